This design comes from an exercise in tuning for small area on the open sky130 flow, not from production work. Function was checked by simulation only, so behaviour that the tests miss may differ from the original. Order is by start time. A run may have started before the one above it ended, and the first run may already hold edits. Some runs may be left out. An edit can pass the tests and still lose a function that they never use.

===== flow/design.v =====
module spdif_decoder ( input clk_in,
    input reset, 
    input rx_in,
    output i2s_bck, 
    output i2s_ws, 
    output i2s_d0,
    output edgedetect
);
  wire clk; 
  assign clk = clk_in; 
  reg [6:0] correlator; 
  always @(posedge clk, negedge reset) 
  begin  
    if (!reset)
      correlator <= 7'b0000000; 
    else 
      correlator <= {correlator[6:0], rx_in};  
  end     
  assign rxup   = rxedge & correlator[1];            
  assign rxdown = rxedge & !correlator[1];           
  assign rxedge = (correlator[2] ^ correlator[1]);   
  localparam  bckclks=17;
  reg [7:0] bitcnt;
  reg [7:0] bckcnt;
  reg [7:0] bitlength;
  reg bitedge_detected; 
  reg i2s_bck_reg, i2s_bck_next; 
  reg phase_reg; 
  always @(posedge clk, negedge reset) 
  begin 
    if (reset == 0)
    begin
      phase_reg <= 1'b0;
      bckcnt    <= 8'h00;
      bitcnt    <= 8'h00;
      bitlength <= 8'h00;
      bitedge_detected  <= 1'b0;
      i2s_bck_reg <= 1'b0;
    end
    else
    begin 
      if (rxedge == 1) 
      begin 
        bitlength        <= bitcnt; 
        bitcnt           <= 8'h00;
        bitedge_detected <= 1'b1;
        if (rxup == 1)
        begin
          bckcnt           <= 8'h00;
          if (((bckcnt > 2*bckclks+8) & (bckcnt < 3*bckclks+8) & (bckcnt!=bitcnt)) | 
             ((bckcnt > 4*bckclks+8) & (bckcnt < 5*bckclks+8)))
            phase_reg <= !phase_reg;
        end
      end 
      else 
      begin
        bitlength <= bitlength;
        bitedge_detected <= 1'b0;   
        bitcnt    <= bitcnt + 8'h01;
        bckcnt    <= bckcnt + 8'h01;
        i2s_bck_reg <= i2s_bck_next;
      end
    end     
  end
  assign edgedetect = rxup;   
  always @* 
  begin
    if (bckcnt <= bckclks)
      i2s_bck_next = !phase_reg;
    else if (bckcnt <= bckclks*2)
      i2s_bck_next = phase_reg;
    else if (bckcnt <= bckclks*3)
      i2s_bck_next = !phase_reg;
    else if (bckcnt <= bckclks*4)
      i2s_bck_next = phase_reg;
    else if (bckcnt <= bckclks*5)
      i2s_bck_next = !phase_reg;
    else if (bckcnt <= bckclks*6)
      i2s_bck_next = phase_reg;
    else if (bckcnt <= bckclks*7)
      i2s_bck_next = !phase_reg;
    else
      i2s_bck_next = !phase_reg;  
  end
  assign i2s_bck = i2s_bck_reg;
 localparam [3:0]   
    INIT_ST            = 4'b0000,
    SEARCH_ST          = 4'b0001,
    FOUND_1_0_ST       = 4'b0010,
    FOUND_1_1_ST       = 4'b0011,
    FOUND_0_ST         = 4'b0100,
    FOUND_SYNC_0_ST    = 4'b0101,
    FOUND_SYNC_B_ST    = 4'b0110,
    FOUND_SYNC_B1_ST   = 4'b0111,
    FOUND_SYNC_B2_ST   = 4'b1000,
    FOUND_SYNC_W_ST    = 4'b1001,
    FOUND_SYNC_W1_ST   = 4'b1010,
    FOUND_SYNC_W2_ST   = 4'b1011,
    FOUND_SYNC_M_ST    = 4'b1100,
    FOUND_SYNC_M1_ST   = 4'b1101,
    FOUND_SYNC_M2_ST   = 4'b1110;
  reg  next_det ; 
 reg [23:0] pcmbufL , pcmbufL_next;
 reg [23:0] pcmbufR , pcmbufR_next;
 reg [4:0]  pcm_index, pcm_index_next ;     
 reg [3:0] ext_state; 
 reg [3:0] ext_next;
 reg i2s_ws_reg, i2s_ws_next;
 reg i2s_d0_reg, i2s_d0_next; 
 assign i2s_ws    = i2s_ws_reg; 
 assign i2s_d0    = i2s_d0_reg; 
 always @(posedge clk, negedge reset)
 begin
   if (!reset) 
   begin 
      ext_state <= INIT_ST; 
      pcm_index <= 5'h00;
      i2s_ws_reg <= 1'b0;
      i2s_d0_reg <= 1'b0;
      pcmbufL <= 24'h0;
      pcmbufR <= 24'h0;
   end
   else 
   begin
     ext_state <= ext_next; 
     pcm_index <= pcm_index_next; 
     i2s_ws_reg <= i2s_ws_next; 
     i2s_d0_reg <= i2s_d0_next; 
     pcmbufL <= pcmbufL_next;
     pcmbufR <= pcmbufR_next;
   end
 end
 localparam [7:0] T3 = 42;
 localparam [7:0] T2 = 38;
 localparam [7:0] T1 = 20;  
 always @*
 begin
    ext_next = ext_state;
    pcm_index_next = pcm_index; 
    pcmbufL_next = pcmbufL; 
    pcmbufR_next = pcmbufR; 
    next_det = 1'b0;
    i2s_ws_next = i2s_ws_reg; 
    i2s_d0_next = i2s_d0_reg;
    case(ext_state) 
      INIT_ST :      
        begin
          i2s_ws_next  = 1'b0;
          i2s_d0_next  = 1'b0;
          ext_next = SEARCH_ST; 
        end     
      SEARCH_ST :    
        begin 
          i2s_ws_next   = 1'b0;
          if (bitedge_detected & (bitlength > T3))
          begin 
            ext_next =  FOUND_SYNC_0_ST; 
          end
        end        
      FOUND_SYNC_0_ST : 
        begin 
          if (bitedge_detected) 
          begin 
            if (bitlength <= T1) 
              ext_next = FOUND_SYNC_B_ST;      
            else if  (bitlength <= T2 ) 
              ext_next = FOUND_SYNC_W_ST;      
            else if  (bitlength > T3) 
              ext_next = FOUND_SYNC_M_ST;      
            else 
              ext_next = SEARCH_ST; 
          end
        end
      FOUND_SYNC_B_ST :  
        begin 
          if (bitedge_detected & (bitlength <= T1) )
            ext_next = FOUND_SYNC_B1_ST;
        end                   
      FOUND_SYNC_B1_ST : 
        begin 
          if (bitedge_detected & (bitlength >= T3) )
            ext_next = FOUND_SYNC_B2_ST;
        end 
      FOUND_SYNC_B2_ST :               
        begin 
          i2s_ws_next = 1'b0; 
          pcm_index_next = 0; 
          if (bitedge_detected) 
          begin 
            if (bitlength <= T1) 
              ext_next = FOUND_1_0_ST; 
            else if (bitlength > (T1) )
              ext_next = FOUND_0_ST; 
            else 
              ext_next = SEARCH_ST;
          end 
        end
      FOUND_SYNC_W_ST :                    
        begin 
          if (bitedge_detected & (bitlength <= T1) )
            ext_next = FOUND_SYNC_W1_ST;
        end                   
      FOUND_SYNC_W1_ST : 
        begin 
          if (bitedge_detected & (bitlength > T1) & (bitlength < T3))
            ext_next = FOUND_SYNC_W2_ST;
        end 
      FOUND_SYNC_W2_ST :               
        begin 
          i2s_ws_next = 1'b1;
          pcm_index_next = 0; 
          if (bitedge_detected) 
          begin 
            if (bitlength <= T1) 
              ext_next = FOUND_1_0_ST; 
            else if (bitlength > T1 )
              ext_next = FOUND_0_ST;
            else 
              ext_next = SEARCH_ST;
          end 
        end
      FOUND_SYNC_M_ST :                   
        begin 
          if (bitedge_detected & (bitlength <= T1) )
            ext_next = FOUND_SYNC_M1_ST;
        end                   
      FOUND_SYNC_M1_ST : 
        begin 
          if (bitedge_detected & (bitlength <= T1) )
            ext_next = FOUND_SYNC_M2_ST;
        end 
      FOUND_SYNC_M2_ST :               
        begin 
          next_det    = 1'b1;
          i2s_ws_next = 1'b0; 
          pcm_index_next = 0; 
          if (bitedge_detected) 
          begin 
            if (bitlength <= T1) 
              ext_next = FOUND_1_0_ST; 
            else if (bitlength > T1 )
              ext_next = FOUND_0_ST;    
            else 
              ext_next = SEARCH_ST;
          end 
        end
      FOUND_1_0_ST : 
        begin 
          if (bitedge_detected & (bitlength <=T1))
            ext_next = FOUND_1_1_ST;
        end
      FOUND_1_1_ST : 
        begin  
          if (pcm_index < 24) 
            if (i2s_ws_reg==0) 
              i2s_d0_next  = pcmbufR[pcm_index]; 
            else 
              i2s_d0_next  = pcmbufL[pcm_index]; 
          if (bitedge_detected) 
          begin 
            if (pcm_index < 24) 
            begin  
              if (i2s_ws_reg==0) 
              begin 
                pcmbufL_next = {pcmbufL[22:0],1'b1}; 
              end                 
              else 
              begin 
                pcmbufR_next = {pcmbufR[22:0],1'b1};  
              end
            end
            pcm_index_next = pcm_index + 1; 
            if (bitlength <= T1)
              ext_next = FOUND_1_0_ST;
            else if ((bitlength > T1) & (bitlength < T3))  
              ext_next = FOUND_0_ST;
            else if (bitlength > T3 )   
              ext_next = FOUND_SYNC_0_ST;
          end
        end
      FOUND_0_ST :
        begin 
          if (pcm_index < 24) 
            if (i2s_ws_reg==0) 
              i2s_d0_next  = pcmbufR[pcm_index]; 
            else 
              i2s_d0_next  = pcmbufL[pcm_index]; 
          if (bitedge_detected) 
          begin 
            if (pcm_index < 24) 
            begin  
                if (i2s_ws_reg==0) 
                begin 
                  pcmbufL_next = {pcmbufL[22:0],1'b0}; 
                end                 
                else 
                begin 
                  pcmbufR_next = {pcmbufR[22:0],1'b0}; 
                end
            end 
            pcm_index_next = pcm_index + 1; 
            if (bitlength <= T1)
              ext_next = FOUND_1_0_ST;
            else if ((bitlength > T1) & (bitlength < T3))  
              ext_next = FOUND_0_ST;
            else if (bitlength > T3 )   
              ext_next = FOUND_SYNC_0_ST;
          end
        end
      default : ext_next =  INIT_ST;
    endcase 
  end    
endmodule
module timer_simple(
     input clk_in, 
     input reset,
     input timer_start,
     output timer_timeout 
     );
   parameter RELOAD_VAL = 16'h5000;
   reg [15:0] counter_reg; 
   reg timer_state_run;
   assign timer_timeout = (counter_reg == RELOAD_VAL) ?1'b1:1'b0; 
   always @(posedge clk_in , negedge reset)
   begin
       if (!reset)
       begin 
         timer_state_run <= 0;
         counter_reg     <= RELOAD_VAL; 
       end 
       else
       begin 
         if (timer_state_run) 
         begin 
           counter_reg    <= counter_reg - 16'h0001 ;
           timer_state_run <= 1;
           if (counter_reg == 0)
           begin
             timer_state_run <= 0; 
           end  
         end 
         else 
         begin 
           counter_reg     <= RELOAD_VAL;
           timer_state_run <= 0;   
           if (timer_start) 
           begin 
             timer_state_run <= 1;   
             counter_reg    <= counter_reg - 16'h0001 ;
           end
         end 
       end
   end
endmodule
module amp_state_control (
    input clk_in,
    input reset,
    input audio_locked_in,
    input nerror_in,
    output nenable_out, 
    output nmute_out,
    output send_config_out);
  wire mute;
  wire enable_delayed; 
  wire timer_timeout;
  reg send_config;  
  reg send_config_delayed;
  reg timer_start;
  reg nenable_reg;
  timer_simple tim(
      .clk_in(clk_in),
      .reset(reset),
      .timer_start(timer_start),
      .timer_timeout(timer_timeout)); 
  localparam [3:0]  
    INIT_ST          = 4'b0000,
    ENABLED_0_ST     = 4'b0001,
    ENABLED_1_ST     = 4'b0010,
    ENABLED_WAIT_ST  = 4'b0011,
    SEND_CFG_0_ST    = 4'b0100,
    SEND_CFG_1_ST    = 4'b0101,
    SEND_CFG_WAIT_ST = 4'b0110,
    UNMUTE_ST        = 4'b0111,
    MUTE_ST          = 4'b1000; 
  reg [3:0] amp_state_reg,  amp_state_next; 
  always @(posedge clk_in , negedge reset)
  begin 
    if (!reset) 
      amp_state_reg <= INIT_ST; 
    else 
      amp_state_reg <= amp_state_next; 
  end 
  always @* 
  begin  
    amp_state_next = amp_state_reg; 
    case(amp_state_reg) 
      INIT_ST :  
        begin
          send_config         = 1'b0;  
          send_config_delayed = 1'b0;
          nenable_reg         = 1'b1;
          timer_start         = 1'b0;
          amp_state_next      = ENABLED_0_ST; 
        end
      ENABLED_0_ST: 
        begin 
         send_config         = 1'b0;  
         send_config_delayed = 1'b0;
         nenable_reg         = 1'b0;
         timer_start         = 1'b1;   
         amp_state_next      = ENABLED_1_ST; 
        end 
      ENABLED_1_ST: 
        begin 
         send_config         = 1'b0;  
         send_config_delayed = 1'b0;
         nenable_reg         = 1'b0;
         timer_start         = 1'b0;   
         amp_state_next      = ENABLED_WAIT_ST; 
        end 
      ENABLED_WAIT_ST: 
        begin 
         send_config         = 1'b0;  
         send_config_delayed = 1'b0;
         nenable_reg         = 1'b0;
         timer_start         = 1'b0;   
         if(timer_timeout) 
         begin 
             amp_state_next = SEND_CFG_0_ST; 
         end 
        end
      SEND_CFG_0_ST:
        begin
          send_config         = 1'b1;  
          send_config_delayed = 1'b0;
          nenable_reg         = 1'b0;
          timer_start         = 1'b1;
          amp_state_next    = SEND_CFG_1_ST; 
        end
      SEND_CFG_1_ST:
        begin
          send_config         = 1'b1;  
          send_config_delayed = 1'b0;
          nenable_reg         = 1'b0;
          timer_start         = 1'b0;
          amp_state_next   = SEND_CFG_WAIT_ST; 
        end
      SEND_CFG_WAIT_ST: 
        begin
          send_config         = 1'b1;  
          send_config_delayed = 1'b0;
          nenable_reg         = 1'b0;
          timer_start         = 1'b0;
          if (timer_timeout) 
            amp_state_next = UNMUTE_ST; 
          else  
            amp_state_next = SEND_CFG_WAIT_ST; 
        end
      UNMUTE_ST: 
        begin
         send_config         = 1'b1;  
         send_config_delayed = 1'b1;
         nenable_reg         = 1'b0;
         timer_start         = 1'b0;
         if (!nerror_in) 
           amp_state_next = MUTE_ST; 
         else  
           amp_state_next = UNMUTE_ST; 
        end
      MUTE_ST: 
        begin
         send_config         = 1'b1;  
         send_config_delayed = 1'b0;
         nenable_reg         = 1'b0;
         timer_start         = 1'b0;
         amp_state_next      = MUTE_ST; 
        end
      default: 
        begin
         send_config         = 1'b0;  
         send_config_delayed = 1'b0;
         nenable_reg         = 1'b1;
         timer_start         = 1'b0;
         amp_state_next      = INIT_ST; 
        end
    endcase
  end 
  assign nenable_out = nenable_reg ;
  assign mute      = ~audio_locked_in | ~send_config_delayed;
  assign nmute_out = ~mute;  
  assign send_config_out = send_config; 
endmodule 
module clk_div 
  #( parameter DIV = 5 )
  (  input clk_in, 
     input reset,
     output tick ); 
   reg [5:0] cc_reg; 
   assign tick = (cc_reg[DIV:0] == {1'b0, {DIV{1'b1}}}); 
   always @(posedge clk_in , negedge reset)
   begin
       if (!reset)
         cc_reg <= 0;
       else
         cc_reg <= cc_reg + 6'h01;
   end
endmodule
module amp_i2c_master (
    input clk_in,
    input reset, 
    input send_cfg, 
    output sda, 
    output scl); 
   localparam [3:0] 
        INIT_ST                = 0,
        INIT_I2C_ST            = 1,
        WAIT_TRIGGER_ST        = 2, 
        SEND_I2C_START_ST      = 3, 
        SEND_I2C_ADR_ST        = 4,
        LOAD_CMD_ST            = 5, 
        DECODE_CMD_ST          = 6,
        SEND_ADR_MSB_ST        = 7,
        SEND_ADR_LSB_ST        = 8, 
        LOAD_DATA_ST           = 9, 
        SEND_DATA_ST           = 10,
        SEND_I2C_STOP_ST       = 11,
        SET_OFFSET_ST          = 12,
        DONE_ST                = 13; 
   wire tick; 
   clk_div div(clk_in,reset,tick);   
   wire [7:0] opcode; 
   reg [2:0] boot_index, boot_next; 
   reg [3:0] state_reg , next_reg; 
   reg [5:0] i2c_cnt , next_cnt;
   reg i2c_scl, i2c_scl_next;
   reg i2c_sda, i2c_sda_next;  
   assign sda = i2c_sda; 
   assign scl = i2c_scl;  
   wire [6:0] i2c_address; 
   assign i2c_address = 7'b0100000;  
   reg [7:0] opcode_rom;
   always @*
     case (boot_index)
       3'd0: opcode_rom = 8'h40;        
       3'd1: opcode_rom = 8'h18;        
       3'd2: opcode_rom = 8'd53;        
       3'd3: opcode_rom = 8'h08;        
       default: opcode_rom = 8'hff;     
     endcase
   assign opcode = opcode_rom;  
   wire [3:0] bit_pos = i2c_cnt[5:2];
   wire adr_bit = (bit_pos >= 4'd2 && bit_pos <= 4'd8) ? i2c_address[bit_pos - 4'd2] : 1'b0;
   wire op_bit  = (bit_pos >= 4'd1 && bit_pos <= 4'd8) ? opcode[bit_pos - 4'd1] : 1'b0;
 always @(posedge clk_in , negedge reset) 
    begin
    if (!reset) 
    begin
      state_reg  <= INIT_ST; 
      boot_index <= 3'b000;
      i2c_cnt    <= 6'b000000;
      i2c_scl    <= 1;
      i2c_sda    <= 1;
    end
    else if (tick) 
    begin 
      state_reg <= next_reg; 
      i2c_cnt   <= next_cnt;
      boot_index <= boot_next; 
    i2c_scl  <= i2c_scl_next; 
      i2c_sda  <= i2c_sda_next; 
    end
   end
   always @*  
   begin
    boot_next = boot_index;   
    next_reg = state_reg;
    next_cnt = i2c_cnt - 6'b1 ;
    i2c_scl_next  = i2c_scl;
    i2c_sda_next  = i2c_sda;
    case (state_reg) 
      INIT_ST:
        begin
            boot_next   = 3'b0;  
            i2c_sda_next      = 1; 
            i2c_scl_next      = 1;
            next_reg     =  WAIT_TRIGGER_ST; 
        end 
      WAIT_TRIGGER_ST: 
        begin 
            boot_next   = 3'b0;  
            i2c_sda_next      = 1; 
            i2c_scl_next      = 1; 
            if (send_cfg) 
                next_reg  = LOAD_CMD_ST; 
        end     
      LOAD_CMD_ST: 
        begin
             i2c_sda_next      = 1; 
             i2c_scl_next      = 1; 
           if (opcode[7] == 1'b0 ) 
            begin
              next_reg     = SEND_I2C_START_ST; 
            end
           else if (opcode[7:6] == 2'b10) 
           begin
             boot_next  = boot_index + 3'h1; 
             next_reg    = LOAD_CMD_ST; 
           end
           else if (opcode[7:5] == 3'b110)  
              next_reg     = SEND_I2C_START_ST; 
           else 
              next_reg     = DONE_ST; 
        end 
      SEND_I2C_START_ST: 
        begin 
            i2c_sda_next      = 0; 
            i2c_scl_next      = 1; 
            next_reg     = SEND_I2C_ADR_ST;
            next_cnt     = 18*2;
         end 
      SEND_I2C_ADR_ST: 
        begin
          if (i2c_cnt == 0) 
          begin
            next_reg     = SEND_ADR_LSB_ST;
            next_cnt     = 18*2;
          end
          if (i2c_cnt > 6 ) 
            i2c_sda_next = adr_bit;
          else if (i2c_cnt > 4)
            i2c_sda_next = 0;              
          else 
            i2c_sda_next = 1;              
          if (i2c_cnt[1:0] == 2'b00) 
             i2c_scl_next = 0; 
          else if(i2c_cnt[1:0] == 2'b01)
             i2c_scl_next = 1;
          else if(i2c_cnt[1:0] == 2'b10)
             i2c_scl_next = 1;
          else if(i2c_cnt[1:0] == 2'b11)
             i2c_scl_next = 0;
        end   
       SEND_ADR_LSB_ST:
        begin
          if (i2c_cnt == 0) 
          begin
            boot_next    = boot_index + 3'b001;
            next_reg     = SEND_DATA_ST;
            next_cnt     = 18*2;
          end
          if (i2c_cnt > 2 ) 
            i2c_sda_next = op_bit;
          else 
            i2c_sda_next = 1;              
          if (i2c_cnt[1:0] == 2'b00) 
             i2c_scl_next = 0; 
          else if(i2c_cnt[1:0] == 2'b01)
             i2c_scl_next = 1;
          else if(i2c_cnt[1:0] == 2'b10)
             i2c_scl_next = 1;
          else if(i2c_cnt[1:0] == 2'b11)
             i2c_scl_next = 0;
        end   
      LOAD_DATA_ST: 
      begin 
          next_reg      = SEND_DATA_ST; 
          next_cnt      = 20;
      end       
      SEND_DATA_ST:
      begin
          if (i2c_cnt == 0) 
          begin
            next_reg   =  SEND_I2C_STOP_ST;
            next_cnt   =  14;
            i2c_scl_next = 1;
          end
          if (i2c_cnt > 2 ) 
            i2c_sda_next = op_bit;
          else 
            i2c_sda_next = 1;              
          if (i2c_cnt[1:0] == 2'b00) 
             i2c_scl_next = 0; 
          else if(i2c_cnt[1:0] == 2'b01)
             i2c_scl_next = 1;
          else if(i2c_cnt[1:0] == 2'b10)
             i2c_scl_next = 1;
          else if(i2c_cnt[1:0] == 2'b11)
             i2c_scl_next = 0;
        end   
      SEND_I2C_STOP_ST:
      begin
         if (i2c_cnt == 0) 
         begin
            next_reg     = LOAD_CMD_ST;
            boot_next    = boot_index + 3'b001;
            i2c_sda_next = 1;
            i2c_scl_next = 1;
         end
         else if (i2c_cnt > 2 )      
         begin 
            i2c_scl_next = 1;
            i2c_sda_next = 0; 
         end
         else if (i2c_cnt == 1 )
         begin
            i2c_scl_next = 1;
            i2c_sda_next = 0; 
         end     
      end        
      DONE_ST:
      begin 
        i2c_scl_next = 1; 
        i2c_sda_next = 1;
        next_reg   =  DONE_ST; 
      end
    endcase
   end
endmodule
module amp_frontend (
    input reset, 
    input wire clk,
    input rx_in, 
    input nerror_in,
    output i2s_bck,
    output i2s_ws,
    output i2s_d0,
    output i2c_sda,
    output i2c_scl,
    output nenable_out,
    output nmute_out);
    wire audio_locked = 1'b1;
    wire rx_out_tmp;
    wire send_config;
    wire i2s_bck_tmp, i2s_ws_tmp, i2s_d0_tmp;
    spdif_decoder spdif(
      .clk_in(clk),
      .reset(!reset),
      .rx_in(rx_in),
      .i2s_bck(i2s_bck_tmp),
      .i2s_ws(i2s_ws_tmp),
      .i2s_d0(i2s_d0_tmp),
      .edgedetect(rx_out_tmp)); 
    assign i2s_d0 = i2s_d0_tmp ;
    assign i2s_ws = i2s_ws_tmp ;
    assign i2s_bck = i2s_bck_tmp ;
    amp_state_control ctrl ( 
        .clk_in(clk),
        .reset(!reset),
        .audio_locked_in(audio_locked),
        .nerror_in(nerror_in), 
        .nenable_out(nenable_out),
        .nmute_out(nmute_out),
        .send_config_out(send_config)); 
    amp_i2c_master i2c (
        .clk_in(clk),
        .reset(!reset),
        .send_cfg(send_config),
        .sda(i2c_sda),
        .scl(i2c_scl)); 
endmodule

===== flow/run.sh =====
#!/bin/bash
# synth_recipe.tcl (not shown) runs the flow's synth.tcl, then flattens the netlist and writes it again
# the make line also repeats each setting of config.mk as NAME=value (left out here)
make -C /OpenROAD-flow-scripts/flow DESIGN_CONFIG=/design/flow/config.mk WORK_HOME=/design/flow/orfs CLKGATE_MAP_FILE= SYNTH_SCRIPT=/design/flow/synth_recipe.tcl finish

===== flow/config.mk =====
export PLATFORM = sky130hd
export DESIGN_NAME = amp_frontend
export DESIGN_NICKNAME = amp_frontend
export VERILOG_FILES = /design/flow/design.v
export SDC_FILE = /design/flow/constraint.sdc
export NUM_CORES = 4
export LEC_CHECK = 0
export CAP_MARGIN = 20
export CORE_MARGIN = 2
export CORE_UTILIZATION = 40
export SLEW_MARGIN = 20

===== flow/constraint.sdc =====
create_clock -name core_clock -period 10.0 [get_ports {clk}]
set_input_delay 2.0000 -clock core_clock [delete_from_list [all_inputs] [get_ports {clk}]]
set_output_delay 2.0000 -clock core_clock [all_outputs]
set_load 0.01 [all_outputs]

==> results of run 1 <==
[layout make-up]
type | count | area, µm²
clock buffers | 23 | 468
fillers | 1633 | 9900
repair buffers | 11 | 108
clock inverters | 9 | 106
flip-flops and latches | 131 | 3280
well taps | 229 | 287
inverters | 33 | 126
multi-input cells | 506 | 3810
[cells by family (layout without fill, tap and decap cells)]
group,after synthesis,after routing,share of synthesized area
compound gates,143,143,0.127
xor+xnor,45,45,0.0532
fa+ha+maj,25,25,0.0419
buf+inv,79,76,0.0434
flops,131,131,0.443
mux,78,78,0.141
simple gates,215,215,0.151
[worst min path at each step]
| stage | from | endpoint | cells after the start |
|---|---|---|---|
| final | spdif.correlator[0]$_DFF_PP0_ | spdif.correlator[1]$_DFF_PP0_ | 0 |
| after global routing | spdif.correlator[0]$_DFF_PP0_ | spdif.correlator[1]$_DFF_PP0_ | 0 |
| after CTS | spdif.correlator[0]$_DFF_PP0_ | spdif.correlator[1]$_DFF_PP0_ | 0 |
| after detailed placement | spdif.correlator[0]$_DFF_PP0_ | spdif.correlator[1]$_DFF_PP0_ | 0 |
| after global placement | spdif.correlator[0]$_DFF_PP0_ | spdif.correlator[1]$_DFF_PP0_ | 0 |
| after floorplan | spdif.correlator[0]$_DFF_PP0_ | spdif.correlator[1]$_DFF_PP0_ | 0 |
[cell usage in the layout, fill, tap and decap left out, types with 4 or more instances in the layout]
| cell | netlist | layout |
|---|---|---|
| dfrtp_1 | 127 | 127 |
| mux2_2 | 59 | 59 |
| nor2_1 | 53 | 53 |
| nand2_1 | 45 | 45 |
| o21ai_0 | 37 | 37 |
| inv_1 | 33 | 32 |
| a21oi_1 | 31 | 30 |
| xor2_1 | 24 | 24 |
| ha_1 | 24 | 24 |
| nor3_1 | 22 | 22 |
| xnor2_1 | 21 | 21 |
| nand3_1 | 20 | 20 |
| clkbuf_16 | 0 | 17 |
| mux4_2 | 15 | 15 |
| nand2b_1 | 13 | 13 |
| or3_1 | 10 | 10 |
| nand4_1 | 10 | 10 |
| clkdlybuf4s50_1 | 0 | 10 |
| o22ai_1 | 7 | 7 |
| or2_2 | 6 | 6 |
| a21o_1 | 6 | 6 |
| o31ai_1 | 6 | 6 |
| a31oi_1 | 6 | 6 |
| a41oi_1 | 5 | 5 |
| nand3b_1 | 4 | 4 |
| and2_1 | 4 | 4 |
| a22oi_1 | 4 | 4 |
| nor3b_1 | 4 | 4 |
| mux2i_1 | 4 | 4 |
| o211ai_1 | 4 | 4 |
| a221oi_1 | 4 | 4 |
| clkbuf_1 | 37 | 4 |
| dfstp_2 | 4 | 4 |
[metal layers]
metal  global-route usage  wire, µm
met1                0.202      6750
met2                0.258      7060
met3               0.0315       323
met4               0.0553       194
met5                    0         0
[stage by stage]
stage	instance area (µm²)	setup slack, ns	util	hold slack, ns	cells
global placement	7610	6.07	0.421	0.336	910
floorplan	7410	4.51	-	0.331	716
detailed placement	7610	6.01	0.421	0.344	910
finish	8190	6.01	0.453	0.353	942
CTS	8190	5.99	0.453	0.357	942
global route	8190	5.91	0.453	0.378	942
==> summary.md, run 1 <==
| Metric | Value |
|---|---|
| Die Height | `140 µm` |
| Fin Setup TNS | `0 ns` |
| Min-Delay Path Class | `reg -> reg` |
| Yosys warnings | `8` |
| RSZ-0062 raised after global routing | `false` |
| Status | `timing/DRC/antenna clean` |
| Critical Path Stages | `3` |
| Num rows | `49` |
| Post-CTS Setup Inserts | `0` |
| Final Cycle Share | `0.399` |
| CP startpoint | `ctrl.amp_state_reg[0]$_DFFE_PP0P_` |
| Layout Skew | `0.00577 ns` |
| Main synth FF type | `dfrtp_1` |
| Setup Viol. Count Final | `0` |
| GPL Wtd Cong | `0.879` |
| Critical path class | `reg -> out` |
| Syn Nets | `744` |
| Max Slew Vio Count | `0` |
| Area leader, netlist | `dfrtp_1` |
| Clock sink count | `131` |
| Buffer depth of the longest clock path | `2` |
| Area Growth Syn to Fin | `10.5%` |
| Via count | `5217` |
| Drt first-iter violations | `343` |
| Final nets | `728` |
| Number of buffers added on ports | `10` |
| FF-to-FF End | `spdif.pcmbufL[19]$_DFFE_PP0P_` |
| Initial Util | `0.410` |
| CTS buffer count | `17` |
| Async set or reset register ratio after synthesis | `1.00` |
| CTS tree | `done` |
| Max Cap Viol | `0` |
| Grt ovf | `0` |
| CP max-delay cell | `clkdlybuf4s50_1` |
| Netlist cell types | `72` |
| Reg2Reg Setup Slack | `6.77 ns` |
| 1st-pass router iterations | `7` |
| Share of layout cells above drive strength 1 | `0.174` |
| Count leader, synth | `dfrtp_1` |
| Worst path arrival time | `1.99 ns` |
| Final HPWL DP | `9730 µm` |
| Number of enable flip-flop cells after synthesis | `0` |
| CP delay by family, top | `buffers and inverters` |
| CP peak stage delay | `0.55 ns` |
| Post-synthesis sequential area ratio | `0.443` |
| RR Startpoint | `spdif.ext_state[2]$_DFFE_PP0P_` |
| Antenna Violating Nets Remaining | `0` |
| Num ports | `11` |
| Count of state elements after synthesis | `131` |
| Post-CTS sizing | `0` |
| Worst Path Max Fanout | `7` |
| Die Area | `19600 µm²` |
| GRT Total Usage | `0.155` |
| Initial antenna violation count | `0` |
| Via-to-Cell Ratio | `5.54` |
| Synth cell count leaders | `dfrtp_1 (127), mux2_2 (59), nor2_1 (53)` |
| Drt drc | `0` |
| Die W | `140 µm` |
| CTS Root Cell | `clkbuf_16` |
| # diodes | `0` |
| Largest net degree at the start of global routing | `68` |
| Synth top area share | `0.429` |
| Vias in the first global route | `5258` |
| Worst-Margin Slew | `1.08 ns` |
| Final WL | `14300 µm` |
| Routed len/inst | `15.2 µm` |
| Clk Latency, worst-skew pair | `0.41 ns` |
| Final hold vios | `0` |
| Worst Path Buf+Inv | `1` |
| CP Cell Sequence | `nor3_1, xor2_1, clkdlybuf4s50_1` |
| Kind of end point of the critical path | `output pin` |
| Fmax | `251 MHz` |
| Post-Syn Area | `7410 µm²` |
| Worst Path Required | `8.00 ns` |
| Depth of the most critical reg-to-reg path | `5` |
| Worst-path clk slew | `0.06 ns` |
| Most area-consuming cells after synthesis | `dfrtp_1 (43%), mux2_2 (9.0%), mux4_2 (4.6%)` |
| H-Tree Depth | `4` |
| Worst Setup EP | `nenable_out` |
| CORE AREA | `18100 µm²` |
| Post-CTS Hold Buffers | `0` |
| Mean post-synth cell area | `10.4 µm²` |
| Synthesized instance count | `716` |
| Worst setup SP type | `register` |
| Min Tclk post-route | `3.99 ns` |
| First-pass GRT wire length | `25200 µm` |
| Rel. slew slack | `0.279` |
Power of run 1 is not shown: the default activity estimate is doubtful for this run.
==> run 2, diff against run 1 <==
==> flow/design.v (replaced) <==
module spdif_decoder (
    input clk_in,
    input reset,             
    input rx_in,
    output i2s_bck,
    output i2s_ws,
    output i2s_d0,
    output init_st);         
  reg [2:0] corr;
  always @(posedge clk_in, posedge reset)
    if (reset) corr <= 3'b000;
    else       corr <= {corr[1:0], rx_in};
  wire rxedge = corr[2] ^ corr[1];
  wire rxup   = rxedge & corr[1];
  wire rxdown = rxedge & !corr[1];
  reg [7:0] bckcnt;
  reg [7:0] bitlen;
  reg bitedge;
  reg diffnz;
  reg bck_reg;
  reg phase;
  wire bck_hi = ((bckcnt >= 8'd18) & (bckcnt <= 8'd34)) |
                ((bckcnt >= 8'd52) & (bckcnt <= 8'd68)) |
                ((bckcnt >= 8'd86) & (bckcnt <= 8'd102));
  wire flip = ((bckcnt >= 8'd43) & (bckcnt <= 8'd58) & diffnz) |
              ((bckcnt >= 8'd77) & (bckcnt <= 8'd92));
  always @(posedge clk_in, posedge reset)
    if (reset) begin
      bckcnt  <= 8'h00;
      bitlen  <= 8'hff;
      bitedge <= 1'b0;
      diffnz  <= 1'b0;
      bck_reg <= 1'b0;
      phase   <= 1'b0;
    end else begin
      bitedge <= rxedge;
      bitlen  <= bitedge ? 8'h00 : bitlen + 8'h01;
      if (rxup) begin
        bckcnt <= 8'h00;
        diffnz <= 1'b0;
        if (flip) phase <= !phase;
      end else if (rxdown) begin
        diffnz <= (bckcnt != 8'h00);
      end else begin
        bckcnt  <= bckcnt + 8'h01;
        bck_reg <= bck_hi ^ !phase;
      end
    end
  assign i2s_bck = bck_reg;
  wire le20 = bitlen <= 8'd20;
  wire le38 = bitlen <= 8'd38;
  wire lt42 = bitlen <  8'd42;
  wire gt42 = bitlen >  8'd42;
  localparam [3:0]
    INIT_ST          = 4'b0000,
    SEARCH_ST        = 4'b0001,
    FOUND_1_0_ST     = 4'b0010,
    FOUND_1_1_ST     = 4'b0011,
    FOUND_0_ST       = 4'b0100,
    FOUND_SYNC_0_ST  = 4'b0101,
    FOUND_SYNC_B_ST  = 4'b0110,
    FOUND_SYNC_B1_ST = 4'b0111,
    FOUND_SYNC_B2_ST = 4'b1000,
    FOUND_SYNC_W_ST  = 4'b1001,
    FOUND_SYNC_W1_ST = 4'b1010,
    FOUND_SYNC_W2_ST = 4'b1011,
    FOUND_SYNC_M_ST  = 4'b1100,
    FOUND_SYNC_M1_ST = 4'b1101,
    FOUND_SYNC_M2_ST = 4'b1110;
  reg [3:0] st, st_next;
  reg [4:0] idx;
  reg ws_reg, d0_reg;
  reg [23:0] bufL, bufR;
  assign init_st = (st == INIT_ST);
  assign i2s_ws = ws_reg;
  assign i2s_d0 = d0_reg;
  wire data_st = (st == FOUND_1_1_ST) | (st == FOUND_0_ST);
  wire sync2_st = (st == FOUND_SYNC_B2_ST) | (st == FOUND_SYNC_W2_ST) | (st == FOUND_SYNC_M2_ST);
  wire in24 = idx < 5'd24;
  wire shift = data_st & bitedge & in24;
  wire newbit = (st == FOUND_1_1_ST);
  always @* begin
    st_next = st;
    case (st)
      INIT_ST:          st_next = SEARCH_ST;
      SEARCH_ST:        if (bitedge & gt42) st_next = FOUND_SYNC_0_ST;
      FOUND_SYNC_0_ST:  if (bitedge) st_next = le20 ? FOUND_SYNC_B_ST :
                                               le38 ? FOUND_SYNC_W_ST :
                                               gt42 ? FOUND_SYNC_M_ST : SEARCH_ST;
      FOUND_SYNC_B_ST:  if (bitedge & le20) st_next = FOUND_SYNC_B1_ST;
      FOUND_SYNC_B1_ST: if (bitedge & !lt42) st_next = FOUND_SYNC_B2_ST;
      FOUND_SYNC_W_ST:  if (bitedge & le20) st_next = FOUND_SYNC_W1_ST;
      FOUND_SYNC_W1_ST: if (bitedge & !le20 & lt42) st_next = FOUND_SYNC_W2_ST;
      FOUND_SYNC_M_ST:  if (bitedge & le20) st_next = FOUND_SYNC_M1_ST;
      FOUND_SYNC_M1_ST: if (bitedge & le20) st_next = FOUND_SYNC_M2_ST;
      FOUND_SYNC_B2_ST, FOUND_SYNC_W2_ST, FOUND_SYNC_M2_ST,
      FOUND_1_0_ST:     if (bitedge) begin
                          if (le20) st_next = (st == FOUND_1_0_ST) ? FOUND_1_1_ST : FOUND_1_0_ST;
                          else if (st != FOUND_1_0_ST) st_next = FOUND_0_ST;
                        end
      FOUND_1_1_ST, FOUND_0_ST:
                        if (bitedge) begin
                          if (le20) st_next = FOUND_1_0_ST;
                          else if (lt42) st_next = FOUND_0_ST;
                          else if (gt42) st_next = FOUND_SYNC_0_ST;
                        end
      default:          st_next = SEARCH_ST;
    endcase
  end
  always @(posedge clk_in, posedge reset)
    if (reset) begin
      st     <= INIT_ST;
      idx    <= 5'd0;
      ws_reg <= 1'b0;
      d0_reg <= 1'b0;
      bufL   <= 24'h0;
      bufR   <= 24'h0;
    end else begin
      st <= st_next;
      if (sync2_st) idx <= 5'd0;
      else if (data_st & bitedge) idx <= idx + 5'd1;
      if (sync2_st) ws_reg <= (st == FOUND_SYNC_W2_ST);
      else if ((st == INIT_ST) | (st == SEARCH_ST)) ws_reg <= 1'b0;
      if (st == INIT_ST) d0_reg <= 1'b0;
      else if (data_st & in24) d0_reg <= ws_reg ? bufL[idx] : bufR[idx];
      if (shift & !ws_reg) bufL <= {bufL[22:0], newbit};
      if (shift & ws_reg)  bufR <= {bufR[22:0], newbit};
    end
endmodule
module timer_simple (
    input clk_in,
    input reset,             
    input [15:0] cnt,
    output reg done);
   wire hit = &{cnt[15:14], cnt[11:5], cnt[2:1]};
   always @(posedge clk_in, posedge reset)
     if (reset)    done <= 1'b0;
     else if (hit) done <= 1'b1;
endmodule
module amp_state_control (
    input clk_in,
    input reset,             
    input nerror_in,
    output nmute_out,
    output i2c_active,
    output [7:0] i2c_tick);
  wire [15:0] cnt;
  wire done;
  reg muted;
  clk_div div (.clk_in(clk_in), .reset(reset), .cnt(cnt));
  timer_simple tim (.clk_in(clk_in), .reset(reset), .cnt(cnt), .done(done));
  always @(posedge clk_in, posedge reset)
    if (reset) muted <= 1'b0;
    else if (done & !nerror_in) muted <= 1'b1;
  assign nmute_out = done & !muted;
  assign i2c_active = cnt[15] & !cnt[14] & !done;
  assign i2c_tick = cnt[13:6];
endmodule
module clk_div (
    input clk_in,
    input reset,             
    output reg [15:0] cnt);
   always @(posedge clk_in, posedge reset)
     if (reset) cnt <= 16'h2fe0;
     else       cnt <= cnt + 16'h0001;
endmodule
module amp_i2c_master (
    input [7:0] tick_idx,
    input active,
    output sda,
    output scl);
   reg [1:0] lines;
   always @*
     case (tick_idx)
       8'd0: lines = 2'b11;
       8'd1: lines = 2'b11;
       8'd2: lines = 2'b01;
       8'd3: lines = 2'b00;
       8'd4: lines = 2'b00;
       8'd5: lines = 2'b01;
       8'd6: lines = 2'b01;
       8'd7: lines = 2'b00;
       8'd8: lines = 2'b10;
       8'd9: lines = 2'b11;
       8'd10: lines = 2'b11;
       8'd11: lines = 2'b10;
       8'd12: lines = 2'b00;
       8'd13: lines = 2'b01;
       8'd14: lines = 2'b01;
       8'd15: lines = 2'b00;
       8'd16: lines = 2'b00;
       8'd17: lines = 2'b01;
       8'd18: lines = 2'b01;
       8'd19: lines = 2'b00;
       8'd20: lines = 2'b00;
       8'd21: lines = 2'b01;
       8'd22: lines = 2'b01;
       8'd23: lines = 2'b00;
       8'd24: lines = 2'b00;
       8'd25: lines = 2'b01;
       8'd26: lines = 2'b01;
       8'd27: lines = 2'b00;
       8'd28: lines = 2'b00;
       8'd29: lines = 2'b01;
       8'd30: lines = 2'b01;
       8'd31: lines = 2'b00;
       8'd32: lines = 2'b00;
       8'd33: lines = 2'b01;
       8'd34: lines = 2'b01;
       8'd35: lines = 2'b10;
       8'd36: lines = 2'b10;
       8'd37: lines = 2'b11;
       8'd38: lines = 2'b11;
       8'd39: lines = 2'b10;
       8'd40: lines = 2'b00;
       8'd41: lines = 2'b00;
       8'd42: lines = 2'b01;
       8'd43: lines = 2'b01;
       8'd44: lines = 2'b00;
       8'd45: lines = 2'b10;
       8'd46: lines = 2'b11;
       8'd47: lines = 2'b11;
       8'd48: lines = 2'b10;
       8'd49: lines = 2'b00;
       8'd50: lines = 2'b01;
       8'd51: lines = 2'b01;
       8'd52: lines = 2'b00;
       8'd53: lines = 2'b00;
       8'd54: lines = 2'b01;
       8'd55: lines = 2'b01;
       8'd56: lines = 2'b00;
       8'd57: lines = 2'b00;
       8'd58: lines = 2'b01;
       8'd59: lines = 2'b01;
       8'd60: lines = 2'b00;
       8'd61: lines = 2'b00;
       8'd62: lines = 2'b01;
       8'd63: lines = 2'b01;
       8'd64: lines = 2'b00;
       8'd65: lines = 2'b00;
       8'd66: lines = 2'b01;
       8'd67: lines = 2'b01;
       8'd68: lines = 2'b00;
       8'd69: lines = 2'b00;
       8'd70: lines = 2'b01;
       8'd71: lines = 2'b01;
       8'd72: lines = 2'b00;
       8'd73: lines = 2'b00;
       8'd74: lines = 2'b11;
       8'd75: lines = 2'b11;
       8'd76: lines = 2'b10;
       8'd77: lines = 2'b00;
       8'd78: lines = 2'b00;
       8'd79: lines = 2'b01;
       8'd80: lines = 2'b01;
       8'd81: lines = 2'b00;
       8'd82: lines = 2'b00;
       8'd83: lines = 2'b01;
       8'd84: lines = 2'b01;
       8'd85: lines = 2'b00;
       8'd86: lines = 2'b00;
       8'd87: lines = 2'b01;
       8'd88: lines = 2'b01;
       8'd89: lines = 2'b00;
       8'd90: lines = 2'b10;
       8'd91: lines = 2'b11;
       8'd92: lines = 2'b11;
       8'd93: lines = 2'b10;
       8'd94: lines = 2'b10;
       8'd95: lines = 2'b11;
       8'd96: lines = 2'b11;
       8'd97: lines = 2'b10;
       8'd98: lines = 2'b00;
       8'd99: lines = 2'b01;
       8'd100: lines = 2'b01;
       8'd101: lines = 2'b00;
       8'd102: lines = 2'b00;
       8'd103: lines = 2'b01;
       8'd104: lines = 2'b01;
       8'd105: lines = 2'b00;
       8'd106: lines = 2'b00;
       8'd107: lines = 2'b01;
       8'd108: lines = 2'b01;
       8'd109: lines = 2'b00;
       8'd110: lines = 2'b00;
       8'd111: lines = 2'b11;
       8'd112: lines = 2'b11;
       8'd113: lines = 2'b10;
       8'd114: lines = 2'b01;
       8'd115: lines = 2'b01;
       8'd116: lines = 2'b01;
       8'd117: lines = 2'b01;
       8'd118: lines = 2'b01;
       8'd119: lines = 2'b01;
       8'd120: lines = 2'b01;
       8'd121: lines = 2'b01;
       8'd122: lines = 2'b01;
       8'd123: lines = 2'b01;
       8'd124: lines = 2'b01;
       8'd125: lines = 2'b01;
       8'd126: lines = 2'b01;
       8'd127: lines = 2'b01;
       8'd128: lines = 2'b11;
       8'd129: lines = 2'b11;
       8'd130: lines = 2'b01;
       8'd131: lines = 2'b00;
       8'd132: lines = 2'b00;
       8'd133: lines = 2'b01;
       8'd134: lines = 2'b01;
       8'd135: lines = 2'b00;
       8'd136: lines = 2'b10;
       8'd137: lines = 2'b11;
       8'd138: lines = 2'b11;
       8'd139: lines = 2'b10;
       8'd140: lines = 2'b00;
       8'd141: lines = 2'b01;
       8'd142: lines = 2'b01;
       8'd143: lines = 2'b00;
       8'd144: lines = 2'b00;
       8'd145: lines = 2'b01;
       8'd146: lines = 2'b01;
       8'd147: lines = 2'b00;
       8'd148: lines = 2'b00;
       8'd149: lines = 2'b01;
       8'd150: lines = 2'b01;
       8'd151: lines = 2'b00;
       8'd152: lines = 2'b00;
       8'd153: lines = 2'b01;
       8'd154: lines = 2'b01;
       8'd155: lines = 2'b00;
       8'd156: lines = 2'b00;
       8'd157: lines = 2'b01;
       8'd158: lines = 2'b01;
       8'd159: lines = 2'b00;
       8'd160: lines = 2'b00;
       8'd161: lines = 2'b01;
       8'd162: lines = 2'b01;
       8'd163: lines = 2'b10;
       8'd164: lines = 2'b10;
       8'd165: lines = 2'b11;
       8'd166: lines = 2'b11;
       8'd167: lines = 2'b10;
       8'd168: lines = 2'b00;
       8'd169: lines = 2'b00;
       8'd170: lines = 2'b01;
       8'd171: lines = 2'b01;
       8'd172: lines = 2'b00;
       8'd173: lines = 2'b00;
       8'd174: lines = 2'b01;
       8'd175: lines = 2'b01;
       8'd176: lines = 2'b00;
       8'd177: lines = 2'b10;
       8'd178: lines = 2'b11;
       8'd179: lines = 2'b11;
       8'd180: lines = 2'b10;
       8'd181: lines = 2'b10;
       8'd182: lines = 2'b11;
       8'd183: lines = 2'b11;
       8'd184: lines = 2'b10;
       8'd185: lines = 2'b00;
       8'd186: lines = 2'b01;
       8'd187: lines = 2'b01;
       8'd188: lines = 2'b00;
       8'd189: lines = 2'b10;
       8'd190: lines = 2'b11;
       8'd191: lines = 2'b11;
       8'd192: lines = 2'b10;
       8'd193: lines = 2'b00;
       8'd194: lines = 2'b01;
       8'd195: lines = 2'b01;
       8'd196: lines = 2'b00;
       8'd197: lines = 2'b10;
       8'd198: lines = 2'b11;
       8'd199: lines = 2'b11;
       8'd200: lines = 2'b10;
       8'd201: lines = 2'b00;
       8'd202: lines = 2'b11;
       8'd203: lines = 2'b11;
       8'd204: lines = 2'b10;
       8'd205: lines = 2'b00;
       8'd206: lines = 2'b00;
       8'd207: lines = 2'b01;
       8'd208: lines = 2'b01;
       8'd209: lines = 2'b00;
       8'd210: lines = 2'b00;
       8'd211: lines = 2'b01;
       8'd212: lines = 2'b01;
       8'd213: lines = 2'b00;
       8'd214: lines = 2'b00;
       8'd215: lines = 2'b01;
       8'd216: lines = 2'b01;
       8'd217: lines = 2'b00;
       8'd218: lines = 2'b00;
       8'd219: lines = 2'b01;
       8'd220: lines = 2'b01;
       8'd221: lines = 2'b00;
       8'd222: lines = 2'b10;
       8'd223: lines = 2'b11;
       8'd224: lines = 2'b11;
       8'd225: lines = 2'b10;
       8'd226: lines = 2'b00;
       8'd227: lines = 2'b01;
       8'd228: lines = 2'b01;
       8'd229: lines = 2'b00;
       8'd230: lines = 2'b00;
       8'd231: lines = 2'b01;
       8'd232: lines = 2'b01;
       8'd233: lines = 2'b00;
       8'd234: lines = 2'b00;
       8'd235: lines = 2'b01;
       8'd236: lines = 2'b01;
       8'd237: lines = 2'b00;
       8'd238: lines = 2'b00;
       8'd239: lines = 2'b11;
       8'd240: lines = 2'b11;
       8'd241: lines = 2'b10;
       8'd242: lines = 2'b01;
       8'd243: lines = 2'b01;
       8'd244: lines = 2'b01;
       8'd245: lines = 2'b01;
       8'd246: lines = 2'b01;
       8'd247: lines = 2'b01;
       8'd248: lines = 2'b01;
       8'd249: lines = 2'b01;
       8'd250: lines = 2'b01;
       8'd251: lines = 2'b01;
       8'd252: lines = 2'b01;
       8'd253: lines = 2'b01;
       8'd254: lines = 2'b01;
       8'd255: lines = 2'b01;
       default: lines = 2'b11;
     endcase
   assign sda = !active | lines[1];
   assign scl = !active | lines[0];
endmodule
module amp_frontend (
    input reset,
    input wire clk,
    input rx_in,
    input nerror_in,
    output i2s_bck,
    output i2s_ws,
    output i2s_d0,
    output i2c_sda,
    output i2c_scl,
    output nenable_out,
    output nmute_out);
    wire init_st;
    wire i2c_active;
    wire [7:0] i2c_tick;
    spdif_decoder spdif (
      .clk_in(clk),
      .reset(reset),
      .rx_in(rx_in),
      .i2s_bck(i2s_bck),
      .i2s_ws(i2s_ws),
      .i2s_d0(i2s_d0),
      .init_st(init_st));
    assign nenable_out = init_st;
    amp_state_control ctrl (
      .clk_in(clk),
      .reset(reset),
      .nerror_in(nerror_in),
      .nmute_out(nmute_out),
      .i2c_active(i2c_active),
      .i2c_tick(i2c_tick));
    amp_i2c_master i2c (
      .tick_idx(i2c_tick),
      .active(i2c_active),
      .sda(i2c_sda),
      .scl(i2c_scl));
endmodule
==> run 2 against run 1 <==
Compared with the run above: critical path type unchanged; routed wire length decreased by 32%; via count shrank 29%; core utilization is 0.35 points lower.
==> summary.md, run 2 <==
| Metric | Value |
|---|---|
| Status | `timing/DRC/antenna clean` |
| Worst Path Required | `8.00 ns (about the same)` |
| Area Growth Syn to Fin | `8.90%` |
| Post-synthesis sequential area ratio | `0.460 (+0.0169)` |
| Depth of the most critical reg-to-reg path | `6 (+1)` |
| 1st-pass router iterations | `6 (-1)` |
| H-Tree Depth | `3 (-1)` |
| Yosys warnings | `5 (-3)` |
| Buffer depth of the longest clock path | `2 (unchanged)` |
| Min-Delay Path Class | `reg -> reg` |
| Final WL | `9800 µm (-32%)` |
| Share of layout cells above drive strength 1 | `0.134 (-0.0399)` |
| Post-CTS sizing | `0 (unchanged)` |
| Worst Path Max Fanout | `8 (+1)` |
| GPL Wtd Cong | `0.904 (+2.8%)` |
| CORE AREA | `13300 µm² (-26%)` |
| Antenna Violating Nets Remaining | `0 (unchanged)` |
| Via-to-Cell Ratio | `5.45 (-1.6%)` |
| Async set or reset register ratio after synthesis | `1.00 (unchanged)` |
| Synthesized instance count | `505 (-29%)` |
| Num rows | `42 (-14%)` |
| Kind of end point of the critical path | `output pin` |
| Grt ovf | `0 (unchanged)` |
| Min-Delay Endpoint | `spdif.corr[1]$_DFF_PP0_` |
| Clk Latency, worst-skew pair | `0.35 ns (-0.06 ns)` |
| RR Startpoint | `spdif.st[2]$_DFFE_PP0P_` |
| CTS buffer count | `9 (-8)` |
| Count of state elements after synthesis | `100 (-24%)` |
| Num ports | `11 (unchanged)` |
| # diodes | `0 (unchanged)` |
| Via count | `3683 (-29%)` |
| Post-CTS Hold Buffers | `0 (unchanged)` |
| CP max-delay cell | `dfstp_2` |
| Min Tclk post-route | `4.76 ns (+0.768 ns)` |
| Max Cap Viol | `0 (unchanged)` |
| Final nets | `514 (-29%)` |
| Fillcell total | `1267 (-22%)` |
| Mean post-synth cell area | `10.9 µm² (+4.9%)` |
| Count leader, synth | `dfrtp_1` |
| Worst Path Buf+Inv | `2 (+1)` |
| Area leader, netlist | `dfrtp_1` |
| Largest net degree at the start of global routing | `53 (-22%)` |
| Layout Skew | `0.0110 ns (+0.00523 ns)` |
| Max Slew Vio Count | `0 (unchanged)` |
| CP Cell Sequence | `inv_1, ha_1, ha_1, mux2i_1, a21oi_1, a21oi_1, a21oi_1, o211ai_1, clkdlybuf4s50_1` |
| Die Area | `14700 µm² (-25%)` |
| Post-Syn Area | `5490 µm² (-26%)` |
| Drt first-iter violations | `233 (-32%)` |
| Final HPWL DP | `6650 µm (-32%)` |
| Fin Setup TNS | `0 ns (unchanged)` |
| First-pass GRT wire length | `17500 µm (-30%)` |
| Post-CTS Setup Inserts | `0 (unchanged)` |
| Critical path class | `reg -> out` |
| Worst setup SP type | `register` |
| Clock sink count | `100 (-24%)` |
| Vias in the first global route | `3612 (-31%)` |
| CP peak stage delay | `0.60 ns (+0.05 ns)` |
| Netlist cell types | `64 (-11%)` |
| Number of buffers added on ports | `10 (unchanged)` |
| Most frequent cell on the critical path | `a21oi_1` |
| Drt drc | `0 (unchanged)` |
| Initial Util | `0.413 (+0.00275)` |
| Rel. slew slack | `0.493 (+0.214)` |
| CP delay by family, top | `buffers and inverters` |
| Number of enable flip-flop cells after synthesis | `0 (unchanged)` |
| Synth top area share | `0.383 (-0.0456)` |
| Worst-Margin Slew | `0.760 ns (-0.321 ns)` |
| RSZ-0062 raised after global routing | `false` |
| Worst-path clk slew | `0.07 ns (about the same)` |
| Syn Nets | `524 (-30%)` |
| Hold path depth | `0 (unchanged)` |
| GRT Total Usage | `0.148 (-0.00673)` |
| Fmax | `210 MHz (-16%)` |
| Die W | `121 µm (-14%)` |
| Worst path arrival time | `2.76 ns (+0.77 ns)` |
| Die Height | `121 µm (-14%)` |
| Most area-consuming cells after synthesis | `dfrtp_1 (38%), mux2_1 (7.8%), dfstp_2 (7.7%)` |
| Synth cell count leaders | `dfrtp_1 (84), mux2_1 (38), nor2_1 (33)` |
| Reg2Reg Setup Slack | `7.18 ns (+0.41 ns)` |
| Initial antenna violation count | `0 (unchanged)` |
| Commonest non-fill, non-tap cell in the layout | `dfrtp_1` |
| FF-to-FF End | `spdif.bufL[9]$_DFFE_PP0P_` |
| Main synth FF type | `dfrtp_1` |
| Final hold vios | `0 (unchanged)` |
| Hold Crit Start | `spdif.corr[0]$_DFF_PP0_` |
| CTS Root Cell | `clkbuf_16` |
| CTS tree | `done` |
| Most frequent cells in the layout | `dfrtp_1 (84), mux2_1 (38), nor2_1 (33)` |
| Routed len/inst | `14.5 µm (-4.7%)` |
| Setup Viol. Count Final | `0 (unchanged)` |
| Final Cycle Share | `0.476 (+0.0768)` |
run 2: cell count changes in the layout (fill, tap and decap cells not counted), moves of 12 or more:
cell     previous run  this run
mux2_2             59        10
dfrtp_1           127        84
mux2_1              0        38
nor2_1             53        33
o21ai_0            37        21
nor3_1             22         8
nand2_1            45        32
dfstp_2             4        16
run 2: worst max-delay path by stage:
| stage | start | end | cells after the start |
|---|---|---|---|
| floorplan | reset | ctrl.div.cnt[0]$_DFF_PP0_ | 1 |
| global placement | ctrl.div.cnt[7]$_DFF_PP1_ | i2c_sda | 9 |
| detailed placement | ctrl.div.cnt[7]$_DFF_PP1_ | i2c_sda | 9 |
| CTS | ctrl.div.cnt[7]$_DFF_PP1_ | i2c_sda | 9 |
| global route | ctrl.div.cnt[7]$_DFF_PP1_ | i2c_sda | 9 |
| finish | ctrl.div.cnt[7]$_DFF_PP1_ | i2c_sda | 9 |
run 2: layout make-up:
class / instances / area (µm²) / area share
Clock buffer: 9 / 225 / 0.0377
Timing Repair Buffer: 13 / 123 / 0.0205
Sequential cell: 100 / 2520 / 0.422
Inverter: 22 / 85.1 / 0.0142
Tap cell: 176 / 220 / 0.0369
Multi-Input combinational cell: 349 / 2720 / 0.455
Clock inverter: 7 / 81.3 / 0.0136
run 2: per-stage QoR:
stage          utilization  hold WS [ns]  instance area [µm²]  instances  setup slack [ns]
2_1_floorplan            -         0.331                 5490        505              5.41
3_3_place_gp         0.426         0.340                 5670        660              5.65
3_5_place_dp         0.426         0.335                 5670        660              5.60
4_1_cts              0.449         0.351                 5970        676              5.21
5_1_grt              0.449         0.361                 5970        676              5.07
6_report             0.449         0.348                 5970        676              5.24
run 2: kinds of logic after synthesis:
family | count (synthesis) | synth area share
buffers and inverters | 56 | 0.0449
multiplexers | 67 | 0.165
AO/OA/AOI/OAI | 92 | 0.111
adder cells (fa/ha/maj) | 16 | 0.0360
flip-flops | 100 | 0.460
AND/OR/NAND/NOR | 144 | 0.135
XOR/XNOR | 30 | 0.0479
run 2: layer usage:
metal / part of all wire / track usage
met2: 0.46 / 0.229
met3: 0.031 / 0.0357
met5: 0 / 0
met1: 0.49 / 0.204
met4: 0.017 / 0.0494
Power of run 2 is not shown: the default activity estimate is doubtful for this run.
==> run 3, diff against run 2 <==
--- a/flow/config.mk
+++ b/flow/config.mk
@@ -8,4 +8,5 @@
 export CAP_MARGIN = 20
 export CORE_MARGIN = 2
 export CORE_UTILIZATION = 40
+export CTS_BUF_LIST = sky130_fd_sc_hd__clkbuf_2 sky130_fd_sc_hd__clkbuf_4 sky130_fd_sc_hd__clkbuf_8
 export SLEW_MARGIN = 20
==> run 3 against run 2 <==
Compared with the run above: still clean; via count is 1.2% lower; first-iteration DRC count is 21% lower; routed wire length is 0.18% lower; synthesized cell count stayed put; core utilization is 0.76 points lower; clock skew is 0.0054 ns higher; fmax is 0.92% lower; register-to-register slack hardly changed; final cell count stayed put; critical path type unchanged.
==> summary.md, run 3 <==
| Metric | Value |
|---|---|
| CP max-delay cell | `dfstp_2` |
| 1st-pass router iterations | `6 (unchanged)` |
| Count leader, synth | `dfrtp_1` |
| Via-to-Cell Ratio | `5.38 (-1.2%)` |
| Area leader, netlist | `dfrtp_1` |
| CP startpoint | `ctrl.div.cnt[7]$_DFF_PP1_` |
| H-Tree Depth | `3 (unchanged)` |
| Die Area | `14700 µm² (unchanged)` |
| Async set or reset register ratio after synthesis | `1.00 (unchanged)` |
| Share of layout cells above drive strength 1 | `0.134 (unchanged)` |
| Syn Nets | `524 (unchanged)` |
| Post-CTS Hold Buffers | `0 (unchanged)` |
| Layout Skew | `0.0164 ns (+0.00536 ns)` |
| Num ports | `11 (unchanged)` |
| Grt ovf | `0 (unchanged)` |
| CP delay by family, top | `buffers and inverters` |
| # diodes | `0 (unchanged)` |
| Final WL | `9780 µm (-0.18%)` |
| Kind of end point of the critical path | `output pin` |
| Finished Core Util | `0.442 (-0.00762)` |
| Worst-Margin Slew | `0.765 ns (+0.00489 ns)` |
| RR Startpoint | `spdif.st[2]$_DFFE_PP0P_` |
| GPL Wtd Cong | `0.904 (unchanged)` |
| Die W | `121 µm (unchanged)` |
| Synth cell count leaders | `dfrtp_1 (84), mux2_1 (38), nor2_1 (33)` |
| Largest net degree at the start of global routing | `53 (unchanged)` |
| Buffer depth of the longest clock path | `2 (unchanged)` |
| Post-CTS sizing | `0 (unchanged)` |
| Area Growth Syn to Fin | `7.05%` |
| Worst path arrival time | `2.80 ns (+0.04 ns)` |
| Clk Latency, worst-skew pair | `0.38 ns (+0.03 ns)` |
| Routed len/inst | `14.5 µm (-0.18%)` |
| Num rows | `42 (unchanged)` |
| Number of buffers added on ports | `10 (unchanged)` |
| Rel. slew slack | `0.490 (-0.00326)` |
| CTS Root Cell | `clkbuf_8` |
| Initial antenna violation count | `0 (unchanged)` |
| CP Cell Sequence | `inv_1, ha_1, ha_1, mux2i_1, a21oi_1, a21oi_1, a21oi_1, o211ai_1, clkdlybuf4s50_1` |
| Setup Viol. Count Final | `0 (unchanged)` |
| Synthesized instance count | `505 (unchanged)` |
| Post-Syn Area | `5490 µm² (unchanged)` |
| Final nets | `514 (unchanged)` |
| Max Slew Vio Count | `0 (unchanged)` |
| Final HPWL DP | `6650 µm (unchanged)` |
| Vias in the first global route | `3598 (-0.39%)` |
| Setup slack after layout | `5.20 ns (-0.0443 ns)` |
| Min-Delay Path Class | `reg -> reg` |
| Via count | `3638 (-1.2%)` |
| Antenna Violating Nets Remaining | `0 (unchanged)` |
| GRT Total Usage | `0.148 (about the same)` |
| Min Tclk post-route | `4.80 ns (+0.0443 ns)` |
| Hold Crit Start | `spdif.corr[0]$_DFF_PP0_` |
| First-pass GRT wire length | `17500 µm (-0.15%)` |
| Most frequent cells in the layout | `dfrtp_1 (84), mux2_1 (38), nor2_1 (33)` |
| Commonest non-fill, non-tap cell in the layout | `dfrtp_1` |
| Critical path class | `reg -> out` |
| Yosys warnings | `5 (unchanged)` |
| Drt first-iter violations | `184 (-21%)` |
| Post-synthesis sequential area ratio | `0.460 (unchanged)` |
| Drt drc | `0 (unchanged)` |
| CP peak stage delay | `0.61 ns (about the same)` |
| Final hold vios | `0 (unchanged)` |
| Initial Util | `0.413 (unchanged)` |
| Netlist cell types | `64 (unchanged)` |
| Worst-path clk slew | `0.10 ns (+0.03 ns)` |
| Status | `timing/DRC/antenna clean` |
| CTS buffer count | `9 (unchanged)` |
| Die Height | `121 µm (unchanged)` |
| CTS tree | `done` |
| Worst Path Max Fanout | `8 (unchanged)` |
| Max Cap Viol | `0 (unchanged)` |
| Fin Setup TNS | `0 ns (unchanged)` |
| Fmax | `208 MHz (-0.92%)` |
| Clock sink count | `100 (unchanged)` |
| Dpl ws | `5.60 ns (unchanged)` |
| Number of enable flip-flop cells after synthesis | `0 (unchanged)` |
| Worst setup SP type | `register` |
| Worst Path Required | `8.00 ns (about the same)` |
| CORE AREA | `13300 µm² (unchanged)` |
| Most area-consuming cells after synthesis | `dfrtp_1 (38%), mux2_1 (7.8%), dfstp_2 (7.7%)` |
| Most frequent cell on the critical path | `a21oi_1` |
| Count of state elements after synthesis | `100 (unchanged)` |
| Mean post-synth cell area | `10.9 µm² (unchanged)` |
| Main synth FF type | `dfrtp_1` |
| Final Cycle Share | `0.480 (+0.00443)` |
| Synth top area share | `0.383 (unchanged)` |
| Worst Path Buf+Inv | `2 (unchanged)` |
| RSZ-0062 raised after global routing | `false` |
| Post-CTS Setup Inserts | `0 (unchanged)` |
[run 3: cell counts after synthesis]
No cell type changed its count.
[run 3: layout make-up]
cell class | instances | area [µm²]
inverter | 22 | 85.1
multi-input combinational | 349 | 2720
clock inverter | 7 | 81.3
tap | 176 | 220
fill | 1278 | 7420
clock buffer | 9 | 124
timing repair buffer | 13 | 123
sequential | 100 | 2520
[run 3: logic make-up (layout without fill, tap and decap cells)]
kind of cell	Yosys count	in the layout	synth area share
and+or+nand+nor	144	144	0.135
xor gates and xnor gates	30	30	0.0479
adders and majority gates	16	16	0.0360
AOI/OAI and AO/OA	92	92	0.111
muxes	67	67	0.165
DFF	100	100	0.460
buffers and inverters	56	51	0.0449
[run 3: path summary, 6_finish.rpt]
check,endpoint,slack (ns),cells after the start
max,i2c_sda,5.20,9
min,spdif.corr[1]$_DFF_PP0_,0.35,0
max reg2reg,spdif.bufL[9]$_DFFE_PP0P_,7.17,6
min reg2reg,spdif.corr[1]$_DFF_PP0_,0.35,0
max in group asynchronous,spdif.bufR[15]$_DFFE_PP0P_,6.88,3
min in group asynchronous,spdif.bck_reg$_DFFE_PP0P_,2.06,2
[run 3: routing by layer]
metal	part of all wire	vias up	track usage	wire length, µm
met2	0.46	55	0.228	4540
li1	-	1784	-	-
met3	0.032	11	0.0357	313
met1	0.49	1788	0.204	4770
met5	0	-	0	0
met4	0.015	0	0.0516	149
[run 3: stage by stage]
step | cells | cell area (µm²) | hold slack, ns
global route | 676 | 5870 | 0.375
floorplan | 505 | 5490 | 0.331
global placement | 660 | 5670 | 0.340
CTS | 676 | 5870 | 0.362
detailed placement | 660 | 5670 | 0.335
finish | 676 | 5870 | 0.354
Power of run 3 is not shown: the default activity estimate is doubtful for this run.
==> run 4, diff against run 3 <==
==> flow/flow/run.sh (new file) <==
#!/bin/bash
cp standard.sh standard_sh.log
export CTS_ARGS="-sink_clustering_enable -repair_clock_nets -dont_use_dummy_load -buf_list {sky130_fd_sc_hd__clkbuf_4 sky130_fd_sc_hd__clkbuf_8}"
export BUFFER_PORTS_ARGS="-buffer_cell sky130_fd_sc_hd__buf_1"
bash standard.sh > standard.log 2>&1
==> flow/standard.sh (new file) <==
#!/bin/bash
# synth_recipe.tcl (not shown) runs the flow's synth.tcl, then flattens the netlist and writes it again
# the make line also repeats each setting of config.mk as NAME=value (left out here)
make -C /OpenROAD-flow-scripts/flow DESIGN_CONFIG=/design/flow/config.mk WORK_HOME=/design/flow/orfs CLKGATE_MAP_FILE= SYNTH_SCRIPT=/design/flow/synth_recipe.tcl "${@:-finish}"
--- a/flow/config.mk
+++ b/flow/config.mk
@@ -8,5 +8,4 @@
 export CAP_MARGIN = 20
 export CORE_MARGIN = 2
 export CORE_UTILIZATION = 40
-export CTS_BUF_LIST = sky130_fd_sc_hd__clkbuf_2 sky130_fd_sc_hd__clkbuf_4 sky130_fd_sc_hd__clkbuf_8
 export SLEW_MARGIN = 20
removed: flow/run.sh
==> run 4 against run 3 <==
Compared with the run above: still clean; synthesized cell count is the same; final cell count shrank 1.0%; non-clock buffer count is the same; via count grew 0.80%; routed wire length grew 1.8%; sequential share of layout area grew 1.1 points; fmax grew 7.0%; first-iteration DRC count grew 17%; core utilization shrank 1.1 points; critical path type unchanged.
==> summary.md, run 4 <==
| Metric | Value |
|---|---|
| Rel. slew slack | `0.470 (-0.0200)` |
| Async set or reset register ratio after synthesis | `1.00 (unchanged)` |
| GPL Wtd Cong | `0.927 (+2.6%)` |
| Setup slack after layout | `5.51 ns (+0.313 ns)` |
| # diodes | `0 (unchanged)` |
| CP Cell Sequence | `inv_1, ha_1, ha_1, nor3_1, a21oi_1, a21oi_1, o221ai_1, o211ai_1, buf_1` |
| Min-Delay Path Class | `reg -> reg` |
| Die Area | `14700 µm² (unchanged)` |
| Post-Layout Cell Count | `669 (-1.0%)` |
| Critical path class | `reg -> out` |
| Post-synthesis sequential area ratio | `0.460 (unchanged)` |
| Worst-Margin Slew | `0.795 ns (+0.0300 ns)` |
| Kind of end point of the critical path | `output pin` |
| Mean post-synth cell area | `10.9 µm² (unchanged)` |
| Worst Path Required | `8.00 ns (about the same)` |
| Worst-path clk slew | `0.09 ns (about the same)` |
| Final Cycle Share | `0.449 (-0.0313)` |
| Fmax | `223 MHz (+7.0%)` |
| H-Tree Depth | `3 (unchanged)` |
| RSZ-0062 raised after global routing | `false` |
| Synthesized instance count | `505 (unchanged)` |
| Worst path arrival time | `2.49 ns (-0.31 ns)` |
| Buffer depth of the longest clock path | `2 (unchanged)` |
| Number of buffers added on ports | `10 (unchanged)` |
| Status | `timing/DRC/antenna clean` |
| CTS Root Cell | `clkbuf_8` |
| Clock sink count | `100 (unchanged)` |
| Die Height | `121 µm (unchanged)` |
| Synth top area share | `0.383 (unchanged)` |
| Area Growth Syn to Fin | `4.43%` |
| Initial antenna violation count | `0 (unchanged)` |
| Post-CTS sizing | `0 (unchanged)` |
| Max Cap Viol | `0 (unchanged)` |
| Most area-consuming cells after synthesis | `dfrtp_1 (38%), mux2_1 (7.8%), dfstp_2 (7.7%)` |
| Grt ovf | `0 (unchanged)` |
| Yosys warnings | `5 (unchanged)` |
| CTS buffer count | `9 (unchanged)` |
| Post-CTS Hold Buffers | `0 (unchanged)` |
| Num ports | `11 (unchanged)` |
| Count of state elements after synthesis | `100 (unchanged)` |
| Final hold vios | `0 (unchanged)` |
| Share of layout cells above drive strength 1 | `0.122 (-0.0123)` |
| Worst Path Max Fanout | `8 (unchanged)` |
| 1st-pass router iterations | `4 (-2)` |
| Initial Util | `0.413 (unchanged)` |
| Min Tclk post-route | `4.49 ns (-0.313 ns)` |
| CORE AREA | `13300 µm² (unchanged)` |
| Most frequent cells in the layout | `dfrtp_1 (84), mux2_1 (38), nor2_1 (33)` |
| CP max-delay cell | `dfstp_2` |
| Synth cell count leaders | `dfrtp_1 (84), mux2_1 (38), nor2_1 (33)` |
| Syn Nets | `524 (unchanged)` |
| Die W | `121 µm (unchanged)` |
| Setup Viol. Count Final | `0 (unchanged)` |
| Via-to-Cell Ratio | `5.48 (+1.9%)` |
| Clk Latency, worst-skew pair | `0.36 ns (-0.02 ns)` |
| Main synth FF type | `dfrtp_1` |
| Post-Syn Area | `5490 µm² (unchanged)` |
| Worst setup SP type | `register` |
| Area leader, netlist | `dfrtp_1` |
| Drt drc | `0 (unchanged)` |
| Final WL | `9960 µm (+1.8%)` |
| Commonest non-fill, non-tap cell in the layout | `dfrtp_1` |
| Number of enable flip-flop cells after synthesis | `0 (unchanged)` |
| First-pass GRT wire length | `17700 µm (+0.98%)` |
| Num rows | `42 (unchanged)` |
| Layout Skew | `0.0182 ns (+0.00186 ns)` |
| Max Slew Vio Count | `0 (unchanged)` |
| Largest net degree at the start of global routing | `54 (+1.9%)` |
| Placed cell count | `660 (unchanged)` |
| Final nets | `514 (unchanged)` |
| GRT Total Usage | `0.150 (+0.00244)` |
| Final HPWL DP | `6760 µm (+1.6%)` |
| Fin Setup TNS | `0 ns (unchanged)` |
| Drt first-iter violations | `215 (+17%)` |
| Count leader, synth | `dfrtp_1` |
| Antenna Violating Nets Remaining | `0 (unchanged)` |
| CP peak stage delay | `0.60 ns (about the same)` |
| Via count | `3667 (+0.80%)` |
| Netlist cell types | `64 (unchanged)` |
| Vias in the first global route | `3642 (+1.2%)` |
| CTS tree | `done` |
| Routed len/inst | `14.9 µm (+2.9%)` |
| Post-CTS Setup Inserts | `0 (unchanged)` |
| Dpl ws | `5.94 ns (+0.344 ns)` |
==> run 4: cells by family after synthesis <==
| group | count (synthesis) | share of synthesized area |
|---|---|---|
| buf+inv | 56 | 0.0449 |
| simple gates | 144 | 0.135 |
| fa+ha+maj | 16 | 0.0360 |
| xor+xnor | 30 | 0.0479 |
| flops | 100 | 0.460 |
| compound gates | 92 | 0.111 |
| mux | 67 | 0.165 |
==> run 4: area by class of cell <==
class	count	area [µm²]
clock buffers	9	124
fillers	1262	7570
inverters	22	85.1
multi-input cells	349	2720
flip-flops and latches	100	2520
well taps	176	220
repair buffers	13	60.1
==> run 4: metrics by stage <==
stage | cell area, µm² | util | hold slack, ns
after detailed placement | 5600 | 0.422 | 0.357
after global routing | 5730 | 0.431 | 0.386
after floorplan | 5490 | - | 0.331
after global placement | 5600 | 0.422 | 0.338
after CTS | 5730 | 0.431 | 0.386
final | 5730 | 0.431 | 0.378
==> run 4: worst max-delay path, delay by kind of cell (launching register included) <==
kind | cells | cell delay [ns]
adder cells (fa/ha/maj) | 2 | 0.54
AND/OR/NAND/NOR | 1 | 0.14
buffers and inverters | 2 | 0.30
flip-flops | 1 | 0.60
AO/OA/AOI/OAI | 4 | 0.54
==> run 4: worst paths after layout <==
kind	from	to	depth (start not counted)	slack, ns
setup / recovery	ctrl.div.cnt[7]$_DFF_PP1_	i2c_sda	9	5.51
hold / removal	spdif.corr[0]$_DFF_PP0_	spdif.corr[1]$_DFF_PP0_	0	0.38
setup reg to reg	spdif.st[2]$_DFFE_PP0P_	spdif.bufR[5]$_DFFE_PP0P_	6	7.28
hold reg to reg	spdif.corr[0]$_DFF_PP0_	spdif.corr[1]$_DFF_PP0_	0	0.38
max in group asynchronous	reset	spdif.bufR[8]$_DFFE_PP0P_	3	7.23
min in group asynchronous	reset	spdif.corr[0]$_DFF_PP0_	2	1.69
==> run 4: layer usage <==
metal	global-route usage	vias to the layer above	wire length, µm
li1	-	1779	-
met1	0.207	1822	4900
met2	0.230	54	4610
met3	0.0357	12	297
met4	0.0603	0	155
met5	0	-	0
Power of run 4 is not shown: the default activity estimate is doubtful for this run.
==> run 5, diff against run 4 <==
==> flow/flow/run.sh (replaced) <==
#!/bin/bash
# The standard layout (standard.sh), with the clock tree built without
# dummy loads and with the buffers and clustering below, and minimum-size
# port buffers. Each tool's output goes to the ORFS logs; make's to standard.log.
export CTS_ARGS="-sink_clustering_enable -repair_clock_nets -dont_use_dummy_load -buf_list {sky130_fd_sc_hd__clkbuf_16} -sink_clustering_size 100 -sink_clustering_max_diameter 500"
export BUFFER_PORTS_ARGS="-buffer_cell sky130_fd_sc_hd__buf_1"
bash standard.sh > standard.log 2>&1
==> run 5 against run 4 <==
Compared with the run above: global-route usage up 0.17 points; clock skew down 0.0028 ns; still clean on timing, DRC and antenna; critical endpoint unchanged; via count about the same; sequential share of layout area down 0.77 points; clock-buffer cell count unchanged; sequential cell count unchanged; largest cell class unchanged; final cell count unchanged.
==> summary.md, run 5 <==
| Metric | Value |
|---|---|
| Worst Path Required | `8.00 ns (about the same)` |
| Post-CTS Hold Buffers | `0 (unchanged)` |
| Rel. slew slack | `0.469 (-0.00133)` |
| Kind of end point of the critical path | `output pin` |
| Finished Core Util | `0.438 (+0.00762)` |
| Count of state elements after synthesis | `100 (unchanged)` |
| Routed len/inst | `15.1 µm (+1.5%)` |
| Min-Delay Endpoint | `spdif.corr[1]$_DFF_PP0_` |
| Worst-path clk slew | `0.07 ns (-0.02 ns)` |
| Yosys warnings | `5 (unchanged)` |
| Synthesized instance count | `505 (unchanged)` |
| Fmax | `224 MHz (+0.49%)` |
| Post-synthesis sequential area ratio | `0.460 (unchanged)` |
| Largest net degree at the start of global routing | `54 (unchanged)` |
| Setup Viol. Count Final | `0 (unchanged)` |
| Initial antenna violation count | `0 (unchanged)` |
| Layout Skew | `0.0154 ns (-0.00281 ns)` |
| RSZ-0062 raised after global routing | `false` |
| Clock sink count | `100 (unchanged)` |
| Max Slew Vio Count | `0 (unchanged)` |
| Final hold vios | `0 (unchanged)` |
| Worst Path Buf+Inv | `2 (unchanged)` |
| Num rows | `42 (unchanged)` |
| Via count | `3670 (+0.082%)` |
| Hold Crit Start | `spdif.corr[0]$_DFF_PP0_` |
| Final HPWL DP | `6760 µm (unchanged)` |
| Mean post-synth cell area | `10.9 µm² (unchanged)` |
| Via-to-Cell Ratio | `5.49 (about the same)` |
| Count leader, synth | `dfrtp_1` |
| Worst-Margin Slew | `0.797 ns (+0.00200 ns)` |
| Critical path class | `reg -> out` |
| CP Cell Sequence | `inv_1, ha_1, ha_1, nor3_1, a21oi_1, a21oi_1, o221ai_1, o211ai_1, buf_1` |
| 1st-pass router iterations | `4 (unchanged)` |
| Placed cell count | `660 (unchanged)` |
| Final Cycle Share | `0.447 (-0.00221)` |
| Hold slack | `0.375 ns (-0.00339 ns)` |
| Worst setup SP type | `register` |
| Vias in the first global route | `3646 (+0.11%)` |
| Die Area | `14700 µm² (unchanged)` |
| RR Startpoint | `spdif.st[2]$_DFFE_PP0P_` |
| Most area-consuming cells after synthesis | `dfrtp_1 (38%), mux2_1 (7.8%), dfstp_2 (7.7%)` |
| Final WL | `10100 µm (+1.5%)` |
| Syn Nets | `524 (unchanged)` |
| Initial Util | `0.413 (unchanged)` |
| GPL Wtd Cong | `0.927 (unchanged)` |
| FF-to-FF End | `spdif.bufR[22]$_DFFE_PP0P_` |
| First-pass GRT wire length | `17800 µm (+0.63%)` |
| Reg2Reg Setup Slack | `7.27 ns (about the same)` |
| Max Cap Viol | `0 (unchanged)` |
| Hold path depth | `0 (unchanged)` |
| Die Height | `121 µm (unchanged)` |
| Final nets | `514 (unchanged)` |
| Num ports | `11 (unchanged)` |
| Min Tclk post-route | `4.47 ns (-0.0221 ns)` |
| CORE AREA | `13300 µm² (unchanged)` |
| Main synth FF type | `dfrtp_1` |
| Post-CTS sizing | `0 (unchanged)` |
| H-Tree Depth | `3 (unchanged)` |
| Post-Syn Area | `5490 µm² (unchanged)` |
| Clk Latency, worst-skew pair | `0.35 ns (about the same)` |
| Drt drc | `0 (unchanged)` |
| Synth cell count leaders | `dfrtp_1 (84), mux2_1 (38), nor2_1 (33)` |
| Most frequent cells in the layout | `dfrtp_1 (84), mux2_1 (38), nor2_1 (33)` |
| Area leader, netlist | `dfrtp_1` |
| # diodes | `0 (unchanged)` |
| Number of enable flip-flop cells after synthesis | `0 (unchanged)` |
| CP delay by family, top | `flip-flops` |
| Die W | `121 µm (unchanged)` |
| Share of layout cells above drive strength 1 | `0.122 (unchanged)` |
| Grt ovf | `0 (unchanged)` |
| Area Growth Syn to Fin | `6.27%` |
| Worst path arrival time | `2.47 ns (-0.02 ns)` |
| CTS tree | `done` |
| Buffer depth of the longest clock path | `2 (unchanged)` |
| GRT Total Usage | `0.152 (+0.00170)` |
| CP max-delay cell | `dfstp_2` |
| CTS buffer count | `9 (unchanged)` |
| CP peak stage delay | `0.60 ns (about the same)` |
| Worst Path Max Fanout | `8 (unchanged)` |
| Synth top area share | `0.383 (unchanged)` |
| Commonest non-fill, non-tap cell in the layout | `dfrtp_1` |
| Post-CTS Setup Inserts | `0 (unchanged)` |
| Fin Setup TNS | `0 ns (unchanged)` |
| Number of buffers added on ports | `10 (unchanged)` |
| CTS Root Cell | `clkbuf_16` |
| Status | `timing/DRC/antenna clean` |
| Post-Layout Cell Count | `669 (unchanged)` |
| Min-Delay Path Class | `reg -> reg` |
| Async set or reset register ratio after synthesis | `1.00 (unchanged)` |
| Depth of the most critical reg-to-reg path | `6 (unchanged)` |
| Netlist cell types | `64 (unchanged)` |
| Drt first-iter violations | `201 (-6.5%)` |
| Antenna Violating Nets Remaining | `0 (unchanged)` |
## run 5: cell counts after synthesis
Identical to the previous run, type by type.
## run 5: per-stage QoR
| stage | worst slack [ns] | instance area, µm² |
|---|---|---|
| 6_report | 5.53 | 5830 |
| 5_1_grt | 5.36 | 5830 |
| 4_1_cts | 5.54 | 5830 |
| 3_5_place_dp | 5.94 | 5600 |
| 3_3_place_gp | 6.02 | 5600 |
| 2_1_floorplan | 5.41 | 5490 |
## run 5: how the worst max path moves through the flow
stage,start,endpoint,slack (ns),cells past startpoint
global placement,ctrl.div.cnt[7]$_DFF_PP1_,i2c_sda,6.02,9
detailed placement,ctrl.div.cnt[7]$_DFF_PP1_,i2c_sda,5.94,9
CTS,ctrl.div.cnt[7]$_DFF_PP1_,i2c_sda,5.54,9
finish,ctrl.div.cnt[7]$_DFF_PP1_,i2c_sda,5.53,9
global route,ctrl.div.cnt[7]$_DFF_PP1_,i2c_sda,5.36,9
floorplan,reset,ctrl.div.cnt[0]$_DFF_PP0_,5.41,1
## run 5: worst register-to-register path: stages, from the launching register on
cell	delay, ns
dfrtp_1	0.67
nor2b_1	0.32
a32oi_1	0.18
a21oi_1	0.40
nand3_1	0.35
buf_4	0.36
mux2_1	0.34
## run 5: cells by family (layout without fill, tap and decap cells)
group                      count (synthesis)  count (layout)  share of synthesized area
buffers and inverters                     56              44                     0.0449
DFF                                      100             100                      0.460
adders and majority gates                 16              16                     0.0360
AOI/OAI and AO/OA                         92              92                      0.111
and+or+nand+nor                          144             144                      0.135
xor gates and xnor gates                  30              30                     0.0479
muxes                                     67              67                      0.165
## run 5: metal layers
metal  vias to the layer above  track usage  routed length, µm  share of wire
met3                        15       0.0399                366          0.036
met5                         -            0                  0              0
li1                       1779            -                  -              -
met1                      1820        0.208               4900           0.48
met2                        56        0.231               4660           0.46
met4                         0       0.0581                186          0.018
## run 5: area by class of cell
| type | count | area (µm²) |
|---|---|---|
| multi-input combinational | 349 | 2720 |
| inverter | 22 | 85.1 |
| fill | 1252 | 7470 |
| timing repair buffer | 13 | 60.1 |
| tap | 176 | 220 |
| clock buffer | 9 | 225 |
| sequential | 100 | 2520 |
Power of run 5 is not shown: the default activity estimate is doubtful for this run.
==> run 6, diff against run 5 <==
==> flow/flow/run.sh (replaced) <==
#!/bin/bash
# The standard layout (standard.sh), with the clock tree built without
# dummy loads and with the buffers and clustering below, and minimum-size
# port buffers. Each tool's output goes to the ORFS logs; make's to standard.log.
export CTS_ARGS="-sink_clustering_enable -repair_clock_nets -dont_use_dummy_load -buf_list {sky130_fd_sc_hd__clkbuf_8 sky130_fd_sc_hd__clkbuf_16} -sink_clustering_size 50 -sink_clustering_max_diameter 200"
export BUFFER_PORTS_ARGS="-buffer_cell sky130_fd_sc_hd__buf_1"
bash standard.sh > standard.log 2>&1
==> run 6 against run 5 <==
Compared with the run above: still clean on timing, DRC and antenna; routed wire length did not move; non-clock buffer count is the same; sequential cell count unchanged; die area unchanged; global-route usage unchanged; fmax did not move; first-iteration DRC count unchanged; core utilization did not move; synthesized cell count stayed put; area after synthesis unchanged; final cell count is the same; via count unchanged; critical endpoint unchanged.
==> summary.md, run 6 <==
| Metric | Value |
|---|---|
| Status | `timing/DRC/antenna clean` |
| Routed len/inst | `15.1 µm (unchanged)` |
| Number of enable flip-flop cells after synthesis | `0 (unchanged)` |
| CP max-delay cell | `dfstp_2` |
| Worst Path Max Fanout | `8 (unchanged)` |
| Post-CTS Hold Buffers | `0 (unchanged)` |
| CTS tree | `done` |
| Final WL | `10100 µm (unchanged)` |
| Worst Setup EP | `i2c_sda` |
| Async set or reset register ratio after synthesis | `1.00 (unchanged)` |
| Critical path class | `reg -> out` |
| Min-Delay Path Class | `reg -> reg` |
| Final hold vios | `0 (unchanged)` |
| Worst-path clk slew | `0.07 ns (about the same)` |
| Fin Setup TNS | `0 ns (unchanged)` |
| H-Tree Depth | `3 (unchanged)` |
| 1st-pass router iterations | `4 (unchanged)` |
| Final nets | `514 (unchanged)` |
| Area Growth Syn to Fin | `6.27% (unchanged)` |
| Post-Syn Area | `5490 µm² (unchanged)` |
| Count of state elements after synthesis | `100 (unchanged)` |
| Most area-consuming cells after synthesis | `dfrtp_1 (38%), mux2_1 (7.8%), dfstp_2 (7.7%)` |
| First-pass GRT wire length | `17800 µm (unchanged)` |
| Synth cell count leaders | `dfrtp_1 (84), mux2_1 (38), nor2_1 (33)` |
| FF-to-FF End | `spdif.bufR[22]$_DFFE_PP0P_` |
| Worst-Margin Slew | `0.797 ns (unchanged)` |
| Die Area | `14700 µm² (unchanged)` |
| Yosys warnings | `5 (unchanged)` |
| Min Tclk post-route | `4.47 ns (unchanged)` |
| Clock sink count | `100 (unchanged)` |
| Synthesized instance count | `505 (unchanged)` |
| CP startpoint | `ctrl.div.cnt[7]$_DFF_PP1_` |
| CTS buffer count | `9 (unchanged)` |
| Fmax | `224 MHz (unchanged)` |
| RSZ-0062 raised after global routing | `false` |
| CTS Root Cell | `clkbuf_16` |
| Mean post-synth cell area | `10.9 µm² (unchanged)` |
| Via count | `3670 (unchanged)` |
| Main synth FF type | `dfrtp_1` |
| Fillcell total | `1252 (unchanged)` |
| Most frequent cells in the layout | `dfrtp_1 (84), mux2_1 (38), nor2_1 (33)` |
| Count leader, synth | `dfrtp_1` |
| CP peak stage delay | `0.60 ns (about the same)` |
| Post-CTS Setup Inserts | `0 (unchanged)` |
| Num rows | `42 (unchanged)` |
| Vias in the first global route | `3646 (unchanged)` |
| Share of layout cells above drive strength 1 | `0.122 (unchanged)` |
| Post-CTS sizing | `0 (unchanged)` |
| Largest net degree at the start of global routing | `54 (unchanged)` |
| Critical Path Stages | `9 (unchanged)` |
| Buffer depth of the longest clock path | `2 (unchanged)` |
| Layout Skew | `0.0154 ns (unchanged)` |
| Max Cap Viol | `0 (unchanged)` |
| CP Cell Sequence | `inv_1, ha_1, ha_1, nor3_1, a21oi_1, a21oi_1, o221ai_1, o211ai_1, buf_1` |
| Depth of the most critical reg-to-reg path | `6 (unchanged)` |
| Num ports | `11 (unchanged)` |
| Die W | `121 µm (unchanged)` |
| Final HPWL DP | `6760 µm (unchanged)` |
| Via-to-Cell Ratio | `5.49 (unchanged)` |
| Initial antenna violation count | `0 (unchanged)` |
| RR Startpoint | `spdif.st[2]$_DFFE_PP0P_` |
| Total area of sequential cells | `2520 µm² (unchanged)` |
| CORE AREA | `13300 µm² (unchanged)` |
| Worst Path Buf+Inv | `2 (unchanged)` |
| Final Cycle Share | `0.447 (unchanged)` |
| Multi-input gate area | `2720 µm² (unchanged)` |
| Netlist cell types | `64 (unchanged)` |
| Worst setup SP type | `register` |
| Worst Path Required | `8.00 ns (about the same)` |
| Syn Nets | `524 (unchanged)` |
| Worst path arrival time | `2.47 ns (about the same)` |
| Setup Viol. Count Final | `0 (unchanged)` |
| GRT Total Usage | `0.152 (unchanged)` |
| Die Height | `121 µm (unchanged)` |
| Max Slew Vio Count | `0 (unchanged)` |
| Commonest non-fill, non-tap cell in the layout | `dfrtp_1` |
| Rel. slew slack | `0.469 (unchanged)` |
| Clk Latency, worst-skew pair | `0.35 ns (about the same)` |
| Synth top area share | `0.383 (unchanged)` |
| CP delay by family, top | `flip-flops` |
| Number of buffers added on ports | `10 (unchanged)` |
| Initial Util | `0.413 (unchanged)` |
| Reg2Reg Setup Slack | `7.27 ns (about the same)` |
| Area leader, netlist | `dfrtp_1` |
| Drt first-iter violations | `201 (unchanged)` |
| Post-synthesis sequential area ratio | `0.460 (unchanged)` |
| Kind of end point of the critical path | `output pin` |
| # diodes | `0 (unchanged)` |
| Drt drc | `0 (unchanged)` |
| GPL Wtd Cong | `0.927 (unchanged)` |
| Antenna Violating Nets Remaining | `0 (unchanged)` |
| Grt ovf | `0 (unchanged)` |
run 6: cell counts after synthesis:
Identical to the previous run, type by type.
run 6: per-layer routing:
layer | share of wire | wire, µm | up-vias | track usage
met5 | 0 | 0 | - | 0
met4 | 0.018 | 186 | 0 | 0.0581
li1 | - | - | 1779 | -
met3 | 0.036 | 366 | 15 | 0.0399
met1 | 0.48 | 4900 | 1820 | 0.208
met2 | 0.46 | 4660 | 56 | 0.231
run 6: worst min path at each step:
stage	slack [ns]	from	endpoint	cells after the start
after global placement	0.34	spdif.corr[0]$_DFF_PP0_	spdif.corr[1]$_DFF_PP0_	0
final	0.37	spdif.corr[0]$_DFF_PP0_	spdif.corr[1]$_DFF_PP0_	0
after global routing	0.38	spdif.corr[0]$_DFF_PP0_	spdif.corr[1]$_DFF_PP0_	0
after CTS	0.38	spdif.corr[0]$_DFF_PP0_	spdif.corr[1]$_DFF_PP0_	0
after detailed placement	0.36	spdif.corr[0]$_DFF_PP0_	spdif.corr[1]$_DFF_PP0_	0
after floorplan	0.33	spdif.corr[0]$_DFF_PP0_	spdif.corr[1]$_DFF_PP0_	0
run 6: cell families (layout without fill, tap and decap cells):
family	Yosys count	after routing	share of synthesized area
compound gates	92	92	0.111
xor+xnor	30	30	0.0479
fa+ha+maj	16	16	0.0360
buf+inv	56	44	0.0449
flops	100	100	0.460
mux	67	67	0.165
simple gates	144	144	0.135
run 6: stage by stage:
step           setup WS, ns  instances  hold WS [ns]  cell area [µm²]   util
2_1_floorplan          5.41        505         0.331             5490      -
3_3_place_gp           6.02        660         0.338             5600  0.422
3_5_place_dp           5.94        660         0.357             5600  0.422
4_1_cts                5.54        669         0.380             5830  0.438
5_1_grt                5.36        669         0.381             5830  0.438
6_report               5.53        669         0.375             5830  0.438
run 6: layout make-up:
| class | instances | area share |
|---|---|---|
| inverters | 22 | 0.0146 |
| well taps | 176 | 0.0378 |
| flip-flops and latches | 100 | 0.433 |
| clock buffers | 9 | 0.0386 |
| multi-input cells | 349 | 0.466 |
| repair buffers | 13 | 0.0103 |
Power of run 6 is not shown: the default activity estimate is doubtful for this run.
==> run 7, diff against run 6 <==
==> flow/flow/run.sh (replaced) <==
#!/bin/bash
# The standard layout (standard.sh), with the clock tree built without
# dummy loads and with the buffers and clustering below, and minimum-size
# port buffers. Each tool's output goes to the ORFS logs; make's to standard.log.
export CTS_ARGS="-repair_clock_nets -dont_use_dummy_load -buf_list {sky130_fd_sc_hd__clkbuf_16}"
export BUFFER_PORTS_ARGS="-buffer_cell sky130_fd_sc_hd__buf_1"
bash standard.sh > standard.log 2>&1
==> run 7 against run 6 <==
Compared with the run above: global-route usage did not move; core utilization unchanged; worst setup slack unchanged; sequential cell count did not move; fmax unchanged; die area unchanged; worst hold slack unchanged; clock-buffer cell count unchanged; via count stayed put; area after synthesis did not move; critical path type unchanged; largest cell class unchanged; highest routed layer unchanged.
==> summary.md, run 7 <==
| Metric | Value |
|---|---|
| CP max-delay cell | `dfstp_2` |
| Worst setup SP type | `register` |
| Hold Crit Start | `spdif.corr[0]$_DFF_PP0_` |
| Layout Skew | `0.0154 ns (unchanged)` |
| Synth cell count leaders | `dfrtp_1 (84), mux2_1 (38), nor2_1 (33)` |
| Die W | `121 µm (unchanged)` |
| Min-Delay Endpoint | `spdif.corr[1]$_DFF_PP0_` |
| Final WL | `10100 µm (unchanged)` |
| Final Cycle Share | `0.447 (unchanged)` |
| CORE AREA | `13300 µm² (unchanged)` |
| First-pass GRT wire length | `17800 µm (unchanged)` |
| Initial Util | `0.413 (unchanged)` |
| Fillcell total | `1252 (unchanged)` |
| Wl on met1 | `4900 µm (unchanged)` |
| Count of state elements after synthesis | `100 (unchanged)` |
| Commonest non-fill, non-tap cell in the layout | `dfrtp_1` |
| Post-synthesis sequential area ratio | `0.460 (unchanged)` |
| Num ports | `11 (unchanged)` |
| CP delay by family, top | `flip-flops` |
| GPL Wtd Cong | `0.927 (unchanged)` |
| Area leader, netlist | `dfrtp_1` |
| Final HPWL DP | `6760 µm (unchanged)` |
| Worst Path Max Fanout | `8 (unchanged)` |
| Vias in the first global route | `3646 (unchanged)` |
| Synthesized instance count | `505 (unchanged)` |
| # diodes | `0 (unchanged)` |
| Hold path depth | `0 (unchanged)` |
| Min Tclk post-route | `4.47 ns (unchanged)` |
| Area Growth Syn to Fin | `6.27% (unchanged)` |
| Grt ovf | `0 (unchanged)` |
| Most frequent cells in the layout | `dfrtp_1 (84), mux2_1 (38), nor2_1 (33)` |
| Die Height | `121 µm (unchanged)` |
| Top Metal Used | `met4` |
| Kind of end point of the critical path | `output pin` |
| Status | `timing/DRC/antenna clean` |
| Synth top area share | `0.383 (unchanged)` |
| Initial antenna violation count | `0 (unchanged)` |
| Fin Setup TNS | `0 ns (unchanged)` |
| Yosys warnings | `5 (unchanged)` |
| Worst path arrival time | `2.47 ns (about the same)` |
| Critical path class | `reg -> out` |
| Syn Nets | `524 (unchanged)` |
| Multi-input gate area | `2720 µm² (unchanged)` |
| Number of buffers added on ports | `10 (unchanged)` |
| Share of layout cells above drive strength 1 | `0.122 (unchanged)` |
| Number of enable flip-flop cells after synthesis | `0 (unchanged)` |
| Worst Path Required | `8.00 ns (about the same)` |
| CP peak stage delay | `0.60 ns (about the same)` |
| Routed len/inst | `15.1 µm (unchanged)` |
| Count leader, synth | `dfrtp_1` |
| Post-Syn Area | `5490 µm² (unchanged)` |
| Worst Path Buf+Inv | `2 (unchanged)` |
| Antenna Violating Nets Remaining | `0 (unchanged)` |
| Reg2Reg Setup Slack | `7.27 ns (about the same)` |
| Largest net degree at the start of global routing | `54 (unchanged)` |
| Main synth FF type | `dfrtp_1` |
| Async set or reset register ratio after synthesis | `1.00 (unchanged)` |
| CTS tree | `done` |
| Final hold vios | `0 (unchanged)` |
| Num rows | `42 (unchanged)` |
| 1st-pass router iterations | `4 (unchanged)` |
| Worst-Margin Slew | `0.797 ns (unchanged)` |
| Fmax | `224 MHz (unchanged)` |
| Die Area | `14700 µm² (unchanged)` |
| H-Tree Depth | `3 (unchanged)` |
| Mean post-synth cell area | `10.9 µm² (unchanged)` |
| Most area-consuming cells after synthesis | `dfrtp_1 (38%), mux2_1 (7.8%), dfstp_2 (7.7%)` |
| Min-Delay Path Class | `reg -> reg` |
| Via-to-Cell Ratio | `5.49 (unchanged)` |
| Clk Latency, worst-skew pair | `0.35 ns (about the same)` |
| Buffer depth of the longest clock path | `2 (unchanged)` |
| Post-CTS Hold Buffers | `0 (unchanged)` |
| Clock sink count | `100 (unchanged)` |
| Final nets | `514 (unchanged)` |
| Depth of the most critical reg-to-reg path | `6 (unchanged)` |
| Worst-path clk slew | `0.07 ns (about the same)` |
| Post-CTS Setup Inserts | `0 (unchanged)` |
| FF-to-FF End | `spdif.bufR[22]$_DFFE_PP0P_` |
| Drt drc | `0 (unchanged)` |
| Netlist cell types | `64 (unchanged)` |
| CTS Root Cell | `clkbuf_16` |
| Max Cap Viol | `0 (unchanged)` |
| Setup Viol. Count Final | `0 (unchanged)` |
| Drt first-iter violations | `201 (unchanged)` |
| Total area of sequential cells | `2520 µm² (unchanged)` |
| GRT Total Usage | `0.152 (unchanged)` |
| Via count | `3670 (unchanged)` |
| CP Cell Sequence | `inv_1, ha_1, ha_1, nor3_1, a21oi_1, a21oi_1, o221ai_1, o211ai_1, buf_1` |
| Rel. slew slack | `0.469 (unchanged)` |
| CTS buffer count | `9 (unchanged)` |
| RSZ-0062 raised after global routing | `false` |
| Wire length on met3 | `366 µm (unchanged)` |
| Max Slew Vio Count | `0 (unchanged)` |
| RR Startpoint | `spdif.st[2]$_DFFE_PP0P_` |
| Post-CTS sizing | `0 (unchanged)` |
| WL met2 | `4660 µm (unchanged)` |
==> run 7: cell counts in the layout (fill, tap and decap cells not counted) <==
No cell type changed its count.
==> run 7: metrics by stage <==
stage | setup WS [ns] | util | instances | cell area [µm²] | hold slack (ns)
floorplan | 5.41 | - | 505 | 5490 | 0.331
global placement | 6.02 | 0.422 | 660 | 5600 | 0.338
detailed placement | 5.94 | 0.422 | 660 | 5600 | 0.357
CTS | 5.54 | 0.438 | 669 | 5830 | 0.380
global route | 5.36 | 0.438 | 669 | 5830 | 0.381
finish | 5.53 | 0.438 | 669 | 5830 | 0.375
==> run 7: worst reg2reg max path, stage by stage (launching register included) <==
cell and delay, ns:
dfrtp_1 0.67, nor2b_1 0.32, a32oi_1 0.18, a21oi_1 0.40, nand3_1 0.35, buf_4 0.36
mux2_1 0.34
==> run 7: layout make-up <==
cell class,instances,share of cell area
clock buffer,9,0.0386
tap,176,0.0378
inverter,22,0.0146
multi-input combinational,349,0.466
sequential,100,0.433
timing repair buffer,13,0.0103
==> run 7: cells by family after synthesis <==
family                     synth area share
AOI/OAI and AO/OA                     0.111
xor gates and xnor gates             0.0479
adders and majority gates            0.0360
buffers and inverters                0.0449
DFF                                   0.460
muxes                                 0.165
and+or+nand+nor                       0.135
==> run 7: worst max-delay path by stage <==
| stage | startpoint | endpoint | slack [ns] | cells after the start |
|---|---|---|---|---|
| 2_1_floorplan | reset | ctrl.div.cnt[0]$_DFF_PP0_ | 5.41 | 1 |
| 3_3_place_gp | ctrl.div.cnt[7]$_DFF_PP1_ | i2c_sda | 6.02 | 9 |
| 3_5_place_dp | ctrl.div.cnt[7]$_DFF_PP1_ | i2c_sda | 5.94 | 9 |
| 4_1_cts | ctrl.div.cnt[7]$_DFF_PP1_ | i2c_sda | 5.54 | 9 |
| 5_1_grt | ctrl.div.cnt[7]$_DFF_PP1_ | i2c_sda | 5.36 | 9 |
| 6_report | ctrl.div.cnt[7]$_DFF_PP1_ | i2c_sda | 5.53 | 9 |
==> run 7: metal layers <==
metal,up-vias,track usage
met4,0,0.0581
met1,1820,0.208
met2,56,0.231
met5,-,0
met3,15,0.0399
li1,1779,-
Power of run 7 is not shown: the default activity estimate is doubtful for this run.
==> run 8, diff against run 7 <==
==> flow/flow/run.sh (replaced) <==
#!/bin/bash
# The standard layout (standard.sh), with the clock tree built without
# dummy loads and with the buffers and clustering below, and minimum-size
# port buffers. Each tool's output goes to the ORFS logs; make's to standard.log.
export CTS_ARGS="-repair_clock_nets -dont_use_dummy_load -sink_clustering_enable -sink_clustering_levels 1 -sink_clustering_size 50 -sink_clustering_max_diameter 300 -buf_list {sky130_fd_sc_hd__clkbuf_8 sky130_fd_sc_hd__clkbuf_16}"
export BUFFER_PORTS_ARGS="-buffer_cell sky130_fd_sc_hd__buf_1"
bash standard.sh > standard.log 2>&1
==> run 8 against run 7 <==
Compared with the run above: still clean on timing, DRC and antenna; die area unchanged; via count unchanged; core utilization unchanged; sequential share of layout area unchanged; critical path depth stayed put; worst setup slack is the same; final cell count unchanged; design area stayed put; synthesized cell count stayed put; first-iteration DRC count did not move; worst hold slack did not move; critical endpoint unchanged.
==> summary.md, run 8 <==
| Metric | Value |
|---|---|
| Status | `timing/DRC/antenna clean` |
| Min-Delay Path Class | `reg -> reg` |
| Async set or reset register ratio after synthesis | `1.00 (unchanged)` |
| Worst-Margin Slew | `0.797 ns (unchanged)` |
| GRT Total Usage | `0.152 (unchanged)` |
| CTS tree | `done` |
| Synth top area share | `0.383 (unchanged)` |
| Final HPWL DP | `6760 µm (unchanged)` |
| Max Slew Vio Count | `0 (unchanged)` |
| CTS Root Cell | `clkbuf_16` |
| Post-CTS Setup Inserts | `0 (unchanged)` |
| Worst-path clk slew | `0.07 ns (about the same)` |
| Largest net degree at the start of global routing | `54 (unchanged)` |
| Synth cell count leaders | `dfrtp_1 (84), mux2_1 (38), nor2_1 (33)` |
| CTS buffer count | `9 (unchanged)` |
| Via count | `3670 (unchanged)` |
| Area Growth Syn to Fin | `6.27% (unchanged)` |
| Worst Path Required | `8.00 ns (about the same)` |
| Vias in the first global route | `3646 (unchanged)` |
| Drt first-iter violations | `201 (unchanged)` |
| Count of state elements after synthesis | `100 (unchanged)` |
| Area leader, netlist | `dfrtp_1` |
| Final WL | `10100 µm (unchanged)` |
| RSZ-0062 raised after global routing | `false` |
| Die Area | `14700 µm² (unchanged)` |
| Rel. slew slack | `0.469 (unchanged)` |
| Max Cap Viol | `0 (unchanged)` |
| Most frequent cells in the layout | `dfrtp_1 (84), mux2_1 (38), nor2_1 (33)` |
| Worst path arrival time | `2.47 ns (about the same)` |
| Share of layout cells above drive strength 1 | `0.122 (unchanged)` |
| H-Tree Depth | `3 (unchanged)` |
| Initial antenna violation count | `0 (unchanged)` |
| Main synth FF type | `dfrtp_1` |
| Mean post-synth cell area | `10.9 µm² (unchanged)` |
| Commonest non-fill, non-tap cell in the layout | `dfrtp_1` |
| Clk Latency, worst-skew pair | `0.35 ns (about the same)` |
| Buffer depth of the longest clock path | `2 (unchanged)` |
| Post-synthesis sequential area ratio | `0.460 (unchanged)` |
| Grt ovf | `0 (unchanged)` |
| CORE AREA | `13300 µm² (unchanged)` |
| Kind of end point of the critical path | `output pin` |
| Setup Viol. Count Final | `0 (unchanged)` |
| Fin Setup TNS | `0 ns (unchanged)` |
| Setup slack after layout | `5.53 ns (unchanged)` |
| Hold slack | `0.375 ns (unchanged)` |
| Post-CTS Hold Buffers | `0 (unchanged)` |
| GPL Wtd Cong | `0.927 (unchanged)` |
| Min Tclk post-route | `4.47 ns (unchanged)` |
| Number of enable flip-flop cells after synthesis | `0 (unchanged)` |
| Final nets | `514 (unchanged)` |
| Post-CTS sizing | `0 (unchanged)` |
| Synthesized instance count | `505 (unchanged)` |
| Count leader, synth | `dfrtp_1` |
| First-pass GRT wire length | `17800 µm (unchanged)` |
| Die W | `121 µm (unchanged)` |
| Yosys warnings | `5 (unchanged)` |
| Fillcell total | `1252 (unchanged)` |
| Fmax | `224 MHz (unchanged)` |
| Num ports | `11 (unchanged)` |
| Syn Nets | `524 (unchanged)` |
| Via-to-Cell Ratio | `5.49 (unchanged)` |
| Num rows | `42 (unchanged)` |
| # diodes | `0 (unchanged)` |
| Die Height | `121 µm (unchanged)` |
| Layout Skew | `0.0154 ns (unchanged)` |
| Post-Syn Area | `5490 µm² (unchanged)` |
| Netlist cell types | `64 (unchanged)` |
| Worst setup SP type | `register` |
| Routed len/inst | `15.1 µm (unchanged)` |
| Worst Path Max Fanout | `8 (unchanged)` |
| 1st-pass router iterations | `4 (unchanged)` |
| Final hold vios | `0 (unchanged)` |
| Number of buffers added on ports | `10 (unchanged)` |
| Most area-consuming cells after synthesis | `dfrtp_1 (38%), mux2_1 (7.8%), dfstp_2 (7.7%)` |
| Dpl ws | `5.94 ns (unchanged)` |
| Drt drc | `0 (unchanged)` |
| Initial Util | `0.413 (unchanged)` |
| Clock sink count | `100 (unchanged)` |
| Final Cycle Share | `0.447 (unchanged)` |
| Critical path class | `reg -> out` |
| Antenna Violating Nets Remaining | `0 (unchanged)` |
[run 8: kinds of logic after synthesis]
group / synth area share
and+or+nand+nor: 0.135
DFF: 0.460
AOI/OAI and AO/OA: 0.111
muxes: 0.165
buffers and inverters: 0.0449
xor gates and xnor gates: 0.0479
adders and majority gates: 0.0360
[run 8: layer usage]
layer  vias to the layer above  global-route usage  part of all wire
met1                      1820               0.208              0.48
met3                        15              0.0399             0.036
li1                       1779                   -                 -
met4                         0              0.0581             0.018
met2                        56               0.231              0.46
met5                         -                   0                 0
[run 8: per-stage QoR]
| step | util | std cells | area (µm²) |
|---|---|---|---|
| after floorplan | - | 505 | 5490 |
| after global placement | 0.422 | 660 | 5600 |
| after detailed placement | 0.422 | 660 | 5600 |
| after CTS | 0.438 | 669 | 5830 |
| after global routing | 0.438 | 669 | 5830 |
| final | 0.438 | 669 | 5830 |
[run 8: layout make-up]
cell class | count | area, µm² | share of cell area
inverters | 22 | 85.1 | 0.0146
flip-flops and latches | 100 | 2520 | 0.433
clock buffers | 9 | 225 | 0.0386
repair buffers | 13 | 60.1 | 0.0103
multi-input cells | 349 | 2720 | 0.466
well taps | 176 | 220 | 0.0378
[run 8: worst max-delay path, cell delays in order (launching register included)]
cell,delay [ns]
dfstp_2,0.60
inv_1,0.13
ha_1,0.24
ha_1,0.30
nor3_1,0.14
a21oi_1,0.07
a21oi_1,0.22
o221ai_1,0.14
o211ai_1,0.11
buf_1,0.17
[run 8: final timing paths]
kind	startpoint	to	slack, ns	cells after the start
setup / recovery	ctrl.div.cnt[7]$_DFF_PP1_	i2c_sda	5.53	9
min in group asynchronous	reset	spdif.corr[0]$_DFF_PP0_	1.71	2
max in group asynchronous	reset	spdif.bufR[8]$_DFFE_PP0P_	7.21	3
setup reg to reg	spdif.st[2]$_DFFE_PP0P_	spdif.bufR[22]$_DFFE_PP0P_	7.27	6
hold / removal	spdif.corr[0]$_DFF_PP0_	spdif.corr[1]$_DFF_PP0_	0.37	0
hold reg to reg	spdif.corr[0]$_DFF_PP0_	spdif.corr[1]$_DFF_PP0_	0.37	0
Power of run 8 is not shown: the default activity estimate is doubtful for this run.
==> run 9, diff against run 8 <==
==> flow/flow/run.sh (replaced) <==
#!/bin/bash
# The standard layout (standard.sh), with the clock tree built without
# dummy loads and with the buffers and clustering below, and minimum-size
# port buffers. Each tool's output goes to the ORFS logs; make's to standard.log.
export CTS_ARGS="-repair_clock_nets -dont_use_dummy_load -sink_clustering_enable -sink_buffer_max_cap_derate 1.0 -buf_list {sky130_fd_sc_hd__clkbuf_8 sky130_fd_sc_hd__clkbuf_16}"
export BUFFER_PORTS_ARGS="-buffer_cell sky130_fd_sc_hd__buf_1"
bash standard.sh > standard.log 2>&1
==> run 9 against run 8 <==
Compared with the run above: still clean on timing, DRC and antenna; final cell count unchanged; largest cell class unchanged; core utilization is 0.76 points lower; routed wire length fell by 1.5%; register-to-register slack is essentially flat; area after synthesis is the same; synthesized cell count did not move; worst hold slack improved by 0.0034 ns; die area stayed put.
==> summary.md, run 9 <==
| Metric | Value |
|---|---|
| Most area-consuming cells after synthesis | `dfrtp_1 (38%), mux2_1 (7.8%), dfstp_2 (7.7%)` |
| Rel. slew slack | `0.470 (+0.00133)` |
| Synthesized instance count | `505 (unchanged)` |
| 1st-pass router iterations | `4 (unchanged)` |
| Die Height | `121 µm (unchanged)` |
| Dpl ws | `5.94 ns (unchanged)` |
| Number of buffers added on ports | `10 (unchanged)` |
| Final Cycle Share | `0.449 (+0.00221)` |
| Fillcell total | `1262 (+0.80%)` |
| Hold path depth | `0 (unchanged)` |
| Count of state elements after synthesis | `100 (unchanged)` |
| Count leader, synth | `dfrtp_1` |
| H-Tree Depth | `3 (unchanged)` |
| Synth cell count leaders | `dfrtp_1 (84), mux2_1 (38), nor2_1 (33)` |
| Min-Delay Path Class | `reg -> reg` |
| Main synth FF type | `dfrtp_1` |
| Worst Setup EP | `i2c_sda` |
| # diodes | `0 (unchanged)` |
| CORE AREA | `13300 µm² (unchanged)` |
| CP startpoint | `ctrl.div.cnt[7]$_DFF_PP1_` |
| CTS buffer count | `9 (unchanged)` |
| Post-CTS sizing | `0 (unchanged)` |
| Status | `timing/DRC/antenna clean` |
| Clock sink count | `100 (unchanged)` |
| Worst path arrival time | `2.49 ns (+0.02 ns)` |
| Share of layout cells above drive strength 1 | `0.122 (unchanged)` |
| Post-Syn Area | `5490 µm² (unchanged)` |
| Drt first-iter violations | `215 (+7.0%)` |
| Mean post-synth cell area | `10.9 µm² (unchanged)` |
| Final HPWL DP | `6760 µm (unchanged)` |
| Max Slew Vio Count | `0 (unchanged)` |
| Num rows | `42 (unchanged)` |
| Syn Nets | `524 (unchanged)` |
| Via count | `3667 (-0.082%)` |
| Synth top area share | `0.383 (unchanged)` |
| Reg2Reg Setup Slack | `7.28 ns (about the same)` |
| Vias in the first global route | `3642 (-0.11%)` |
| RR Startpoint | `spdif.st[2]$_DFFE_PP0P_` |
| Min Tclk post-route | `4.49 ns (+0.0221 ns)` |
| CTS tree | `done` |
| CTS Root Cell | `clkbuf_8` |
| Die Area | `14700 µm² (unchanged)` |
| Clk Latency, worst-skew pair | `0.36 ns (about the same)` |
| Area leader, netlist | `dfrtp_1` |
| Initial Util | `0.413 (unchanged)` |
| Most frequent cells in the layout | `dfrtp_1 (84), mux2_1 (38), nor2_1 (33)` |
| Fin Setup TNS | `0 ns (unchanged)` |
| Kind of end point of the critical path | `output pin` |
| Depth of the most critical reg-to-reg path | `6 (unchanged)` |
| Drt drc | `0 (unchanged)` |
| Setup Viol. Count Final | `0 (unchanged)` |
| Worst Path Required | `8.00 ns (about the same)` |
| Commonest non-fill, non-tap cell in the layout | `dfrtp_1` |
| Async set or reset register ratio after synthesis | `1.00 (unchanged)` |
| GRT Total Usage | `0.150 (-0.00170)` |
| Worst Path Max Fanout | `8 (unchanged)` |
| Netlist cell types | `64 (unchanged)` |
| Layout Skew | `0.0182 ns (+0.00281 ns)` |
| Antenna Violating Nets Remaining | `0 (unchanged)` |
| Num ports | `11 (unchanged)` |
| Fmax | `223 MHz (-0.49%)` |
| FF-to-FF End | `spdif.bufR[5]$_DFFE_PP0P_` |
| Final hold vios | `0 (unchanged)` |
| Worst-Margin Slew | `0.795 ns (-0.00200 ns)` |
| Final WL | `9960 µm (-1.5%)` |
| Post-CTS Setup Inserts | `0 (unchanged)` |
| Yosys warnings | `5 (unchanged)` |
| Critical path class | `reg -> out` |
| Buffer depth of the longest clock path | `2 (unchanged)` |
| Grt ovf | `0 (unchanged)` |
| Die W | `121 µm (unchanged)` |
| Initial antenna violation count | `0 (unchanged)` |
| Largest net degree at the start of global routing | `54 (unchanged)` |
| Worst-path clk slew | `0.09 ns (+0.02 ns)` |
| Setup slack after layout | `5.51 ns (-0.0221 ns)` |
| Max Cap Viol | `0 (unchanged)` |
| Final nets | `514 (unchanged)` |
| Routed len/inst | `14.9 µm (-1.5%)` |
| GPL Wtd Cong | `0.927 (unchanged)` |
| First-pass GRT wire length | `17700 µm (-0.62%)` |
| Post-synthesis sequential area ratio | `0.460 (unchanged)` |
| Worst setup SP type | `register` |
| Via-to-Cell Ratio | `5.48 (about the same)` |
| Area Growth Syn to Fin | `4.43%` |
| Number of enable flip-flop cells after synthesis | `0 (unchanged)` |
| Post-CTS Hold Buffers | `0 (unchanged)` |
| RSZ-0062 raised after global routing | `false` |
==> run 9: worst min path at each step <==
stage	start	to	slack, ns
final	spdif.corr[0]$_DFF_PP0_	spdif.corr[1]$_DFF_PP0_	0.38
after global routing	spdif.corr[0]$_DFF_PP0_	spdif.corr[1]$_DFF_PP0_	0.39
after CTS	spdif.corr[0]$_DFF_PP0_	spdif.corr[1]$_DFF_PP0_	0.39
after detailed placement	spdif.corr[0]$_DFF_PP0_	spdif.corr[1]$_DFF_PP0_	0.36
after global placement	spdif.corr[0]$_DFF_PP0_	spdif.corr[1]$_DFF_PP0_	0.34
after floorplan	spdif.corr[0]$_DFF_PP0_	spdif.corr[1]$_DFF_PP0_	0.33
==> run 9: worst max-delay path, stage by stage (launching register included) <==
cell      delay, ns
dfstp_2        0.60
inv_1          0.13
ha_1           0.24
ha_1           0.30
nor3_1         0.14
a21oi_1        0.07
a21oi_1        0.22
o221ai_1       0.14
o211ai_1       0.11
buf_1          0.17
==> run 9: layout make-up <==
| type | count | area (µm²) | area share |
|---|---|---|---|
| Multi-Input combinational cell | 349 | 2720 | 0.474 |
| Timing Repair Buffer | 13 | 60.1 | 0.0105 |
| Clock buffer | 9 | 124 | 0.0216 |
| Inverter | 22 | 85.1 | 0.0149 |
| Sequential cell | 100 | 2520 | 0.440 |
| Tap cell | 176 | 220 | 0.0384 |
==> run 9: stage by stage <==
stage          cells  hold slack, ns  instance area [µm²]   util
2_1_floorplan    505           0.331                 5490      -
3_3_place_gp     660           0.338                 5600  0.422
3_5_place_dp     660           0.357                 5600  0.422
4_1_cts          669           0.386                 5730  0.431
5_1_grt          669           0.386                 5730  0.431
6_report         669           0.378                 5730  0.431
==> run 9: per-layer routing <==
metal / global-route usage / wire length, µm / up-vias
li1: - / - / 1779
met1: 0.207 / 4900 / 1822
met2: 0.230 / 4610 / 54
met3: 0.0357 / 297 / 12
met4: 0.0603 / 155 / 0
met5: 0 / 0 / -
==> run 9: cell families (layout without fill, tap and decap cells) <==
logic type | count (synthesis) | in the layout | share of synthesized area
buffers and inverters | 56 | 44 | 0.0449
flip-flops | 100 | 100 | 0.460
XOR/XNOR | 30 | 30 | 0.0479
AO/OA/AOI/OAI | 92 | 92 | 0.111
AND/OR/NAND/NOR | 144 | 144 | 0.135
multiplexers | 67 | 67 | 0.165
adder cells (fa/ha/maj) | 16 | 16 | 0.0360
Power of run 9 is not shown: the default activity estimate is doubtful for this run.
==> run 10, diff against run 9 <==
==> flow/flow/run.sh (replaced) <==
#!/bin/bash
# The standard layout (standard.sh), with the clock tree built without
# dummy loads and with the buffers and clustering below, and minimum-size
# port buffers. Each tool's output goes to the ORFS logs; make's to standard.log.
export CTS_ARGS="-repair_clock_nets -dont_use_dummy_load -sink_clustering_enable -sink_buffer_max_cap_derate 0.5 -sink_clustering_size 40 -buf_list {sky130_fd_sc_hd__clkbuf_16}"
export BUFFER_PORTS_ARGS="-buffer_cell sky130_fd_sc_hd__buf_1"
bash standard.sh > standard.log 2>&1
==> run 10 against run 9 <==
Compared with the run above: worst setup slack gained 0.022 ns; core utilization up 0.76 points; clock skew is 0.0028 ns lower; clock-buffer cell count stayed put.
==> summary.md, run 10 <==
| Metric | Value |
|---|---|
| Rel. slew slack | `0.469 (-0.00133)` |
| Post-CTS Hold Buffers | `0 (unchanged)` |
| Mean post-synth cell area | `10.9 µm² (unchanged)` |
| CORE AREA | `13300 µm² (unchanged)` |
| First-pass GRT wire length | `17800 µm (+0.63%)` |
| Num ports | `11 (unchanged)` |
| Largest net degree at the start of global routing | `54 (unchanged)` |
| Async set or reset register ratio after synthesis | `1.00 (unchanged)` |
| Via count | `3670 (+0.082%)` |
| Synthesized instance count | `505 (unchanged)` |
| Final WL | `10100 µm (+1.5%)` |
| Worst path arrival time | `2.47 ns (-0.02 ns)` |
| Area Growth Syn to Fin | `6.27%` |
| Layout Skew | `0.0154 ns (-0.00281 ns)` |
| Clk Latency, worst-skew pair | `0.35 ns (about the same)` |
| Final Cycle Share | `0.447 (-0.00221)` |
| # diodes | `0 (unchanged)` |
| Final nets | `514 (unchanged)` |
| Worst Path Required | `8.00 ns (about the same)` |
| Worst Path Max Fanout | `8 (unchanged)` |
| Via-to-Cell Ratio | `5.49 (about the same)` |
| Fin Setup TNS | `0 ns (unchanged)` |
| Commonest non-fill, non-tap cell in the layout | `dfrtp_1` |
| Post-synthesis sequential area ratio | `0.460 (unchanged)` |
| Min Tclk post-route | `4.47 ns (-0.0221 ns)` |
| GRT Total Usage | `0.152 (+0.00170)` |
| Die W | `121 µm (unchanged)` |
| Drt drc | `0 (unchanged)` |
| Buffer depth of the longest clock path | `2 (unchanged)` |
| Setup Viol. Count Final | `0 (unchanged)` |
| Final hold vios | `0 (unchanged)` |
| Die Area | `14700 µm² (unchanged)` |
| Worst-path clk slew | `0.07 ns (-0.02 ns)` |
| Yosys warnings | `5 (unchanged)` |
| Die Height | `121 µm (unchanged)` |
| Fmax | `224 MHz (+0.49%)` |
| H-Tree Depth | `3 (unchanged)` |
| Drt first-iter violations | `201 (-6.5%)` |
| Synth cell count leaders | `dfrtp_1 (84), mux2_1 (38), nor2_1 (33)` |
| Most frequent cells in the layout | `dfrtp_1 (84), mux2_1 (38), nor2_1 (33)` |
| Clock sink count | `100 (unchanged)` |
| CTS tree | `done` |
| Synth top area share | `0.383 (unchanged)` |
| Number of buffers added on ports | `10 (unchanged)` |
| Post-Syn Area | `5490 µm² (unchanged)` |
| Final HPWL DP | `6760 µm (unchanged)` |
| Status | `timing/DRC/antenna clean` |
| Critical path class | `reg -> out` |
| Min-Delay Path Class | `reg -> reg` |
| Worst setup SP type | `register` |
| Count of state elements after synthesis | `100 (unchanged)` |
| Worst-Margin Slew | `0.797 ns (+0.00200 ns)` |
| RSZ-0062 raised after global routing | `false` |
| Grt ovf | `0 (unchanged)` |
| Main synth FF type | `dfrtp_1` |
| Max Slew Vio Count | `0 (unchanged)` |
| CTS buffer count | `9 (unchanged)` |
| Post-CTS Setup Inserts | `0 (unchanged)` |
| 1st-pass router iterations | `4 (unchanged)` |
| Routed len/inst | `15.1 µm (+1.5%)` |
| Initial Util | `0.413 (unchanged)` |
| Post-CTS sizing | `0 (unchanged)` |
| GPL Wtd Cong | `0.927 (unchanged)` |
| Syn Nets | `524 (unchanged)` |
| Initial antenna violation count | `0 (unchanged)` |
| Vias in the first global route | `3646 (+0.11%)` |
| Netlist cell types | `64 (unchanged)` |
| Count leader, synth | `dfrtp_1` |
| Number of enable flip-flop cells after synthesis | `0 (unchanged)` |
| Kind of end point of the critical path | `output pin` |
| Max Cap Viol | `0 (unchanged)` |
| CTS Root Cell | `clkbuf_16` |
| Most area-consuming cells after synthesis | `dfrtp_1 (38%), mux2_1 (7.8%), dfstp_2 (7.7%)` |
| Antenna Violating Nets Remaining | `0 (unchanged)` |
| Share of layout cells above drive strength 1 | `0.122 (unchanged)` |
| Area leader, netlist | `dfrtp_1` |
| Num rows | `42 (unchanged)` |
## run 10: area by class of cell
type,instances,area (µm²)
Fill cell,1252,7470
Clock buffer,9,225
Sequential cell,100,2520
Timing Repair Buffer,13,60.1
Multi-Input combinational cell,349,2720
Inverter,22,85.1
Tap cell,176,220
## run 10: cells by family after synthesis
family | count (synthesis) | share of synthesized area
and+or+nand+nor | 144 | 0.135
xor gates and xnor gates | 30 | 0.0479
buffers and inverters | 56 | 0.0449
DFF | 100 | 0.460
muxes | 67 | 0.165
AOI/OAI and AO/OA | 92 | 0.111
adders and majority gates | 16 | 0.0360
## run 10: worst paths after layout
kind	start	slack (ns)	endpoint	depth (start not counted)
max	ctrl.div.cnt[7]$_DFF_PP1_	5.53	i2c_sda	9
min in group asynchronous	reset	1.71	spdif.corr[0]$_DFF_PP0_	2
max in group asynchronous	reset	7.21	spdif.bufR[8]$_DFFE_PP0P_	3
max reg2reg	spdif.st[2]$_DFFE_PP0P_	7.27	spdif.bufR[22]$_DFFE_PP0P_	6
min	spdif.corr[0]$_DFF_PP0_	0.37	spdif.corr[1]$_DFF_PP0_	0
min reg2reg	spdif.corr[0]$_DFF_PP0_	0.37	spdif.corr[1]$_DFF_PP0_	0
## run 10: layer usage
metal / up-vias / GRT usage / share of wire
met5: - / 0 / 0
met4: 0 / 0.0581 / 0.018
met3: 15 / 0.0399 / 0.036
met2: 56 / 0.231 / 0.46
met1: 1820 / 0.208 / 0.48
li1: 1779 / - / -
## run 10: critical path, cell delays in order, from the launching register on
cell,delay [ns]
dfstp_2,0.60
inv_1,0.13
ha_1,0.24
ha_1,0.30
nor3_1,0.14
a21oi_1,0.07
a21oi_1,0.22
o221ai_1,0.14
o211ai_1,0.11
buf_1,0.17
## run 10: stage by stage
stage          hold slack, ns  setup slack [ns]   util  instance area, µm²  std cells
3_5_place_dp            0.357              5.94  0.422                5600        660
3_3_place_gp            0.338              6.02  0.422                5600        660
4_1_cts                 0.380              5.54  0.438                5830        669
6_report                0.375              5.53  0.438                5830        669
2_1_floorplan           0.331              5.41      -                5490        505
5_1_grt                 0.381              5.36  0.438                5830        669
Power of run 10 is not shown: the default activity estimate is doubtful for this run.
==> run 11, diff against run 10 <==
==> flow/flow/run.sh (replaced) <==
#!/bin/bash
# The standard layout (standard.sh) with three changes:
#  - synthesis maps the logic with an area-oriented ABC recipe (area.abc) and
#    leaves adders to ABC instead of mapping them to adder cells first;
#  - the clock tree is built without dummy load cells;
#  - ports get minimum-size buffers.
# make's output goes to standard.log; each tool's log is in orfs/logs.
set -euo pipefail
W=$PWD
export AREA_ABC_SCRIPT=$W/flow/area.abc
export FLOW_SYNTH_TCL=$W/synth_recipe.tcl
export ADDER_MAP_FILE=
export CTS_ARGS="-sink_clustering_enable -repair_clock_nets -dont_use_dummy_load -buf_list {sky130_fd_sc_hd__clkbuf_4 sky130_fd_sc_hd__clkbuf_8}"
export BUFFER_PORTS_ARGS="-buffer_cell sky130_fd_sc_hd__buf_1"
sed "s#SYNTH_SCRIPT=[^ ]*#SYNTH_SCRIPT=$W/flow/area_synth.tcl#" standard.sh > area_standard.sh
grep -q "SYNTH_SCRIPT=$W/flow/area_synth.tcl" area_standard.sh
bash area_standard.sh > standard.log 2>&1
==> flow/flow/area.abc (new file) <==
strash
&get -n
&fraig -x
&put
scorr
dc2
strash
&get -n
&deepsyn -T 30 -S 7
&put
dch -f
amap
==> flow/flow/area_synth.tcl (new file) <==
# The standard flow's synthesis script (synth_recipe.tcl, which sources ORFS's synth.tcl)
# with one change: the ABC call uses the area-oriented recipe in area.abc
# instead of ORFS's speed script. Registers are mapped before ABC runs, so
# they are the same as in the standard synthesis.
proc abc {args} {
  set i [lsearch $args -script]
  if {$i >= 0} { lset args [expr {$i + 1}] $::env(AREA_ABC_SCRIPT) }
  yosys abc {*}$args
}
source $::env(FLOW_SYNTH_TCL)
==> run 11 against run 10 <==
Compared with the run above: die area fell by 16%; non-clock buffer count did not move; area after synthesis fell by 17%; routed wire length fell by 8.1%; clock-buffer cell count did not move; via count fell by 1.7%; core utilization rose by 0.91 points; clock skew rose by 0.0089 ns; register-to-register slack got worse by 0.71 ns.
==> summary.md, run 11 <==
| Metric | Value |
|---|---|
| Status | `timing/DRC/antenna clean` |
| CP max-delay cell | `dfstp_2` |
| CP Cell Sequence | `clkinv_1, nor2_1, clkinv_1, a22oi_1, nor2_1, or4_1, a31oi_1, or3_1, buf_1` |
| CORE AREA | `11000 µm² (-17%)` |
| Post-CTS Hold Buffers | `0 (unchanged)` |
| GRT Total Usage | `0.162 (+0.00943)` |
| Worst Path Buf+Inv | `3 (+1)` |
| Commonest non-fill, non-tap cell in the layout | `nor2_1` |
| RR Startpoint | `ctrl.div.cnt[1]$_DFF_PP0_` |
| CTS buffer count | `9 (unchanged)` |
| H-Tree Depth | `3 (unchanged)` |
| Final WL | `9300 µm (-8.1%)` |
| Fin Setup TNS | `0 ns (unchanged)` |
| Async set or reset register ratio after synthesis | `1.00 (unchanged)` |
| Number of enable flip-flop cells after synthesis | `0 (unchanged)` |
| Final HPWL DP | `6700 µm (-0.86%)` |
| CP delay by family, top | `simple AND/OR/NAND/NOR gates` |
| Clock sink count | `100 (unchanged)` |
| Post-CTS sizing | `0 (unchanged)` |
| # diodes | `0 (unchanged)` |
| Initial antenna violation count | `0 (unchanged)` |
| Critical path class | `reg -> out` |
| Post-Syn Area | `4550 µm² (-17%)` |
| Fmax | `219 MHz (-2.3%)` |
| Max Cap Viol | `0 (unchanged)` |
| CP startpoint | `ctrl.div.cnt[7]$_DFF_PP1_` |
| Post-synthesis sequential area ratio | `0.554 (+0.0940)` |
| Synth cell count leaders | `nor2_1 (105), dfrtp_1 (84), clkinv_1 (79)` |
| Via count | `3609 (-1.7%)` |
| Final Cycle Share | `0.457 (+0.0105)` |
| Rel. slew slack | `0.398 (-0.0712)` |
| Max Slew Vio Count | `0 (unchanged)` |
| Worst-Margin Slew | `0.904 ns (+0.107 ns)` |
| Number of buffers added on ports | `10 (unchanged)` |
| Area Growth Syn to Fin | `7.94%` |
| Worst-path clk slew | `0.08 ns (about the same)` |
| Worst setup SP type | `register` |
| CTS tree | `done` |
| Post-CTS Setup Inserts | `0 (unchanged)` |
| Num ports | `11 (unchanged)` |
| Mean post-synth cell area | `9.15 µm² (-16%)` |
| Drt first-iter violations | `193 (-4.0%)` |
| Grt ovf | `0 (unchanged)` |
| Routed len/inst | `14.1 µm (-6.8%)` |
| Count of state elements after synthesis | `100 (unchanged)` |
| GPL Wtd Cong | `0.880 (-5.1%)` |
| Min-Delay Path Class | `reg -> reg` |
| Hold Crit Start | `spdif.corr[0]$_DFF_PP0_` |
| CP peak stage delay | `0.61 ns (about the same)` |
| Vias in the first global route | `3525 (-3.3%)` |
| Num rows | `38 (-9.5%)` |
| Final hold vios | `0 (unchanged)` |
| Buffer depth of the longest clock path | `2 (unchanged)` |
| Antenna Violating Nets Remaining | `0 (unchanged)` |
| Count leader, synth | `nor2_1` |
| Area leader, netlist | `dfrtp_1` |
| 1st-pass router iterations | `6 (+2)` |
| CTS Root Cell | `clkbuf_8` |
| Worst path arrival time | `2.57 ns (+0.10 ns)` |
| Layout Skew | `0.0243 ns (+0.00890 ns)` |
| Min Tclk post-route | `4.57 ns (+0.105 ns)` |
| First-pass GRT wire length | `16500 µm (-7.1%)` |
| Final nets | `526 (+2.3%)` |
| Worst Path Max Fanout | `8 (unchanged)` |
| Kind of end point of the critical path | `output pin` |
| Synth top area share | `0.462 (+0.0783)` |
| Initial Util | `0.415 (+0.00210)` |
| Worst Path Required | `8.00 ns (about the same)` |
| Main synth FF type | `dfrtp_1` |
| Die Height | `111 µm (-8.6%)` |
| Clk Latency, worst-skew pair | `0.36 ns (about the same)` |
| Largest net degree at the start of global routing | `74 (+37%)` |
| Share of layout cells above drive strength 1 | `0.0558 (-0.0659)` |
| Syn Nets | `502 (-4.2%)` |
| Netlist cell types | `34 (-47%)` |
| Synthesized instance count | `498 (-1.4%)` |
| Die Area | `12300 µm² (-16%)` |
| RSZ-0062 raised after global routing | `false` |
| Most frequent cells in the layout | `nor2_1 (105), dfrtp_1 (84), clkinv_1 (78)` |
| Drt drc | `0 (unchanged)` |
| Most area-consuming cells after synthesis | `dfrtp_1 (46%), dfstp_2 (9.2%), nor2_1 (8.7%)` |
| Hold slack | `0.362 ns (-0.0130 ns)` |
| Via-to-Cell Ratio | `5.47 (-0.32%)` |
| Yosys warnings | `5 (unchanged)` |
| Setup Viol. Count Final | `0 (unchanged)` |
| Die W | `111 µm (-8.6%)` |
## run 11: per-layer routing
metal  track usage  share of wire
met3        0.0361          0.030
met1         0.225           0.49
met4        0.0567          0.020
met5             0              0
met2         0.250           0.46
## run 11: stage by stage
step           std cells  worst slack, ns   util  instance area, µm²
2_1_floorplan        498             6.07      -                4550
3_3_place_gp         651             5.83  0.436                4790
3_5_place_dp         651             5.80  0.436                4790
4_1_cts              660             5.40  0.448                4920
5_1_grt              660             5.22  0.448                4920
6_report             660             5.43  0.448                4920
## run 11: cell families after synthesis
logic type      count (synthesis)  synth area share
compound gates                149             0.227
buf+inv                        79            0.0651
flops                         100             0.554
simple gates                  170             0.154
## run 11: final cells by class
class / instances / area (µm²)
Sequential cell: 100 / 2520
Multi-Input combinational cell: 319 / 1740
Timing Repair Buffer: 13 / 60.1
Fill cell: 1082 / 6070
Clock buffer: 9 / 124
Inverter: 79 / 299
Tap cell: 140 / 175
## run 11: worst paths after layout
kind | end | slack, ns | depth (start not counted)
worst max-delay path | i2c_sda | 5.43 | 9
max in group asynchronous | spdif.bufR[0]$_DFFE_PP0P_ | 7.17 | 3
min in group asynchronous | spdif.d0_reg$_DFFE_PP0P_ | 1.60 | 2
worst max register to register | ctrl.div.cnt[15]$_DFF_PP0_ | 6.56 | 20
worst min-delay path | spdif.corr[1]$_DFF_PP0_ | 0.36 | 0
worst min register to register | spdif.corr[1]$_DFF_PP0_ | 0.36 | 0
## run 11: worst register-to-register path, delay by kind of cell, from the launching register on
| kind | cells | cell delay (ns) |
|---|---|---|
| simple gates | 12 | 2.10 |
| buf+inv | 7 | 0.77 |
| flops | 1 | 0.36 |
| compound gates | 1 | 0.10 |
Power of run 11 is not shown: the default activity estimate is doubtful for this run.
==> run 12, diff against run 11 <==
--- a/flow/config.mk
+++ b/flow/config.mk
@@ -7,5 +7,5 @@
 export LEC_CHECK = 0
 export CAP_MARGIN = 20
 export CORE_MARGIN = 2
-export CORE_UTILIZATION = 40
+export CORE_UTILIZATION = 65
 export SLEW_MARGIN = 20
==> run 12 against run 11 <==
Compared with the run above: still clean on timing, DRC and antenna; first-iteration DRC count increased by 54%; clock-buffer cell count unchanged; critical path depth unchanged; sequential cell count unchanged; area after synthesis unchanged; final cell count decreased by 6.7%; fmax decreased by 0.69%; synthesized cell count unchanged; critical endpoint unchanged.
==> summary.md, run 12 <==
| Metric | Value |
|---|---|
| Max Slew Vio Count | `0 (unchanged)` |
| Commonest non-fill, non-tap cell in the layout | `nor2_1` |
| Worst path arrival time | `2.60 ns (+0.03 ns)` |
| Adder-cell share of the synthesized area | `0 (unchanged)` |
| Dpl ws | `5.82 ns (+0.0136 ns)` |
| Main synth FF type | `dfrtp_1` |
| Die Height | `87.7 µm (-21%)` |
| Fin Setup TNS | `0 ns (unchanged)` |
| Post-synthesis sequential area ratio | `0.554 (unchanged)` |
| Min-Delay Path Class | `reg -> reg` |
| Min Tclk post-route | `4.60 ns (+0.0318 ns)` |
| Worst-Margin Slew | `0.708 ns (-0.196 ns)` |
| Setup Viol. Count Final | `0 (unchanged)` |
| CP delay by family, top | `simple AND/OR/NAND/NOR gates` |
| Hold Crit Start | `spdif.corr[0]$_DFF_PP0_` |
| 1st-pass router iterations | `5 (-1)` |
| GRT Total Usage | `0.255 (+0.0937)` |
| CP peak stage delay | `0.60 ns (about the same)` |
| RR Startpoint | `ctrl.div.cnt[1]$_DFF_PP0_` |
| Setup slack after layout | `5.40 ns (-0.0318 ns)` |
| Vias in the first global route | `3390 (-3.8%)` |
| CORE AREA | `6790 µm² (-38%)` |
| Async set or reset register ratio after synthesis | `1.00 (unchanged)` |
| Routed len/inst | `14.7 µm (+4.4%)` |
| Largest family of logic cells by synthesized area | `compound AO/OA/AOI/OAI gates` |
| Status | `timing/DRC/antenna clean` |
| Post-CTS Setup Inserts | `0 (unchanged)` |
| Number of enable flip-flop cells after synthesis | `0 (unchanged)` |
| Initial Util | `0.670 (+0.256)` |
| Placed cell count | `607 (-6.8%)` |
| Worst setup SP type | `register` |
| Max Cap Viol | `0 (unchanged)` |
| Post-CTS sizing | `0 (unchanged)` |
| Final WL | `9060 µm (-2.5%)` |
| Netlist cell types | `34 (unchanged)` |
| Area Growth Syn to Fin | `6.73%` |
| H-Tree Depth | `3 (unchanged)` |
| Largest net degree at the start of global routing | `56 (-24%)` |
| Fmax | `217 MHz (-0.69%)` |
| Reg2Reg Setup Slack | `6.58 ns (+0.02 ns)` |
| Count leader, synth | `nor2_1` |
| Synth top area share | `0.462 (unchanged)` |
| First-pass GRT wire length | `15600 µm (-5.8%)` |
| Antenna Violating Nets Remaining | `0 (unchanged)` |
| Num ports | `11 (unchanged)` |
| Rel. slew slack | `0.523 (+0.126)` |
| Mean post-synth cell area | `9.15 µm² (unchanged)` |
| CP Cell Sequence | `clkinv_1, nor2_1, clkinv_1, a22oi_1, nor2_1, or4_1, a31oi_1, or3_1, buf_1` |
| Via-to-Cell Ratio | `5.90 (+7.8%)` |
| Post-Syn Area | `4550 µm² (unchanged)` |
| Worst Path Max Fanout | `8 (unchanged)` |
| Layout Skew | `0.0195 ns (-0.00483 ns)` |
| CP max-delay cell | `dfstp_2` |
| Yosys warnings | `5 (unchanged)` |
| Final hold vios | `0 (unchanged)` |
| Initial antenna violation count | `0 (unchanged)` |
| Post-Layout Cell Count | `616 (-6.7%)` |
| Count of state elements after synthesis | `100 (unchanged)` |
| Final Cycle Share | `0.460 (+0.00318)` |
| Most area-consuming cells after synthesis | `dfrtp_1 (46%), dfstp_2 (9.2%), nor2_1 (8.7%)` |
| XOR/XNOR Fraction of Synth Area | `0 (unchanged)` |
| Synth Area in Compound Gates | `0.227 (unchanged)` |
| Synthesized instance count | `498 (unchanged)` |
| Via count | `3632 (+0.64%)` |
| Worst Path Buf+Inv | `3 (unchanged)` |
| Synth cell count leaders | `nor2_1 (105), dfrtp_1 (84), clkinv_1 (79)` |
| Drt drc | `0 (unchanged)` |
| Hold path depth | `0 (unchanged)` |
| Critical path class | `reg -> out` |
| Num rows | `30 (-21%)` |
| Die W | `87.7 µm (-21%)` |
| Depth of the most critical reg-to-reg path | `20 (unchanged)` |
| FF-to-FF End | `ctrl.div.cnt[15]$_DFF_PP0_` |
| Final HPWL DP | `6450 µm (-3.7%)` |
| CTS Root Cell | `clkbuf_8` |
| Post-CTS Hold Buffers | `0 (unchanged)` |
| Worst-path clk slew | `0.09 ns (about the same)` |
| Worst Path Required | `8.00 ns (about the same)` |
| Min-Delay Endpoint | `spdif.corr[1]$_DFF_PP0_` |
| Area leader, netlist | `dfrtp_1` |
| RSZ-0062 raised after global routing | `false` |
| Mux contribution to synthesized area | `0 (unchanged)` |
| Kind of end point of the critical path | `output pin` |
| CTS buffer count | `9 (unchanged)` |
| Buffer depth of the longest clock path | `2 (unchanged)` |
| Fillcell total | `535 (-51%)` |
| Number of buffers added on ports | `10 (unchanged)` |
| Simple-gate share of the synthesized area | `0.154 (unchanged)` |
| Hold slack | `0.358 ns (-0.00386 ns)` |
| Most frequent cells in the layout | `nor2_1 (105), dfrtp_1 (84), clkinv_1 (78)` |
| Clock sink count | `100 (unchanged)` |
| Grt ovf | `0 (unchanged)` |
| Critical Path Stages | `9 (unchanged)` |
| Syn Nets | `502 (unchanged)` |
| Final nets | `526 (unchanged)` |
| Drt first-iter violations | `297 (+54%)` |
| GPL Wtd Cong | `0.905 (+2.9%)` |
| Share of layout cells above drive strength 1 | `0.0558 (unchanged)` |
| CTS tree | `done` |
| Clk Latency, worst-skew pair | `0.35 ns (about the same)` |
| # diodes | `0 (unchanged)` |
| Die Area | `7690 µm² (-37%)` |
run 12: cell counts after synthesis:
Identical to the previous run, type by type.
run 12: metrics by stage:
step	area (µm²)	util
2_1_floorplan	4550	-
3_3_place_gp	4740	0.697
4_1_cts	4860	0.715
5_1_grt	4860	0.715
6_report	4860	0.715
3_5_place_dp	4740	0.697
run 12: area by class of cell:
| class | count | area, µm² | share of cell area |
|---|---|---|---|
| Sequential cell | 100 | 2520 | 0.519 |
| Timing Repair Buffer | 13 | 60.1 | 0.0124 |
| Clock buffer | 9 | 124 | 0.0255 |
| Inverter | 79 | 299 | 0.0615 |
| Tap cell | 96 | 120 | 0.0247 |
| Multi-Input combinational cell | 319 | 1740 | 0.357 |
run 12: worst register-to-register path, stage by stage, from the launching register on:
cell      delay (ns)
dfrtp_1         0.36
clkinv_1        0.08
nor2_1          0.16
and3_1          0.23
nand2_1         0.10
nor2_1          0.14
clkinv_1        0.12
nor2_1          0.14
clkinv_1        0.09
nor2_1          0.25
clkinv_1        0.13
nor2_1          0.14
clkinv_1        0.10
nor3_1          0.30
clkinv_1        0.15
nor2_1          0.17
clkinv_1        0.11
nor2_1          0.17
nand2_1         0.11
nor2_1          0.16
o21ai_0         0.09
run 12: logic make-up (layout without fill, tap and decap cells):
group | after synthesis | in the layout
and+or+nand+nor | 170 | 170
buffers and inverters | 79 | 101
AOI/OAI and AO/OA | 149 | 149
DFF | 100 | 100
run 12: per-layer routing:
layer  share of wire  GRT usage  up-vias
met5               0          0        -
met4           0.014     0.0615        0
met3           0.036     0.0518       11
met2            0.47      0.410       73
met1            0.48      0.361     1728
li1                -          -     1820
run 12: worst max-delay path by stage:
stage,endpoint,slack (ns),startpoint
floorplan,i2c_sda,6.07,ctrl.div.cnt[7]$_DFF_PP1_
finish,i2c_sda,5.40,ctrl.div.cnt[7]$_DFF_PP1_
global placement,i2c_sda,5.82,ctrl.div.cnt[7]$_DFF_PP1_
CTS,i2c_sda,5.42,ctrl.div.cnt[7]$_DFF_PP1_
global route,i2c_sda,5.22,ctrl.div.cnt[7]$_DFF_PP1_
detailed placement,i2c_sda,5.82,ctrl.div.cnt[7]$_DFF_PP1_
Power of run 12 is not shown: the default activity estimate is doubtful for this run.
==> run 13, diff against run 12 <==
--- a/flow/flow/run.sh
+++ b/flow/flow/run.sh
@@ -10,7 +10,7 @@
 export AREA_ABC_SCRIPT=$W/flow/area.abc
 export FLOW_SYNTH_TCL=$W/synth_recipe.tcl
 export ADDER_MAP_FILE=
-export CTS_ARGS="-sink_clustering_enable -repair_clock_nets -dont_use_dummy_load -buf_list {sky130_fd_sc_hd__clkbuf_4 sky130_fd_sc_hd__clkbuf_8}"
+export CTS_ARGS="-sink_clustering_enable -repair_clock_nets -dont_use_dummy_load -buf_list {sky130_fd_sc_hd__clkbuf_2 sky130_fd_sc_hd__clkbuf_4 sky130_fd_sc_hd__clkbuf_8} -sink_clustering_size 20 -sink_clustering_max_diameter 60"
 export BUFFER_PORTS_ARGS="-buffer_cell sky130_fd_sc_hd__buf_1"
 sed "s#SYNTH_SCRIPT=[^ ]*#SYNTH_SCRIPT=$W/flow/area_synth.tcl#" standard.sh > area_standard.sh
 grep -q "SYNTH_SCRIPT=$W/flow/area_synth.tcl" area_standard.sh
==> run 13 against run 12 <==
Compared with the run above: global-route usage did not move; design area did not move; first-iteration DRC count did not move; die area did not move; core utilization did not move; final cell count did not move; critical path depth did not move; clock skew did not move; non-clock buffer count did not move; worst setup slack did not move; clock-buffer cell count did not move; worst hold slack did not move.
==> summary.md, run 13 <==
| Metric | Value |
|---|---|
| Count leader, synth | `nor2_1` |
| Worst Path Max Fanout | `8 (unchanged)` |
| Main synth FF type | `dfrtp_1` |
| Finished Core Util | `0.715 (unchanged)` |
| Top Metal Used | `met4` |
| Wl on met1 | `4340 µm (unchanged)` |
| CP Cell Sequence | `clkinv_1, nor2_1, clkinv_1, a22oi_1, nor2_1, or4_1, a31oi_1, or3_1, buf_1` |
| Syn Nets | `502 (unchanged)` |
| Post-CTS Hold Buffers | `0 (unchanged)` |
| Final Cycle Share | `0.460 (unchanged)` |
| Commonest non-fill, non-tap cell in the layout | `nor2_1` |
| First-pass GRT wire length | `15600 µm (unchanged)` |
| Netlist cell types | `34 (unchanged)` |
| Via count | `3632 (unchanged)` |
| Worst Path Buf+Inv | `3 (unchanged)` |
| Synthesized instance count | `498 (unchanged)` |
| Count of state elements after synthesis | `100 (unchanged)` |
| Max Slew Vio Count | `0 (unchanged)` |
| CP delay by family, top | `simple AND/OR/NAND/NOR gates` |
| H-Tree Depth | `3 (unchanged)` |
| Final HPWL DP | `6450 µm (unchanged)` |
| Post-Syn Area | `4550 µm² (unchanged)` |
| Final hold vios | `0 (unchanged)` |
| Yosys warnings | `5 (unchanged)` |
| Layout Skew | `0.0195 ns (unchanged)` |
| GRT Total Usage | `0.255 (unchanged)` |
| Die Area | `7690 µm² (unchanged)` |
| Die Height | `87.7 µm (unchanged)` |
| Fillcell total | `535 (unchanged)` |
| Synth top area share | `0.462 (unchanged)` |
| Clock sink count | `100 (unchanged)` |
| Synth cell count leaders | `nor2_1 (105), dfrtp_1 (84), clkinv_1 (79)` |
| Die W | `87.7 µm (unchanged)` |
| Initial Util | `0.670 (unchanged)` |
| Final WL | `9060 µm (unchanged)` |
| # diodes | `0 (unchanged)` |
| Kind of end point of the critical path | `output pin` |
| Status | `timing/DRC/antenna clean` |
| Routed len/inst | `14.7 µm (unchanged)` |
| Share of layout cells above drive strength 1 | `0.0558 (unchanged)` |
| Setup Viol. Count Final | `0 (unchanged)` |
| Fmax | `217 MHz (unchanged)` |
| Setup slack after layout | `5.40 ns (unchanged)` |
| WL met2 | `4280 µm (unchanged)` |
| Grt ovf | `0 (unchanged)` |
| Buffer depth of the longest clock path | `2 (unchanged)` |
| CP max-delay cell | `dfstp_2` |
| Clk Latency, worst-skew pair | `0.35 ns (about the same)` |
| Via-to-Cell Ratio | `5.90 (unchanged)` |
| Critical path class | `reg -> out` |
| Num ports | `11 (unchanged)` |
| Drt first-iter violations | `297 (unchanged)` |
| Antenna Violating Nets Remaining | `0 (unchanged)` |
| Number of enable flip-flop cells after synthesis | `0 (unchanged)` |
| Max Cap Viol | `0 (unchanged)` |
| Worst-path clk slew | `0.09 ns (about the same)` |
| Worst-Margin Slew | `0.708 ns (unchanged)` |
| Area leader, netlist | `dfrtp_1` |
| Final nets | `526 (unchanged)` |
| Mean post-synth cell area | `9.15 µm² (unchanged)` |
| Worst setup SP type | `register` |
| Min-Delay Path Class | `reg -> reg` |
| Num rows | `30 (unchanged)` |
| CTS Root Cell | `clkbuf_8` |
| Post-CTS sizing | `0 (unchanged)` |
| Worst path arrival time | `2.60 ns (about the same)` |
| CTS tree | `done` |
| GPL Wtd Cong | `0.905 (unchanged)` |
| Dpl ws | `5.82 ns (unchanged)` |
| Post-synthesis sequential area ratio | `0.554 (unchanged)` |
| Rel. slew slack | `0.523 (unchanged)` |
| Largest net degree at the start of global routing | `56 (unchanged)` |
| Min Tclk post-route | `4.60 ns (unchanged)` |
| Vias in the first global route | `3390 (unchanged)` |
| RSZ-0062 raised after global routing | `false` |
| Most frequent cells in the layout | `nor2_1 (105), dfrtp_1 (84), clkinv_1 (78)` |
| CORE AREA | `6790 µm² (unchanged)` |
| Wire length on met3 | `323 µm (unchanged)` |
| Number of buffers added on ports | `10 (unchanged)` |
| Drt drc | `0 (unchanged)` |
| Initial antenna violation count | `0 (unchanged)` |
| Fin Setup TNS | `0 ns (unchanged)` |
| Worst Path Required | `8.00 ns (about the same)` |
| Most area-consuming cells after synthesis | `dfrtp_1 (46%), dfstp_2 (9.2%), nor2_1 (8.7%)` |
| Area Growth Syn to Fin | `6.73% (unchanged)` |
| 1st-pass router iterations | `5 (unchanged)` |
| CTS buffer count | `9 (unchanged)` |
| Post-CTS Setup Inserts | `0 (unchanged)` |
| Async set or reset register ratio after synthesis | `1.00 (unchanged)` |
| CP peak stage delay | `0.60 ns (about the same)` |
-- run 13: cell counts after synthesis --
No cell type changed its count.
-- run 13: worst reg2reg max path, cell delays in order (launching register included) --
cell      delay, ns
dfrtp_1        0.36
clkinv_1       0.08
nor2_1         0.16
and3_1         0.23
nand2_1        0.10
nor2_1         0.14
clkinv_1       0.12
nor2_1         0.14
clkinv_1       0.09
nor2_1         0.25
clkinv_1       0.13
nor2_1         0.14
clkinv_1       0.10
nor3_1         0.30
clkinv_1       0.15
nor2_1         0.17
clkinv_1       0.11
nor2_1         0.17
nand2_1        0.11
nor2_1         0.16
o21ai_0        0.09
-- run 13: cell families (layout without fill, tap and decap cells) --
family                 Yosys count  count (layout)  synth area share
DFF                            100             100             0.554
buffers and inverters           79             101            0.0651
AOI/OAI and AO/OA              149             149             0.227
and+or+nand+nor                170             170             0.154
-- run 13: cell type report --
cell class | instances | area [µm²] | area share
sequential | 100 | 2520 | 0.519
inverter | 79 | 299 | 0.0615
multi-input combinational | 319 | 1740 | 0.357
tap | 96 | 120 | 0.0247
clock buffer | 9 | 124 | 0.0255
timing repair buffer | 13 | 60.1 | 0.0124
-- run 13: final timing paths --
kind                                      startpoint                          to  slack (ns)  cells after the start
max                        ctrl.div.cnt[7]$_DFF_PP1_                     i2c_sda        5.40                      9
min                          spdif.corr[0]$_DFF_PP0_     spdif.corr[1]$_DFF_PP0_        0.36                      0
max reg2reg                ctrl.div.cnt[1]$_DFF_PP0_  ctrl.div.cnt[15]$_DFF_PP0_        6.58                     20
min reg2reg                  spdif.corr[0]$_DFF_PP0_     spdif.corr[1]$_DFF_PP0_        0.36                      0
max in group asynchronous                      reset     spdif.st[3]$_DFFE_PP0P_        7.23                      3
min in group asynchronous                      reset      ctrl.muted$_DFFE_PP0P_        1.68                      2
-- run 13: metal layers --
layer	global-route usage	up-vias
li1	-	1820
met1	0.361	1728
met2	0.410	73
met3	0.0518	11
met4	0.0615	0
met5	0	-
-- run 13: metrics by stage --
stage	hold WS, ns	std cells	instance area (µm²)
floorplan	0.331	498	4550
finish	0.358	616	4860
CTS	0.360	616	4860
global placement	0.336	607	4740
detailed placement	0.338	607	4740
global route	0.368	616	4860
Power of run 13 is not shown: the default activity estimate is doubtful for this run.
==> run 14, diff against run 13 <==
--- a/flow/design.v
+++ b/flow/design.v
@@ -132,7 +132,7 @@
     input reset,             
     input [15:0] cnt,
     output reg done);
-   wire hit = &{cnt[15:14], cnt[11:5], cnt[2:1]};
+   wire hit = &{cnt[15:14], cnt[11:6], cnt[5], !cnt[4], cnt[3:2]};
    always @(posedge clk_in, posedge reset)
      if (reset)    done <= 1'b0;
      else if (hit) done <= 1'b1;
@@ -159,10 +159,20 @@
 module clk_div (
     input clk_in,
     input reset,             
-    output reg [15:0] cnt);
+    output [15:0] cnt);
+   reg [9:0] hi;
+   reg [5:0] lo;
+   wire lo_z = (lo[4:0] == 5'b00000);
+   wire wrap = lo[5] & lo_z;
    always @(posedge clk_in, posedge reset)
-     if (reset) cnt <= 16'h2fe0;
-     else       cnt <= cnt + 16'h0001;
+     if (reset) begin
+       hi <= 10'h0bf;
+       lo <= 6'b100100;
+     end else begin
+       lo <= {lo[4:0], lo[5] ^ lo[4] ^ lo_z};
+       if (wrap) hi <= hi + 10'h001;
+     end
+   assign cnt = {hi, lo};
 endmodule
 module amp_i2c_master (
     input [7:0] tick_idx,
--- a/flow/flow/run.sh
+++ b/flow/flow/run.sh
@@ -10,7 +10,7 @@
 export AREA_ABC_SCRIPT=$W/flow/area.abc
 export FLOW_SYNTH_TCL=$W/synth_recipe.tcl
 export ADDER_MAP_FILE=
-export CTS_ARGS="-sink_clustering_enable -repair_clock_nets -dont_use_dummy_load -buf_list {sky130_fd_sc_hd__clkbuf_2 sky130_fd_sc_hd__clkbuf_4 sky130_fd_sc_hd__clkbuf_8} -sink_clustering_size 20 -sink_clustering_max_diameter 60"
+export CTS_ARGS="-sink_clustering_enable -repair_clock_nets -dont_use_dummy_load -buf_list {sky130_fd_sc_hd__clkbuf_4 sky130_fd_sc_hd__clkbuf_8}"
 export BUFFER_PORTS_ARGS="-buffer_cell sky130_fd_sc_hd__buf_1"
 sed "s#SYNTH_SCRIPT=[^ ]*#SYNTH_SCRIPT=$W/flow/area_synth.tcl#" standard.sh > area_standard.sh
 grep -q "SYNTH_SCRIPT=$W/flow/area_synth.tcl" area_standard.sh
--- a/flow/config.mk
+++ b/flow/config.mk
@@ -7,5 +7,5 @@
 export LEC_CHECK = 0
 export CAP_MARGIN = 20
 export CORE_MARGIN = 2
-export CORE_UTILIZATION = 65
+export CORE_UTILIZATION = 40
 export SLEW_MARGIN = 20
==> run 14 against run 13 <==
Compared with the run above: still clean; synthesized cell count increased by 0.80%; first-iteration DRC count up 7.1%; core utilization down 27 points; critical path depth fell by 1; fmax rose by 8.7%; area after synthesis down 0.44%; clock skew rose by 0.019 ns.
==> summary.md, run 14 <==
| Metric | Value |
|---|---|
| Final HPWL DP | `6680 µm (+3.5%)` |
| Via-to-Cell Ratio | `5.41 (-8.3%)` |
| Worst-path clk slew | `0.08 ns (about the same)` |
| Depth of the most critical reg-to-reg path | `12 (-40%)` |
| Syn Nets | `506 (+0.80%)` |
| Synthesized instance count | `502 (+0.80%)` |
| Worst path arrival time | `2.24 ns (-0.36 ns)` |
| Share of layout cells above drive strength 1 | `0.0573 (+0.00148)` |
| Grt ovf | `0 (unchanged)` |
| FF-to-FF End | `spdif.bufL[2]$_DFFE_PP0P_` |
| Final hold vios | `0 (unchanged)` |
| RR Startpoint | `spdif.st[1]$_DFFE_PP0P_` |
| Post-CTS sizing | `0 (unchanged)` |
| Post-Syn Area | `4530 µm² (-0.44%)` |
| First-pass GRT wire length | `16600 µm (+6.4%)` |
| Buffer depth of the longest clock path | `2 (unchanged)` |
| Vias in the first global route | `3487 (+2.9%)` |
| Most area-consuming cells after synthesis | `dfrtp_1 (46%), dfstp_2 (9.9%), o22ai_1 (7.7%)` |
| Num rows | `38 (+27%)` |
| Die Height | `110 µm (+26%)` |
| CTS tree | `done` |
| Worst Path Required | `8.00 ns (about the same)` |
| Worst Path Buf+Inv | `2 (-1)` |
| Yosys warnings | `5 (unchanged)` |
| Initial Util | `0.415 (-0.256)` |
| CTS Root Cell | `clkbuf_8` |
| Most frequent cells in the layout | `clkinv_1 (90), nor2_1 (83), dfrtp_1 (83)` |
| Post-CTS Setup Inserts | `0 (unchanged)` |
| Routed len/inst | `14.2 µm (-3.4%)` |
| Clock sink count | `100 (unchanged)` |
| H-Tree Depth | `3 (unchanged)` |
| Post-synthesis sequential area ratio | `0.557 (+0.00272)` |
| Area leader, netlist | `dfrtp_1` |
| Worst Path Max Fanout | `6 (-2)` |
| Synth top area share | `0.458 (-0.00348)` |
| Status | `timing/DRC/antenna clean` |
| Area Growth Syn to Fin | `7.97%` |
| Die W | `110 µm (+26%)` |
| Mean post-synth cell area | `9.03 µm² (-1.2%)` |
| Fmax | `236 MHz (+8.7%)` |
| CP Cell Sequence | `clkinv_1, nand2_1, a22oi_1, nor4_1, a31oi_1, o21a_1, o31ai_1, buf_1` |
| Min Tclk post-route | `4.24 ns (-0.370 ns)` |
| Final WL | `9440 µm (+4.2%)` |
| Worst-Margin Slew | `0.738 ns (+0.0307 ns)` |
| Die Area | `12200 µm² (+59%)` |
| Hold path depth | `0 (unchanged)` |
| Largest net degree at the start of global routing | `52 (-7.1%)` |
| Async set or reset register ratio after synthesis | `1.00 (unchanged)` |
| Min-Delay Path Class | `reg -> reg` |
| CTS buffer count | `9 (unchanged)` |
| Final Cycle Share | `0.424 (-0.0370)` |
| CORE AREA | `10900 µm² (+61%)` |
| Hold Crit Start | `spdif.corr[0]$_DFF_PP0_` |
| Drt first-iter violations | `318 (+7.1%)` |
| Kind of end point of the critical path | `output pin` |
| Clk Latency, worst-skew pair | `0.38 ns (+0.03 ns)` |
| Setup Viol. Count Final | `0 (unchanged)` |
| Antenna Violating Nets Remaining | `0 (unchanged)` |
| RSZ-0062 raised after global routing | `false` |
| Initial antenna violation count | `0 (unchanged)` |
| Fin Setup TNS | `0 ns (unchanged)` |
| Synth cell count leaders | `clkinv_1 (91), dfrtp_1 (83), nor2_1 (83)` |
| CP peak stage delay | `0.55 ns (-0.05 ns)` |
| Drt drc | `0 (unchanged)` |
| CP delay by family, top | `compound AO/OA/AOI/OAI gates` |
| Post-CTS Hold Buffers | `0 (unchanged)` |
| Count of state elements after synthesis | `100 (unchanged)` |
| Via count | `3589 (-1.2%)` |
| Netlist cell types | `38 (+12%)` |
| Max Slew Vio Count | `0 (unchanged)` |
| CP max-delay cell | `dfstp_2` |
| Number of enable flip-flop cells after synthesis | `0 (unchanged)` |
| Reg2Reg Setup Slack | `7.26 ns (+0.68 ns)` |
| Rel. slew slack | `0.508 (-0.0155)` |
| Worst setup SP type | `register` |
| Layout Skew | `0.0383 ns (+0.0189 ns)` |
| Count leader, synth | `clkinv_1` |
| Min-Delay Endpoint | `spdif.corr[1]$_DFF_PP0_` |
| Number of buffers added on ports | `10 (unchanged)` |
| Num ports | `11 (unchanged)` |
| Final nets | `530 (+0.76%)` |
| Main synth FF type | `dfrtp_1` |
| Commonest non-fill, non-tap cell in the layout | `clkinv_1` |
| Max Cap Viol | `0 (unchanged)` |
| # diodes | `0 (unchanged)` |
| Critical path class | `reg -> out` |
| GRT Total Usage | `0.165 (-0.0907)` |
| 1st-pass router iterations | `4 (-1)` |
| GPL Wtd Cong | `0.889 (-1.8%)` |
[run 14: cell count changes after synthesis, sizes merged, moves of 6 or more]
cell    delta
clkinv    +12
o21a       +6
nor2      -22
o22ai     +30
o22a      -28
[run 14: how the worst max path moves through the flow]
stage | slack, ns | to | startpoint | cells after the start
after CTS | 5.76 | i2c_sda | ctrl.div.hi[1]$_DFFE_PP1P_ | 8
after global placement | 6.26 | i2c_sda | ctrl.div.hi[1]$_DFFE_PP1P_ | 8
after global routing | 5.63 | i2c_sda | ctrl.div.hi[1]$_DFFE_PP1P_ | 8
final | 5.76 | i2c_sda | ctrl.div.hi[1]$_DFFE_PP1P_ | 8
after detailed placement | 6.17 | i2c_sda | ctrl.div.hi[1]$_DFFE_PP1P_ | 8
after floorplan | 6.32 | ctrl.div.hi[6]$_DFFE_PP0P_ | reset | 1
[run 14: area by class of cell]
| class | instances | area (µm²) |
|---|---|---|
| Clock buffer | 9 | 124 |
| Timing Repair Buffer | 13 | 60.1 |
| Sequential cell | 100 | 2520 |
| Tap cell | 140 | 175 |
| Multi-Input combinational cell | 311 | 1670 |
| Fill cell | 1068 | 6040 |
| Inverter | 91 | 344 |
[run 14: metrics by stage]
step | hold WS [ns] | util | setup slack, ns | area, µm² | std cells
3_5_place_dp | 0.340 | 0.436 | 6.17 | 4770 | 655
4_1_cts | 0.361 | 0.448 | 5.76 | 4900 | 664
2_1_floorplan | 0.331 | - | 6.32 | 4530 | 502
3_3_place_gp | 0.335 | 0.436 | 6.26 | 4770 | 655
6_report | 0.355 | 0.448 | 5.76 | 4900 | 664
5_1_grt | 0.388 | 0.448 | 5.63 | 4900 | 664
[run 14: kinds of logic (layout without fill, tap and decap cells)]
kind of cell / Yosys count / in the layout / synth area share
AND/OR/NAND/NOR: 162 / 162 / 0.156
AO/OA/AOI/OAI: 149 / 149 / 0.212
flip-flops: 100 / 100 / 0.557
buffers and inverters: 91 / 113 / 0.0753
[run 14: metal layers]
layer / wire [µm] / GRT usage / up-vias / share of wire
li1: - / - / 1818 / -
met1: 4590 / 0.221 / 1692 / 0.49
met2: 4400 / 0.258 / 65 / 0.47
met3: 277 / 0.0477 / 14 / 0.029
met4: 170 / 0.0533 / 0 / 0.018
met5: 0 / 0 / - / 0
Power of run 14 is not shown: the default activity estimate is doubtful for this run.
==> run 15, diff against run 14 <==
--- a/flow/design.v
+++ b/flow/design.v
@@ -51,62 +51,58 @@
   wire le38 = bitlen <= 8'd38;
   wire lt42 = bitlen <  8'd42;
   wire gt42 = bitlen >  8'd42;
-  localparam [3:0]
-    INIT_ST          = 4'b0000,
-    SEARCH_ST        = 4'b0001,
-    FOUND_1_0_ST     = 4'b0010,
-    FOUND_1_1_ST     = 4'b0011,
-    FOUND_0_ST       = 4'b0100,
-    FOUND_SYNC_0_ST  = 4'b0101,
-    FOUND_SYNC_B_ST  = 4'b0110,
-    FOUND_SYNC_B1_ST = 4'b0111,
-    FOUND_SYNC_B2_ST = 4'b1000,
-    FOUND_SYNC_W_ST  = 4'b1001,
-    FOUND_SYNC_W1_ST = 4'b1010,
-    FOUND_SYNC_W2_ST = 4'b1011,
-    FOUND_SYNC_M_ST  = 4'b1100,
-    FOUND_SYNC_M1_ST = 4'b1101,
-    FOUND_SYNC_M2_ST = 4'b1110;
-  reg [3:0] st, st_next;
+  reg [3:0] st;
   reg [4:0] idx;
   reg ws_reg, d0_reg;
   reg [23:0] bufL, bufR;
-  assign init_st = (st == INIT_ST);
   assign i2s_ws = ws_reg;
   assign i2s_d0 = d0_reg;
-  wire data_st = (st == FOUND_1_1_ST) | (st == FOUND_0_ST);
-  wire sync2_st = (st == FOUND_SYNC_B2_ST) | (st == FOUND_SYNC_W2_ST) | (st == FOUND_SYNC_M2_ST);
-  wire in24 = idx < 5'd24;
-  wire shift = data_st & bitedge & in24;
-  wire newbit = (st == FOUND_1_1_ST);
+  localparam [3:0] INIT_ST = 4'd15;
+  localparam [3:0] SEARCH_ST = 4'd7;
+  localparam [3:0] S0_ST = 4'd1;
+  localparam [3:0] B_ST = 4'd14;
+  localparam [3:0] B1_ST = 4'd8;
+  localparam [3:0] W_ST = 4'd13;
+  localparam [3:0] W1_ST = 4'd5;
+  localparam [3:0] M_ST = 4'd2;
+  localparam [3:0] M1_ST = 4'd0;
+  localparam [3:0] X2L_ST = 4'd6;
+  localparam [3:0] W2_ST = 4'd4;
+  localparam [3:0] F10_ST = 4'd12;
+  localparam [3:0] F11_ST = 4'd9;
+  localparam [3:0] F0_ST = 4'd11;
+  reg [3:0] st_next;
   always @* begin
     st_next = st;
     case (st)
-      INIT_ST:          st_next = SEARCH_ST;
-      SEARCH_ST:        if (bitedge & gt42) st_next = FOUND_SYNC_0_ST;
-      FOUND_SYNC_0_ST:  if (bitedge) st_next = le20 ? FOUND_SYNC_B_ST :
-                                               le38 ? FOUND_SYNC_W_ST :
-                                               gt42 ? FOUND_SYNC_M_ST : SEARCH_ST;
-      FOUND_SYNC_B_ST:  if (bitedge & le20) st_next = FOUND_SYNC_B1_ST;
-      FOUND_SYNC_B1_ST: if (bitedge & !lt42) st_next = FOUND_SYNC_B2_ST;
-      FOUND_SYNC_W_ST:  if (bitedge & le20) st_next = FOUND_SYNC_W1_ST;
-      FOUND_SYNC_W1_ST: if (bitedge & !le20 & lt42) st_next = FOUND_SYNC_W2_ST;
-      FOUND_SYNC_M_ST:  if (bitedge & le20) st_next = FOUND_SYNC_M1_ST;
-      FOUND_SYNC_M1_ST: if (bitedge & le20) st_next = FOUND_SYNC_M2_ST;
-      FOUND_SYNC_B2_ST, FOUND_SYNC_W2_ST, FOUND_SYNC_M2_ST,
-      FOUND_1_0_ST:     if (bitedge) begin
-                          if (le20) st_next = (st == FOUND_1_0_ST) ? FOUND_1_1_ST : FOUND_1_0_ST;
-                          else if (st != FOUND_1_0_ST) st_next = FOUND_0_ST;
-                        end
-      FOUND_1_1_ST, FOUND_0_ST:
-                        if (bitedge) begin
-                          if (le20) st_next = FOUND_1_0_ST;
-                          else if (lt42) st_next = FOUND_0_ST;
-                          else if (gt42) st_next = FOUND_SYNC_0_ST;
-                        end
-      default:          st_next = SEARCH_ST;
+      INIT_ST:   st_next = SEARCH_ST;
+      SEARCH_ST: if (bitedge & gt42) st_next = S0_ST;
+      S0_ST:     if (bitedge) st_next = le20 ? B_ST : le38 ? W_ST : gt42 ? M_ST : SEARCH_ST;
+      B_ST:      if (bitedge & le20) st_next = B1_ST;
+      B1_ST:     if (bitedge & !lt42) st_next = X2L_ST;
+      W_ST:      if (bitedge & le20) st_next = W1_ST;
+      W1_ST:     if (bitedge & !le20 & lt42) st_next = W2_ST;
+      M_ST:      if (bitedge & le20) st_next = M1_ST;
+      M1_ST:     if (bitedge & le20) st_next = X2L_ST;
+      X2L_ST, W2_ST: if (bitedge) st_next = le20 ? F10_ST : F0_ST;
+      F10_ST:    if (bitedge & le20) st_next = F11_ST;
+      F11_ST, F0_ST: if (bitedge) begin
+                   if (le20) st_next = F10_ST;
+                   else if (lt42) st_next = F0_ST;
+                   else if (gt42) st_next = S0_ST;
+                 end
+      default:   st_next = SEARCH_ST;
     endcase
   end
+  wire init_st_w = (st == INIT_ST);
+  wire data_st  = (st == F11_ST) | (st == F0_ST);
+  wire sync2_st = (st == X2L_ST) | (st == W2_ST);
+  wire w2_st    = (st == W2_ST);
+  wire search_st = (st == SEARCH_ST);
+  wire newbit   = (st == F11_ST);
+  assign init_st = init_st_w;
+  wire in24 = idx < 5'd24;
+  wire shift = data_st & bitedge & in24;
   always @(posedge clk_in, posedge reset)
     if (reset) begin
       st     <= INIT_ST;
@@ -119,9 +115,9 @@
       st <= st_next;
       if (sync2_st) idx <= 5'd0;
       else if (data_st & bitedge) idx <= idx + 5'd1;
-      if (sync2_st) ws_reg <= (st == FOUND_SYNC_W2_ST);
-      else if ((st == INIT_ST) | (st == SEARCH_ST)) ws_reg <= 1'b0;
-      if (st == INIT_ST) d0_reg <= 1'b0;
+      if (sync2_st) ws_reg <= w2_st;
+      else if (init_st_w | search_st) ws_reg <= 1'b0;
+      if (init_st_w) d0_reg <= 1'b0;
       else if (data_st & in24) d0_reg <= ws_reg ? bufL[idx] : bufR[idx];
       if (shift & !ws_reg) bufL <= {bufL[22:0], newbit};
       if (shift & ws_reg)  bufR <= {bufR[22:0], newbit};
--- a/flow/flow/run.sh
+++ b/flow/flow/run.sh
@@ -1,6 +1,7 @@
 #!/bin/bash
 # The standard layout (standard.sh) with three changes:
-#  - synthesis maps the logic with an area-oriented ABC recipe (area.abc) and
+#  - synthesis maps the logic with an area-oriented ABC recipe (area.abc,
+#    best of a few seeds) and
 #    leaves adders to ABC instead of mapping them to adder cells first;
 #  - the clock tree is built without dummy load cells;
 #  - ports get minimum-size buffers.
@@ -9,6 +10,8 @@
 W=$PWD
 export AREA_ABC_SCRIPT=$W/flow/area.abc
 export FLOW_SYNTH_TCL=$W/synth_recipe.tcl
+export AREA_ABC_DIR=$W/abc_runs
+mkdir -p $AREA_ABC_DIR
 export ADDER_MAP_FILE=
 export CTS_ARGS="-sink_clustering_enable -repair_clock_nets -dont_use_dummy_load -buf_list {sky130_fd_sc_hd__clkbuf_4 sky130_fd_sc_hd__clkbuf_8}"
 export BUFFER_PORTS_ARGS="-buffer_cell sky130_fd_sc_hd__buf_1"
==> flow/flow/area.abc (replaced) <==
strash
&get -n
&fraig -x
&put
scorr
dc2
strash
&get -n
&deepsyn -T 30 -S SEED
&put
dch -f
amap
==> flow/flow/area_synth.tcl (replaced) <==
# The standard flow's synthesis script (synth_recipe.tcl, which sources ORFS's synth.tcl)
# with one change: the ABC call uses the area-oriented recipe in area.abc
# instead of ORFS's speed script. The recipe's &deepsyn step is run with a
# few random seeds and the mapping with the smallest cell area is kept.
# Registers are mapped before ABC runs, so they are the same as in the
# standard synthesis.
proc abc {args} {
  set i [lsearch $args -script]
  set lib [lindex $args [expr {[lsearch $args -liberty] + 1}]]
  set recipe [read [set f [open $::env(AREA_ABC_SCRIPT)]]][close $f]
  yosys design -save pre_abc
  set best_area ""
  foreach seed {1 3 7 11} {
    yosys design -load pre_abc
    set script $::env(AREA_ABC_DIR)/area_seed$seed.abc
    set f [open $script w]
    puts -nonewline $f [string map [list SEED $seed] $recipe]
    close $f
    if {$i >= 0} { lset args [expr {$i + 1}] $script }
    yosys abc {*}$args
    yosys tee -q -o $::env(AREA_ABC_DIR)/area_seed$seed.stat stat -liberty $lib
    set f [open $::env(AREA_ABC_DIR)/area_seed$seed.stat]
    regexp {Chip area for module [^:]*:\s*([0-9.]+)} [read $f] -> area
    close $f
    puts "area-oriented ABC, seed $seed: cell area $area"
    if {$best_area eq "" || $area < $best_area} {
      set best_area $area
      set best_seed $seed
      yosys design -save best_abc
    }
  }
  puts "area-oriented ABC: keeping seed $best_seed ($best_area)"
  yosys design -load best_abc
}
source $::env(FLOW_SYNTH_TCL)
==> run 15 against run 14 <==
Compared with the run above: clock skew down 0.017 ns; synthesized cell count down 4.0%; fmax down 1.1%; routed wire length down 2.0%; area after synthesis down 0.88%; final cell count down 3.0%; via count up 0.28%; critical endpoint unchanged.
==> summary.md, run 15 <==
| Metric | Value |
|---|---|
| Status | `timing/DRC/antenna clean` |
| CTS tree | `done` |
| Largest net degree at the start of global routing | `81 (+56%)` |
| Min-Delay Path Class | `reg -> reg` |
| Netlist cell types | `36 (-5.3%)` |
| Met2 Usage GRT | `0.268 (+0.0105)` |
| Count of state elements after synthesis | `100 (unchanged)` |
| CP max-delay cell | `dfstp_2` |
| Initial antenna violation count | `0 (unchanged)` |
| Post-Syn Area | `4490 µm² (-0.88%)` |
| Num rows | `38 (unchanged)` |
| Area leader, netlist | `dfrtp_1` |
| Fillcell total | `1066 (-0.19%)` |
| GR met3 Demand/Resource | `0.0288 (-0.0189)` |
| RSZ-0062 raised after global routing | `false` |
| Final WL | `9250 µm (-2.0%)` |
| Post-CTS Hold Buffers | `0 (unchanged)` |
| # diodes | `0 (unchanged)` |
| Worst path arrival time | `2.28 ns (+0.04 ns)` |
| Drt drc | `0 (unchanged)` |
| Busiest grt layer | `met2` |
| Via count | `3599 (+0.28%)` |
| Final HPWL DP | `6470 µm (-3.1%)` |
| Worst setup SP type | `register` |
| Reg2Reg Setup Slack | `7.17 ns (-0.09 ns)` |
| CTS Root Cell | `clkbuf_8` |
| Area Growth Syn to Fin | `8.05% (about the same)` |
| Antenna Violating Nets Remaining | `0 (unchanged)` |
| Routed len/inst | `14.4 µm (+1.1%)` |
| Final nets | `510 (-3.8%)` |
| Final hold vios | `0 (unchanged)` |
| Worst-path clk slew | `0.09 ns (about the same)` |
| Clock sink count | `100 (unchanged)` |
| Final Cycle Share | `0.428 (+0.00459)` |
| Most frequent cells in the layout | `nor2_1 (86), dfrtp_1 (79), clkinv_1 (70)` |
| Share of layout cells above drive strength 1 | `0.0675 (+0.0102)` |
| Post-CTS sizing | `0 (unchanged)` |
| Max Slew Vio Count | `0 (unchanged)` |
| Met1 Resource Use GR | `0.230 (+0.00939)` |
| Async set or reset register ratio after synthesis | `1.00 (unchanged)` |
| CP Cell Sequence | `clkinv_1, a22oi_1, nor2_1, nor4_1, nor2_1, nor3_1, nor2_1, nor2_1, a31oi_1, buf_1` |
| Via-to-Cell Ratio | `5.59 (+3.4%)` |
| H-Tree Depth | `3 (unchanged)` |
| Layout Skew | `0.0217 ns (-0.0167 ns)` |
| Buffer depth of the longest clock path | `2 (unchanged)` |
| Commonest non-fill, non-tap cell in the layout | `nor2_1` |
| Most frequent cell on the critical path | `nor2_1` |
| Die Height | `110 µm (-0.43%)` |
| Min Tclk post-route | `4.28 ns (+0.0459 ns)` |
| Critical path class | `reg -> out` |
| Max Cap Viol | `0 (unchanged)` |
| Number of enable flip-flop cells after synthesis | `0 (unchanged)` |
| CORE AREA | `10900 µm² (-0.44%)` |
| Number of buffers added on ports | `10 (unchanged)` |
| Kind of end point of the critical path | `output pin` |
| Fmax | `234 MHz (-1.1%)` |
| Post-CTS Setup Inserts | `0 (unchanged)` |
| Initial Util | `0.413 (-0.00187)` |
| Mean post-synth cell area | `9.32 µm² (+3.2%)` |
| Syn Nets | `486 (-4.0%)` |
| Die W | `110 µm (-0.43%)` |
| Drt first-iter violations | `225 (-29%)` |
| Main synth FF type | `dfrtp_1` |
| First-pass GRT wire length | `16100 µm (-2.6%)` |
| Vias in the first global route | `3486 (-0.029%)` |
| Fin Setup TNS | `0 ns (unchanged)` |
| Grt ovf | `0 (unchanged)` |
| Synth cell count leaders | `nor2_1 (86), dfrtp_1 (79), clkinv_1 (71)` |
| Synth top area share | `0.440 (-0.0182)` |
| CP peak stage delay | `0.52 ns (-0.03 ns)` |
| 1st-pass router iterations | `4 (unchanged)` |
| Worst Path Max Fanout | `7 (+1)` |
| CTS buffer count | `9 (unchanged)` |
| Setup Viol. Count Final | `0 (unchanged)` |
| Yosys warnings | `5 (unchanged)` |
| Worst Path Required | `8.00 ns (about the same)` |
| GPL Wtd Cong | `0.920 (+3.5%)` |
| Post-synthesis sequential area ratio | `0.563 (+0.00607)` |
| Count leader, synth | `nor2_1` |
| Most area-consuming cells after synthesis | `dfrtp_1 (44%), dfstp_2 (12%), nor2_1 (7.2%)` |
| Die Area | `12100 µm² (-0.85%)` |
| GRT Total Usage | `0.169 (+0.00411)` |
| Worst-Margin Slew | `0.961 ns (+0.222 ns)` |
| Clk Latency, worst-skew pair | `0.37 ns (about the same)` |
| Synthesized instance count | `482 (-4.0%)` |
| Rel. slew slack | `0.360 (-0.148)` |
| Num ports | `11 (unchanged)` |
==> run 15: final cells by class <==
| cell class | count | area, µm² | share of cell area |
|---|---|---|---|
| Clock buffer | 9 | 124 | 0.0255 |
| Sequential cell | 100 | 2530 | 0.521 |
| Multi-Input combinational cell | 311 | 1700 | 0.350 |
| Tap cell | 140 | 175 | 0.0361 |
| Timing Repair Buffer | 13 | 60.1 | 0.0124 |
| Inverter | 71 | 269 | 0.0554 |
==> run 15: per-layer routing <==
layer,share of wire,wire [µm]
met4,0.019,179
met3,0.026,237
met5,0,0
met1,0.48,4470
met2,0.47,4370
==> run 15: logic make-up (layout without fill, tap and decap cells) <==
kind of cell	count (synthesis)	count (layout)	synth area share
AOI/OAI and AO/OA	163	163	0.239
xor gates and xnor gates	1	1	0.00195
buffers and inverters	71	93	0.0593
DFF	100	100	0.563
and+or+nand+nor	147	147	0.138
==> run 15: metrics by stage <==
step / setup slack [ns] / hold WS, ns / cell area, µm² / utilization / cells
5_1_grt: 5.62 / 0.367 / 4860 / 0.446 / 644
6_report: 5.72 / 0.355 / 4860 / 0.446 / 644
3_3_place_gp: 6.26 / 0.333 / 4730 / 0.435 / 635
2_1_floorplan: 6.33 / 0.331 / 4490 / - / 482
4_1_cts: 5.76 / 0.358 / 4860 / 0.446 / 644
3_5_place_dp: 6.15 / 0.335 / 4730 / 0.435 / 635
==> run 15: worst paths after layout <==
kind	start	end	cells after the start
min reg2reg	spdif.corr[0]$_DFF_PP0_	spdif.corr[1]$_DFF_PP0_	0
max	ctrl.div.hi[0]$_DFFE_PP1P_	i2c_sda	10
min	spdif.corr[0]$_DFF_PP0_	spdif.corr[1]$_DFF_PP0_	0
min in group asynchronous	reset	spdif.corr[0]$_DFF_PP0_	2
max reg2reg	spdif.st[0]$_DFFE_PP1P_	spdif.bufL[13]$_DFFE_PP0P_	9
max in group asynchronous	reset	spdif.bufL[19]$_DFFE_PP0P_	3
==> run 15: critical path, delay by kind of cell (launching register included) <==
family | cells | cell delay (ns)
AO/OA/AOI/OAI | 2 | 0.31
buffers and inverters | 2 | 0.33
flip-flops | 1 | 0.52
AND/OR/NAND/NOR | 6 | 0.78
Power of run 15 is not shown: the default activity estimate is doubtful for this run.
==> run 16, diff against run 15 <==
--- a/flow/flow/area_synth.tcl
+++ b/flow/flow/area_synth.tcl
@@ -10,7 +10,7 @@
   set recipe [read [set f [open $::env(AREA_ABC_SCRIPT)]]][close $f]
   yosys design -save pre_abc
   set best_area ""
-  foreach seed {1 3 7 11} {
+  foreach seed {1 3 7 11 13 19 29 37} {
     yosys design -load pre_abc
     set script $::env(AREA_ABC_DIR)/area_seed$seed.abc
     set f [open $script w]
==> run 16 against run 15 <==
Compared with the run above: still clean on timing, DRC and antenna; area after synthesis shrank 0.70%; worst hold slack barely moved; sequential cell count unchanged; routed wire length is 0.38% lower; global-route usage down 0.14 points; first-iteration DRC count fell by 11%; design area shrank 0.64%; clock skew increased by 0.0026 ns; synthesized cell count shrank 6.6%; via count is 4.4% lower; die area down 0.67%; critical endpoint unchanged.
==> summary.md, run 16 <==
| Metric | Value |
|---|---|
| Max Cap Viol | `0 (unchanged)` |
| CP Cell Sequence | `clkinv_1, nor2_1, nor2_1, a21oi_1, o21ai_0, o41a_1, o221ai_1, buf_1` |
| Kind of end point of the critical path | `output pin` |
| RSZ-0062 raised after global routing | `false` |
| Die W | `110 µm (-0.34%)` |
| Worst Path Max Fanout | `8 (+1)` |
| Routed len/inst | `15.1 µm (+4.8%)` |
| Antenna Violating Nets Remaining | `0 (unchanged)` |
| Setup Viol. Count Final | `0 (unchanged)` |
| Clk Latency, worst-skew pair | `0.36 ns (about the same)` |
| Most area-consuming cells after synthesis | `dfrtp_1 (44%), dfstp_2 (12%), o22a_1 (9.4%)` |
| GPL Wtd Cong | `0.902 (-1.9%)` |
| Via count | `3441 (-4.4%)` |
| Synth top area share | `0.443 (+0.00308)` |
| GRT Total Usage | `0.167 (-0.00140)` |
| Max Slew Vio Count | `0 (unchanged)` |
| Min Tclk post-route | `4.24 ns (-0.0379 ns)` |
| CORE AREA | `10800 µm² (-0.44%)` |
| Async set or reset register ratio after synthesis | `1.00 (unchanged)` |
| Worst path arrival time | `2.24 ns (-0.04 ns)` |
| CTS Root Cell | `clkbuf_8` |
| Synth cell count leaders | `nor2_1 (82), dfrtp_1 (79), o22a_1 (48)` |
| Initial Util | `0.412 (-0.00108)` |
| Num rows | `38 (unchanged)` |
| Count leader, synth | `nor2_1` |
| Clock sink count | `100 (unchanged)` |
| Die Height | `110 µm (-0.34%)` |
| Yosys warnings | `5 (unchanged)` |
| Mean post-synth cell area | `9.92 µm² (+6.4%)` |
| Post-CTS sizing | `0 (unchanged)` |
| Grt ovf | `0 (unchanged)` |
| # diodes | `0 (unchanged)` |
| Worst Path Required | `8.00 ns (about the same)` |
| Final nets | `478 (-6.3%)` |
| Fmax | `236 MHz (+0.89%)` |
| Via-to-Cell Ratio | `5.62 (+0.61%)` |
| Post-synthesis sequential area ratio | `0.567 (+0.00394)` |
| Layout Skew | `0.0243 ns (+0.00261 ns)` |
| Worst setup SP type | `register` |
| Initial antenna violation count | `0 (unchanged)` |
| Synthesized instance count | `450 (-6.6%)` |
| Worst-Margin Slew | `0.732 ns (-0.229 ns)` |
| Num ports | `11 (unchanged)` |
| Critical path class | `reg -> out` |
| Min-Delay Path Class | `reg -> reg` |
| Status | `timing/DRC/antenna clean` |
| Drt first-iter violations | `200 (-11%)` |
| Buffer depth of the longest clock path | `2 (unchanged)` |
| H-Tree Depth | `3 (unchanged)` |
| Post-CTS Hold Buffers | `0 (unchanged)` |
| Main synth FF type | `dfrtp_1` |
| Syn Nets | `454 (-6.6%)` |
| Drt drc | `0 (unchanged)` |
| Count of state elements after synthesis | `100 (unchanged)` |
| Worst-path clk slew | `0.09 ns (about the same)` |
| Final hold vios | `0 (unchanged)` |
| Most frequent cells in the layout | `nor2_1 (82), dfrtp_1 (79), o22a_1 (48)` |
| First-pass GRT wire length | `15800 µm (-2.4%)` |
| Largest net degree at the start of global routing | `58 (-28%)` |
| CTS buffer count | `9 (unchanged)` |
| Netlist cell types | `39 (+8.3%)` |
| Post-CTS Setup Inserts | `0 (unchanged)` |
| Post-Syn Area | `4460 µm² (-0.70%)` |
| Fin Setup TNS | `0 ns (unchanged)` |
| CP peak stage delay | `0.61 ns (+0.09 ns)` |
| Final Cycle Share | `0.424 (-0.00379)` |
| 1st-pass router iterations | `6 (+2)` |
| Final WL | `9220 µm (-0.38%)` |
| Number of enable flip-flop cells after synthesis | `0 (unchanged)` |
| Commonest non-fill, non-tap cell in the layout | `nor2_1` |
| Number of buffers added on ports | `10 (unchanged)` |
| Rel. slew slack | `0.512 (+0.152)` |
| Most frequent cell on the critical path | `nor2_1` |
| Die Area | `12000 µm² (-0.67%)` |
| Area Growth Syn to Fin | `8.10% (about the same)` |
| Vias in the first global route | `3396 (-2.6%)` |
| Share of layout cells above drive strength 1 | `0.0720 (+0.00457)` |
| Final HPWL DP | `6330 µm (-2.1%)` |
| CP max-delay cell | `dfstp_2` |
| Area leader, netlist | `dfrtp_1` |
| CTS tree | `done` |
## run 16: cell types whose count changed after synthesis, sizes merged, moves of 4 or more
cell,previous run,this run
o22a,19,48
nor3,16,23
a2111oi,8,0
nor4,7,1
a21oi,26,21
nor2,86,82
o21ai,31,24
o22ai,38,13
clkinv,71,46
o221ai,1,7
## run 16: area by class of cell
class / count / area [µm²]
clock buffer: 9 / 124
tap: 140 / 175
fill: 1036 / 6020
multi-input combinational: 304 / 1760
inverter: 46 / 175
timing repair buffer: 13 / 60.1
sequential: 100 / 2530
## run 16: per-stage QoR
stage	hold WS [ns]	utilization	setup WS, ns	area, µm²	std cells
2_1_floorplan	0.331	-	6.33	4460	450
3_3_place_gp	0.338	0.434	6.15	4700	603
3_5_place_dp	0.343	0.434	6.17	4700	603
4_1_cts	0.360	0.445	5.76	4820	612
5_1_grt	0.364	0.445	5.62	4820	612
6_report	0.356	0.445	5.76	4820	612
## run 16: final timing paths
kind / depth (start not counted) / from / endpoint / slack [ns]
setup reg to reg: 9 / spdif.st[0]$_DFFE_PP1P_ / spdif.bufL[2]$_DFFE_PP0P_ / 7.05
max in group asynchronous: 3 / reset / spdif.diffnz$_DFFE_PP0N_ / 7.20
setup / recovery: 8 / ctrl.div.hi[1]$_DFFE_PP1P_ / i2c_sda / 5.76
hold / removal: 0 / spdif.corr[0]$_DFF_PP0_ / spdif.corr[1]$_DFF_PP0_ / 0.36
min in group asynchronous: 2 / reset / ctrl.div.hi[6]$_DFFE_PP0P_ / 1.68
hold reg to reg: 0 / spdif.corr[0]$_DFF_PP0_ / spdif.corr[1]$_DFF_PP0_ / 0.36
## run 16: critical path: cells and delay by family, from the launching register on
kind | cells | cell delay (ns)
simple gates | 2 | 0.37
flops | 1 | 0.61
buf+inv | 2 | 0.31
compound gates | 4 | 0.59
## run 16: routing by layer
layer  vias up  GRT usage  part of all wire
li1       1694          -                 -
met1      1667      0.219              0.48
met2        60      0.273              0.47
met3        20     0.0273             0.029
met4         0     0.0750             0.021
met5         -          0                 0
## run 16: cells by family after synthesis
group / share of synthesized area
AO/OA/AOI/OAI: 0.257
AND/OR/NAND/NOR: 0.138
flip-flops: 0.567
buffers and inverters: 0.0387
Power of run 16 is not shown: the default activity estimate is doubtful for this run.
==> run 17, diff against run 16 <==
--- a/flow/design.v
+++ b/flow/design.v
@@ -28,12 +28,10 @@
     if (reset) begin
       bckcnt  <= 8'h00;
       bitlen  <= 8'hff;
-      bitedge <= 1'b0;
       diffnz  <= 1'b0;
       bck_reg <= 1'b0;
       phase   <= 1'b0;
     end else begin
-      bitedge <= rxedge;
       bitlen  <= bitedge ? 8'h00 : bitlen + 8'h01;
       if (rxup) begin
         bckcnt <= 8'h00;
@@ -106,15 +104,12 @@
   always @(posedge clk_in, posedge reset)
     if (reset) begin
       st     <= INIT_ST;
-      idx    <= 5'd0;
       ws_reg <= 1'b0;
       d0_reg <= 1'b0;
       bufL   <= 24'h0;
       bufR   <= 24'h0;
     end else begin
       st <= st_next;
-      if (sync2_st) idx <= 5'd0;
-      else if (data_st & bitedge) idx <= idx + 5'd1;
       if (sync2_st) ws_reg <= w2_st;
       else if (init_st_w | search_st) ws_reg <= 1'b0;
       if (init_st_w) d0_reg <= 1'b0;
@@ -122,6 +117,11 @@
       if (shift & !ws_reg) bufL <= {bufL[22:0], newbit};
       if (shift & ws_reg)  bufR <= {bufR[22:0], newbit};
     end
+  always @(posedge clk_in) begin
+    bitedge <= rxedge;
+    if (sync2_st) idx <= 5'd0;
+    else if (data_st & bitedge) idx <= idx + 5'd1;
+  end
 endmodule
 module timer_simple (
     input clk_in,
==> run 17 against run 16 <==
Compared with the run above: area after synthesis is 0.90% lower; critical path depth is 1 lower; final cell count stayed put; via count is 2.5% lower; worst hold slack hardly changed; die area is 0.86% lower; synthesized cell count stayed put; global-route usage is 0.27 points lower; core utilization is 0.19 points lower; clock skew is 0.0027 ns higher.
==> summary.md, run 17 <==
| Metric | Value |
|---|---|
| Rel. slew slack | `0.528 (+0.0157)` |
| Count of state elements after synthesis | `100 (unchanged)` |
| Worst-path clk slew | `0.07 ns (-0.02 ns)` |
| Post-synthesis sequential area ratio | `0.565 (-0.00166)` |
| Count leader, synth | `nor2_1` |
| Synth cell count leaders | `nor2_1 (75), dfrtp_1 (73), o22a_1 (47)` |
| Via-to-Cell Ratio | `5.48 (-2.5%)` |
| Final Cycle Share | `0.425 (+0.000895)` |
| Number of buffers added on ports | `10 (unchanged)` |
| Vias in the first global route | `3171 (-6.6%)` |
| Largest family of logic cells by synthesized area | `compound AO/OA/AOI/OAI gates` |
| Placed cell count | `603 (unchanged)` |
| XOR/XNOR Fraction of Synth Area | `0 (unchanged)` |
| Synthesized instance count | `450 (unchanged)` |
| Post-CTS Setup Inserts | `0 (unchanged)` |
| 1st-pass router iterations | `5 (-1)` |
| CP peak stage delay | `0.61 ns (about the same)` |
| CTS Root Cell | `clkbuf_8` |
| Area leader, netlist | `dfrtp_1` |
| Main synth FF type | `dfrtp_1` |
| Worst Path Required | `8.00 ns (about the same)` |
| Number of enable flip-flop cells after synthesis | `0 (unchanged)` |
| Final hold vios | `0 (unchanged)` |
| CP Cell Sequence | `clkinv_1, a2111oi_0, a221oi_1, o21ai_0, nand2_1, o221ai_1, buf_1` |
| Largest net degree at the start of global routing | `59 (+1.7%)` |
| Final WL | `9010 µm (-2.3%)` |
| Antenna Violating Nets Remaining | `0 (unchanged)` |
| Initial antenna violation count | `0 (unchanged)` |
| Initial Util | `0.410 (-0.00190)` |
| Simple-gate share of the synthesized area | `0.145 (+0.00691)` |
| Worst path arrival time | `2.25 ns (about the same)` |
| RSZ-0062 raised after global routing | `false` |
| H-Tree Depth | `3 (unchanged)` |
| Final nets | `478 (unchanged)` |
| Die Area | `11900 µm² (-0.86%)` |
| Via count | `3354 (-2.5%)` |
| Worst Path Buf+Inv | `2 (unchanged)` |
| Finished Core Util | `0.443 (-0.00187)` |
| Worst Path Max Fanout | `8 (unchanged)` |
| Mean post-synth cell area | `9.83 µm² (-0.90%)` |
| Fmax | `235 MHz (-0.21%)` |
| Mux contribution to synthesized area | `0 (unchanged)` |
| Num rows | `38 (unchanged)` |
| Commonest non-fill, non-tap cell in the layout | `nor2_1` |
| CORE AREA | `10800 µm² (-0.44%)` |
| Dpl ws | `6.15 ns (-0.0232 ns)` |
| Drt first-iter violations | `296 (+48%)` |
| Area Growth Syn to Fin | `8.15% (about the same)` |
| Kind of end point of the critical path | `output pin` |
| Setup Viol. Count Final | `0 (unchanged)` |
| # diodes | `0 (unchanged)` |
| CP max-delay cell | `dfstp_2` |
| CTS tree | `done` |
| Status | `timing/DRC/antenna clean` |
| Max Slew Vio Count | `0 (unchanged)` |
| Worst setup SP type | `register` |
| Syn Nets | `454 (unchanged)` |
| Die Height | `109 µm (-0.43%)` |
| First-pass GRT wire length | `15200 µm (-3.5%)` |
| Most area-consuming cells after synthesis | `dfrtp_1 (41%), dfstp_2 (12%), o22a_1 (9.3%)` |
| Post-CTS Hold Buffers | `0 (unchanged)` |
| Routed len/inst | `14.7 µm (-2.3%)` |
| GRT Total Usage | `0.165 (-0.00267)` |
| Fillcell total | `997 (-3.8%)` |
| Netlist cell types | `34 (-13%)` |
| Buffer depth of the longest clock path | `2 (unchanged)` |
| Post-Layout Cell Count | `612 (unchanged)` |
| Adder-cell share of the synthesized area | `0 (unchanged)` |
| Grt ovf | `0 (unchanged)` |
| CP delay by family, top | `compound AO/OA/AOI/OAI gates` |
| Clock sink count | `100 (unchanged)` |
| Async set or reset register ratio after synthesis | `0.940 (-0.0600)` |
| Most frequent cells in the layout | `nor2_1 (75), dfrtp_1 (73), o22a_1 (47)` |
| Drt drc | `0 (unchanged)` |
| Worst-Margin Slew | `0.708 ns (-0.0236 ns)` |
| Min-Delay Path Class | `reg -> reg` |
| Max Cap Viol | `0 (unchanged)` |
| Final HPWL DP | `6200 µm (-2.1%)` |
| CTS buffer count | `9 (unchanged)` |
| Yosys warnings | `5 (unchanged)` |
| Share of layout cells above drive strength 1 | `0.0720 (unchanged)` |
| Critical path class | `reg -> out` |
| Setup slack after layout | `5.75 ns (-0.00895 ns)` |
| Post-Syn Area | `4420 µm² (-0.90%)` |
| Synth top area share | `0.413 (-0.0299)` |
| GPL Wtd Cong | `0.938 (+4.0%)` |
| Fin Setup TNS | `0 ns (unchanged)` |
| Clk Latency, worst-skew pair | `0.37 ns (about the same)` |
| Synth Area in Compound Gates | `0.258 (+0.00119)` |
| Layout Skew | `0.0269 ns (+0.00265 ns)` |
| Num ports | `11 (unchanged)` |
| Post-CTS sizing | `0 (unchanged)` |
| Die W | `109 µm (-0.43%)` |
| Min Tclk post-route | `4.25 ns (+0.00895 ns)` |
[run 17: kinds of logic after synthesis]
logic type	count (synthesis)
DFF	100
and+or+nand+nor	153
buffers and inverters	38
AOI/OAI and AO/OA	159
[run 17: through the flow]
step / cell area [µm²] / hold slack [ns]
floorplan: 4420 / 0.331
global placement: 4660 / 0.331
detailed placement: 4660 / 0.336
CTS: 4780 / 0.355
global route: 4780 / 0.371
finish: 4780 / 0.355
[run 17: final timing paths]
path,startpoint,to,slack (ns),depth (start not counted)
worst max-delay path,ctrl.div.hi[1]$_DFFE_PP1P_,i2c_sda,5.75,7
min in group asynchronous,reset,spdif.d0_reg$_DFFE_PP0P_,1.67,2
worst max register to register,spdif.st[3]$_DFFE_PP1P_,spdif.bufL[18]$_DFFE_PP0P_,7.03,9
worst min register to register,spdif.corr[0]$_DFF_PP0_,spdif.corr[1]$_DFF_PP0_,0.36,0
max in group asynchronous,reset,spdif.bufR[14]$_DFFE_PP0P_,7.17,3
worst min-delay path,spdif.corr[0]$_DFF_PP0_,spdif.corr[1]$_DFF_PP0_,0.36,0
[run 17: area by class of cell]
| cell class | instances | area (µm²) | share of cell area |
|---|---|---|---|
| flip-flops and latches | 100 | 2500 | 0.522 |
| repair buffers | 13 | 60.1 | 0.0126 |
| well taps | 140 | 175 | 0.0366 |
| inverters | 38 | 144 | 0.0301 |
| multi-input cells | 312 | 1780 | 0.372 |
| clock buffers | 9 | 124 | 0.0259 |
[run 17: routing by layer]
| layer | vias up | GRT usage | share of wire |
|---|---|---|---|
| met4 | 0 | 0.0723 | 0.019 |
| met5 | - | 0 | 0 |
| met3 | 16 | 0.0293 | 0.038 |
| li1 | 1699 | - | - |
| met1 | 1581 | 0.234 | 0.51 |
| met2 | 58 | 0.245 | 0.44 |
Power of run 17 is not shown: the default activity estimate is doubtful for this run.
==> run 18, diff against run 17 <==
--- a/flow/design.v
+++ b/flow/design.v
@@ -55,20 +55,20 @@
   reg [23:0] bufL, bufR;
   assign i2s_ws = ws_reg;
   assign i2s_d0 = d0_reg;
-  localparam [3:0] INIT_ST = 4'd15;
-  localparam [3:0] SEARCH_ST = 4'd7;
-  localparam [3:0] S0_ST = 4'd1;
-  localparam [3:0] B_ST = 4'd14;
-  localparam [3:0] B1_ST = 4'd8;
-  localparam [3:0] W_ST = 4'd13;
-  localparam [3:0] W1_ST = 4'd5;
-  localparam [3:0] M_ST = 4'd2;
-  localparam [3:0] M1_ST = 4'd0;
-  localparam [3:0] X2L_ST = 4'd6;
-  localparam [3:0] W2_ST = 4'd4;
-  localparam [3:0] F10_ST = 4'd12;
-  localparam [3:0] F11_ST = 4'd9;
-  localparam [3:0] F0_ST = 4'd11;
+  localparam [3:0] INIT_ST = 4'd7;
+  localparam [3:0] SEARCH_ST = 4'd5;
+  localparam [3:0] S0_ST = 4'd12;
+  localparam [3:0] B_ST = 4'd13;
+  localparam [3:0] B1_ST = 4'd1;
+  localparam [3:0] W_ST = 4'd0;
+  localparam [3:0] W1_ST = 4'd3;
+  localparam [3:0] M_ST = 4'd10;
+  localparam [3:0] M1_ST = 4'd2;
+  localparam [3:0] X2L_ST = 4'd9;
+  localparam [3:0] W2_ST = 4'd8;
+  localparam [3:0] F10_ST = 4'd6;
+  localparam [3:0] F11_ST = 4'd4;
+  localparam [3:0] F0_ST = 4'd14;
   reg [3:0] st_next;
   always @* begin
     st_next = st;
==> run 18 against run 17 <==
Compared with the run above: sequential cell count is the same; non-clock buffer count is the same; register-to-register slack is essentially flat; core utilization is essentially flat; via count grew 1.7%; still clean on timing, DRC and antenna; routed wire length grew 1.4%; global-route usage grew 0.85 points; die area shrank 0.11%; clock skew shrank 0.0091 ns; synthesized cell count grew 1.3%; worst setup slack lost 0.067 ns; sequential share of layout area is essentially flat; highest routed layer unchanged.
==> summary.md, run 18 <==
| Metric | Value |
|---|---|
| Status | `timing/DRC/antenna clean` |
| Post-CTS Setup Inserts | `0 (unchanged)` |
| Worst setup SP type | `register` |
| Routed len/inst | `14.8 µm (+0.41%)` |
| Final nets | `484 (+1.3%)` |
| Simple-gate share of the synthesized area | `0.150 (+0.00554)` |
| Clock sink count | `100 (unchanged)` |
| Setup Viol. Count Final | `0 (unchanged)` |
| XOR/XNOR Fraction of Synth Area | `0.00198 (+0.00198)` |
| Fmax | `232 MHz (-1.5%)` |
| Hold Crit Start | `spdif.corr[0]$_DFF_PP0_` |
| Main synth FF type | `dfrtp_1` |
| Synth Area in Compound Gates | `0.241 (-0.0173)` |
| Die W | `109 µm (about the same)` |
| Adder-cell share of the synthesized area | `0 (unchanged)` |
| Synth top area share | `0.419 (+0.00613)` |
| Synthesized instance count | `456 (+1.3%)` |
| Most frequent cells in the layout | `nor2_1 (92), dfrtp_1 (74), clkinv_1 (48), o22a_1 (48)` |
| CORE AREA | `10800 µm² (unchanged)` |
| Drt first-iter violations | `225 (-24%)` |
| Area Growth Syn to Fin | `8.16% (about the same)` |
| GRT Total Usage | `0.173 (+0.00855)` |
| Mux contribution to synthesized area | `0 (unchanged)` |
| Worst path arrival time | `2.32 ns (+0.07 ns)` |
| Final Cycle Share | `0.432 (+0.00667)` |
| First-pass GRT wire length | `15900 µm (+4.8%)` |
| Syn Nets | `460 (+1.3%)` |
| Final HPWL DP | `6310 µm (+1.7%)` |
| Final hold vios | `0 (unchanged)` |
| Synth cell count leaders | `nor2_1 (92), dfrtp_1 (74), clkinv_1 (49)` |
| Vias in the first global route | `3344 (+5.5%)` |
| CTS Root Cell | `clkbuf_8` |
| GPL Wtd Cong | `0.904 (-3.6%)` |
| Share of layout cells above drive strength 1 | `0.0690 (-0.00300)` |
| Die Height | `109 µm (about the same)` |
| RSZ-0062 raised after global routing | `false` |
| Met1 Resource Use GR | `0.234 (-0.000688)` |
| Initial antenna violation count | `0 (unchanged)` |
| Rel. slew slack | `0.367 (-0.161)` |
| Post-Syn Area | `4420 µm² (-0.11%)` |
| RR Startpoint | `spdif.st[1]$_DFFE_PP1P_` |
| # diodes | `0 (unchanged)` |
| H-Tree Depth | `3 (unchanged)` |
| Min Tclk post-route | `4.32 ns (+0.0667 ns)` |
| Final WL | `9130 µm (+1.4%)` |
| Via count | `3412 (+1.7%)` |
| Critical path class | `reg -> out` |
| Die Area | `11900 µm² (-0.11%)` |
| Layout Skew | `0.0178 ns (-0.00915 ns)` |
| Num ports | `11 (unchanged)` |
| Kind of end point of the critical path | `output pin` |
| CTS tree | `done` |
| Worst Path Required | `8.00 ns (about the same)` |
| Clk Latency, worst-skew pair | `0.36 ns (about the same)` |
| GR met3 Demand/Resource | `0.0335 (+0.00418)` |
| Number of buffers added on ports | `10 (unchanged)` |
| Drt drc | `0 (unchanged)` |
| Max Cap Viol | `0 (unchanged)` |
| CTS buffer count | `9 (unchanged)` |
| Post-CTS sizing | `0 (unchanged)` |
| Post-CTS Hold Buffers | `0 (unchanged)` |
| Busiest grt layer | `met2` |
| Num rows | `38 (unchanged)` |
| Largest net degree at the start of global routing | `77 (+31%)` |
| Grt ovf | `0 (unchanged)` |
| Min-Delay Path Class | `reg -> reg` |
| Buffer depth of the longest clock path | `2 (unchanged)` |
| Netlist cell types | `37 (+8.8%)` |
| Antenna Violating Nets Remaining | `0 (unchanged)` |
| Most area-consuming cells after synthesis | `dfrtp_1 (42%), dfstp_2 (12%), o22a_1 (9.5%)` |
| 1st-pass router iterations | `4 (-1)` |
| Async set or reset register ratio after synthesis | `0.940 (unchanged)` |
| Initial Util | `0.409 (-0.000464)` |
| CP startpoint | `ctrl.div.hi[2]$_DFFE_PP1P_` |
| Worst Path Max Fanout | `6 (-2)` |
| Area leader, netlist | `dfrtp_1` |
| Worst-path clk slew | `0.09 ns (+0.02 ns)` |
| Post-synthesis sequential area ratio | `0.565 (about the same)` |
| Number of enable flip-flop cells after synthesis | `0 (unchanged)` |
| Via-to-Cell Ratio | `5.52 (+0.74%)` |
| Mean post-synth cell area | `9.69 µm² (-1.4%)` |
| Commonest non-fill, non-tap cell in the layout | `nor2_1` |
| Largest family of logic cells by synthesized area | `compound AO/OA/AOI/OAI gates` |
| Worst-Margin Slew | `0.950 ns (+0.241 ns)` |
| Met2 Usage GRT | `0.275 (+0.0297)` |
| Count of state elements after synthesis | `100 (unchanged)` |
| Count leader, synth | `nor2_1` |
| Max Slew Vio Count | `0 (unchanged)` |
| Yosys warnings | `5 (unchanged)` |
| Fin Setup TNS | `0 ns (unchanged)` |
[run 18: cell count changes in the layout (fill, tap and decap cells not counted), sizes merged, moves of 3 or more]
cell    delta
a211oi     -5
a21oi      +3
clkinv    +11
nand2     -14
nand3      -3
nor2      +17
nor4       +4
o211ai     -4
o221a      -3
[run 18: per-layer routing]
metal | vias up | routed length, µm
met3 | 14 | 381
met1 | 1630 | 4410
li1 | 1704 | -
met4 | 0 | 146
met2 | 64 | 4200
met5 | - | 0
[run 18: through the flow]
| stage | instance area, µm² | hold slack, ns | std cells | utilization | setup slack [ns] |
|---|---|---|---|---|---|
| 3_5_place_dp | 4650 | 0.341 | 609 | 0.431 | 6.07 |
| 3_3_place_gp | 4650 | 0.334 | 609 | 0.431 | 6.10 |
| 4_1_cts | 4780 | 0.366 | 618 | 0.443 | 5.66 |
| 5_1_grt | 4780 | 0.394 | 618 | 0.443 | 5.54 |
| 6_report | 4780 | 0.369 | 618 | 0.443 | 5.68 |
| 2_1_floorplan | 4420 | 0.331 | 456 | - | 6.28 |
[run 18: area by class of cell]
| class | instances | area (µm²) |
|---|---|---|
| clock buffers | 9 | 124 |
| fillers | 1046 | 6010 |
| inverters | 49 | 185 |
| multi-input cells | 307 | 1740 |
| flip-flops and latches | 100 | 2500 |
| well taps | 140 | 175 |
| repair buffers | 13 | 60.1 |
[run 18: kinds of logic after synthesis]
group / count (synthesis)
buffers and inverters: 49
XOR/XNOR: 1
AO/OA/AOI/OAI: 150
AND/OR/NAND/NOR: 156
flip-flops: 100
[run 18: final timing paths]
path                       cells after the start  slack, ns                    endpoint
min in group asynchronous                      2       1.54  ctrl.div.hi[8]$_DFFE_PP0P_
min reg2reg                                    0       0.37     spdif.corr[1]$_DFF_PP0_
max reg2reg                                   10       7.02   spdif.bufR[5]$_DFFE_PP0P_
min                                            0       0.37     spdif.corr[1]$_DFF_PP0_
max                                            8       5.68                     i2c_sda
max in group asynchronous                      3       7.20    spdif.d0_reg$_DFFE_PP0P_
[run 18: worst max-delay path, cell delays in order, from the launching register on]
cell,delay (ns)
dfstp_2,0.58
clkinv_1,0.16
nor2_1,0.17
a21oi_1,0.07
or4_1,0.40
a31oi_1,0.20
nor2_1,0.08
a31oi_1,0.14
buf_1,0.17
Power of run 18 is not shown: the default activity estimate is doubtful for this run.
==> run 19, diff against run 18 <==
--- a/flow/design.v
+++ b/flow/design.v
@@ -55,20 +55,20 @@
   reg [23:0] bufL, bufR;
   assign i2s_ws = ws_reg;
   assign i2s_d0 = d0_reg;
-  localparam [3:0] INIT_ST = 4'd7;
-  localparam [3:0] SEARCH_ST = 4'd5;
-  localparam [3:0] S0_ST = 4'd12;
-  localparam [3:0] B_ST = 4'd13;
-  localparam [3:0] B1_ST = 4'd1;
-  localparam [3:0] W_ST = 4'd0;
-  localparam [3:0] W1_ST = 4'd3;
-  localparam [3:0] M_ST = 4'd10;
-  localparam [3:0] M1_ST = 4'd2;
-  localparam [3:0] X2L_ST = 4'd9;
-  localparam [3:0] W2_ST = 4'd8;
-  localparam [3:0] F10_ST = 4'd6;
-  localparam [3:0] F11_ST = 4'd4;
-  localparam [3:0] F0_ST = 4'd14;
+  localparam [3:0] INIT_ST = 4'd15;
+  localparam [3:0] SEARCH_ST = 4'd7;
+  localparam [3:0] S0_ST = 4'd1;
+  localparam [3:0] B_ST = 4'd14;
+  localparam [3:0] B1_ST = 4'd8;
+  localparam [3:0] W_ST = 4'd13;
+  localparam [3:0] W1_ST = 4'd5;
+  localparam [3:0] M_ST = 4'd2;
+  localparam [3:0] M1_ST = 4'd0;
+  localparam [3:0] X2L_ST = 4'd6;
+  localparam [3:0] W2_ST = 4'd4;
+  localparam [3:0] F10_ST = 4'd12;
+  localparam [3:0] F11_ST = 4'd9;
+  localparam [3:0] F0_ST = 4'd11;
   reg [3:0] st_next;
   always @* begin
     st_next = st;
--- a/flow/flow/run.sh
+++ b/flow/flow/run.sh
@@ -13,7 +13,7 @@
 export AREA_ABC_DIR=$W/abc_runs
 mkdir -p $AREA_ABC_DIR
 export ADDER_MAP_FILE=
-export CTS_ARGS="-sink_clustering_enable -repair_clock_nets -dont_use_dummy_load -buf_list {sky130_fd_sc_hd__clkbuf_4 sky130_fd_sc_hd__clkbuf_8}"
+export CTS_ARGS="-repair_clock_nets -dont_use_dummy_load -sink_clustering_size 50 -buf_list {sky130_fd_sc_hd__clkbuf_16}"
 export BUFFER_PORTS_ARGS="-buffer_cell sky130_fd_sc_hd__buf_1"
 sed "s#SYNTH_SCRIPT=[^ ]*#SYNTH_SCRIPT=$W/flow/area_synth.tcl#" standard.sh > area_standard.sh
 grep -q "SYNTH_SCRIPT=$W/flow/area_synth.tcl" area_standard.sh
--- a/flow/flow/area_synth.tcl
+++ b/flow/flow/area_synth.tcl
@@ -10,7 +10,7 @@
   set recipe [read [set f [open $::env(AREA_ABC_SCRIPT)]]][close $f]
   yosys design -save pre_abc
   set best_area ""
-  foreach seed {1 3 7 11 13 19 29 37} {
+  foreach seed {19} {
     yosys design -load pre_abc
     set script $::env(AREA_ABC_DIR)/area_seed$seed.abc
     set f [open $script w]
==> run 19 against run 18 <==
Compared with the run above: still clean on timing, DRC and antenna; core utilization rose by 1.4 points; die area rose by 2.2%; sequential share of layout area decreased by 2.2 points; area after synthesis increased by 2.3%; critical endpoint unchanged; largest cell class unchanged.
==> summary.md, run 19 <==
| Metric | Value |
|---|---|
| Status | `timing/DRC/antenna clean` |
| Total area of sequential cells | `2500 µm² (about the same)` |
| Yosys warnings | `5 (unchanged)` |
| # diodes | `0 (unchanged)` |
| Largest net degree at the start of global routing | `55 (-29%)` |
| Die Height | `110 µm (+1.1%)` |
| Most frequent cells in the layout | `nor2_1 (102), dfrtp_1 (73), clkinv_1 (67)` |
| Fillcell total | `1085 (+3.7%)` |
| Worst path arrival time | `2.35 ns (+0.03 ns)` |
| CORE AREA | `10900 µm² (+1.3%)` |
| Min Tclk post-route | `4.35 ns (+0.0275 ns)` |
| Via-to-Cell Ratio | `5.43 (-1.6%)` |
| Clock sink count | `100 (unchanged)` |
| GPL Wtd Cong | `0.932 (+3.1%)` |
| 1st-pass router iterations | `5 (+1)` |
| Synth top area share | `0.404 (-0.0150)` |
| Die W | `110 µm (+1.1%)` |
| Max Slew Vio Count | `0 (unchanged)` |
| CTS buffer count | `9 (unchanged)` |
| Post-Syn Area | `4520 µm² (+2.3%)` |
| Worst setup SP type | `register` |
| Fmax | `230 MHz (-0.63%)` |
| Rel. slew slack | `0.511 (+0.144)` |
| Layout Skew | `0.0105 ns (-0.00734 ns)` |
| Post-CTS Setup Inserts | `0 (unchanged)` |
| Mean post-synth cell area | `9.04 µm² (-6.7%)` |
| Critical path class | `reg -> out` |
| Final WL | `9370 µm (+2.6%)` |
| Antenna Violating Nets Remaining | `0 (unchanged)` |
| Main synth FF type | `dfrtp_1` |
| Worst-Margin Slew | `0.726 ns (-0.223 ns)` |
| Worst-path clk slew | `0.06 ns (-0.03 ns)` |
| Routed len/inst | `14.2 µm (-4.2%)` |
| Placed cell count | `653 (+7.2%)` |
| Drt first-iter violations | `229 (+1.8%)` |
| Finished Core Util | `0.457 (+0.0138)` |
| CP peak stage delay | `0.65 ns (+0.07 ns)` |
| GRT Total Usage | `0.173 (+0.000241)` |
| Number of enable flip-flop cells after synthesis | `0 (unchanged)` |
| Syn Nets | `504 (+9.6%)` |
| Final HPWL DP | `6750 µm (+7.1%)` |
| Multi-input gate area | `1780 µm² (+2.3%)` |
| Num ports | `11 (unchanged)` |
| Most area-consuming cells after synthesis | `dfrtp_1 (40%), dfstp_2 (12%), nor2_1 (8.5%)` |
| CTS tree | `done` |
| Synth cell count leaders | `nor2_1 (102), dfrtp_1 (73), clkinv_1 (68)` |
| CTS Root Cell | `clkbuf_16` |
| Area Growth Syn to Fin | `10.4%` |
| Setup slack after layout | `5.65 ns (-0.0275 ns)` |
| Worst Path Max Fanout | `7 (+1)` |
| First-pass GRT wire length | `16300 µm (+2.5%)` |
| Worst Path Buf+Inv | `2 (unchanged)` |
| Final nets | `528 (+9.1%)` |
| Number of buffers added on ports | `10 (unchanged)` |
| Buffer depth of the longest clock path | `2 (unchanged)` |
| Share of layout cells above drive strength 1 | `0.0690 (-0.0000721)` |
| Async set or reset register ratio after synthesis | `0.940 (unchanged)` |
| Via count | `3597 (+5.4%)` |
| Final hold vios | `0 (unchanged)` |
| Post-synthesis sequential area ratio | `0.553 (-0.0126)` |
| Die Area | `12200 µm² (+2.2%)` |
| Num rows | `38 (unchanged)` |
| Drt drc | `0 (unchanged)` |
| Commonest non-fill, non-tap cell in the layout | `nor2_1` |
| RSZ-0062 raised after global routing | `false` |
| Post-Layout Cell Count | `662 (+7.1%)` |
| CP Cell Sequence | `clkinv_1, nand2_1, nor2_1, a2111oi_0, o311a_1, a31oi_1, buf_1` |
| Area leader, netlist | `dfrtp_1` |
| CP max-delay cell | `a2111oi_0` |
| Kind of end point of the critical path | `output pin` |
| Worst Path Required | `8.00 ns (about the same)` |
| Netlist cell types | `38 (+2.7%)` |
| Max Cap Viol | `0 (unchanged)` |
| Post-CTS sizing | `0 (unchanged)` |
| Fin Setup TNS | `0 ns (unchanged)` |
| Setup Viol. Count Final | `0 (unchanged)` |
| Final Cycle Share | `0.435 (+0.00275)` |
| Count leader, synth | `nor2_1` |
| H-Tree Depth | `3 (unchanged)` |
| CP delay by family, top | `compound AO/OA/AOI/OAI gates` |
| Grt ovf | `0 (unchanged)` |
| Clk Latency, worst-skew pair | `0.33 ns (-0.03 ns)` |
| Count of state elements after synthesis | `100 (unchanged)` |
| Initial Util | `0.413 (+0.00404)` |
| Initial antenna violation count | `0 (unchanged)` |
| Vias in the first global route | `3488 (+4.3%)` |
| Dpl ws | `6.01 ns (-0.0579 ns)` |
| Min-Delay Path Class | `reg -> reg` |
| Post-CTS Hold Buffers | `0 (unchanged)` |
| Synthesized instance count | `500 (+9.6%)` |
-- run 19: area by class of cell --
type	instances	share of cell area
multi-input cells	332	0.356
flip-flops and latches	100	0.501
inverters	68	0.0514
repair buffers	13	0.0120
well taps	140	0.0351
clock buffers	9	0.0451
-- run 19: metal layers --
layer,wire length [µm],vias to the layer above,track usage
met4,110,0,0.0455
met2,4420,63,0.276
met5,0,-,0
met3,336,9,0.0412
met1,4510,1708,0.239
li1,-,1817,-
-- run 19: worst reg2reg max path, stage by stage (launching register included) --
cell and delay, ns:
dfstp_2 0.54, clkinv_1 0.09, nor2_1 0.11, nor2_1 0.04, o21ai_0 0.57, clkinv_1 0.30, o31ai_1 0.47, clkinv_1 0.18
nor2_1 0.17, a221oi_1 0.09, or2_0 0.23, a31oi_1 0.27, o21a_1 0.16, nor3_1 0.04
-- run 19: worst paths after layout --
path / slack [ns] / cells after the start / endpoint / start
hold / removal: 0.36 / 0 / spdif.corr[1]$_DFF_PP0_ / spdif.corr[0]$_DFF_PP0_
hold reg to reg: 0.36 / 0 / spdif.corr[1]$_DFF_PP0_ / spdif.corr[0]$_DFF_PP0_
setup / recovery: 5.65 / 7 / i2c_sda / ctrl.div.hi[2]$_DFFE_PP1P_
max in group asynchronous: 7.13 / 3 / spdif.bufR[2]$_DFFE_PP0P_ / reset
min in group asynchronous: 1.74 / 2 / spdif.corr[0]$_DFF_PP0_ / reset
setup reg to reg: 6.66 / 13 / spdif.st[1]$_DFFE_PP1P_ / spdif.bitlen[2]$_DFF_PP1_
-- run 19: through the flow --
step,cell area (µm²),hold slack (ns)
floorplan,4520,0.331
global placement,4770,0.333
detailed placement,4770,0.346
CTS,4990,0.360
global route,4990,0.375
finish,4990,0.355
-- run 19: cells by family after synthesis --
family,after synthesis,share of synthesized area
AND/OR/NAND/NOR,176,0.164
AO/OA/AOI/OAI,156,0.227
flip-flops,100,0.553
buffers and inverters,68,0.0565
Power of run 19 is not shown: the default activity estimate is doubtful for this run.
==> run 20, diff against run 19 <==
--- a/flow/design.v
+++ b/flow/design.v
@@ -27,12 +27,12 @@
   always @(posedge clk_in, posedge reset)
     if (reset) begin
       bckcnt  <= 8'h00;
-      bitlen  <= 8'hff;
+      bitedge <= 1'b1;
       diffnz  <= 1'b0;
       bck_reg <= 1'b0;
       phase   <= 1'b0;
     end else begin
-      bitlen  <= bitedge ? 8'h00 : bitlen + 8'h01;
+      bitedge <= rxedge;
       if (rxup) begin
         bckcnt <= 8'h00;
         diffnz <= 1'b0;
@@ -55,20 +55,20 @@
   reg [23:0] bufL, bufR;
   assign i2s_ws = ws_reg;
   assign i2s_d0 = d0_reg;
-  localparam [3:0] INIT_ST = 4'd15;
-  localparam [3:0] SEARCH_ST = 4'd7;
-  localparam [3:0] S0_ST = 4'd1;
-  localparam [3:0] B_ST = 4'd14;
-  localparam [3:0] B1_ST = 4'd8;
-  localparam [3:0] W_ST = 4'd13;
-  localparam [3:0] W1_ST = 4'd5;
-  localparam [3:0] M_ST = 4'd2;
-  localparam [3:0] M1_ST = 4'd0;
-  localparam [3:0] X2L_ST = 4'd6;
-  localparam [3:0] W2_ST = 4'd4;
-  localparam [3:0] F10_ST = 4'd12;
-  localparam [3:0] F11_ST = 4'd9;
-  localparam [3:0] F0_ST = 4'd11;
+  localparam [3:0] INIT_ST = 4'd7;
+  localparam [3:0] SEARCH_ST = 4'd5;
+  localparam [3:0] S0_ST = 4'd12;
+  localparam [3:0] B_ST = 4'd13;
+  localparam [3:0] B1_ST = 4'd1;
+  localparam [3:0] W_ST = 4'd0;
+  localparam [3:0] W1_ST = 4'd3;
+  localparam [3:0] M_ST = 4'd10;
+  localparam [3:0] M1_ST = 4'd2;
+  localparam [3:0] X2L_ST = 4'd9;
+  localparam [3:0] W2_ST = 4'd8;
+  localparam [3:0] F10_ST = 4'd6;
+  localparam [3:0] F11_ST = 4'd4;
+  localparam [3:0] F0_ST = 4'd14;
   reg [3:0] st_next;
   always @* begin
     st_next = st;
@@ -118,7 +118,7 @@
       if (shift & ws_reg)  bufR <= {bufR[22:0], newbit};
     end
   always @(posedge clk_in) begin
-    bitedge <= rxedge;
+    bitlen <= bitedge ? 8'h00 : bitlen + 8'h01;
     if (sync2_st) idx <= 5'd0;
     else if (data_st & bitedge) idx <= idx + 5'd1;
   end
--- a/flow/flow/run.sh
+++ b/flow/flow/run.sh
@@ -13,7 +13,7 @@
 export AREA_ABC_DIR=$W/abc_runs
 mkdir -p $AREA_ABC_DIR
 export ADDER_MAP_FILE=
-export CTS_ARGS="-repair_clock_nets -dont_use_dummy_load -sink_clustering_size 50 -buf_list {sky130_fd_sc_hd__clkbuf_16}"
+export CTS_ARGS="-sink_clustering_enable -repair_clock_nets -dont_use_dummy_load -buf_list {sky130_fd_sc_hd__clkbuf_4 sky130_fd_sc_hd__clkbuf_8}"
 export BUFFER_PORTS_ARGS="-buffer_cell sky130_fd_sc_hd__buf_1"
 sed "s#SYNTH_SCRIPT=[^ ]*#SYNTH_SCRIPT=$W/flow/area_synth.tcl#" standard.sh > area_standard.sh
 grep -q "SYNTH_SCRIPT=$W/flow/area_synth.tcl" area_standard.sh
--- a/flow/flow/area_synth.tcl
+++ b/flow/flow/area_synth.tcl
@@ -10,7 +10,7 @@
   set recipe [read [set f [open $::env(AREA_ABC_SCRIPT)]]][close $f]
   yosys design -save pre_abc
   set best_area ""
-  foreach seed {19} {
+  foreach seed {1 3 7 11 13 19 29 37} {
     yosys design -load pre_abc
     set script $::env(AREA_ABC_DIR)/area_seed$seed.abc
     set f [open $script w]
==> run 20 against run 19 <==
Compared with the run above: synthesized cell count fell by 4.4%; worst setup slack improved by 0.18 ns; via count fell by 2.7%; first-iteration DRC count rose by 25%; sequential cell count did not move; fmax rose by 4.4%; core utilization fell by 1.6 points; final cell count fell by 3.3%; clock skew rose by 0.017 ns; area after synthesis fell by 2.7%; highest routed layer unchanged.
==> summary.md, run 20 <==
| Metric | Value |
|---|---|
| Post-CTS sizing | `0 (unchanged)` |
| Mean post-synth cell area | `9.20 µm² (+1.7%)` |
| Post-synthesis sequential area ratio | `0.558 (+0.00533)` |
| Worst setup SP type | `register` |
| GPL Wtd Cong | `0.957 (+2.7%)` |
| Routed len/inst | `13.7 µm (-3.0%)` |
| 1st-pass router iterations | `6 (+1)` |
| Yosys warnings | `5 (unchanged)` |
| Worst Path Max Fanout | `5 (-2)` |
| CP Cell Sequence | `clkinv_1, nand2_1, clkinv_1, nor2_1, o221ai_1, o221a_1, nor3_1, nor2_1, o21ai_0, buf_1` |
| Num rows | `38 (unchanged)` |
| Drt drc | `0 (unchanged)` |
| Netlist cell types | `32 (-16%)` |
| Synth top area share | `0.421 (+0.0171)` |
| First-pass GRT wire length | `15400 µm (-5.6%)` |
| Depth of the most critical reg-to-reg path | `9 (-4)` |
| Antenna Violating Nets Remaining | `0 (unchanged)` |
| Async set or reset register ratio after synthesis | `0.870 (-0.0700)` |
| Area leader, netlist | `dfrtp_1` |
| Grt ovf | `0 (unchanged)` |
| Synth cell count leaders | `nor2_1 (97), dfrtp_1 (74), clkinv_1 (56)` |
| CP max-delay cell | `dfstp_2` |
| CTS Root Cell | `clkbuf_8` |
| Main synth FF type | `dfrtp_1` |
| Max Cap Viol | `0 (unchanged)` |
| Drt first-iter violations | `286 (+25%)` |
| Buffer depth of the longest clock path | `2 (unchanged)` |
| Commonest non-fill, non-tap cell in the layout | `nor2_1` |
| Final Cycle Share | `0.416 (-0.0183)` |
| Count of state elements after synthesis | `100 (unchanged)` |
| GRT Total Usage | `0.166 (-0.00758)` |
| Most area-consuming cells after synthesis | `dfrtp_1 (42%), nor2_1 (8.3%), dfstp_2 (7.8%)` |
| Critical path class | `reg -> out` |
| Worst Path Required | `8.00 ns (about the same)` |
| Num ports | `11 (unchanged)` |
| Worst-path clk slew | `0.10 ns (+0.04 ns)` |
| Worst Path Buf+Inv | `3 (+1)` |
| Min Tclk post-route | `4.16 ns (-0.183 ns)` |
| Clk Latency, worst-skew pair | `0.36 ns (+0.03 ns)` |
| Largest net degree at the start of global routing | `67 (+22%)` |
| Max Slew Vio Count | `0 (unchanged)` |
| H-Tree Depth | `3 (unchanged)` |
| CTS buffer count | `9 (unchanged)` |
| Final nets | `506 (-4.2%)` |
| Post-CTS Hold Buffers | `0 (unchanged)` |
| Final HPWL DP | `6330 µm (-6.3%)` |
| # diodes | `0 (unchanged)` |
| Final WL | `8790 µm (-6.2%)` |
| Number of buffers added on ports | `10 (unchanged)` |
| Final hold vios | `0 (unchanged)` |
| Post-CTS Setup Inserts | `0 (unchanged)` |
| Finished Core Util | `0.441 (-0.0158)` |
| CP peak stage delay | `0.58 ns (-0.07 ns)` |
| Hold path depth | `0 (unchanged)` |
| Via-to-Cell Ratio | `5.47 (+0.68%)` |
| Area Growth Syn to Fin | `8.20%` |
| Critical Path Stages | `10 (+3)` |
| Syn Nets | `482 (-4.4%)` |
| RSZ-0062 raised after global routing | `false` |
| Hold slack | `0.359 ns (+0.00361 ns)` |
| Worst-Margin Slew | `0.807 ns (+0.0810 ns)` |
| Min-Delay Path Class | `reg -> reg` |
| CP delay by family, top | `flip-flops` |
| Number of enable flip-flop cells after synthesis | `0 (unchanged)` |
| Post-Syn Area | `4400 µm² (-2.7%)` |
| Die W | `109 µm (-1.3%)` |
| Rel. slew slack | `0.462 (-0.0489)` |
| Vias in the first global route | `3362 (-3.6%)` |
| Via count | `3501 (-2.7%)` |
| Die Height | `109 µm (-1.3%)` |
| CORE AREA | `10800 µm² (-1.3%)` |
| Status | `timing/DRC/antenna clean` |
| Layout Skew | `0.0272 ns (+0.0168 ns)` |
| Kind of end point of the critical path | `output pin` |
| Synthesized instance count | `478 (-4.4%)` |
| Worst path arrival time | `2.16 ns (-0.19 ns)` |
| Fin Setup TNS | `0 ns (unchanged)` |
| Setup Viol. Count Final | `0 (unchanged)` |
| Die Area | `11800 µm² (-2.6%)` |
| Initial antenna violation count | `0 (unchanged)` |
| Clock sink count | `100 (unchanged)` |
| Most frequent cells in the layout | `nor2_1 (97), dfrtp_1 (74), clkinv_1 (55)` |
| Share of layout cells above drive strength 1 | `0.0520 (-0.0170)` |
| Count leader, synth | `nor2_1` |
| Initial Util | `0.407 (-0.00601)` |
| CTS tree | `done` |
| Fmax | `240 MHz (+4.4%)` |
## run 20: cells by family (layout without fill, tap and decap cells)
logic type,after synthesis,count (layout),share of synthesized area
buffers and inverters,56,78,0.0478
DFF,100,100,0.558
AOI/OAI and AO/OA,154,154,0.237
and+or+nand+nor,168,168,0.157
## run 20: final cells by class
class,instances,area [µm²]
clock buffers,9,124
fillers,1038,6040
inverters,56,211
multi-input cells,322,1730
flip-flops and latches,100,2450
well taps,140,175
repair buffers,13,60.1
## run 20: metal layers
| metal | GRT usage | share of wire | routed length (µm) | vias up |
|---|---|---|---|---|
| li1 | - | - | - | 1745 |
| met4 | 0.0614 | 0.021 | 187 | 0 |
| met2 | 0.268 | 0.47 | 4150 | 77 |
| met1 | 0.216 | 0.47 | 4160 | 1655 |
| met5 | 0 | 0 | 0 | - |
| met3 | 0.0418 | 0.034 | 299 | 24 |
## run 20: path summary, 6_finish.rpt
| check | from | endpoint | slack [ns] |
|---|---|---|---|
| setup / recovery | ctrl.div.hi[3]$_DFFE_PP1P_ | i2c_sda | 5.84 |
| hold / removal | spdif.corr[0]$_DFF_PP0_ | spdif.corr[1]$_DFF_PP0_ | 0.36 |
| setup reg to reg | spdif.st[2]$_DFFE_PP1P_ | spdif.bufR[13]$_DFFE_PP0P_ | 7.11 |
| hold reg to reg | spdif.corr[0]$_DFF_PP0_ | spdif.corr[1]$_DFF_PP0_ | 0.36 |
| max in group asynchronous | reset | spdif.bufR[7]$_DFFE_PP0P_ | 7.23 |
| min in group asynchronous | reset | ctrl.div.hi[6]$_DFFE_PP0P_ | 1.59 |
## run 20: through the flow
step / setup WS (ns) / cells / instance area (µm²)
after global placement: 6.31 / 631 / 4630
after floorplan: 6.51 / 478 / 4400
final: 5.84 / 640 / 4760
after CTS: 5.83 / 640 / 4760
after detailed placement: 6.25 / 631 / 4630
after global routing: 5.53 / 640 / 4760
Power of run 20 is not shown: the default activity estimate is doubtful for this run.
==> run 21, diff against run 20 <==
--- a/flow/design.v
+++ b/flow/design.v
@@ -106,17 +106,22 @@
       st     <= INIT_ST;
       ws_reg <= 1'b0;
       d0_reg <= 1'b0;
-      bufL   <= 24'h0;
-      bufR   <= 24'h0;
     end else begin
       st <= st_next;
       if (sync2_st) ws_reg <= w2_st;
       else if (init_st_w | search_st) ws_reg <= 1'b0;
       if (init_st_w) d0_reg <= 1'b0;
       else if (data_st & in24) d0_reg <= ws_reg ? bufL[idx] : bufR[idx];
+    end
+  always @(posedge clk_in) begin
+    if (init_st_w) begin
+      bufL <= 24'h0;
+      bufR <= 24'h0;
+    end else begin
       if (shift & !ws_reg) bufL <= {bufL[22:0], newbit};
       if (shift & ws_reg)  bufR <= {bufR[22:0], newbit};
     end
+  end
   always @(posedge clk_in) begin
     bitlen <= bitedge ? 8'h00 : bitlen + 8'h01;
     if (sync2_st) idx <= 5'd0;
==> run 21 against run 20 <==
Compared with the run above: fmax is 5.2% lower; final cell count grew 1.9%; worst setup slack got worse by 0.23 ns; clock-buffer cell count unchanged; sequential share of layout area is 2.9 points lower; clock skew rose by 0.0028 ns; die area down 4.2%; still clean; via count up 1.6%.
==> summary.md, run 21 <==
| Metric | Value |
|---|---|
| Most frequent cell on the critical path | `nand2_1` |
| Share of layout cells above drive strength 1 | `0.0446 (-0.00743)` |
| Routed len/inst | `13.4 µm (-2.6%)` |
| Antenna Violating Nets Remaining | `0 (unchanged)` |
| Post-DP Area | `4420 µm² (-4.6%)` |
| Grt ovf | `0 (unchanged)` |
| Count leader, synth | `clkinv_1` |
| CP peak stage delay | `0.57 ns (about the same)` |
| Post-CTS Hold Buffers | `0 (unchanged)` |
| Critical path class | `reg -> out` |
| Final HPWL DP | `6140 µm (-2.9%)` |
| RR Startpoint | `spdif.st[2]$_DFFE_PP1P_` |
| Setup Viol. Count Final | `0 (unchanged)` |
| XOR/XNOR Fraction of Synth Area | `0 (unchanged)` |
| Commonest non-fill, non-tap cell in the layout | `clkinv_1` |
| Count of state elements after synthesis | `100 (unchanged)` |
| Die W | `107 µm (-2.1%)` |
| Die Height | `107 µm (-2.1%)` |
| CP max-delay cell | `dfstp_2` |
| Clk Latency, worst-skew pair | `0.36 ns (about the same)` |
| GRT Total Usage | `0.163 (-0.00236)` |
| Critical Path Stages | `9 (-1)` |
| CORE AREA | `10300 µm² (-4.8%)` |
| Max Slew Vio Count | `0 (unchanged)` |
| Number of buffers added on ports | `10 (unchanged)` |
| Async set or reset register ratio after synthesis | `0.390 (-0.480)` |
| Via count | `3556 (+1.6%)` |
| Kind of end point of the critical path | `output pin` |
| Die Area | `11400 µm² (-4.2%)` |
| Synth Area in Compound Gates | `0.241 (+0.00359)` |
| Fmax | `228 MHz (-5.2%)` |
| Depth of the most critical reg-to-reg path | `6 (-3)` |
| Synth top area share | `0.290 (-0.131)` |
| Netlist cell types | `41 (+28%)` |
| Post-synthesis sequential area ratio | `0.526 (-0.0319)` |
| Post-CTS sizing | `0 (unchanged)` |
| Post-route cell area | `4550 µm² (-4.4%)` |
| Via-to-Cell Ratio | `5.45 (-0.30%)` |
| Number of enable flip-flop cells after synthesis | `0 (unchanged)` |
| Num ports | `11 (unchanged)` |
| Synth cell count leaders | `clkinv_1 (93), nor2_1 (81), o22ai_1 (64)` |
| CTS buffer count | `9 (unchanged)` |
| Area Growth Syn to Fin | `8.06%` |
| Worst-path clk slew | `0.08 ns (-0.02 ns)` |
| First-pass GRT wire length | `15200 µm (-1.4%)` |
| Syn Nets | `500 (+3.7%)` |
| CP startpoint | `ctrl.div.hi[1]$_DFFE_PP1P_` |
| Max Cap Viol | `0 (unchanged)` |
| Simple-gate share of the synthesized area | `0.150 (-0.00689)` |
| Mean post-synth cell area | `8.48 µm² (-7.8%)` |
| # diodes | `0 (unchanged)` |
| Min-Delay Path Class | `reg -> reg` |
| Rel. slew slack | `0.369 (-0.0932)` |
| Layout Skew | `0.0300 ns (+0.00281 ns)` |
| Worst Path Required | `8.00 ns (about the same)` |
| Initial antenna violation count | `0 (unchanged)` |
| Initial Util | `0.409 (+0.00193)` |
| Fin Setup TNS | `0 ns (unchanged)` |
| H-Tree Depth | `3 (unchanged)` |
| FF-to-FF End | `spdif.bufR[3]$_SDFFE_PP0P_` |
| CTS tree | `done` |
| Largest family of logic cells by synthesized area | `compound AO/OA/AOI/OAI gates` |
| Fillcell total | `1021 (-1.6%)` |
| Reg2Reg Setup Slack | `6.64 ns (-0.47 ns)` |
| Vias in the first global route | `3383 (+0.62%)` |
| 1st-pass router iterations | `5 (-1)` |
| Mux contribution to synthesized area | `0 (unchanged)` |
| Yosys warnings | `5 (unchanged)` |
| Post-Syn Area | `4210 µm² (-4.3%)` |
| Drt drc | `0 (unchanged)` |
| Buffer depth of the longest clock path | `2 (unchanged)` |
| GPL Wtd Cong | `0.919 (-4.0%)` |
| Area leader, netlist | `dfxtp_1` |
| Drt first-iter violations | `149 (-48%)` |
| Worst setup SP type | `register` |
| Most frequent cells in the layout | `clkinv_1 (93), nor2_1 (81), o22ai_1 (64)` |
| Num rows | `37 (-2.6%)` |
| Worst path arrival time | `2.39 ns (+0.23 ns)` |
| Worst Setup EP | `i2c_sda` |
| Final nets | `522 (+3.2%)` |
| RSZ-0062 raised after global routing | `false` |
| Worst-Margin Slew | `0.945 ns (+0.137 ns)` |
| Post-CTS Setup Inserts | `0 (unchanged)` |
| Clock sink count | `100 (unchanged)` |
| Worst Path Buf+Inv | `2 (-1)` |
| Main synth FF type | `dfxtp_1` |
| Final Cycle Share | `0.439 (+0.0227)` |
| Min Tclk post-route | `4.39 ns (+0.227 ns)` |
| Adder-cell share of the synthesized area | `0 (unchanged)` |
| Synthesized instance count | `496 (+3.8%)` |
| Final WL | `8720 µm (-0.77%)` |
| Worst Path Max Fanout | `7 (+2)` |
| Most area-consuming cells after synthesis | `dfxtp_1 (29%), dfrtp_1 (15%), o22ai_1 (9.5%)` |
| Largest net degree at the start of global routing | `40 (-40%)` |
| CTS Root Cell | `clkbuf_8` |
| Final hold vios | `0 (unchanged)` |
| CP delay by family, top | `simple AND/OR/NAND/NOR gates` |
| Status | `timing/DRC/antenna clean` |
| CP Cell Sequence | `clkinv_1, nand2_1, nand2_1, and2_0, o32a_1, nor4_1, nor2_1, o21ai_0, buf_1` |
## run 21: cell types whose count changed in the layout (fill, tap and decap cells not counted), moves of 7 or more
cell       change
nor2_1        -16
dfrtp_1       -48
o22ai_1       +37
o22a_1        -31
a2111oi_0      +7
dfxtp_1       +48
clkinv_1      +38
nand2_1       -10
## run 21: worst min path at each step
stage | startpoint | to | slack, ns | cells after the start
2_1_floorplan | spdif.corr[0]$_DFF_PP0_ | spdif.corr[1]$_DFF_PP0_ | 0.33 | 0
3_3_place_gp | spdif.corr[0]$_DFF_PP0_ | spdif.corr[1]$_DFF_PP0_ | 0.34 | 0
3_5_place_dp | spdif.corr[0]$_DFF_PP0_ | spdif.corr[1]$_DFF_PP0_ | 0.35 | 0
4_1_cts | spdif.corr[0]$_DFF_PP0_ | spdif.corr[1]$_DFF_PP0_ | 0.37 | 0
5_1_grt | spdif.corr[0]$_DFF_PP0_ | spdif.corr[1]$_DFF_PP0_ | 0.38 | 0
6_report | spdif.corr[0]$_DFF_PP0_ | spdif.corr[1]$_DFF_PP0_ | 0.37 | 0
## run 21: routing by layer
metal / share of wire / track usage / up-vias
met5: 0 / 0 / -
li1: - / - / 1800
met3: 0.038 / 0.0386 / 18
met2: 0.47 / 0.275 / 88
met4: 0.017 / 0.0492 / 0
met1: 0.47 / 0.209 / 1650
## run 21: worst register-to-register path, cell delays in order, from the launching register on
cell and delay [ns]:
dfstp_2 0.63, o21ai_0 0.13, or3_1 0.35, a21oi_1 0.26, nand3_1 0.70, nand2b_1 0.98
o22ai_1 0.15
## run 21: area by class of cell
type | instances | area, µm² | area share
Clock buffer | 9 | 124 | 0.0273
Inverter | 93 | 349 | 0.0768
Multi-Input combinational cell | 303 | 1640 | 0.362
Sequential cell | 100 | 2210 | 0.487
Tap cell | 136 | 170 | 0.0374
Timing Repair Buffer | 11 | 45.0 | 0.00991
## run 21: cells by family after synthesis
| kind of cell | Yosys count |
|---|---|
| AND/OR/NAND/NOR | 146 |
| buffers and inverters | 93 |
| flip-flops | 100 |
| AO/OA/AOI/OAI | 157 |
## run 21: per-stage QoR
stage          worst slack, ns  utilization  cells  hold WS [ns]
2_1_floorplan             6.19            -    496         0.331
5_1_grt                   5.41        0.442    652         0.379
3_5_place_dp              6.01        0.430    643         0.354
6_report                  5.61        0.442    652         0.365
3_3_place_gp              6.08        0.430    643         0.336
4_1_cts                   5.61        0.442    652         0.371
Power of run 21 is not shown: the default activity estimate is doubtful for this run.
==> run 22, diff against run 21 <==
--- a/flow/design.v
+++ b/flow/design.v
@@ -6,10 +6,26 @@
     output i2s_ws,
     output i2s_d0,
     output init_st);         
+  localparam [3:0] INIT_ST = 4'd7;
+  localparam [3:0] SEARCH_ST = 4'd5;
+  localparam [3:0] S0_ST = 4'd12;
+  localparam [3:0] B_ST = 4'd13;
+  localparam [3:0] B1_ST = 4'd1;
+  localparam [3:0] W_ST = 4'd0;
+  localparam [3:0] W1_ST = 4'd3;
+  localparam [3:0] M_ST = 4'd10;
+  localparam [3:0] M1_ST = 4'd2;
+  localparam [3:0] X2L_ST = 4'd9;
+  localparam [3:0] W2_ST = 4'd8;
+  localparam [3:0] F10_ST = 4'd6;
+  localparam [3:0] F11_ST = 4'd4;
+  localparam [3:0] F0_ST = 4'd14;
+  reg [3:0] st;
+  wire init = (st == INIT_ST);
+  assign init_st = init;
   reg [2:0] corr;
-  always @(posedge clk_in, posedge reset)
-    if (reset) corr <= 3'b000;
-    else       corr <= {corr[1:0], rx_in};
+  always @(posedge clk_in)
+    corr <= {corr[1:0] & {2{!init}}, rx_in};
   wire rxedge = corr[2] ^ corr[1];
   wire rxup   = rxedge & corr[1];
   wire rxdown = rxedge & !corr[1];
@@ -25,14 +41,23 @@
   wire flip = ((bckcnt >= 8'd43) & (bckcnt <= 8'd58) & diffnz) |
               ((bckcnt >= 8'd77) & (bckcnt <= 8'd92));
   always @(posedge clk_in, posedge reset)
-    if (reset) begin
-      bckcnt  <= 8'h00;
-      bitedge <= 1'b1;
-      diffnz  <= 1'b0;
+    if (reset)
       bck_reg <= 1'b0;
+    else if (init)
+      bck_reg <= 1'b1;
+    else if (!rxedge)
+      bck_reg <= bck_hi ^ !phase;
+  assign i2s_bck = bck_reg;
+  always @(posedge clk_in)
+    if (init) begin
+      bckcnt  <= 8'h01;
+      bitedge <= 1'b0;
+      bitlen  <= 8'h00;
+      diffnz  <= 1'b0;
       phase   <= 1'b0;
     end else begin
       bitedge <= rxedge;
+      bitlen  <= bitedge ? 8'h00 : bitlen + 8'h01;
       if (rxup) begin
         bckcnt <= 8'h00;
         diffnz <= 1'b0;
@@ -40,35 +65,13 @@
       end else if (rxdown) begin
         diffnz <= (bckcnt != 8'h00);
       end else begin
-        bckcnt  <= bckcnt + 8'h01;
-        bck_reg <= bck_hi ^ !phase;
+        bckcnt <= bckcnt + 8'h01;
       end
     end
-  assign i2s_bck = bck_reg;
   wire le20 = bitlen <= 8'd20;
   wire le38 = bitlen <= 8'd38;
   wire lt42 = bitlen <  8'd42;
   wire gt42 = bitlen >  8'd42;
-  reg [3:0] st;
-  reg [4:0] idx;
-  reg ws_reg, d0_reg;
-  reg [23:0] bufL, bufR;
-  assign i2s_ws = ws_reg;
-  assign i2s_d0 = d0_reg;
-  localparam [3:0] INIT_ST = 4'd7;
-  localparam [3:0] SEARCH_ST = 4'd5;
-  localparam [3:0] S0_ST = 4'd12;
-  localparam [3:0] B_ST = 4'd13;
-  localparam [3:0] B1_ST = 4'd1;
-  localparam [3:0] W_ST = 4'd0;
-  localparam [3:0] W1_ST = 4'd3;
-  localparam [3:0] M_ST = 4'd10;
-  localparam [3:0] M1_ST = 4'd2;
-  localparam [3:0] X2L_ST = 4'd9;
-  localparam [3:0] W2_ST = 4'd8;
-  localparam [3:0] F10_ST = 4'd6;
-  localparam [3:0] F11_ST = 4'd4;
-  localparam [3:0] F0_ST = 4'd14;
   reg [3:0] st_next;
   always @* begin
     st_next = st;
@@ -92,13 +95,14 @@
       default:   st_next = SEARCH_ST;
     endcase
   end
-  wire init_st_w = (st == INIT_ST);
-  wire data_st  = (st == F11_ST) | (st == F0_ST);
-  wire sync2_st = (st == X2L_ST) | (st == W2_ST);
-  wire w2_st    = (st == W2_ST);
+  wire data_st   = (st == F11_ST) | (st == F0_ST);
+  wire sync2_st  = (st == X2L_ST) | (st == W2_ST);
+  wire w2_st     = (st == W2_ST);
   wire search_st = (st == SEARCH_ST);
-  wire newbit   = (st == F11_ST);
-  assign init_st = init_st_w;
+  wire newbit    = (st == F11_ST);
+  reg [4:0] idx;
+  reg ws_reg, d0_reg;
+  reg [23:0] bufL, bufR;
   wire in24 = idx < 5'd24;
   wire shift = data_st & bitedge & in24;
   always @(posedge clk_in, posedge reset)
@@ -109,21 +113,20 @@
     end else begin
       st <= st_next;
       if (sync2_st) ws_reg <= w2_st;
-      else if (init_st_w | search_st) ws_reg <= 1'b0;
-      if (init_st_w) d0_reg <= 1'b0;
+      else if (init | search_st) ws_reg <= 1'b0;
+      if (init) d0_reg <= 1'b0;
       else if (data_st & in24) d0_reg <= ws_reg ? bufL[idx] : bufR[idx];
     end
+  assign i2s_ws = ws_reg;
+  assign i2s_d0 = d0_reg;
   always @(posedge clk_in) begin
-    if (init_st_w) begin
+    if (init) begin
       bufL <= 24'h0;
       bufR <= 24'h0;
     end else begin
       if (shift & !ws_reg) bufL <= {bufL[22:0], newbit};
       if (shift & ws_reg)  bufR <= {bufR[22:0], newbit};
     end
-  end
-  always @(posedge clk_in) begin
-    bitlen <= bitedge ? 8'h00 : bitlen + 8'h01;
     if (sync2_st) idx <= 5'd0;
     else if (data_st & bitedge) idx <= idx + 5'd1;
   end
==> run 22 against run 21 <==
Compared with the run above: final cell count up 1.8%; highest routed layer unchanged; design area down 1.3%; clock-buffer cell count unchanged; register-to-register slack better by 0.05 ns; largest cell class unchanged; global-route usage down 0.096 points; via count down 1.9%; sequential cell count unchanged; non-clock buffer count unchanged; core utilization down 0.16 points; routed wire length down 4.2%; still clean on timing, DRC and antenna; worst setup slack better by 0.0042 ns; synthesized cell count up 2.4%.
==> summary.md, run 22 <==
| Metric | Value |
|---|---|
| Die Area | `11200 µm² (-1.3%)` |
| Via-to-Cell Ratio | `5.25 (-3.7%)` |
| CTS Root Cell | `clkbuf_8` |
| CORE AREA | `10200 µm² (-0.90%)` |
| Fillcell total | `1010 (-1.1%)` |
| Final WL | `8360 µm (-4.2%)` |
| Mean post-synth cell area | `8.17 µm² (-3.7%)` |
| Final HPWL DP | `5970 µm (-2.9%)` |
| Area Growth Syn to Fin | `8.17%` |
| Main synth FF type | `dfxtp_1` |
| Kind of end point of the critical path | `output pin` |
| Most area-consuming cells after synthesis | `dfxtp_1 (36%), o22ai_1 (8.9%), clkinv_1 (8.8%)` |
| Layout Skew | `0.0223 ns (-0.00776 ns)` |
| Grt ovf | `0 (unchanged)` |
| Final nets | `534 (+2.3%)` |
| CP peak stage delay | `0.58 ns (about the same)` |
| CTS tree | `done` |
| Max Cap Viol | `0 (unchanged)` |
| Netlist cell types | `34 (-17%)` |
| Die W | `106 µm (-0.66%)` |
| First-pass GRT wire length | `15000 µm (-1.7%)` |
| RSZ-0062 raised after global routing | `false` |
| Routed len/inst | `12.6 µm (-5.9%)` |
| Multi-input gate area | `1640 µm² (about the same)` |
| Rel. slew slack | `0.365 (-0.00352)` |
| CP Cell Sequence | `clkinv_1, nor2_1, nor3_1, o21a_1, a2111oi_0, o21ai_0, o211ai_1, nand3_1, buf_1` |
| Antenna Violating Nets Remaining | `0 (unchanged)` |
| Post-CTS Hold Buffers | `0 (unchanged)` |
| Commonest non-fill, non-tap cell in the layout | `clkinv_1` |
| Drt drc | `0 (unchanged)` |
| Min-Delay Path Class | `reg -> reg` |
| Post-CTS Setup Inserts | `0 (unchanged)` |
| Top Metal Used | `met4` |
| Worst Path Max Fanout | `6 (-1)` |
| Total area of sequential cells | `2140 µm² (-3.2%)` |
| Count leader, synth | `clkinv_1` |
| Worst Path Required | `8.00 ns (about the same)` |
| Critical path class | `reg -> out` |
| 1st-pass router iterations | `5 (unchanged)` |
| GRT Total Usage | `0.162 (-0.000962)` |
| Yosys warnings | `5 (unchanged)` |
| Fmax | `228 MHz (about the same)` |
| Via count | `3489 (-1.9%)` |
| Synth top area share | `0.362 (+0.0716)` |
| # diodes | `0 (unchanged)` |
| CTS buffer count | `9 (unchanged)` |
| Drt first-iter violations | `182 (+22%)` |
| Post-Layout Cell Count | `664 (+1.8%)` |
| CP delay by family, top | `compound AO/OA/AOI/OAI gates` |
| Synthesized instance count | `508 (+2.4%)` |
| Worst setup SP type | `register` |
| Number of enable flip-flop cells after synthesis | `0 (unchanged)` |
| Syn Nets | `512 (+2.4%)` |
| Synth cell count leaders | `clkinv_1 (97), nor2_1 (89), dfxtp_1 (75)` |
| Post-synthesis sequential area ratio | `0.516 (-0.00989)` |
| WL met2 | `3880 µm (-6.1%)` |
| Worst path arrival time | `2.39 ns (about the same)` |
| Clock sink count | `100 (unchanged)` |
| Buffer depth of the longest clock path | `2 (unchanged)` |
| Fin Setup TNS | `0 ns (unchanged)` |
| Wl on met1 | `4060 µm (-1.5%)` |
| Post-Syn Area | `4150 µm² (-1.4%)` |
| Placed cell count | `655 (+1.9%)` |
| Wire length on met3 | `307 µm (-8.4%)` |
| Clk Latency, worst-skew pair | `0.35 ns (about the same)` |
| Count of state elements after synthesis | `100 (unchanged)` |
| Area leader, netlist | `dfxtp_1` |
| Status | `timing/DRC/antenna clean` |
| Initial antenna violation count | `0 (unchanged)` |
| Die Height | `106 µm (-0.66%)` |
| Setup Viol. Count Final | `0 (unchanged)` |
| H-Tree Depth | `3 (unchanged)` |
| Vias in the first global route | `3288 (-2.8%)` |
| Initial Util | `0.407 (-0.00193)` |
| Worst-path clk slew | `0.09 ns (about the same)` |
| Min Tclk post-route | `4.39 ns (-0.00420 ns)` |
| Worst Path Buf+Inv | `2 (unchanged)` |
| Final Cycle Share | `0.439 (about the same)` |
| CP max-delay cell | `dfstp_2` |
| Final hold vios | `0 (unchanged)` |
| Largest net degree at the start of global routing | `26 (-35%)` |
| Num rows | `37 (unchanged)` |
| Number of buffers added on ports | `10 (unchanged)` |
| Worst-Margin Slew | `0.950 ns (+0.00526 ns)` |
| Most frequent cells in the layout | `clkinv_1 (97), nor2_1 (89), dfxtp_1 (75)` |
| Num ports | `11 (unchanged)` |
| Post-CTS sizing | `0 (unchanged)` |
| Share of layout cells above drive strength 1 | `0.0417 (-0.00291)` |
| Max Slew Vio Count | `0 (unchanged)` |
| GPL Wtd Cong | `0.890 (-3.1%)` |
| Async set or reset register ratio after synthesis | `0.250 (-0.140)` |
==> run 22: changes by cell type in the layout (fill, tap and decap cells not counted), moves of 3 or more <==
cell       change
a2111oi_0      -3
dfxtp_1       +14
o22ai_1        -5
a22oi_1        -4
a21oi_1        +4
clkinv_1       +4
nor2_1         +8
o21ai_0        +8
a211oi_1       +3
dfrtp_1       -13
==> run 22: area by class of cell <==
class	count	share of cell area
tap	136	0.0379
inverter	97	0.0811
sequential	100	0.477
multi-input combinational	311	0.366
clock buffer	9	0.0276
timing repair buffer	11	0.0100
==> run 22: worst paths after layout <==
kind,slack (ns),depth (start not counted),to,startpoint
max,5.61,9,i2c_sda,ctrl.div.hi[3]$_DFFE_PP1P_
min,0.39,0,ctrl.div.lo[1]$_DFF_PP0_,ctrl.div.lo[0]$_DFF_PP0_
max reg2reg,6.69,7,spdif.bufR[23]$_SDFFE_PP0P_,spdif.st[1]$_DFFE_PP1P_
min reg2reg,0.39,0,ctrl.div.lo[1]$_DFF_PP0_,ctrl.div.lo[0]$_DFF_PP0_
max in group asynchronous,7.89,2,spdif.st[3]$_DFFE_PP0P_,reset
min in group asynchronous,1.69,2,ctrl.div.hi[8]$_DFFE_PP0P_,reset
==> run 22: routing by layer <==
metal,track usage,vias to the layer above
met4,0.0508,0
met1,0.210,1581
met2,0.267,73
li1,-,1824
met5,0,-
met3,0.0421,11
==> run 22: logic make-up (layout without fill, tap and decap cells) <==
kind of cell,Yosys count,after routing,share of synthesized area
AO/OA/AOI/OAI,160,160,0.243
buffers and inverters,97,117,0.0878
flip-flops,100,100,0.516
AND/OR/NAND/NOR,151,151,0.153
==> run 22: per-stage QoR <==
stage / area, µm² / utilization / hold slack [ns] / setup slack, ns
2_1_floorplan: 4150 / - / 0.354 / 6.30
3_3_place_gp: 4360 / 0.429 / 0.368 / 6.12
3_5_place_dp: 4360 / 0.429 / 0.369 / 6.02
4_1_cts: 4490 / 0.441 / 0.391 / 5.62
5_1_grt: 4490 / 0.441 / 0.411 / 5.42
6_report: 4490 / 0.441 / 0.388 / 5.61
Power of run 22 is not shown: the default activity estimate is doubtful for this run.
==> run 23, diff against run 22 <==
==> flow/flow/area.abc (replaced) <==
strash
&get -n
&fraig -x
&put
scorr
dc2
strash
&get -n
&deepsyn -T 30 -S SEED
MAP
==> flow/flow/area_synth.tcl (replaced) <==
# The standard flow's synthesis script (synth_recipe.tcl, which sources ORFS's synth.tcl)
# with one change: the ABC call uses the area-oriented recipe in area.abc
# instead of ORFS's speed script. The recipe's &deepsyn step is run with a
# few random seeds, each followed by two mappers (amap and &nf), and the
# mapping with the smallest cell area is kept.
# Registers are mapped before ABC runs, so they are the same as in the
# standard synthesis.
proc abc {args} {
  set i [lsearch $args -script]
  set lib [lindex $args [expr {[lsearch $args -liberty] + 1}]]
  set recipe [read [set f [open $::env(AREA_ABC_SCRIPT)]]][close $f]
  yosys design -save pre_abc
  set best_area ""
  set maps [dict create amap "&put\ndch -f\namap" nf "&dch -f\n&nf -R 1000\n&put"]
  foreach seed {1 3 7 11 13 19 29 37} {
   foreach m {amap nf} {
    yosys design -load pre_abc
    set script $::env(AREA_ABC_DIR)/area_seed${seed}_$m.abc
    set f [open $script w]
    puts -nonewline $f [string map [list SEED $seed MAP [subst -nocommands -novariables [dict get $maps $m]]] $recipe]
    close $f
    if {$i >= 0} { lset args [expr {$i + 1}] $script }
    yosys abc {*}$args
    yosys tee -q -o $::env(AREA_ABC_DIR)/area_seed${seed}_$m.stat stat -liberty $lib
    set f [open $::env(AREA_ABC_DIR)/area_seed${seed}_$m.stat]
    regexp {Chip area for module [^:]*:\s*([0-9.]+)} [read $f] -> area
    close $f
    puts "area-oriented ABC, seed $seed, $m: cell area $area"
    if {$best_area eq "" || $area < $best_area} {
      set best_area $area
      set best_seed "$seed, $m"
      yosys design -save best_abc
    }
   }
  }
  puts "area-oriented ABC: keeping seed $best_seed ($best_area)"
  yosys design -load best_abc
}
source $::env(FLOW_SYNTH_TCL)
==> run 23 against run 22 <==
Compared with the run above: critical path depth decreased by 1; routed wire length increased by 3.0%; worst setup slack improved by 0.15 ns; sequential cell count unchanged; register-to-register slack improved by 0.59 ns; sequential share of layout area increased by 0.61 points; first-iteration DRC count increased by 26%; critical path type unchanged; largest cell class unchanged.
==> summary.md, run 23 <==
| Metric | Value |
|---|---|
| Layout Skew | `0.0247 ns (+0.00240 ns)` |
| CTS tree | `done` |
| Simple-gate share of the synthesized area | `0.186 (+0.0335)` |
| Buffer depth of the longest clock path | `2 (unchanged)` |
| Synth cell count leaders | `dfxtp_1 (75), nor2_1 (48), a22o_1 (46)` |
| Async set or reset register ratio after synthesis | `0.250 (unchanged)` |
| Synth top area share | `0.368 (+0.00599)` |
| Die W | `105 µm (-0.79%)` |
| Worst-Margin Slew | `0.903 ns (-0.0471 ns)` |
| Post-Syn Area | `4080 µm² (-1.6%)` |
| Syn Nets | `429 (-16%)` |
| Antenna Violating Nets Remaining | `0 (unchanged)` |
| Grt ovf | `0 (unchanged)` |
| Synthesized instance count | `425 (-16%)` |
| Count leader, synth | `dfxtp_1` |
| Fillcell total | `984 (-2.6%)` |
| Num ports | `11 (unchanged)` |
| XOR/XNOR Fraction of Synth Area | `0.0258 (+0.0258)` |
| Die Height | `105 µm (-0.79%)` |
| Min-Delay Path Class | `reg -> reg` |
| CTS Root Cell | `clkbuf_8` |
| Post-synthesis sequential area ratio | `0.525 (+0.00855)` |
| Clk Latency, worst-skew pair | `0.36 ns (about the same)` |
| Worst-path clk slew | `0.09 ns (about the same)` |
| Netlist cell types | `41 (+21%)` |
| Number of enable flip-flop cells after synthesis | `0 (unchanged)` |
| Post-CTS Hold Buffers | `0 (unchanged)` |
| GRT Total Usage | `0.164 (+0.00202)` |
| Fin Setup TNS | `0 ns (unchanged)` |
| Most area-consuming cells after synthesis | `dfxtp_1 (37%), a22o_1 (9.9%), dfrtp_1 (8.0%)` |
| Post-CTS sizing | `0 (unchanged)` |
| Initial Util | `0.416 (+0.00828)` |
| Drt first-iter violations | `229 (+26%)` |
| Via count | `3346 (-4.1%)` |
| Vias in the first global route | `3068 (-6.7%)` |
| H-Tree Depth | `3 (unchanged)` |
| Max Slew Vio Count | `0 (unchanged)` |
| Worst Path Required | `8.00 ns (about the same)` |
| Status | `timing/DRC/antenna clean` |
| Count of state elements after synthesis | `100 (unchanged)` |
| RR Startpoint | `spdif.st[1]$_DFFE_PP1P_` |
| Number of buffers added on ports | `10 (unchanged)` |
| Largest net degree at the start of global routing | `26 (unchanged)` |
| Kind of end point of the critical path | `output pin` |
| Die Area | `11000 µm² (-1.6%)` |
| 1st-pass router iterations | `5 (unchanged)` |
| Critical path class | `reg -> out` |
| Final HPWL DP | `5660 µm (-5.2%)` |
| Adder-cell share of the synthesized area | `0 (unchanged)` |
| Hold Crit Start | `ctrl.div.lo[0]$_DFF_PP0_` |
| Clock sink count | `100 (unchanged)` |
| Final hold vios | `0 (unchanged)` |
| Commonest non-fill, non-tap cell in the layout | `dfxtp_1` |
| Mux contribution to synthesized area | `0.00552 (+0.00552)` |
| Via-to-Cell Ratio | `5.77 (+9.8%)` |
| CP startpoint | `ctrl.div.hi[3]$_DFFE_PP1P_` |
| Min Tclk post-route | `4.24 ns (-0.145 ns)` |
| Routed len/inst | `14.8 µm (+18%)` |
| Main synth FF type | `dfxtp_1` |
| Worst setup SP type | `register` |
| Share of layout cells above drive strength 1 | `0.0537 (+0.0120)` |
| CP peak stage delay | `0.43 ns (-0.15 ns)` |
| Area Growth Syn to Fin | `8.58%` |
| Drt drc | `0 (unchanged)` |
| CORE AREA | `9820 µm² (-3.6%)` |
| Final Cycle Share | `0.424 (-0.0145)` |
| Reg2Reg Setup Slack | `7.28 ns (+0.59 ns)` |
| Initial antenna violation count | `0 (unchanged)` |
| GPL Wtd Cong | `0.930 (+4.5%)` |
| Final nets | `453 (-15%)` |
| Worst Path Max Fanout | `10 (+4)` |
| Most frequent cells in the layout | `dfxtp_1 (75), nor2_1 (48), a22o_1 (46)` |
| Area leader, netlist | `dfxtp_1` |
| Largest family of logic cells by synthesized area | `compound AO/OA/AOI/OAI gates` |
| Max Cap Viol | `0 (unchanged)` |
| Num rows | `36 (-2.7%)` |
| CP Cell Sequence | `or3_1, o21ai_0, mux2_1, nand3_1, a21oi_1, a31oi_1, o211ai_1, buf_1` |
| Yosys warnings | `5 (unchanged)` |
| Fmax | `236 MHz (+3.4%)` |
| Rel. slew slack | `0.398 (+0.0332)` |
| Setup Viol. Count Final | `0 (unchanged)` |
| CTS buffer count | `9 (unchanged)` |
| Post-CTS Setup Inserts | `0 (unchanged)` |
| Worst path arrival time | `2.24 ns (-0.15 ns)` |
| Final WL | `8610 µm (+3.0%)` |
| # diodes | `0 (unchanged)` |
| First-pass GRT wire length | `15000 µm (+0.23%)` |
| RSZ-0062 raised after global routing | `false` |
| CP max-delay cell | `or3_1` |
| Synth Area in Compound Gates | `0.252 (+0.00893)` |
| Mean post-synth cell area | `9.60 µm² (+18%)` |
==> run 23: metrics by stage <==
step,cell area [µm²],util,hold WS (ns),worst slack [ns],cells
after global placement,4310,0.439,0.360,6.19,571
after CTS,4430,0.451,0.385,5.76,580
after detailed placement,4310,0.439,0.369,6.15,571
after floorplan,4080,-,0.354,6.35,425
final,4430,0.451,0.379,5.76,580
after global routing,4430,0.451,0.394,5.55,580
==> run 23: final timing paths <==
kind	to	depth (start not counted)
worst max register to register	spdif.bufR[22]$_SDFFE_PP0P_	7
worst min-delay path	ctrl.div.lo[1]$_DFF_PP0_	0
worst max-delay path	i2c_sda	8
max in group asynchronous	spdif.bck_reg$_DFFE_PP0P_	2
worst min register to register	ctrl.div.lo[1]$_DFF_PP0_	0
min in group asynchronous	ctrl.div.hi[8]$_DFFE_PP0P_	2
==> run 23: metal layers <==
layer | global-route usage | routed length [µm]
met5 | 0 | 0
met4 | 0.0457 | 65
met3 | 0.0331 | 340
met2 | 0.251 | 3870
met1 | 0.236 | 4330
==> run 23: cell families (layout without fill, tap and decap cells) <==
kind of cell / Yosys count / after routing
and+or+nand+nor: 157 / 157
AOI/OAI and AO/OA: 148 / 148
xor gates and xnor gates: 12 / 12
buffers and inverters: 6 / 28
muxes: 2 / 2
DFF: 100 / 100
==> run 23: critical path: cells and delay by family (launching register included) <==
family / cells / cell delay, ns
mux: 1 / 0.33
compound gates: 4 / 0.47
flops: 1 / 0.42
buf+inv: 1 / 0.15
simple gates: 2 / 0.51
==> run 23: final cells by class <==
cell class | count | area [µm²] | area share
well taps | 133 | 166 | 0.0375
multi-input cells | 319 | 1920 | 0.433
flip-flops and latches | 100 | 2140 | 0.483
clock buffers | 9 | 124 | 0.0280
inverters | 6 | 22.5 | 0.00508
repair buffers | 13 | 60.1 | 0.0136
Power of run 23 is not shown: the default activity estimate is doubtful for this run.
==> run 24, diff against run 23 <==
--- a/flow/flow/area_synth.tcl
+++ b/flow/flow/area_synth.tcl
@@ -12,7 +12,7 @@
   yosys design -save pre_abc
   set best_area ""
   set maps [dict create amap "&put\ndch -f\namap" nf "&dch -f\n&nf -R 1000\n&put"]
-  foreach seed {1 3 7 11 13 19 29 37} {
+  foreach seed {1 3 7 11 13 17 19 23 29 31 37 41 43 47 53 59} {
    foreach m {amap nf} {
     yosys design -load pre_abc
     set script $::env(AREA_ABC_DIR)/area_seed${seed}_$m.abc
==> run 24 against run 23 <==
Compared with the run above: fmax is the same; critical path type unchanged; global-route usage did not move; worst hold slack did not move; sequential cell count did not move; core utilization unchanged; highest routed layer unchanged; critical path depth did not move; sequential share of layout area unchanged.
==> summary.md, run 24 <==
| Metric | Value |
|---|---|
| Final Cycle Share | `0.424 (unchanged)` |
| Final HPWL DP | `5660 µm (unchanged)` |
| Vias in the first global route | `3068 (unchanged)` |
| RR Startpoint | `spdif.st[1]$_DFFE_PP1P_` |
| Initial antenna violation count | `0 (unchanged)` |
| Status | `timing/DRC/antenna clean` |
| # diodes | `0 (unchanged)` |
| Final WL | `8610 µm (unchanged)` |
| Area Growth Syn to Fin | `8.58% (unchanged)` |
| RSZ-0062 raised after global routing | `false` |
| Via-to-Cell Ratio | `5.77 (unchanged)` |
| Drt first-iter violations | `229 (unchanged)` |
| Grt ovf | `0 (unchanged)` |
| Fin Setup TNS | `0 ns (unchanged)` |
| Via count | `3346 (unchanged)` |
| Count leader, synth | `dfxtp_1` |
| CTS tree | `done` |
| Async set or reset register ratio after synthesis | `0.250 (unchanged)` |
| Num ports | `11 (unchanged)` |
| Share of layout cells above drive strength 1 | `0.0537 (unchanged)` |
| Buffer depth of the longest clock path | `2 (unchanged)` |
| Hold Crit Start | `ctrl.div.lo[0]$_DFF_PP0_` |
| Reg2Reg Setup Slack | `7.28 ns (about the same)` |
| Post-CTS Hold Buffers | `0 (unchanged)` |
| Most area-consuming cells after synthesis | `dfxtp_1 (37%), a22o_1 (9.9%), dfrtp_1 (8.0%)` |
| H-Tree Depth | `3 (unchanged)` |
| Syn Nets | `429 (unchanged)` |
| Mean post-synth cell area | `9.60 µm² (unchanged)` |
| Initial Util | `0.416 (unchanged)` |
| Max Slew Vio Count | `0 (unchanged)` |
| Most frequent cells in the layout | `dfxtp_1 (75), nor2_1 (48), a22o_1 (46)` |
| CP max-delay cell | `or3_1` |
| Worst Path Max Fanout | `10 (unchanged)` |
| Final nets | `453 (unchanged)` |
| Final hold vios | `0 (unchanged)` |
| Number of enable flip-flop cells after synthesis | `0 (unchanged)` |
| Multi-input gate area | `1920 µm² (unchanged)` |
| Kind of end point of the critical path | `output pin` |
| Total area of sequential cells | `2140 µm² (unchanged)` |
| Worst setup SP type | `register` |
| Clk Latency, worst-skew pair | `0.36 ns (about the same)` |
| Synthesized instance count | `425 (unchanged)` |
| Synth top area share | `0.368 (unchanged)` |
| Layout Skew | `0.0247 ns (unchanged)` |
| Clock sink count | `100 (unchanged)` |
| Fillcell total | `984 (unchanged)` |
| Synth cell count leaders | `dfxtp_1 (75), nor2_1 (48), a22o_1 (46)` |
| Yosys warnings | `5 (unchanged)` |
| Post-CTS Setup Inserts | `0 (unchanged)` |
| First-pass GRT wire length | `15000 µm (unchanged)` |
| Count of state elements after synthesis | `100 (unchanged)` |
| Main synth FF type | `dfxtp_1` |
| Area leader, netlist | `dfxtp_1` |
| Antenna Violating Nets Remaining | `0 (unchanged)` |
| Fmax | `236 MHz (unchanged)` |
| GPL Wtd Cong | `0.930 (unchanged)` |
| Die Height | `105 µm (unchanged)` |
| Max Cap Viol | `0 (unchanged)` |
| Commonest non-fill, non-tap cell in the layout | `dfxtp_1` |
| Routed len/inst | `14.8 µm (unchanged)` |
| Post-CTS sizing | `0 (unchanged)` |
| Worst Path Required | `8.00 ns (about the same)` |
| CTS buffer count | `9 (unchanged)` |
| 1st-pass router iterations | `5 (unchanged)` |
| Die Area | `11000 µm² (unchanged)` |
| Drt drc | `0 (unchanged)` |
| Num rows | `36 (unchanged)` |
| CP startpoint | `ctrl.div.hi[3]$_DFFE_PP1P_` |
| Worst path arrival time | `2.24 ns (about the same)` |
| CTS Root Cell | `clkbuf_8` |
| Number of buffers added on ports | `10 (unchanged)` |
| Largest net degree at the start of global routing | `26 (unchanged)` |
| CP peak stage delay | `0.43 ns (about the same)` |
| Rel. slew slack | `0.398 (unchanged)` |
| Critical path class | `reg -> out` |
| Min-Delay Path Class | `reg -> reg` |
| Worst-Margin Slew | `0.903 ns (unchanged)` |
| CP Cell Sequence | `or3_1, o21ai_0, mux2_1, nand3_1, a21oi_1, a31oi_1, o211ai_1, buf_1` |
| Min Tclk post-route | `4.24 ns (unchanged)` |
| CORE AREA | `9820 µm² (unchanged)` |
| Post-synthesis sequential area ratio | `0.525 (unchanged)` |
| Netlist cell types | `41 (unchanged)` |
| Die W | `105 µm (unchanged)` |
| Worst-path clk slew | `0.09 ns (about the same)` |
| Post-Syn Area | `4080 µm² (unchanged)` |
| Setup Viol. Count Final | `0 (unchanged)` |
| GRT Total Usage | `0.164 (unchanged)` |
==> run 24: cell counts in the layout (fill, tap and decap cells not counted) <==
Identical to the previous run, type by type.
==> run 24: routing by layer <==
layer | wire length (µm) | GRT usage | vias up | share of wire
met4 | 65 | 0.0457 | 0 | 0.0076
met1 | 4330 | 0.236 | 1621 | 0.50
li1 | - | - | 1645 | -
met3 | 340 | 0.0331 | 9 | 0.040
met2 | 3870 | 0.251 | 71 | 0.45
met5 | 0 | 0 | - | 0
==> run 24: final timing paths <==
path	endpoint	depth (start not counted)
worst max-delay path	i2c_sda	8
max in group asynchronous	spdif.bck_reg$_DFFE_PP0P_	2
worst max register to register	spdif.bufR[22]$_SDFFE_PP0P_	7
worst min register to register	ctrl.div.lo[1]$_DFF_PP0_	0
worst min-delay path	ctrl.div.lo[1]$_DFF_PP0_	0
min in group asynchronous	ctrl.div.hi[8]$_DFFE_PP0P_	2
==> run 24: kinds of logic (layout without fill, tap and decap cells) <==
logic type,count (synthesis),in the layout,share of synthesized area
buf+inv,6,28,0.00552
xor+xnor,12,12,0.0258
compound gates,148,148,0.252
flops,100,100,0.525
mux,2,2,0.00552
simple gates,157,157,0.186
==> run 24: cell type report <==
| class | count | area share |
|---|---|---|
| inverters | 6 | 0.00508 |
| multi-input cells | 319 | 0.433 |
| repair buffers | 13 | 0.0136 |
| flip-flops and latches | 100 | 0.483 |
| well taps | 133 | 0.0375 |
| clock buffers | 9 | 0.0280 |
==> run 24: metrics by stage <==
step / hold slack [ns] / worst slack [ns] / cells / utilization / area [µm²]
after floorplan: 0.354 / 6.35 / 425 / - / 4080
after global placement: 0.360 / 6.19 / 571 / 0.439 / 4310
after detailed placement: 0.369 / 6.15 / 571 / 0.439 / 4310
after CTS: 0.385 / 5.76 / 580 / 0.451 / 4430
after global routing: 0.394 / 5.55 / 580 / 0.451 / 4430
final: 0.379 / 5.76 / 580 / 0.451 / 4430
==> run 24: worst max-delay path, delay by kind of cell (launching register included) <==
kind / cells / cell delay, ns
AO/OA/AOI/OAI: 4 / 0.47
flip-flops: 1 / 0.42
AND/OR/NAND/NOR: 2 / 0.51
multiplexers: 1 / 0.33
buffers and inverters: 1 / 0.15
Power of run 24 is not shown: the default activity estimate is doubtful for this run.

[port drivers added, routing unchanged]
How much do the figures lean on ideal ports? The routed layouts below were timed once more, with nothing changed but the port constraints.
Step 1, drivers: a clkbuf_16 drives clk and a buf_2 each remaining input, both assumed.
Step 2 adds t to the input delays and takes it off the output delays; t is the mean of the earliest and latest rising clock arrival at the registers after step 1. Input paths then give back, and output paths get back, about the clock's delay inside the block.
a / b / c = ideal / step 1 / step 2; a / b = the first two.
run	shift t [ns]	setup WS [ns]	hold slack, ns	worst setup path after step 2	pins driven straight from the clock port
run 1	0.449	6.010 / 5.967 / 6.144	0.353 / 0.353 / 0.353	input, reset recovery	1
run 2	0.381	5.242 / 5.205 / 5.585	0.348 / 0.348 / 0.348	register to output	1
run 3	0.404	5.198 / 5.164 / 5.569	0.354 / 0.354 / 0.354	register to output	1
run 4	0.393	5.510 / 5.473 / 5.866	0.378 / 0.378 / 0.378	register to output	1
run 5	0.381	5.533 / 5.491 / 5.872	0.375 / 0.375 / 0.375	register to output	1
run 6	0.381	5.533 / 5.491 / 5.872	0.375 / 0.375 / 0.375	register to output	1
run 7	0.381	5.533 / 5.491 / 5.872	0.375 / 0.375 / 0.375	register to output	1
run 8	0.381	5.533 / 5.491 / 5.872	0.375 / 0.375 / 0.375	register to output	1
run 9	0.393	5.510 / 5.473 / 5.866	0.378 / 0.378 / 0.378	register to output	1
run 10	0.381	5.533 / 5.491 / 5.872	0.375 / 0.375 / 0.375	register to output	1
run 11	0.379	5.427 / 5.395 / 5.774	0.362 / 0.362 / 0.362	register to output	1
run 12	0.378	5.395 / 5.362 / 5.740	0.358 / 0.358 / 0.358	register to output	1
run 13	0.378	5.395 / 5.362 / 5.740	0.358 / 0.358 / 0.358	register to output	1
run 14	0.398	5.765 / 5.729 / 6.127	0.355 / 0.355 / 0.355	register to output	1
run 15	0.389	5.719 / 5.688 / 6.077	0.355 / 0.355 / 0.355	register to output	1
run 16	0.386	5.757 / 5.723 / 6.108	0.356 / 0.356 / 0.356	register to output	1
run 17	0.388	5.748 / 5.713 / 6.101	0.355 / 0.355 / 0.355	register to output	1
run 18	0.383	5.681 / 5.649 / 6.032	0.369 / 0.369 / 0.369	register to output	1
run 19	0.365	5.654 / 5.616 / 5.982	0.355 / 0.355 / 0.355	register to output	1
run 20	0.379	5.837 / 5.802 / 6.181	0.359 / 0.359 / 0.359	register to output	1
run 21	0.380	5.610 / 5.579 / 5.959	0.365 / 0.365 / 0.365	register to output	1
run 22	0.377	5.614 / 5.581 / 5.958	0.388 / 0.388 / 0.388	register to output	1
run 23	0.376	5.759 / 5.726 / 6.102	0.379 / 0.379 / 0.379	register to output	1
run 24	0.376	5.759 / 5.726 / 6.102	0.379 / 0.379 / 0.379	register to output	1
After both steps every run listed still meets setup and hold. Setup slack includes reset recovery checks.
